Source: an optimization exercise on an open RTL-to-GDS flow (aim: small area, a short achievable clock period and few clock cycles). Production flows keep margins and buffers that such runs may drop. At most, simulation tests tie the RTL to the original design; equivalence was not proved. Runs are listed by start time; runs that overlapped did not see each other's results, and the first one shown may already differ from the original design. The series may have gaps, and a smaller design here may also do less where the tests do not look. For runs 2 to 7, only the layout was checked, not whether the RTL still works. Power is estimated from default activity; no workload was simulated.

===== flow/config.mk =====
export PLATFORM = sky130hd
export DESIGN_NAME = booth_mul
export DESIGN_NICKNAME = booth_mul
export VERILOG_FILES = /design/flow/design.v
export SDC_FILE = /design/flow/constraint.sdc
export NUM_CORES = 4
export LEC_CHECK = 0
export CAP_MARGIN = 20
export CORE_MARGIN = 2
export CORE_UTILIZATION = 40
export PLACE_DENSITY = 0.6
export SLEW_MARGIN = 20

===== flow/constraint.sdc =====
create_clock -name core_clock -period 8.0 [get_ports {clk}]
set_input_delay 1.6000 -clock core_clock [delete_from_list [all_inputs] [get_ports {clk}]]
set_output_delay 1.6000 -clock core_clock [all_outputs]
set_load 0.01 [all_outputs]

===== flow/design.v =====
module booth (clk, rst, start, multiplicand, multiplier, product, total_add_ops, total_sub_ops, done);
    input clk;
    input rst;
    input start;
    input signed [31:0] multiplicand;
    input signed [31:0] multiplier;
    output reg signed [63:0] product;
    output reg [4:0] total_add_ops;
    output reg [4:0] total_sub_ops;
    output reg done;
    reg [4:0] i;
    reg prev_bit;
    reg busy;
    reg signed [31:0] mcand;
    reg signed [31:0] mplier;
    wire curr_bit = mplier[i];
    wire signed [31:0] early_checker = mplier >>> (i + 5'd1);
    always @(posedge clk) begin
        if (rst) begin
            product <= 0;
            done <= 0;
            busy <= 0;
            total_add_ops <= 0;
            total_sub_ops <= 0;
            prev_bit <= 0;
            i <= 0;
        end
        else if (start && !busy) begin
            mcand <= multiplicand;
            mplier <= multiplier;
            product <= 0;
            done <= 0;
            busy <= 1;
            total_add_ops <= 0;
            total_sub_ops <= 0;
            i <= 0;
            prev_bit <= 0;
        end
        else if (busy) begin
            if (curr_bit != prev_bit) begin
                if (curr_bit == 1) begin
                    product <= product - (mcand <<< i);
                    total_sub_ops <= total_sub_ops + 1;
                end
                else begin
                    product <= product + (mcand <<< i);
                    total_add_ops <= total_add_ops + 1;
                end
            end
            if ((curr_bit == 0 && early_checker == 0) ||
                (curr_bit == 1 && early_checker == -1) ||
                (i == 31)) begin
                done <= 1;
                busy <= 0;
            end
            prev_bit <= curr_bit;
            i <= i + 1;
        end
    end
endmodule
module booth_mul (clk, rst, start, multiplicand, multiplier, product, total_add_ops, total_sub_ops, done);
    input clk;
    input rst;
    input start;
    input [31:0] multiplicand;
    input [31:0] multiplier;
    output [63:0] product;
    output [4:0] total_add_ops;
    output [4:0] total_sub_ops;
    output done;
    booth B (clk, rst, start, multiplicand, multiplier, product, total_add_ops, total_sub_ops, done);
endmodule

===== flow/run.sh =====
#!/bin/bash
# synth_recipe.tcl (not shown) runs the flow's synth.tcl, then flattens the netlist and writes it again
# the make line also repeats each setting of config.mk as NAME=value (left out here)
make -C /OpenROAD-flow-scripts/flow DESIGN_CONFIG=/design/flow/config.mk WORK_HOME=/design/flow/orfs CLKGATE_MAP_FILE= SYNTH_SCRIPT=/design/flow/synth_recipe.tcl finish

==> notes.md, run 1 <==
status: complete, no violations
Syn Nets: 2,035
fmax: 139 MHz
combined area of the multi-input logic cells: 11,600 um^2
Tcrit/Tclk final: 0.901
dpl hpwl: 38.3 mm
filler instances: 3,840
Post-route DRC: 0
worst min-delay path category: reg2reg
Crit Path Class: reg2reg
Post-synth top cells: nand2_1, a21oi_1, nor2_1
crit start category: flip-flop
synthesized cell area: 15,900 um^2
Max Slew Vio Count: 0
ANT nets after route: 0
share of cells above drive strength 1: 0.109
Total GRT Usage: 0.243
first-pass GRT wire length: 80.0 mm
largest family of logic cells by synthesized area: compound AO/OA/AOI/OAI gates
clock latency (worst-skew pair): 0.49 ns
Finish-stage setup viols: 0
Core Region: 38,900 um^2
Die Ht: 203 um
crit path DAT: 7.61 ns
Distinct cells, synth: 95
Ports: 142
largest net degree at the start of global routing: 75
via density per instance: 6.06
GRT Residual Overflow: 0
Power Dens Cells: 141 nW/um^2
Post-CTS Setup Bufs: 0
Seq. cell area: 3570 um^2
DRT iter0 DRCs: 1,619
gpl congestion: 0.939
leakage: 6.80 nW
cts repair resizes: 0
Worst Setup End Kind: flip-flop
total power: 2.55 mW
maximum VDD drop: 0.172 mV
Min Hold Slack: 0.473 ns
Slew headroom: 0.285
Worst Skew: 0.0151 ns
mux cell area share after synthesis: 0.193
nets: 2,083
minimum clock period: 7.21 ns
post-synthesis adder-cell area fraction: 0.0564
drt pass-1 iters: 6
area leader, netlist: edfxtp_1
number of flops mapped to enable cells by yosys: 64
Cells after Synth: 1,897
post-synth top area share: 0.121
CTS tree: done
routed via count: 15,000
Max-Cap Viols: 0
Synth Area in XOR/XNOR: 0.0689
CP max FO: 74
Layout area overhead: 14.1%
RSZ-0062 raised after global routing: false
Post-Synth Simple-Gate Area: 0.191
Max Root-Sink Buffers: 2
PortBufs: 141
Hold-fix buffers, CTS: 0
Root Buffer: clkbuf_16
Synth Flop Type: dfxtp_1
number of synthesized register bits: 146
number of buffers created by CTS: 17
width of the die: 203 um
clock sinks: 146
post-synthesis sequential area ratio: 0.224
Synth Warn #: 1
final worst slack: 0.795 ns
Antenna diodes: 0
Syn Area/Cell: 8.37 um^2
cell row count: 72
synth top area cells: edfxtp_1, mux4_2, dfxtp_1
Avg WL per Cell: 20.3 um
starting density of the core: 0.408
clk slew on worst S/H paths: 0.07 ns
Synth Area in Compound Gates: 0.218
DP Cell Count: 2,444
Layout Cells excl Fill: 2,476
fin util: 0.466
H-tree depth: 4
setup tns final: 0 ns
Slew @ Worst Pin: 1.07 ns
initial antenna violation count: 1
Place WS: 0.945 ns
vias in the first global route: 14,200
area of the die: 41,300 um^2
Total Wirelength: 50.2 mm
Placed Area: 17,500 um^2
post-route cell area: 18,100 um^2
fraction of registers with async set/reset: 0
Crit path required time: 8.40 ns
count leader, synth: nand2_1
Fin. Hold Viols: 0
-- path summary, 6_finish.rpt --
kind | end | start | cells after the start | slack (ns)
worst max register to register | B.product[63]$_SDFFE_PP0P_ | B.i[1]$_SDFFE_PP0P_ | 25 | 0.79
worst max-delay path | B.product[63]$_SDFFE_PP0P_ | B.i[1]$_SDFFE_PP0P_ | 25 | 0.79
worst min register to register | B.done$_SDFFE_PP0P_ | B.done$_SDFFE_PP0P_ | 1 | 0.47
worst min-delay path | B.done$_SDFFE_PP0P_ | B.done$_SDFFE_PP0P_ | 1 | 0.47
-- cells in the final DEF, fill, tap and decap left out, types with 10 or more instances in the layout --
master	count
and3_1	30
o21a_1	15
nor2_1	147
a211oi_1	29
dfxtp_1	77
nand2b_1	20
a31oi_1	29
buf_4	21
and2_1	18
nor4_1	10
ha_1	69
mux2i_1	69
mux2_2	37
a21oi_1	182
nor3_1	22
o21ai_0	91
clkbuf_16	17
clkdlybuf4s50_1	141
xnor2_1	64
nor2b_1	22
xor2_1	58
o211ai_1	11
a311oi_1	11
inv_1	30
mux4_2	77
nand3_1	51
o21bai_1	16
nand4_1	22
nand2_1	276
a21o_1	51
edfxtp_1	64
-- final cells by class --
| class | instances | area share |
|---|---|---|
| clock inverters | 15 | 0.00981 |
| inverters | 31 | 0.00642 |
| repair buffers | 162 | 0.0866 |
| clock buffers | 17 | 0.0235 |
| flip-flops and latches | 146 | 0.197 |
| multi-input cells | 1587 | 0.641 |
| well taps | 518 | 0.0358 |
-- worst max-delay path, cell delays in order, from the launching register on --
cell       delay, ns
dfxtp_4         1.01
mux2i_1         0.50
o22ai_1         0.25
o311ai_0        0.57
o2111ai_1       0.29
nor3_1          0.42
and2_1          0.27
nand3_1         0.21
nor3_1          0.39
nand2b_1        0.20
nor2_1          0.17
a31oi_1         0.11
xor2_1          0.17
ha_1            0.39
a21o_1          0.21
a21o_1          0.18
a21o_1          0.18
a21oi_1         0.14
nor2_1          0.05
o211ai_1        0.25
nand4_1         0.15
a311oi_1        0.28
nor2b_1         0.10
xor2_1          0.17
or3_1           0.31
a21oi_1         0.13
-- flip-flops by register name (all words and copies together), names as in the netlist --
signal           count
B.busy               1
B.done               1
B.i                  5
B.mcand             32
B.mplier            32
B.prev_bit           1
B.product           64
B.total_add_ops      5
B.total_sub_ops      5
-- routing by layer --
layer	up-vias	share of wire	track usage
li1	7177	-	-
met1	7128	0.48	0.364
met2	634	0.43	0.352
met3	63	0.072	0.0479
met4	0	0.020	0.0701
met5	-	0	0
-- report_power, final --
| group | switching, mW | leakage [nW] | internal [mW] |
|---|---|---|---|
| logic | 0.490 | 5.24 | 0.358 |
| clock network | 0.390 | 0.300 | 0.449 |
| registers | 0.0548 | 1.26 | 0.811 |
-- cell families (layout without fill, tap and decap cells) --
group / after synthesis / after routing
mux: 196 / 196
compound gates: 538 / 538
simple gates: 657 / 657
flops: 146 / 146
buf+inv: 164 / 225
xor+xnor: 125 / 125
fa+ha+maj: 71 / 71
Testbench counts, summed over its fixed seeds: cycles 45,967.
==> run 2: too many edits to list; what changed since run 1 <==
flow/design.v: 72 -> 1594 lines; modules unchanged: 0
  booth_core: new, 1560 lines, shown in part
  booth_mul: edited, 12 -> 34 lines
  removed: booth
==> module booth_core as of run 2, first 34 of 1560 lines <==
module booth_core (a, b, p);
    input [31:0] a;
    input [31:0] b;
    output [63:0] p;
    wire one0 = b[0] ^ 1'b0;
    wire two0 = (b[1] & ~b[0] & ~1'b0) | (~b[1] & b[0] & 1'b0);
    wire neg0 = b[1];
    wire pp0_0 = ((one0 & a[0]) | (two0 & 1'b0)) ^ neg0;
    wire pp0_1 = ((one0 & a[1]) | (two0 & a[0])) ^ neg0;
    wire pp0_2 = ((one0 & a[2]) | (two0 & a[1])) ^ neg0;
    wire pp0_3 = ((one0 & a[3]) | (two0 & a[2])) ^ neg0;
    wire pp0_4 = ((one0 & a[4]) | (two0 & a[3])) ^ neg0;
    wire pp0_5 = ((one0 & a[5]) | (two0 & a[4])) ^ neg0;
    wire pp0_6 = ((one0 & a[6]) | (two0 & a[5])) ^ neg0;
    wire pp0_7 = ((one0 & a[7]) | (two0 & a[6])) ^ neg0;
    wire pp0_8 = ((one0 & a[8]) | (two0 & a[7])) ^ neg0;
    wire pp0_9 = ((one0 & a[9]) | (two0 & a[8])) ^ neg0;
    wire pp0_10 = ((one0 & a[10]) | (two0 & a[9])) ^ neg0;
    wire pp0_11 = ((one0 & a[11]) | (two0 & a[10])) ^ neg0;
    wire pp0_12 = ((one0 & a[12]) | (two0 & a[11])) ^ neg0;
    wire pp0_13 = ((one0 & a[13]) | (two0 & a[12])) ^ neg0;
    wire pp0_14 = ((one0 & a[14]) | (two0 & a[13])) ^ neg0;
    wire pp0_15 = ((one0 & a[15]) | (two0 & a[14])) ^ neg0;
    wire pp0_16 = ((one0 & a[16]) | (two0 & a[15])) ^ neg0;
    wire pp0_17 = ((one0 & a[17]) | (two0 & a[16])) ^ neg0;
    wire pp0_18 = ((one0 & a[18]) | (two0 & a[17])) ^ neg0;
    wire pp0_19 = ((one0 & a[19]) | (two0 & a[18])) ^ neg0;
    wire pp0_20 = ((one0 & a[20]) | (two0 & a[19])) ^ neg0;
    wire pp0_21 = ((one0 & a[21]) | (two0 & a[20])) ^ neg0;
    wire pp0_22 = ((one0 & a[22]) | (two0 & a[21])) ^ neg0;
    wire pp0_23 = ((one0 & a[23]) | (two0 & a[22])) ^ neg0;
    wire pp0_24 = ((one0 & a[24]) | (two0 & a[23])) ^ neg0;
    wire pp0_25 = ((one0 & a[25]) | (two0 & a[24])) ^ neg0;
    wire pp0_26 = ((one0 & a[26]) | (two0 & a[25])) ^ neg0;
==> module booth_mul as of run 2 <==
module booth_mul (clk, rst, start, multiplicand, multiplier, product, total_add_ops, total_sub_ops, done);
    input clk;
    input rst;
    input start;
    input [31:0] multiplicand;
    input [31:0] multiplier;
    output [63:0] product;
    output [4:0] total_add_ops;
    output [4:0] total_sub_ops;
    output reg done;
    reg [31:0] a_r;
    reg [31:0] b_r;
    always @(posedge clk) begin
        if (rst)
            done <= 1'b0;
        else if (start)
            done <= 1'b1;
        if (start && !rst) begin
            a_r <= multiplicand;
            b_r <= multiplier;
        end
    end
    booth_core M (.a(a_r), .b(b_r), .p(product));
    wire [31:0] tr = b_r ^ {b_r[30:0], 1'b0};
    reg [5:0] t;
    integer k;
    always @(*) begin
        t = 6'd0;
        for (k = 0; k < 32; k = k + 1)
            t = t + {5'd0, tr[k]};
    end
    assign total_add_ops = t[5:1];
    assign total_sub_ops = t[5:1] + {4'd0, t[0]};
endmodule
==> run 2 against run 1 <==
Against the previous run:
- now fails the layout checks on negative setup slack
- critical endpoint is now product[60]
- via count rose by 66%
- maximum frequency fell by 20%
- synthesized cell count rose by 59%
- core utilization grew 6.8 points
- largest cell class unchanged
- highest routed layer unchanged
- die area is 72% higher
- clock skew decreased by 0.015 ns
- hold slack better by 0.0036 ns
- sequential cell count fell by 81
- area after synthesis increased by 74%
==> notes.md, run 2 <==
status: failed layout checks
SO Viols: negative setup slack
number of synthesized register bits: 65
Antenna diodes: 0
initial antenna violation count: 0
routed via count: 25,000
Die Ht: 267 um
Reg2Reg Launch Point: done$_SDFFE_PP0P_
Core Region: 68,500 um^2
Finish-stage setup viols: 39
worst min-delay path category: reg2reg
drt pass-1 iters: 6
Syn Area/Cell: 9.13 um^2
width of the die: 267 um
GRT Residual Overflow: 0
fin util: 0.534
Min Hold Slack: 0.476 ns
post-synth top area share: 0.317
vias in the first global route: 26,600
Total Wirelength: 103 mm
clk slew on worst S/H paths: 0.06 ns
ANT nets after route: 0
Top Registers: a_r: 32 flops, b_r: 32 flops, done: 1 flops
RSZ-0062 raised after global routing: true
Synth Flop Type: edfxtp_1
starting density of the core: 0.403
Distinct cells, synth: 80
worst hold start: done$_SDFFE_PP0P_
cell count of the worst hold path: 2
area of the die: 71,100 um^2
met1 usage: 0.374
Slew headroom: 0.458
dpl hpwl: 81.4 mm
most common cell after layout, fill and taps aside: xnor2_1
Post-synth top cells: xnor2_1, inv_1, a22oi_1
Ports: 142
Fin. Hold Viols: 0
Worst R2R End: done$_SDFFE_PP0P_
Slew @ Worst Pin: 0.813 ns
Max Slew Vio Count: 0
nets: 4,151
filler instances: 6,167
largest net degree at the start of global routing: 65
Worst Setup End Kind: output pin
synth top area cells: fa_1, xnor2_1, a22oi_1
Worst path slowest cell: fa_2
H-tree depth: 3
Worst Hold Endpoint: done$_SDFFE_PP0P_
number of flops mapped to enable cells by yosys: 64
Avg WL per Cell: 23.6 um
synthesized cell area: 27,600 um^2
Max-Cap Viols: 0
first-pass GRT wire length: 158 mm
minimum clock period: 8.98 ns
fraction of registers with async set/reset: 0
number of buffers created by CTS: 9
Worst Skew: 0 ns
CTS tree: done
CP max FO: 6
final worst slack: -0.978 ns
Total GRT Usage: 0.289
most frequent cells in the layout: xnor2_1, buf_4, inv_1
cell row count: 96
clock sinks: 65
Synth Warn #: 1
crit path DAT: 7.38 ns
Cells after Synth: 3,019
Worst path max stage delay: 0.59 ns
post-synthesis sequential area ratio: 0.0704
post-route cell area: 36,500 um^2
busiest grt layer: met2
Layout area overhead: 32.5%
count leader, synth: xnor2_1
fmax: 111 MHz
reg2reg setup slack: 7.45 ns
PortBufs: 141
DRT iter0 DRCs: 2,245
Crit Path Class: reg2out
share of cells above drive strength 1: 0.315
Crit path required time: 6.40 ns
area leader, netlist: fa_1
gpl congestion: 0.965
R2R depth: 2
Placed Area: 33,600 um^2
Root Buffer: clkbuf_16
Tcrit/Tclk final: 1.12
crit start category: flip-flop
Max Root-Sink Buffers: 2
Syn Nets: 3,682
met2 Track Usage GR: 0.488
Post-route DRC: 0
clock latency (worst-skew pair): 0.34 ns
via density per instance: 5.70
routing usage on met3: 0.0384
==> run 2: changes by cell type after synthesis, moves of 90 or more <==
cell | before | now
a21oi_1 | 182 | 74
nor2_1 | 148 | 34
clkbuf_1 | 74 | 232
a22oi_1 | 5 | 497
inv_1 | 30 | 505
nand2_1 | 276 | 79
ha_1 | 70 | 160
xnor2_1 | 66 | 557
fa_1 | 1 | 436
==> run 2: timing repair <==
| action | 4_1_cts | 5_1_grt |
|---|---|---|
| resized for setup | 512 | 154 |
| buffers inserted | 52 | 43 |
| endpoints found under the setup margin | 47 | 49 |
| hold buffers | 0 | 0 |
| endpoints found under the hold margin | 0 | 0 |
| pin swaps | 166 | 113 |
| gates cloned | 4 | 0 |
==> run 2: through the flow <==
stage               std cells  setup TNS [ns]  setup WS [ns]
floorplan                3019          -0.404         -0.254
global placement         4269          -36.69          -1.29
global route             4375          -31.24          -1.15
finish                   4375          -22.15         -0.978
detailed placement       4269          -39.30          -1.32
CTS                      4338          -20.97         -0.984
==> run 2: cell type report <==
cell class              count  area, um^2  share of cell area
well taps                 882        1100              0.0302
multi-input cells        2167       24900               0.682
repair buffers            728        6280               0.172
flip-flops and latches     65        1940              0.0531
clock buffers               9         225             0.00616
inverters                 517        1980              0.0542
clock inverters             7        93.8             0.00257
==> run 2: worst max-delay path, delay by kind of cell, from the launching register on <==
kind | cells | cell delay [ns]
multiplexers | 1 | 0.34
XOR/XNOR | 2 | 0.26
AO/OA/AOI/OAI | 9 | 1.78
buffers and inverters | 8 | 0.92
adder cells (fa/ha/maj) | 8 | 3.29
flip-flops | 1 | 0.41
==> run 2: per-layer routing <==
layer / wire (um) / part of all wire / vias up
met1: 41400 / 0.40 / 12700
met3: 7540 / 0.073 / 234
met2: 49400 / 0.48 / 1152
met4: 4770 / 0.046 / 0
li1: - / - / 10900
met5: 0 / 0 / -
==> run 2: logic make-up (layout without fill, tap and decap cells) <==
kind of cell	count (synthesis)	count (layout)	synth area share
buffers and inverters	788	1261	0.109
adder cells (fa/ha/maj)	596	596	0.389
multiplexers	23	24	0.00917
XOR/XNOR	610	610	0.194
flip-flops	65	65	0.0704
AO/OA/AOI/OAI	746	746	0.196
AND/OR/NAND/NOR	191	191	0.0329
==> run 2: worst max-delay path by stage <==
stage | from | to | slack (ns) | cells after the start
after floorplan | b_r[5]$_DFFE_PP_ | product[62] | -0.25 | 26
after global placement | b_r[1]$_DFFE_PP_ | product[55] | -1.29 | 27
after detailed placement | b_r[9]$_DFFE_PP_ | product[60] | -1.32 | 27
after CTS | b_r[3]$_DFFE_PP_ | product[62] | -0.98 | 25
after global routing | b_r[3]$_DFFE_PP_ | product[62] | -1.15 | 25
final | b_r[9]$_DFFE_PP_ | product[60] | -0.98 | 28
Power of run 2 is left out: the tool's default activity adds up to more than one toggle a clock period on the data nets, which glitch-free logic cannot reach.
==> run 3, diff against run 2 <==
==> flow/design.v (replaced) <==
module booth (clk, rst, start, multiplicand, multiplier, product, total_add_ops, total_sub_ops, done);
    input clk;
    input rst;
    input start;
    input [31:0] multiplicand;
    input [31:0] multiplier;
    output [63:0] product;
    output [4:0] total_add_ops;
    output [4:0] total_sub_ops;
    output reg done;
    reg [31:0] a_r;
    reg [31:0] b_r;
    reg        swap;       
    reg [7:0]  sel;        
    reg        busy;
    reg [63:0] p;
    reg [5:0]  t;          
    function [7:0] groups_needed;
        input [31:0] v;
        reg [30:0] d;
        integer j;
        begin
            d = v[31:1] ^ v[30:0];    
            groups_needed[0] = 1'b1;
            for (j = 1; j < 8; j = j + 1)
                groups_needed[j] = |(d & ~((31'd1 << (4*j-1)) - 31'd1));
        end
    endfunction
    wire [7:0] need_a = groups_needed(multiplicand);
    wire [7:0] need_b = groups_needed(multiplier);
    wire [7:0] need   = need_a & need_b;
    wire       swap_in = |(need_b & ~need_a);
    wire [7:0] top    = need & ~{1'b0, need[7:1]};
    wire [31:0] x = swap ? b_r : a_r;
    wire [31:0] y = swap ? a_r : b_r;
    wire [32:0] yx = {y, 1'b0};
    reg  [4:0]  win;
    integer k;
    always @(*) begin
        win = 5'd0;
        for (k = 0; k < 8; k = k + 1)
            win = win | ({5{sel[k]}} & yx[4*k +: 5]);
    end
    wire one_l = win[1] ^ win[0];
    wire two_l = (win[2] & ~win[1] & ~win[0]) | (~win[2] & win[1] & win[0]);
    wire neg_l = win[2];
    wire one_h = win[3] ^ win[2];
    wire two_h = (win[4] & ~win[3] & ~win[2]) | (~win[4] & win[3] & win[2]);
    wire neg_h = win[4];
    wire [32:0] xs = {x[31], x};
    wire [32:0] xd = {x, 1'b0};
    wire [32:0] l = (({33{one_l}} & xs) | ({33{two_l}} & xd)) ^ {33{neg_l}};
    wire [32:0] h = (({33{one_h}} & xs) | ({33{two_h}} & xd)) ^ {33{neg_h}};
    wire [35:0] v1 = {p[31:0], 1'b0, neg_h, 1'b0, neg_l};
    wire [35:0] v2 = {1'b1, ~l[32], l[32], l[32], l[31:0]};
    wire [35:0] v3 = {1'b0, ~h[32], h[31:0], 2'b00};
    wire [37:0] lo = {2'b00, v1} + {2'b00, v2} + {2'b00, v3};
    wire        inc = lo[37];
    wire        dec = ~lo[37] & ~lo[36];
    wire [27:0] hp = p[59:32];
    reg  [27:0] hi;
    reg         ones, zeros;
    integer m;
    always @(*) begin
        ones = 1'b1;
        zeros = 1'b1;
        for (m = 0; m < 28; m = m + 1) begin
            hi[m] = hp[m] ^ ((inc & ones) | (dec & zeros));
            ones = ones & hp[m];
            zeros = zeros & ~hp[m];
        end
    end
    wire [31:0] tr = b_r ^ {b_r[30:0], 1'b0};
    reg  [5:0]  tcount;
    integer q;
    always @(*) begin
        tcount = 6'd0;
        for (q = 0; q < 32; q = q + 1)
            tcount = tcount + {5'd0, tr[q]};
    end
    always @(posedge clk) begin
        if (start) begin
            a_r <= multiplicand;
            b_r <= multiplier;
            swap <= swap_in;
            sel <= top;
        end else if (busy) begin
            sel <= {1'b0, sel[7:1]};
        end
        if (start)
            p <= 64'd0;
        else if (busy)
            p <= {hi, lo[35:0]};
        if (busy)
            t <= tcount;
        if (rst) begin
            busy <= 1'b0;
            done <= 1'b0;
        end else if (start) begin
            busy <= 1'b1;
            done <= 1'b0;
        end else if (busy && sel[0]) begin
            busy <= 1'b0;
            done <= 1'b1;
        end
    end
    assign product = p;
    assign total_add_ops = t[5:1];
    assign total_sub_ops = t[5:1] + {4'd0, t[0]};
endmodule
module booth_mul (clk, rst, start, multiplicand, multiplier, product, total_add_ops, total_sub_ops, done);
    input clk;
    input rst;
    input start;
    input [31:0] multiplicand;
    input [31:0] multiplier;
    output [63:0] product;
    output [4:0] total_add_ops;
    output [4:0] total_sub_ops;
    output done;
    booth B (clk, rst, start, multiplicand, multiplier, product, total_add_ops, total_sub_ops, done);
endmodule
==> run 3 against run 2 <==
Against the previous run:
- the run now finishes clean
- wire length decreased by 51%
- hold slack improved by 0.0077 ns
- cell count shrank 47%
- area after synthesis shrank 48%
- sequential share of layout area grew 16 points
- largest cell class unchanged
==> notes.md, run 3 <==
status: complete, no violations
Finish-stage setup viols: 0
Synth Area in XOR/XNOR: 0.0668
crit-path most repeated cell: buf_6
count leader, synth: nor2_1
Place WS: -0.109 ns
Synth Flop Type: edfxtp_1
final worst slack: 0.180 ns
worst hold start: B.p[62]$_SDFFE_PP0P_
fraction of registers with async set/reset: 0
Root Buffer: clkbuf_16
CP max FO: 8
worst min-delay path category: reg2reg
gpl congestion: 0.947
Syn Area/Cell: 8.52 um^2
share of cells above drive strength 1: 0.140
Crit path required time: 8.37 ns
drt pass-1 iters: 6
Synth Warn #: 1
post-synthesis sequential area ratio: 0.259
via density per instance: 6.20
Synth Area in Compound Gates: 0.269
width of the die: 193 um
largest family of logic cells by synthesized area: compound AO/OA/AOI/OAI gates
ANT nets after route: 0
Fin. Hold Viols: 0
Total GRT Usage: 0.272
Worst R2R End: B.p[50]$_SDFFE_PP0P_
Distinct cells, synth: 87
Largest Register: B.p
area of the die: 37,200 um^2
number of flops mapped to enable cells by yosys: 79
post-synth top area share: 0.166
Worst path max stage delay: 0.46 ns
Worst path slowest cell: or4_4
crit start category: flip-flop
Top Registers: B.p: 64 flops, B.a_r: 32 flops, B.b_r: 32 flops
Worst Setup End Kind: flip-flop
CTS tree: done
Avg WL per Cell: 21.9 um
largest net degree at the start of global routing: 71
clock sinks: 145
reg2reg setup slack: 0.18 ns
number of synthesized register bits: 145
Layout area overhead: 23.5%
clk slew on worst S/H paths: 0.08 ns
Max Root-Sink Buffers: 2
crit path DAT: 8.19 ns
most frequent cells in the layout: clkdlybuf4s50_1, nor2_1, nand2_1
filler instances: 3,380
post-synthesis adder-cell area fraction: 0.103
Crit Path Class: reg2reg
nets: 2,003
max FFs per register: 64
clock latency (worst-skew pair): 0.46 ns
fmax: 128 MHz
DRT iter0 DRCs: 1,382
synth top area cells: edfxtp_1, dfxtp_1, ha_1
cell count of the worst hold path: 2
Slew @ Worst Pin: 1.01 ns
area leader, netlist: edfxtp_1
PortBufs: 141
Reg2Reg Launch Point: B.swap$_DFFE_PP_
R2R depth: 38
Slew headroom: 0.329
dpl hpwl: 38.0 mm
Core Region: 35,300 um^2
Worst Skew: 0.0128 ns
vias in the first global route: 13,900
Ports: 142
Tcrit/Tclk final: 0.978
first-pass GRT wire length: 78.5 mm
Total Wirelength: 50.5 mm
Min Hold Slack: 0.484 ns
synthesized cell area: 14,300 um^2
Post-route DRC: 0
cell row count: 69
Post-Synth Simple-Gate Area: 0.164
number of buffers created by CTS: 17
Die Ht: 193 um
Syn Nets: 1,844
GRT Residual Overflow: 0
Cells after Synth: 1,674
routed via count: 14,300
RSZ-0062 raised after global routing: true
initial antenna violation count: 1
Max Slew Vio Count: 0
Post-synth top cells: nor2_1, nand2_1, a21oi_1
most common cell after layout, fill and taps aside: clkdlybuf4s50_1
starting density of the core: 0.404
H-tree depth: 4
minimum clock period: 7.82 ns
mux cell area share after synthesis: 0.0896
Max-Cap Viols: 0
Worst Hold Endpoint: B.p[62]$_SDFFE_PP0P_
## run 3: how the worst max path moves through the flow
stage | endpoint | cells after the start | slack [ns] | start
floorplan | B.p[45]$_SDFFE_PP0P_ | 34 | 0.005 | B.swap$_DFFE_PP_
global placement | B.p[54]$_SDFFE_PP0P_ | 32 | -0.03 | B.swap$_DFFE_PP_
detailed placement | B.p[54]$_SDFFE_PP0P_ | 34 | -0.11 | B.swap$_DFFE_PP_
CTS | B.p[54]$_SDFFE_PP0P_ | 33 | 0.03 | B.swap$_DFFE_PP_
global route | B.p[51]$_SDFFE_PP0P_ | 35 | -0.17 | B.swap$_DFFE_PP_
finish | B.p[50]$_SDFFE_PP0P_ | 38 | 0.18 | B.swap$_DFFE_PP_
## run 3: cell families (layout without fill, tap and decap cells)
kind of cell    count (synthesis)  after routing
flops                         145            145
xor+xnor                      108            108
other cells                     0              1
compound gates                549            549
fa+ha+maj                     103            103
buf+inv                       171            343
simple gates                  478            478
mux                           120            120
## run 3: cell type report
type                       count  area, um^2  area share
inverter                      64         240      0.0136
sequential                   145        3690       0.210
timing repair buffer         247        2380       0.135
clock buffer                  17         425      0.0241
antenna                        1        2.50    0.000142
multi-input combinational   1358       10100       0.575
clock inverter                15         171     0.00973
tap                          461         577      0.0327
## run 3: repair_timing
action | CTS | global route
cloned | 0 | 4
pin swaps | 0 | 39
hold buffers | 0 | 0
setup endpoints to repair | 20 | 28
hold endpoints to repair | 0 | 0
resized for setup | 6 | 79
setup buffers | 0 | 19
## run 3: critical path: cells and delay by family, from the launching register on
kind / cells / cell delay [ns]
AOI/OAI and AO/OA: 16 / 2.99
xor gates and xnor gates: 2 / 0.20
adders and majority gates: 2 / 0.67
buffers and inverters: 8 / 1.20
DFF: 1 / 0.43
muxes: 1 / 0.30
and+or+nand+nor: 9 / 1.95
## run 3: per-layer routing
metal  global-route usage  up-vias  part of all wire
met4               0.0837        0             0.027
li1                     -     6760                 -
met5                    0        -                 0
met3               0.0362       77             0.050
met2                0.476      484              0.49
met1                0.346     6982              0.43
## run 3: per-stage QoR
step | instances | utilization | cell area, um^2 | setup TNS [ns]
2_1_floorplan | 1674 | - | 14300 | 0
3_3_place_gp | 2252 | 0.466 | 16500 | -0.0268
3_5_place_dp | 2252 | 0.466 | 16500 | -0.608
4_1_cts | 2284 | 0.484 | 17100 | 0
5_1_grt | 2307 | 0.499 | 17600 | -2.49
6_report | 2308 | 0.499 | 17600 | 0
Power of run 3 is not shown: the default activity estimate is doubtful for this run.
==> run 4, diff against run 3 <==
--- a/flow/config.mk
+++ b/flow/config.mk
@@ -7,2 +7,3 @@
 export LEC_CHECK = 0
+export ABC_CLOCK_PERIOD_IN_PS = 3000
 export CAP_MARGIN = 20
@@ -11,2 +12,3 @@
 export PLACE_DENSITY = 0.6
+export SETUP_SLACK_MARGIN = 5
 export SLEW_MARGIN = 20
==> run 4 against run 3 <==
Against the previous run:
- clock skew up 0.0059 ns
- largest cell class unchanged
- worst setup slack better by 0.27 ns
- critical path depth down 7
==> notes.md, run 4 <==
number of synthesized register bits: 145
post-synth top area share: 0.166
Max Root-Sink Buffers: 2
R2R depth: 31
Total Wirelength: 54.2 mm
initial antenna violation count: 4
status: complete, no violations
Hold-fix buffers, CTS: 0
Layout area overhead: 38.1%
Min Hold Slack: 0.467 ns
Total GRT Usage: 0.283
Crit Path Class: reg2reg
area of the die: 37,200 um^2
Post-Synth Simple-Gate Area: 0.164
routed via count: 14,900
Synth Area in Compound Gates: 0.269
reg2reg setup slack: 0.45 ns
Synth Warn #: 1
Max-Cap Viols: 0
cell row count: 69
post-synthesis sequential area ratio: 0.259
nets: 2,097
fmax: 132 MHz
clock latency (worst-skew pair): 0.47 ns
Worst path slowest cell: or4_4
GRT Residual Overflow: 0
Worst Skew: 0.0187 ns
Finish-stage setup viols: 0
Avg WL per Cell: 22.6 um
Post-synth top cells: nor2_1, nand2_1, a21oi_1
count leader, synth: nor2_1
Slew headroom: 0.338
share of cells above drive strength 1: 0.287
Max Slew Vio Count: 0
cell count of the worst hold path: 2
crit-path most repeated cell: a21o_1
CTS tree: done
ANT nets after route: 0
Worst path max stage delay: 0.54 ns
first-pass GRT wire length: 81.1 mm
Core Region: 35,300 um^2
Distinct cells, synth: 87
crit path DAT: 7.91 ns
Reg2Reg Launch Point: B.swap$_DFFE_PP_
largest family of logic cells by synthesized area: compound AO/OA/AOI/OAI gates
Syn Area/Cell: 8.52 um^2
Synth Flop Type: edfxtp_1
Cells after Synth: 1,674
via density per instance: 6.20
vias in the first global route: 14,300
synthesized cell area: 14,300 um^2
clk slew on worst S/H paths: 0.08 ns
largest net degree at the start of global routing: 85
H-tree depth: 4
Seq. cell area: 3770 um^2
Synth Area in XOR/XNOR: 0.0668
Worst Hold Endpoint: B.p[62]$_SDFFE_PP0P_
worst min-delay path category: reg2reg
Slew @ Worst Pin: 0.992 ns
number of flops mapped to enable cells by yosys: 79
Ports: 142
setup tns final: 0 ns
synth top area cells: edfxtp_1, dfxtp_1, ha_1
dpl hpwl: 37.7 mm
Fin. Hold Viols: 0
most common cell after layout, fill and taps aside: buf_4
Tcrit/Tclk final: 0.944
filler instances: 3,188
number of buffers created by CTS: 17
post-synthesis adder-cell area fraction: 0.103
worst hold start: B.p[62]$_SDFFE_PP0P_
fraction of registers with async set/reset: 0
combined area of the multi-input logic cells: 11,100 um^2
drt pass-1 iters: 6
starting density of the core: 0.404
Top Registers: B.p: 64 flops, B.a_r: 32 flops, B.b_r: 32 flops
Syn Nets: 1,844
Root Buffer: clkbuf_16
clock sinks: 145
width of the die: 193 um
PortBufs: 141
DRT iter0 DRCs: 1,376
CP max FO: 10
Worst R2R End: B.p[51]$_SDFFE_PP0P_
most frequent cells in the layout: buf_4, nor2_1, nand2_1
max FFs per register: 64
RSZ-0062 raised after global routing: true
Largest Register: B.p
gpl congestion: 0.902
crit start category: flip-flop
Crit path required time: 8.36 ns
mux cell area share after synthesis: 0.0896
minimum clock period: 7.55 ns
Die Ht: 193 um
Post-route DRC: 0
Worst Setup End Kind: flip-flop
area leader, netlist: edfxtp_1
## run 4: cell families (layout without fill, tap and decap cells)
logic type | Yosys count | after routing
flops | 145 | 145
other cells | 0 | 2
xor+xnor | 108 | 108
buf+inv | 171 | 433
simple gates | 478 | 482
compound gates | 549 | 549
fa+ha+maj | 103 | 103
mux | 120 | 120
## run 4: per-layer routing
| metal | share of wire | routed length [um] | global-route usage |
|---|---|---|---|
| met2 | 0.49 | 26300 | 0.492 |
| met4 | 0.036 | 1950 | 0.104 |
| met1 | 0.42 | 22700 | 0.352 |
| met3 | 0.060 | 3260 | 0.0460 |
| met5 | 0.00024 | 13 | 0 |
## run 4: worst max path at each step
stage / endpoint / slack [ns] / from / cells after the start
6_report: B.p[51]$_SDFFE_PP0P_ / 0.45 / B.swap$_DFFE_PP_ / 31
3_5_place_dp: B.p[49]$_SDFFE_PP0P_ / 0.01 / B.swap$_DFFE_PP_ / 32
5_1_grt: B.p[59]$_SDFFE_PP0P_ / 0.17 / B.swap$_DFFE_PP_ / 33
4_1_cts: B.p[51]$_SDFFE_PP0P_ / 0.63 / B.swap$_DFFE_PP_ / 34
3_3_place_gp: B.p[55]$_SDFFE_PP0P_ / 0.13 / B.swap$_DFFE_PP_ / 31
2_1_floorplan: B.p[60]$_SDFFE_PP0P_ / 0.66 / B.swap$_DFFE_PP_ / 37
## run 4: metrics by stage
| stage | std cells | cell area, um^2 | setup WS, ns | utilization |
|---|---|---|---|---|
| 2_1_floorplan | 1674 | 14600 | 0.660 | - |
| 3_3_place_gp | 2220 | 16500 | 0.129 | 0.466 |
| 3_5_place_dp | 2220 | 16500 | 0.0116 | 0.466 |
| 4_1_cts | 2351 | 18500 | 0.627 | 0.525 |
| 5_1_grt | 2402 | 19700 | 0.172 | 0.558 |
| 6_report | 2403 | 19700 | 0.449 | 0.558 |
## run 4: repair_timing
action,in CTS,in global routing
pin swaps,92,80
gates resized for setup,152,305
setup endpoints to repair,154,205
buffers inserted,89,49
gates cloned,10,1
## run 4: layout make-up
type	instances	share of cell area
inverters	64	0.0124
diodes	2	0.000254
well taps	461	0.0293
repair buffers	337	0.171
flip-flops and latches	145	0.191
multi-input cells	1362	0.566
clock inverters	15	0.00838
clock buffers	17	0.0216
## run 4: critical path, delay by kind of cell, from the launching register on
kind	cells	cell delay, ns
adder cells (fa/ha/maj)	2	0.61
flip-flops	1	0.48
multiplexers	1	0.32
buffers and inverters	7	0.99
AO/OA/AOI/OAI	12	2.38
AND/OR/NAND/NOR	9	2.62
Power of run 4 is not shown: the default activity estimate is doubtful for this run.
==> run 5, diff against run 4 <==
--- a/flow/design.v
+++ b/flow/design.v
@@ -56,3 +56,5 @@
     wire [35:0] v3 = {1'b0, ~h[32], h[31:0], 2'b00};
-    wire [37:0] lo = {2'b00, v1} + {2'b00, v2} + {2'b00, v3};
+    wire [35:0] cs_s = v1 ^ v2 ^ v3;
+    wire [35:0] cs_c = (v1 & v2) | (v1 & v3) | (v2 & v3);
+    wire [37:0] lo = {2'b00, cs_s} + {1'b0, cs_c, 1'b0};
     wire        inc = lo[37];
==> run 5 against run 4 <==
Against the previous run:
- wire length is 0.85% higher
- clock skew fell by 0.0010 ns
- still clean on timing, DRC and antenna
- sequential cell count unchanged
- core utilization up 5.7 points
- die area down 4.3%
- synthesized cell count decreased by 2.7%
- via count is 0.50% lower
==> notes.md, run 5 <==
synth top area cells: edfxtp_1, dfxtp_1, fa_1
crit-path most repeated cell: buf_6
filler instances: 2,703
Layout Cells excl Fill: 2,372
first-pass GRT wire length: 79.8 mm
Reg2Reg Launch Point: B.swap$_DFFE_PP_
worst min-delay path category: reg2reg
number of synthesized register bits: 145
Largest Register: B.p
PortBufs: 141
Synth Flop Type: edfxtp_1
Fin. Hold Viols: 0
Worst Skew: 0.0176 ns
gpl congestion: 0.896
GRT Residual Overflow: 0
setup tns final: 0 ns
initial antenna violation count: 0
Slew @ Worst Pin: 0.913 ns
RSZ-0062 raised after global routing: true
Tcrit/Tclk final: 0.728
area leader, netlist: edfxtp_1
clock latency (worst-skew pair): 0.47 ns
CTS tree: done
synthesized cell area: 13,600 um^2
DP Cell Count: 2,128
Core Region: 33,500 um^2
minimum clock period: 5.82 ns
clock sinks: 145
H-tree depth: 4
Max Root-Sink Buffers: 2
Syn Nets: 1,799
dpl hpwl: 32.3 mm
R2R depth: 24
CP endpoint: B.p[53]$_SDFFE_PP0P_
max FFs per register: 64
Layout area overhead: 51.1%
fraction of registers with async set/reset: 0
crit start category: flip-flop
Post-synth top cells: nand2_1, inv_1, o21ai_0
Ports: 142
Crit. Startpoint: B.swap$_DFFE_PP_
routed via count: 14,800
status: complete, no violations
Worst path slowest cell: mux2i_1
Worst R2R End: B.p[53]$_SDFFE_PP0P_
Total Wirelength: 54.7 mm
Avg WL per Cell: 23.1 um
Antenna diodes: 0
CP max FO: 37
number of buffers created by CTS: 17
Hold-fix buffers, CTS: 0
width of the die: 189 um
DRT iter0 DRCs: 1,695
Die Ht: 189 um
post-synth top area share: 0.174
Seq. cell area: 3760 um^2
nets: 2,081
most common cell after layout, fill and taps aside: buf_4
Post-route DRC: 0
vias in the first global route: 14,200
starting density of the core: 0.407
Crit Path Class: reg2reg
Top Registers: B.p: 64 flops, B.a_r: 32 flops, B.b_r: 32 flops
largest net degree at the start of global routing: 63
reg2reg setup slack: 2.18 ns
Min Hold Slack: 0.490 ns
crit path cell chain: buf_6, buf_8, buf_4, bufbuf_16, mux2i_1, nand3_1, a31oi_1, nor2_2, fa_1, inv_2, ha_4, a21o_1, a21oi_4, o21ai_2, a311o_1, buf_6, nand4_1, buf_6, a21oi_4, buf_6, and3_1, a31oi_1, xor2_1, o21ai_1
Synth Warn #: 1
most frequent cells in the layout: buf_4, inv_1, nand2_1
Crit path required time: 8.33 ns
Syn Area/Cell: 8.38 um^2
Cells after Synth: 1,629
clk slew on worst S/H paths: 0.06 ns
Worst Setup End Kind: flip-flop
cell row count: 67
drt pass-1 iters: 6
Distinct cells, synth: 77
crit path DAT: 6.15 ns
Worst path max stage delay: 0.77 ns
combined area of the multi-input logic cells: 11,500 um^2
fmax: 172 MHz
ANT nets after route: 0
Root Buffer: clkbuf_16
post-synthesis sequential area ratio: 0.271
count leader, synth: nand2_1
Max Slew Vio Count: 0
area of the die: 35,600 um^2
share of cells above drive strength 1: 0.366
via density per instance: 6.25
Max-Cap Viols: 0
Total GRT Usage: 0.287
Finish-stage setup viols: 0
number of flops mapped to enable cells by yosys: 79
Slew headroom: 0.379
-- run 5: changes by cell type in the layout (fill, tap and decap cells not counted), sizes merged, moves of 22 or more --
cell	change
fa	+30
a222oi	-32
buf	+30
dlymetal6s2s	-61
ha	-30
nor2	-65
a221oi	-28
nand2	+35
inv	+66
a21o	-24
dlygate4sd2	+51
maj3	+22
a22oi	+29
mux2	-25
-- run 5: how the worst min path moves through the flow --
| stage | startpoint | to | slack [ns] | depth (start not counted) |
|---|---|---|---|---|
| 6_report | B.p[62]$_SDFFE_PP0P_ | B.p[62]$_SDFFE_PP0P_ | 0.49 | 2 |
| 2_1_floorplan | B.p[53]$_SDFFE_PP0P_ | B.p[53]$_SDFFE_PP0P_ | 0.51 | 2 |
| 3_5_place_dp | B.p[62]$_SDFFE_PP0P_ | B.p[62]$_SDFFE_PP0P_ | 0.48 | 2 |
| 5_1_grt | B.p[53]$_SDFFE_PP0P_ | B.p[53]$_SDFFE_PP0P_ | 0.51 | 2 |
| 4_1_cts | B.p[53]$_SDFFE_PP0P_ | B.p[53]$_SDFFE_PP0P_ | 0.49 | 2 |
| 3_3_place_gp | B.p[62]$_SDFFE_PP0P_ | B.p[62]$_SDFFE_PP0P_ | 0.47 | 2 |
-- run 5: final cells by class --
class	count	area share
multi-input cells	1248	0.558
well taps	448	0.0272
clock inverters	15	0.00449
flip-flops and latches	145	0.182
inverters	137	0.0254
clock buffers	17	0.0206
repair buffers	362	0.181
-- run 5: kinds of logic (layout without fill, tap and decap cells) --
logic type / after synthesis / count (layout) / synth area share
compound gates: 477 / 479 / 0.224
simple gates: 457 / 466 / 0.164
buf+inv: 247 / 531 / 0.0738
flops: 145 / 145 / 0.271
fa+ha+maj: 125 / 125 / 0.141
mux: 93 / 93 / 0.0716
xor+xnor: 85 / 85 / 0.0546
-- run 5: metal layers --
| metal | share of wire | track usage | vias up |
|---|---|---|---|
| li1 | - | - | 6599 |
| met1 | 0.40 | 0.370 | 7185 |
| met2 | 0.47 | 0.466 | 850 |
| met4 | 0.041 | 0.122 | 0 |
| met5 | 0 | 0 | - |
| met3 | 0.089 | 0.0602 | 195 |
-- run 5: through the flow --
| stage | util | setup WS [ns] | area (um^2) |
|---|---|---|---|
| floorplan | - | 2.64 | 14200 |
| global placement | 0.467 | 1.17 | 15700 |
| detailed placement | 0.467 | 0.955 | 15700 |
| CTS | 0.564 | 2.44 | 18900 |
| global route | 0.615 | 2.05 | 20600 |
| finish | 0.615 | 2.18 | 20600 |
-- run 5: what timing repair did --
item                                    4_1_cts  5_1_grt
resized for setup                           494      265
pin swaps                                   118      148
buffers inserted                            120       63
gates cloned                                 22        6
endpoints found under the setup margin      135      105
-- run 5: worst max-delay path: cells and delay by family, from the launching register on --
family                   cells  cell delay, ns
multiplexers                 1            0.77
buffers and inverters        8            1.31
XOR/XNOR                     1            0.19
adder cells (fa/ha/maj)      2            0.79
flip-flops                   1            0.38
AO/OA/AOI/OAI                8            1.57
AND/OR/NAND/NOR              4            0.65
Power of run 5 is not shown: the default activity estimate is doubtful for this run.
==> run 6, diff against run 5 <==
--- a/flow/design.v
+++ b/flow/design.v
@@ -10,4 +10,4 @@
     output reg done;
-    reg [31:0] a_r;
-    reg [31:0] b_r;
+    reg [31:0] x_r;        
+    reg [31:0] y_r;        
     reg        swap;       
@@ -17,2 +17,3 @@
     reg [5:0]  t;          
+    reg        one_l, two_l, neg_l, one_h, two_h, neg_h;
     function [7:0] groups_needed;
@@ -28,25 +29,24 @@
     endfunction
-    wire [7:0] need_a = groups_needed(multiplicand);
-    wire [7:0] need_b = groups_needed(multiplier);
-    wire [7:0] need   = need_a & need_b;
+    function [4:0] window;
+        input [31:0] v;
+        input [7:0] s;
+        reg [32:0] vx;
+        integer j;
+        begin
+            vx = {v, 1'b0};
+            window = 5'd0;
+            for (j = 0; j < 8; j = j + 1)
+                window = window | ({5{s[j]}} & vx[4*j +: 5]);
+        end
+    endfunction
+    wire [7:0] need_a  = groups_needed(multiplicand);
+    wire [7:0] need_b  = groups_needed(multiplier);
+    wire [7:0] need    = need_a & need_b;
     wire       swap_in = |(need_b & ~need_a);
-    wire [7:0] top    = need & ~{1'b0, need[7:1]};
-    wire [31:0] x = swap ? b_r : a_r;
-    wire [31:0] y = swap ? a_r : b_r;
-    wire [32:0] yx = {y, 1'b0};
-    reg  [4:0]  win;
-    integer k;
-    always @(*) begin
-        win = 5'd0;
-        for (k = 0; k < 8; k = k + 1)
-            win = win | ({5{sel[k]}} & yx[4*k +: 5]);
-    end
-    wire one_l = win[1] ^ win[0];
-    wire two_l = (win[2] & ~win[1] & ~win[0]) | (~win[2] & win[1] & win[0]);
-    wire neg_l = win[2];
-    wire one_h = win[3] ^ win[2];
-    wire two_h = (win[4] & ~win[3] & ~win[2]) | (~win[4] & win[3] & win[2]);
-    wire neg_h = win[4];
-    wire [32:0] xs = {x[31], x};
-    wire [32:0] xd = {x, 1'b0};
+    wire [7:0] top     = need & ~{1'b0, need[7:1]};
+    wire [31:0] y_in   = swap_in ? multiplicand : multiplier;
+    wire [7:0] sel_nx  = {1'b0, sel[7:1]};
+    wire [4:0] win     = start ? window(y_in, top) : window(y_r, sel_nx);
+    wire [32:0] xs = {x_r[31], x_r};
+    wire [32:0] xd = {x_r, 1'b0};
     wire [32:0] l = (({33{one_l}} & xs) | ({33{two_l}} & xd)) ^ {33{neg_l}};
@@ -74,3 +74,4 @@
     end
-    wire [31:0] tr = b_r ^ {b_r[30:0], 1'b0};
+    wire [31:0] b_v = swap ? x_r : y_r;
+    wire [31:0] tr = b_v ^ {b_v[30:0], 1'b0};
     reg  [5:0]  tcount;
@@ -84,4 +85,4 @@
         if (start) begin
-            a_r <= multiplicand;
-            b_r <= multiplier;
+            x_r <= swap_in ? multiplier : multiplicand;
+            y_r <= y_in;
             swap <= swap_in;
@@ -89,3 +90,11 @@
         end else if (busy) begin
-            sel <= {1'b0, sel[7:1]};
+            sel <= sel_nx;
+        end
+        if (start || busy) begin
+            one_l <= win[1] ^ win[0];
+            two_l <= (win[2] & ~win[1] & ~win[0]) | (~win[2] & win[1] & win[0]);
+            neg_l <= win[2];
+            one_h <= win[3] ^ win[2];
+            two_h <= (win[4] & ~win[3] & ~win[2]) | (~win[4] & win[3] & win[2]);
+            neg_h <= win[4];
         end
==> run 6 against run 5 <==
Against the previous run:
- clock skew is 0.0091 ns lower
- maximum frequency grew 6.5%
- count of clock-buffer cells in the layout rose by 1
- global-route usage shrank 3.4 points
- area after synthesis is 3.4% lower
- cell count is 12% lower
- synthesized cell count decreased by 15%
- sequential cell count up 6
- register-to-register slack improved by 0.35 ns
- worst setup slack gained 0.35 ns
- critical path type unchanged
==> notes.md, run 6 <==
status: complete, no violations
Highest Signal Layer: met4
drt pass-1 iters: 6
Avg WL per Cell: 21.1 um
post-route cell area: 19,200 um^2
initial antenna violation count: 0
vias in the first global route: 11,500
Layout area overhead: 46.0%
Slew @ Worst Pin: 0.979 ns
M1 WL: 19.7 mm
Finish-stage setup viols: 0
worst min-delay path category: reg2reg
Cells after Synth: 1,377
Top Registers: B.p: 64 flops, B.x_r: 32 flops, B.y_r: 32 flops
Total Wirelength: 44.0 mm
Antenna diodes: 0
CP max FO: 5
Max-Cap Viols: 0
clock latency (worst-skew pair): 0.44 ns
via density per instance: 5.71
Placed Area: 15,900 um^2
Place WS: 2.15 ns
ANT nets after route: 0
Core Region: 32,500 um^2
share of cells above drive strength 1: 0.400
area leader, netlist: edfxtp_1
post-synth top area share: 0.194
Slew headroom: 0.347
gpl congestion: 0.870
fraction of registers with async set/reset: 0
first-pass GRT wire length: 66.7 mm
met3 WL: 2.08 mm
DRT iter0 DRCs: 960
minimum clock period: 5.47 ns
GRT Residual Overflow: 0
Distinct cells, synth: 84
max FFs per register: 64
Die Ht: 185 um
starting density of the core: 0.406
Crit path required time: 8.19 ns
Tcrit/Tclk final: 0.683
Synth Warn #: 1
Syn Nets: 1,547
Syn Area/Cell: 9.57 um^2
width of the die: 185 um
fmax: 183 MHz
nets: 1,796
PortBufs: 141
DR WL met2: 20.7 mm
Max Slew Vio Count: 0
CTS tree: done
most common cell after layout, fill and taps aside: xnor2_1
Worst Setup End Kind: flip-flop
clk slew on worst S/H paths: 0.07 ns
Max Root-Sink Buffers: 2
clock sinks: 151
Synth Flop Type: edfxtp_1
synthesized cell area: 13,200 um^2
Crit Path Class: reg2reg
count leader, synth: xnor2_1
Ports: 142
cell row count: 66
area of the die: 34,400 um^2
Fin. Hold Viols: 0
RSZ-0062 raised after global routing: true
Largest Register: B.p
final worst slack: 2.53 ns
Total GRT Usage: 0.253
setup tns final: 0 ns
routed via count: 11,900
number of synthesized register bits: 151
post-synthesis sequential area ratio: 0.294
crit start category: flip-flop
Post-route DRC: 0
largest net degree at the start of global routing: 72
Post-synth top cells: xnor2_1, nand2_1, edfxtp_1
H-tree depth: 4
Min Hold Slack: 0.453 ns
Worst Skew: 0.00848 ns
crit path DAT: 5.65 ns
synth top area cells: edfxtp_1, dfxtp_1, fa_1
number of flops mapped to enable cells by yosys: 85
dpl hpwl: 29.5 mm
number of buffers created by CTS: 17
most frequent cells in the layout: xnor2_1, buf_4, edfxtp_1
Root Buffer: clkbuf_16
-- run 6: final cells by class --
type	instances	area [um^2]
Fill cell	2638	13200
Multi-Input combinational cell	1083	10600
Sequential cell	151	3960
Timing Repair Buffer	324	3350
Tap cell	442	553
Clock buffer	18	429
Inverter	49	184
Clock inverter	14	116
-- run 6: final timing paths --
| path | end | start | slack [ns] | cells after the start |
|---|---|---|---|---|
| worst max-delay path | B.t[4]$_DFFE_PP_ | B.swap$_DFFE_PP_ | 2.53 | 15 |
| worst max register to register | B.t[4]$_DFFE_PP_ | B.swap$_DFFE_PP_ | 2.53 | 15 |
| worst min register to register | B.p[60]$_SDFFE_PP0P_ | B.p[60]$_SDFFE_PP0P_ | 0.45 | 2 |
| worst min-delay path | B.p[60]$_SDFFE_PP0P_ | B.p[60]$_SDFFE_PP0P_ | 0.45 | 2 |
-- run 6: timing repair --
item | CTS | global route
hold buffers | 0 | 0
endpoints found under the hold margin | 0 | 0
setup buffers | 107 | 45
gates resized for setup | 472 | 156
pin swaps | 93 | 92
setup endpoints to repair | 213 | 163
cloned | 17 | 1
-- run 6: stage by stage --
stage | cells | utilization
after CTS | 2035 | 0.567
after detailed placement | 1879 | 0.490
after global routing | 2081 | 0.593
final | 2081 | 0.593
after floorplan | 1377 | -
after global placement | 1879 | 0.490
-- run 6: kinds of logic after synthesis --
kind of cell / synth area share
fa+ha+maj: 0.129
flops: 0.294
compound gates: 0.178
mux: 0.103
buf+inv: 0.0443
simple gates: 0.134
xor+xnor: 0.118
-- run 6: layer usage --
metal,track usage,vias up
met5,0,-
met2,0.417,414
met4,0.0911,0
met1,0.342,5838
met3,0.0295,96
li1,-,5536
-- run 6: worst max-delay path: stages (launching register included) --
cell,delay (ns)
edfxtp_1,0.53
buf_6,0.16
mux2i_4,0.27
ha_4,0.24
fa_1,0.47
fa_1,0.52
fa_1,0.43
fa_1,0.51
fa_1,0.43
fa_1,0.52
inv_2,0.04
fa_2,0.34
fa_2,0.35
a21o_1,0.19
a21oi_2,0.14
xnor2_1,0.07
Power of run 6 is not shown: the default activity estimate is doubtful for this run.
==> run 7, diff against run 6 <==
==> flow/design.v (replaced) <==
module booth_step (p, x, one, two, neg, s);
    input  [63:0] p;
    input  [31:0] x;
    input  [7:0] one;
    input  [7:0] two;
    input  [7:0] neg;
    output [63:0] s;
    wire pp0_0 = ((one[0] & x[0]) | (two[0] & 1'b0)) ^ neg[0];
    wire pp0_1 = ((one[0] & x[1]) | (two[0] & x[0])) ^ neg[0];
    wire pp0_2 = ((one[0] & x[2]) | (two[0] & x[1])) ^ neg[0];
    wire pp0_3 = ((one[0] & x[3]) | (two[0] & x[2])) ^ neg[0];
    wire pp0_4 = ((one[0] & x[4]) | (two[0] & x[3])) ^ neg[0];
    wire pp0_5 = ((one[0] & x[5]) | (two[0] & x[4])) ^ neg[0];
    wire pp0_6 = ((one[0] & x[6]) | (two[0] & x[5])) ^ neg[0];
    wire pp0_7 = ((one[0] & x[7]) | (two[0] & x[6])) ^ neg[0];
    wire pp0_8 = ((one[0] & x[8]) | (two[0] & x[7])) ^ neg[0];
    wire pp0_9 = ((one[0] & x[9]) | (two[0] & x[8])) ^ neg[0];
    wire pp0_10 = ((one[0] & x[10]) | (two[0] & x[9])) ^ neg[0];
    wire pp0_11 = ((one[0] & x[11]) | (two[0] & x[10])) ^ neg[0];
    wire pp0_12 = ((one[0] & x[12]) | (two[0] & x[11])) ^ neg[0];
    wire pp0_13 = ((one[0] & x[13]) | (two[0] & x[12])) ^ neg[0];
    wire pp0_14 = ((one[0] & x[14]) | (two[0] & x[13])) ^ neg[0];
    wire pp0_15 = ((one[0] & x[15]) | (two[0] & x[14])) ^ neg[0];
    wire pp0_16 = ((one[0] & x[16]) | (two[0] & x[15])) ^ neg[0];
    wire pp0_17 = ((one[0] & x[17]) | (two[0] & x[16])) ^ neg[0];
    wire pp0_18 = ((one[0] & x[18]) | (two[0] & x[17])) ^ neg[0];
    wire pp0_19 = ((one[0] & x[19]) | (two[0] & x[18])) ^ neg[0];
    wire pp0_20 = ((one[0] & x[20]) | (two[0] & x[19])) ^ neg[0];
    wire pp0_21 = ((one[0] & x[21]) | (two[0] & x[20])) ^ neg[0];
    wire pp0_22 = ((one[0] & x[22]) | (two[0] & x[21])) ^ neg[0];
    wire pp0_23 = ((one[0] & x[23]) | (two[0] & x[22])) ^ neg[0];
    wire pp0_24 = ((one[0] & x[24]) | (two[0] & x[23])) ^ neg[0];
    wire pp0_25 = ((one[0] & x[25]) | (two[0] & x[24])) ^ neg[0];
    wire pp0_26 = ((one[0] & x[26]) | (two[0] & x[25])) ^ neg[0];
    wire pp0_27 = ((one[0] & x[27]) | (two[0] & x[26])) ^ neg[0];
    wire pp0_28 = ((one[0] & x[28]) | (two[0] & x[27])) ^ neg[0];
    wire pp0_29 = ((one[0] & x[29]) | (two[0] & x[28])) ^ neg[0];
    wire pp0_30 = ((one[0] & x[30]) | (two[0] & x[29])) ^ neg[0];
    wire pp0_31 = ((one[0] & x[31]) | (two[0] & x[30])) ^ neg[0];
    wire pp0_32 = ((one[0] & x[31]) | (two[0] & x[31])) ^ neg[0];
    wire pp0_s = ~pp0_32;
    wire pp1_0 = ((one[1] & x[0]) | (two[1] & 1'b0)) ^ neg[1];
    wire pp1_1 = ((one[1] & x[1]) | (two[1] & x[0])) ^ neg[1];
    wire pp1_2 = ((one[1] & x[2]) | (two[1] & x[1])) ^ neg[1];
    wire pp1_3 = ((one[1] & x[3]) | (two[1] & x[2])) ^ neg[1];
    wire pp1_4 = ((one[1] & x[4]) | (two[1] & x[3])) ^ neg[1];
    wire pp1_5 = ((one[1] & x[5]) | (two[1] & x[4])) ^ neg[1];
    wire pp1_6 = ((one[1] & x[6]) | (two[1] & x[5])) ^ neg[1];
    wire pp1_7 = ((one[1] & x[7]) | (two[1] & x[6])) ^ neg[1];
    wire pp1_8 = ((one[1] & x[8]) | (two[1] & x[7])) ^ neg[1];
    wire pp1_9 = ((one[1] & x[9]) | (two[1] & x[8])) ^ neg[1];
    wire pp1_10 = ((one[1] & x[10]) | (two[1] & x[9])) ^ neg[1];
    wire pp1_11 = ((one[1] & x[11]) | (two[1] & x[10])) ^ neg[1];
    wire pp1_12 = ((one[1] & x[12]) | (two[1] & x[11])) ^ neg[1];
    wire pp1_13 = ((one[1] & x[13]) | (two[1] & x[12])) ^ neg[1];
    wire pp1_14 = ((one[1] & x[14]) | (two[1] & x[13])) ^ neg[1];
    wire pp1_15 = ((one[1] & x[15]) | (two[1] & x[14])) ^ neg[1];
    wire pp1_16 = ((one[1] & x[16]) | (two[1] & x[15])) ^ neg[1];
    wire pp1_17 = ((one[1] & x[17]) | (two[1] & x[16])) ^ neg[1];
    wire pp1_18 = ((one[1] & x[18]) | (two[1] & x[17])) ^ neg[1];
    wire pp1_19 = ((one[1] & x[19]) | (two[1] & x[18])) ^ neg[1];
    wire pp1_20 = ((one[1] & x[20]) | (two[1] & x[19])) ^ neg[1];
    wire pp1_21 = ((one[1] & x[21]) | (two[1] & x[20])) ^ neg[1];
    wire pp1_22 = ((one[1] & x[22]) | (two[1] & x[21])) ^ neg[1];
    wire pp1_23 = ((one[1] & x[23]) | (two[1] & x[22])) ^ neg[1];
    wire pp1_24 = ((one[1] & x[24]) | (two[1] & x[23])) ^ neg[1];
    wire pp1_25 = ((one[1] & x[25]) | (two[1] & x[24])) ^ neg[1];
    wire pp1_26 = ((one[1] & x[26]) | (two[1] & x[25])) ^ neg[1];
    wire pp1_27 = ((one[1] & x[27]) | (two[1] & x[26])) ^ neg[1];
    wire pp1_28 = ((one[1] & x[28]) | (two[1] & x[27])) ^ neg[1];
    wire pp1_29 = ((one[1] & x[29]) | (two[1] & x[28])) ^ neg[1];
    wire pp1_30 = ((one[1] & x[30]) | (two[1] & x[29])) ^ neg[1];
    wire pp1_31 = ((one[1] & x[31]) | (two[1] & x[30])) ^ neg[1];
    wire pp1_32 = ((one[1] & x[31]) | (two[1] & x[31])) ^ neg[1];
    wire pp1_s = ~pp1_32;
    wire pp2_0 = ((one[2] & x[0]) | (two[2] & 1'b0)) ^ neg[2];
    wire pp2_1 = ((one[2] & x[1]) | (two[2] & x[0])) ^ neg[2];
    wire pp2_2 = ((one[2] & x[2]) | (two[2] & x[1])) ^ neg[2];
    wire pp2_3 = ((one[2] & x[3]) | (two[2] & x[2])) ^ neg[2];
    wire pp2_4 = ((one[2] & x[4]) | (two[2] & x[3])) ^ neg[2];
    wire pp2_5 = ((one[2] & x[5]) | (two[2] & x[4])) ^ neg[2];
    wire pp2_6 = ((one[2] & x[6]) | (two[2] & x[5])) ^ neg[2];
    wire pp2_7 = ((one[2] & x[7]) | (two[2] & x[6])) ^ neg[2];
    wire pp2_8 = ((one[2] & x[8]) | (two[2] & x[7])) ^ neg[2];
    wire pp2_9 = ((one[2] & x[9]) | (two[2] & x[8])) ^ neg[2];
    wire pp2_10 = ((one[2] & x[10]) | (two[2] & x[9])) ^ neg[2];
    wire pp2_11 = ((one[2] & x[11]) | (two[2] & x[10])) ^ neg[2];
    wire pp2_12 = ((one[2] & x[12]) | (two[2] & x[11])) ^ neg[2];
    wire pp2_13 = ((one[2] & x[13]) | (two[2] & x[12])) ^ neg[2];
    wire pp2_14 = ((one[2] & x[14]) | (two[2] & x[13])) ^ neg[2];
    wire pp2_15 = ((one[2] & x[15]) | (two[2] & x[14])) ^ neg[2];
    wire pp2_16 = ((one[2] & x[16]) | (two[2] & x[15])) ^ neg[2];
    wire pp2_17 = ((one[2] & x[17]) | (two[2] & x[16])) ^ neg[2];
    wire pp2_18 = ((one[2] & x[18]) | (two[2] & x[17])) ^ neg[2];
    wire pp2_19 = ((one[2] & x[19]) | (two[2] & x[18])) ^ neg[2];
    wire pp2_20 = ((one[2] & x[20]) | (two[2] & x[19])) ^ neg[2];
    wire pp2_21 = ((one[2] & x[21]) | (two[2] & x[20])) ^ neg[2];
    wire pp2_22 = ((one[2] & x[22]) | (two[2] & x[21])) ^ neg[2];
    wire pp2_23 = ((one[2] & x[23]) | (two[2] & x[22])) ^ neg[2];
    wire pp2_24 = ((one[2] & x[24]) | (two[2] & x[23])) ^ neg[2];
    wire pp2_25 = ((one[2] & x[25]) | (two[2] & x[24])) ^ neg[2];
    wire pp2_26 = ((one[2] & x[26]) | (two[2] & x[25])) ^ neg[2];
    wire pp2_27 = ((one[2] & x[27]) | (two[2] & x[26])) ^ neg[2];
    wire pp2_28 = ((one[2] & x[28]) | (two[2] & x[27])) ^ neg[2];
    wire pp2_29 = ((one[2] & x[29]) | (two[2] & x[28])) ^ neg[2];
    wire pp2_30 = ((one[2] & x[30]) | (two[2] & x[29])) ^ neg[2];
    wire pp2_31 = ((one[2] & x[31]) | (two[2] & x[30])) ^ neg[2];
    wire pp2_32 = ((one[2] & x[31]) | (two[2] & x[31])) ^ neg[2];
    wire pp2_s = ~pp2_32;
    wire pp3_0 = ((one[3] & x[0]) | (two[3] & 1'b0)) ^ neg[3];
    wire pp3_1 = ((one[3] & x[1]) | (two[3] & x[0])) ^ neg[3];
    wire pp3_2 = ((one[3] & x[2]) | (two[3] & x[1])) ^ neg[3];
    wire pp3_3 = ((one[3] & x[3]) | (two[3] & x[2])) ^ neg[3];
    wire pp3_4 = ((one[3] & x[4]) | (two[3] & x[3])) ^ neg[3];
    wire pp3_5 = ((one[3] & x[5]) | (two[3] & x[4])) ^ neg[3];
    wire pp3_6 = ((one[3] & x[6]) | (two[3] & x[5])) ^ neg[3];
    wire pp3_7 = ((one[3] & x[7]) | (two[3] & x[6])) ^ neg[3];
    wire pp3_8 = ((one[3] & x[8]) | (two[3] & x[7])) ^ neg[3];
    wire pp3_9 = ((one[3] & x[9]) | (two[3] & x[8])) ^ neg[3];
    wire pp3_10 = ((one[3] & x[10]) | (two[3] & x[9])) ^ neg[3];
    wire pp3_11 = ((one[3] & x[11]) | (two[3] & x[10])) ^ neg[3];
    wire pp3_12 = ((one[3] & x[12]) | (two[3] & x[11])) ^ neg[3];
    wire pp3_13 = ((one[3] & x[13]) | (two[3] & x[12])) ^ neg[3];
    wire pp3_14 = ((one[3] & x[14]) | (two[3] & x[13])) ^ neg[3];
    wire pp3_15 = ((one[3] & x[15]) | (two[3] & x[14])) ^ neg[3];
    wire pp3_16 = ((one[3] & x[16]) | (two[3] & x[15])) ^ neg[3];
    wire pp3_17 = ((one[3] & x[17]) | (two[3] & x[16])) ^ neg[3];
    wire pp3_18 = ((one[3] & x[18]) | (two[3] & x[17])) ^ neg[3];
    wire pp3_19 = ((one[3] & x[19]) | (two[3] & x[18])) ^ neg[3];
    wire pp3_20 = ((one[3] & x[20]) | (two[3] & x[19])) ^ neg[3];
    wire pp3_21 = ((one[3] & x[21]) | (two[3] & x[20])) ^ neg[3];
    wire pp3_22 = ((one[3] & x[22]) | (two[3] & x[21])) ^ neg[3];
    wire pp3_23 = ((one[3] & x[23]) | (two[3] & x[22])) ^ neg[3];
    wire pp3_24 = ((one[3] & x[24]) | (two[3] & x[23])) ^ neg[3];
    wire pp3_25 = ((one[3] & x[25]) | (two[3] & x[24])) ^ neg[3];
    wire pp3_26 = ((one[3] & x[26]) | (two[3] & x[25])) ^ neg[3];
    wire pp3_27 = ((one[3] & x[27]) | (two[3] & x[26])) ^ neg[3];
    wire pp3_28 = ((one[3] & x[28]) | (two[3] & x[27])) ^ neg[3];
    wire pp3_29 = ((one[3] & x[29]) | (two[3] & x[28])) ^ neg[3];
    wire pp3_30 = ((one[3] & x[30]) | (two[3] & x[29])) ^ neg[3];
    wire pp3_31 = ((one[3] & x[31]) | (two[3] & x[30])) ^ neg[3];
    wire pp3_32 = ((one[3] & x[31]) | (two[3] & x[31])) ^ neg[3];
    wire pp3_s = ~pp3_32;
    wire pp4_0 = ((one[4] & x[0]) | (two[4] & 1'b0)) ^ neg[4];
    wire pp4_1 = ((one[4] & x[1]) | (two[4] & x[0])) ^ neg[4];
    wire pp4_2 = ((one[4] & x[2]) | (two[4] & x[1])) ^ neg[4];
    wire pp4_3 = ((one[4] & x[3]) | (two[4] & x[2])) ^ neg[4];
    wire pp4_4 = ((one[4] & x[4]) | (two[4] & x[3])) ^ neg[4];
    wire pp4_5 = ((one[4] & x[5]) | (two[4] & x[4])) ^ neg[4];
    wire pp4_6 = ((one[4] & x[6]) | (two[4] & x[5])) ^ neg[4];
    wire pp4_7 = ((one[4] & x[7]) | (two[4] & x[6])) ^ neg[4];
    wire pp4_8 = ((one[4] & x[8]) | (two[4] & x[7])) ^ neg[4];
    wire pp4_9 = ((one[4] & x[9]) | (two[4] & x[8])) ^ neg[4];
    wire pp4_10 = ((one[4] & x[10]) | (two[4] & x[9])) ^ neg[4];
    wire pp4_11 = ((one[4] & x[11]) | (two[4] & x[10])) ^ neg[4];
    wire pp4_12 = ((one[4] & x[12]) | (two[4] & x[11])) ^ neg[4];
    wire pp4_13 = ((one[4] & x[13]) | (two[4] & x[12])) ^ neg[4];
    wire pp4_14 = ((one[4] & x[14]) | (two[4] & x[13])) ^ neg[4];
    wire pp4_15 = ((one[4] & x[15]) | (two[4] & x[14])) ^ neg[4];
    wire pp4_16 = ((one[4] & x[16]) | (two[4] & x[15])) ^ neg[4];
    wire pp4_17 = ((one[4] & x[17]) | (two[4] & x[16])) ^ neg[4];
    wire pp4_18 = ((one[4] & x[18]) | (two[4] & x[17])) ^ neg[4];
    wire pp4_19 = ((one[4] & x[19]) | (two[4] & x[18])) ^ neg[4];
    wire pp4_20 = ((one[4] & x[20]) | (two[4] & x[19])) ^ neg[4];
    wire pp4_21 = ((one[4] & x[21]) | (two[4] & x[20])) ^ neg[4];
    wire pp4_22 = ((one[4] & x[22]) | (two[4] & x[21])) ^ neg[4];
    wire pp4_23 = ((one[4] & x[23]) | (two[4] & x[22])) ^ neg[4];
    wire pp4_24 = ((one[4] & x[24]) | (two[4] & x[23])) ^ neg[4];
    wire pp4_25 = ((one[4] & x[25]) | (two[4] & x[24])) ^ neg[4];
    wire pp4_26 = ((one[4] & x[26]) | (two[4] & x[25])) ^ neg[4];
    wire pp4_27 = ((one[4] & x[27]) | (two[4] & x[26])) ^ neg[4];
    wire pp4_28 = ((one[4] & x[28]) | (two[4] & x[27])) ^ neg[4];
    wire pp4_29 = ((one[4] & x[29]) | (two[4] & x[28])) ^ neg[4];
    wire pp4_30 = ((one[4] & x[30]) | (two[4] & x[29])) ^ neg[4];
    wire pp4_31 = ((one[4] & x[31]) | (two[4] & x[30])) ^ neg[4];
    wire pp4_32 = ((one[4] & x[31]) | (two[4] & x[31])) ^ neg[4];
    wire pp4_s = ~pp4_32;
    wire pp5_0 = ((one[5] & x[0]) | (two[5] & 1'b0)) ^ neg[5];
    wire pp5_1 = ((one[5] & x[1]) | (two[5] & x[0])) ^ neg[5];
    wire pp5_2 = ((one[5] & x[2]) | (two[5] & x[1])) ^ neg[5];
    wire pp5_3 = ((one[5] & x[3]) | (two[5] & x[2])) ^ neg[5];
    wire pp5_4 = ((one[5] & x[4]) | (two[5] & x[3])) ^ neg[5];
    wire pp5_5 = ((one[5] & x[5]) | (two[5] & x[4])) ^ neg[5];
    wire pp5_6 = ((one[5] & x[6]) | (two[5] & x[5])) ^ neg[5];
    wire pp5_7 = ((one[5] & x[7]) | (two[5] & x[6])) ^ neg[5];
    wire pp5_8 = ((one[5] & x[8]) | (two[5] & x[7])) ^ neg[5];
    wire pp5_9 = ((one[5] & x[9]) | (two[5] & x[8])) ^ neg[5];
    wire pp5_10 = ((one[5] & x[10]) | (two[5] & x[9])) ^ neg[5];
    wire pp5_11 = ((one[5] & x[11]) | (two[5] & x[10])) ^ neg[5];
    wire pp5_12 = ((one[5] & x[12]) | (two[5] & x[11])) ^ neg[5];
    wire pp5_13 = ((one[5] & x[13]) | (two[5] & x[12])) ^ neg[5];
    wire pp5_14 = ((one[5] & x[14]) | (two[5] & x[13])) ^ neg[5];
    wire pp5_15 = ((one[5] & x[15]) | (two[5] & x[14])) ^ neg[5];
    wire pp5_16 = ((one[5] & x[16]) | (two[5] & x[15])) ^ neg[5];
    wire pp5_17 = ((one[5] & x[17]) | (two[5] & x[16])) ^ neg[5];
    wire pp5_18 = ((one[5] & x[18]) | (two[5] & x[17])) ^ neg[5];
    wire pp5_19 = ((one[5] & x[19]) | (two[5] & x[18])) ^ neg[5];
    wire pp5_20 = ((one[5] & x[20]) | (two[5] & x[19])) ^ neg[5];
    wire pp5_21 = ((one[5] & x[21]) | (two[5] & x[20])) ^ neg[5];
    wire pp5_22 = ((one[5] & x[22]) | (two[5] & x[21])) ^ neg[5];
    wire pp5_23 = ((one[5] & x[23]) | (two[5] & x[22])) ^ neg[5];
    wire pp5_24 = ((one[5] & x[24]) | (two[5] & x[23])) ^ neg[5];
    wire pp5_25 = ((one[5] & x[25]) | (two[5] & x[24])) ^ neg[5];
    wire pp5_26 = ((one[5] & x[26]) | (two[5] & x[25])) ^ neg[5];
    wire pp5_27 = ((one[5] & x[27]) | (two[5] & x[26])) ^ neg[5];
    wire pp5_28 = ((one[5] & x[28]) | (two[5] & x[27])) ^ neg[5];
    wire pp5_29 = ((one[5] & x[29]) | (two[5] & x[28])) ^ neg[5];
    wire pp5_30 = ((one[5] & x[30]) | (two[5] & x[29])) ^ neg[5];
    wire pp5_31 = ((one[5] & x[31]) | (two[5] & x[30])) ^ neg[5];
    wire pp5_32 = ((one[5] & x[31]) | (two[5] & x[31])) ^ neg[5];
    wire pp5_s = ~pp5_32;
    wire pp6_0 = ((one[6] & x[0]) | (two[6] & 1'b0)) ^ neg[6];
    wire pp6_1 = ((one[6] & x[1]) | (two[6] & x[0])) ^ neg[6];
    wire pp6_2 = ((one[6] & x[2]) | (two[6] & x[1])) ^ neg[6];
    wire pp6_3 = ((one[6] & x[3]) | (two[6] & x[2])) ^ neg[6];
    wire pp6_4 = ((one[6] & x[4]) | (two[6] & x[3])) ^ neg[6];
    wire pp6_5 = ((one[6] & x[5]) | (two[6] & x[4])) ^ neg[6];
    wire pp6_6 = ((one[6] & x[6]) | (two[6] & x[5])) ^ neg[6];
    wire pp6_7 = ((one[6] & x[7]) | (two[6] & x[6])) ^ neg[6];
    wire pp6_8 = ((one[6] & x[8]) | (two[6] & x[7])) ^ neg[6];
    wire pp6_9 = ((one[6] & x[9]) | (two[6] & x[8])) ^ neg[6];
    wire pp6_10 = ((one[6] & x[10]) | (two[6] & x[9])) ^ neg[6];
    wire pp6_11 = ((one[6] & x[11]) | (two[6] & x[10])) ^ neg[6];
    wire pp6_12 = ((one[6] & x[12]) | (two[6] & x[11])) ^ neg[6];
    wire pp6_13 = ((one[6] & x[13]) | (two[6] & x[12])) ^ neg[6];
    wire pp6_14 = ((one[6] & x[14]) | (two[6] & x[13])) ^ neg[6];
    wire pp6_15 = ((one[6] & x[15]) | (two[6] & x[14])) ^ neg[6];
    wire pp6_16 = ((one[6] & x[16]) | (two[6] & x[15])) ^ neg[6];
    wire pp6_17 = ((one[6] & x[17]) | (two[6] & x[16])) ^ neg[6];
    wire pp6_18 = ((one[6] & x[18]) | (two[6] & x[17])) ^ neg[6];
    wire pp6_19 = ((one[6] & x[19]) | (two[6] & x[18])) ^ neg[6];
    wire pp6_20 = ((one[6] & x[20]) | (two[6] & x[19])) ^ neg[6];
    wire pp6_21 = ((one[6] & x[21]) | (two[6] & x[20])) ^ neg[6];
    wire pp6_22 = ((one[6] & x[22]) | (two[6] & x[21])) ^ neg[6];
    wire pp6_23 = ((one[6] & x[23]) | (two[6] & x[22])) ^ neg[6];
    wire pp6_24 = ((one[6] & x[24]) | (two[6] & x[23])) ^ neg[6];
    wire pp6_25 = ((one[6] & x[25]) | (two[6] & x[24])) ^ neg[6];
    wire pp6_26 = ((one[6] & x[26]) | (two[6] & x[25])) ^ neg[6];
    wire pp6_27 = ((one[6] & x[27]) | (two[6] & x[26])) ^ neg[6];
    wire pp6_28 = ((one[6] & x[28]) | (two[6] & x[27])) ^ neg[6];
    wire pp6_29 = ((one[6] & x[29]) | (two[6] & x[28])) ^ neg[6];
    wire pp6_30 = ((one[6] & x[30]) | (two[6] & x[29])) ^ neg[6];
    wire pp6_31 = ((one[6] & x[31]) | (two[6] & x[30])) ^ neg[6];
    wire pp6_32 = ((one[6] & x[31]) | (two[6] & x[31])) ^ neg[6];
    wire pp6_s = ~pp6_32;
    wire pp7_0 = ((one[7] & x[0]) | (two[7] & 1'b0)) ^ neg[7];
    wire pp7_1 = ((one[7] & x[1]) | (two[7] & x[0])) ^ neg[7];
    wire pp7_2 = ((one[7] & x[2]) | (two[7] & x[1])) ^ neg[7];
    wire pp7_3 = ((one[7] & x[3]) | (two[7] & x[2])) ^ neg[7];
    wire pp7_4 = ((one[7] & x[4]) | (two[7] & x[3])) ^ neg[7];
    wire pp7_5 = ((one[7] & x[5]) | (two[7] & x[4])) ^ neg[7];
    wire pp7_6 = ((one[7] & x[6]) | (two[7] & x[5])) ^ neg[7];
    wire pp7_7 = ((one[7] & x[7]) | (two[7] & x[6])) ^ neg[7];
    wire pp7_8 = ((one[7] & x[8]) | (two[7] & x[7])) ^ neg[7];
    wire pp7_9 = ((one[7] & x[9]) | (two[7] & x[8])) ^ neg[7];
    wire pp7_10 = ((one[7] & x[10]) | (two[7] & x[9])) ^ neg[7];
    wire pp7_11 = ((one[7] & x[11]) | (two[7] & x[10])) ^ neg[7];
    wire pp7_12 = ((one[7] & x[12]) | (two[7] & x[11])) ^ neg[7];
    wire pp7_13 = ((one[7] & x[13]) | (two[7] & x[12])) ^ neg[7];
    wire pp7_14 = ((one[7] & x[14]) | (two[7] & x[13])) ^ neg[7];
    wire pp7_15 = ((one[7] & x[15]) | (two[7] & x[14])) ^ neg[7];
    wire pp7_16 = ((one[7] & x[16]) | (two[7] & x[15])) ^ neg[7];
    wire pp7_17 = ((one[7] & x[17]) | (two[7] & x[16])) ^ neg[7];
    wire pp7_18 = ((one[7] & x[18]) | (two[7] & x[17])) ^ neg[7];
    wire pp7_19 = ((one[7] & x[19]) | (two[7] & x[18])) ^ neg[7];
    wire pp7_20 = ((one[7] & x[20]) | (two[7] & x[19])) ^ neg[7];
    wire pp7_21 = ((one[7] & x[21]) | (two[7] & x[20])) ^ neg[7];
    wire pp7_22 = ((one[7] & x[22]) | (two[7] & x[21])) ^ neg[7];
    wire pp7_23 = ((one[7] & x[23]) | (two[7] & x[22])) ^ neg[7];
    wire pp7_24 = ((one[7] & x[24]) | (two[7] & x[23])) ^ neg[7];
    wire pp7_25 = ((one[7] & x[25]) | (two[7] & x[24])) ^ neg[7];
    wire pp7_26 = ((one[7] & x[26]) | (two[7] & x[25])) ^ neg[7];
    wire pp7_27 = ((one[7] & x[27]) | (two[7] & x[26])) ^ neg[7];
    wire pp7_28 = ((one[7] & x[28]) | (two[7] & x[27])) ^ neg[7];
    wire pp7_29 = ((one[7] & x[29]) | (two[7] & x[28])) ^ neg[7];
    wire pp7_30 = ((one[7] & x[30]) | (two[7] & x[29])) ^ neg[7];
    wire pp7_31 = ((one[7] & x[31]) | (two[7] & x[30])) ^ neg[7];
    wire pp7_32 = ((one[7] & x[31]) | (two[7] & x[31])) ^ neg[7];
    wire pp7_s = ~pp7_32;
    wire s1 = pp0_s ^ pp1_30;
    wire c2 = pp0_s & pp1_30;
    wire s3 = pp1_31 ^ pp2_29;
    wire c4 = pp1_31 & pp2_29;
    wire s5 = pp0_10 ^ pp1_8;
    wire c6 = pp0_10 & pp1_8;
    wire s7 = pp0_11 ^ pp1_9;
    wire c8 = pp0_11 & pp1_9;
    wire s9 = pp0_12 ^ pp1_10 ^ pp2_8;
    wire c10 = (pp0_12 & pp1_10) | (pp0_12 & pp2_8) | (pp1_10 & pp2_8);
    wire s11 = pp3_6 ^ pp4_4;
    wire c12 = pp3_6 & pp4_4;
    wire s13 = pp0_13 ^ pp1_11 ^ pp2_9;
    wire c14 = (pp0_13 & pp1_11) | (pp0_13 & pp2_9) | (pp1_11 & pp2_9);
    wire s15 = pp3_7 ^ pp4_5;
    wire c16 = pp3_7 & pp4_5;
    wire s17 = pp0_14 ^ pp1_12 ^ pp2_10;
    wire c18 = (pp0_14 & pp1_12) | (pp0_14 & pp2_10) | (pp1_12 & pp2_10);
    wire s19 = pp3_8 ^ pp4_6 ^ pp5_4;
    wire c20 = (pp3_8 & pp4_6) | (pp3_8 & pp5_4) | (pp4_6 & pp5_4);
    wire s21 = pp6_2 ^ pp7_0;
    wire c22 = pp6_2 & pp7_0;
    wire s23 = pp0_15 ^ pp1_13 ^ pp2_11;
    wire c24 = (pp0_15 & pp1_13) | (pp0_15 & pp2_11) | (pp1_13 & pp2_11);
    wire s25 = pp3_9 ^ pp4_7 ^ pp5_5;
    wire c26 = (pp3_9 & pp4_7) | (pp3_9 & pp5_5) | (pp4_7 & pp5_5);
    wire s27 = pp6_3 ^ pp7_1;
    wire c28 = pp6_3 & pp7_1;
    wire s29 = pp0_16 ^ pp1_14 ^ pp2_12;
    wire c30 = (pp0_16 & pp1_14) | (pp0_16 & pp2_12) | (pp1_14 & pp2_12);
    wire s31 = pp3_10 ^ pp4_8 ^ pp5_6;
    wire c32 = (pp3_10 & pp4_8) | (pp3_10 & pp5_6) | (pp4_8 & pp5_6);
    wire s33 = pp6_4 ^ pp7_2 ^ p[0];
    wire c34 = (pp6_4 & pp7_2) | (pp6_4 & p[0]) | (pp7_2 & p[0]);
    wire s35 = pp0_17 ^ pp1_15 ^ pp2_13;
    wire c36 = (pp0_17 & pp1_15) | (pp0_17 & pp2_13) | (pp1_15 & pp2_13);
    wire s37 = pp3_11 ^ pp4_9 ^ pp5_7;
    wire c38 = (pp3_11 & pp4_9) | (pp3_11 & pp5_7) | (pp4_9 & pp5_7);
    wire s39 = pp6_5 ^ pp7_3 ^ p[1];
    wire c40 = (pp6_5 & pp7_3) | (pp6_5 & p[1]) | (pp7_3 & p[1]);
    wire s41 = pp0_18 ^ pp1_16 ^ pp2_14;
    wire c42 = (pp0_18 & pp1_16) | (pp0_18 & pp2_14) | (pp1_16 & pp2_14);
    wire s43 = pp3_12 ^ pp4_10 ^ pp5_8;
    wire c44 = (pp3_12 & pp4_10) | (pp3_12 & pp5_8) | (pp4_10 & pp5_8);
    wire s45 = pp6_6 ^ pp7_4 ^ p[2];
    wire c46 = (pp6_6 & pp7_4) | (pp6_6 & p[2]) | (pp7_4 & p[2]);
    wire s47 = pp0_19 ^ pp1_17 ^ pp2_15;
    wire c48 = (pp0_19 & pp1_17) | (pp0_19 & pp2_15) | (pp1_17 & pp2_15);
    wire s49 = pp3_13 ^ pp4_11 ^ pp5_9;
    wire c50 = (pp3_13 & pp4_11) | (pp3_13 & pp5_9) | (pp4_11 & pp5_9);
    wire s51 = pp6_7 ^ pp7_5 ^ p[3];
    wire c52 = (pp6_7 & pp7_5) | (pp6_7 & p[3]) | (pp7_5 & p[3]);
    wire s53 = pp0_20 ^ pp1_18 ^ pp2_16;
    wire c54 = (pp0_20 & pp1_18) | (pp0_20 & pp2_16) | (pp1_18 & pp2_16);
    wire s55 = pp3_14 ^ pp4_12 ^ pp5_10;
    wire c56 = (pp3_14 & pp4_12) | (pp3_14 & pp5_10) | (pp4_12 & pp5_10);
    wire s57 = pp6_8 ^ pp7_6 ^ p[4];
    wire c58 = (pp6_8 & pp7_6) | (pp6_8 & p[4]) | (pp7_6 & p[4]);
    wire s59 = pp0_21 ^ pp1_19 ^ pp2_17;
    wire c60 = (pp0_21 & pp1_19) | (pp0_21 & pp2_17) | (pp1_19 & pp2_17);
    wire s61 = pp3_15 ^ pp4_13 ^ pp5_11;
    wire c62 = (pp3_15 & pp4_13) | (pp3_15 & pp5_11) | (pp4_13 & pp5_11);
    wire s63 = pp6_9 ^ pp7_7 ^ p[5];
    wire c64 = (pp6_9 & pp7_7) | (pp6_9 & p[5]) | (pp7_7 & p[5]);
    wire s65 = pp0_22 ^ pp1_20 ^ pp2_18;
    wire c66 = (pp0_22 & pp1_20) | (pp0_22 & pp2_18) | (pp1_20 & pp2_18);
    wire s67 = pp3_16 ^ pp4_14 ^ pp5_12;
    wire c68 = (pp3_16 & pp4_14) | (pp3_16 & pp5_12) | (pp4_14 & pp5_12);
    wire s69 = pp6_10 ^ pp7_8 ^ p[6];
    wire c70 = (pp6_10 & pp7_8) | (pp6_10 & p[6]) | (pp7_8 & p[6]);
    wire s71 = pp0_23 ^ pp1_21 ^ pp2_19;
    wire c72 = (pp0_23 & pp1_21) | (pp0_23 & pp2_19) | (pp1_21 & pp2_19);
    wire s73 = pp3_17 ^ pp4_15 ^ pp5_13;
    wire c74 = (pp3_17 & pp4_15) | (pp3_17 & pp5_13) | (pp4_15 & pp5_13);
    wire s75 = pp6_11 ^ pp7_9 ^ p[7];
    wire c76 = (pp6_11 & pp7_9) | (pp6_11 & p[7]) | (pp7_9 & p[7]);
    wire s77 = pp0_24 ^ pp1_22 ^ pp2_20;
    wire c78 = (pp0_24 & pp1_22) | (pp0_24 & pp2_20) | (pp1_22 & pp2_20);
    wire s79 = pp3_18 ^ pp4_16 ^ pp5_14;
    wire c80 = (pp3_18 & pp4_16) | (pp3_18 & pp5_14) | (pp4_16 & pp5_14);
    wire s81 = pp6_12 ^ pp7_10 ^ p[8];
    wire c82 = (pp6_12 & pp7_10) | (pp6_12 & p[8]) | (pp7_10 & p[8]);
    wire s83 = pp0_25 ^ pp1_23 ^ pp2_21;
    wire c84 = (pp0_25 & pp1_23) | (pp0_25 & pp2_21) | (pp1_23 & pp2_21);
    wire s85 = pp3_19 ^ pp4_17 ^ pp5_15;
    wire c86 = (pp3_19 & pp4_17) | (pp3_19 & pp5_15) | (pp4_17 & pp5_15);
    wire s87 = pp6_13 ^ pp7_11 ^ p[9];
    wire c88 = (pp6_13 & pp7_11) | (pp6_13 & p[9]) | (pp7_11 & p[9]);
    wire s89 = pp0_26 ^ pp1_24 ^ pp2_22;
    wire c90 = (pp0_26 & pp1_24) | (pp0_26 & pp2_22) | (pp1_24 & pp2_22);
    wire s91 = pp3_20 ^ pp4_18 ^ pp5_16;
    wire c92 = (pp3_20 & pp4_18) | (pp3_20 & pp5_16) | (pp4_18 & pp5_16);
    wire s93 = pp6_14 ^ pp7_12 ^ p[10];
    wire c94 = (pp6_14 & pp7_12) | (pp6_14 & p[10]) | (pp7_12 & p[10]);
    wire s95 = pp0_27 ^ pp1_25 ^ pp2_23;
    wire c96 = (pp0_27 & pp1_25) | (pp0_27 & pp2_23) | (pp1_25 & pp2_23);
    wire s97 = pp3_21 ^ pp4_19 ^ pp5_17;
    wire c98 = (pp3_21 & pp4_19) | (pp3_21 & pp5_17) | (pp4_19 & pp5_17);
    wire s99 = pp6_15 ^ pp7_13 ^ p[11];
    wire c100 = (pp6_15 & pp7_13) | (pp6_15 & p[11]) | (pp7_13 & p[11]);
    wire s101 = pp0_28 ^ pp1_26 ^ pp2_24;
    wire c102 = (pp0_28 & pp1_26) | (pp0_28 & pp2_24) | (pp1_26 & pp2_24);
    wire s103 = pp3_22 ^ pp4_20 ^ pp5_18;
    wire c104 = (pp3_22 & pp4_20) | (pp3_22 & pp5_18) | (pp4_20 & pp5_18);
    wire s105 = pp6_16 ^ pp7_14 ^ p[12];
    wire c106 = (pp6_16 & pp7_14) | (pp6_16 & p[12]) | (pp7_14 & p[12]);
    wire s107 = pp0_29 ^ pp1_27 ^ pp2_25;
    wire c108 = (pp0_29 & pp1_27) | (pp0_29 & pp2_25) | (pp1_27 & pp2_25);
    wire s109 = pp3_23 ^ pp4_21 ^ pp5_19;
    wire c110 = (pp3_23 & pp4_21) | (pp3_23 & pp5_19) | (pp4_21 & pp5_19);
    wire s111 = pp6_17 ^ pp7_15 ^ p[13];
    wire c112 = (pp6_17 & pp7_15) | (pp6_17 & p[13]) | (pp7_15 & p[13]);
    wire s113 = pp0_30 ^ pp1_28 ^ pp2_26;
    wire c114 = (pp0_30 & pp1_28) | (pp0_30 & pp2_26) | (pp1_28 & pp2_26);
    wire s115 = pp3_24 ^ pp4_22 ^ pp5_20;
    wire c116 = (pp3_24 & pp4_22) | (pp3_24 & pp5_20) | (pp4_22 & pp5_20);
    wire s117 = pp6_18 ^ pp7_16 ^ p[14];
    wire c118 = (pp6_18 & pp7_16) | (pp6_18 & p[14]) | (pp7_16 & p[14]);
    wire s119 = pp0_31 ^ pp1_29 ^ pp2_27;
    wire c120 = (pp0_31 & pp1_29) | (pp0_31 & pp2_27) | (pp1_29 & pp2_27);
    wire s121 = pp3_25 ^ pp4_23 ^ pp5_21;
    wire c122 = (pp3_25 & pp4_23) | (pp3_25 & pp5_21) | (pp4_23 & pp5_21);
    wire s123 = pp6_19 ^ pp7_17 ^ p[15];
    wire c124 = (pp6_19 & pp7_17) | (pp6_19 & p[15]) | (pp7_17 & p[15]);
    wire s125 = s1 ^ pp2_28 ^ pp3_26;
    wire c126 = (s1 & pp2_28) | (s1 & pp3_26) | (pp2_28 & pp3_26);
    wire s127 = pp4_24 ^ pp5_22 ^ pp6_20;
    wire c128 = (pp4_24 & pp5_22) | (pp4_24 & pp6_20) | (pp5_22 & pp6_20);
    wire s129 = pp7_18 ^ p[16] ^ 1'b1;
    wire c130 = (pp7_18 & p[16]) | (pp7_18 & 1'b1) | (p[16] & 1'b1);
    wire s131 = c2 ^ s3 ^ pp3_27;
    wire c132 = (c2 & s3) | (c2 & pp3_27) | (s3 & pp3_27);
    wire s133 = pp4_25 ^ pp5_23 ^ pp6_21;
    wire c134 = (pp4_25 & pp5_23) | (pp4_25 & pp6_21) | (pp5_23 & pp6_21);
    wire s135 = pp7_19 ^ p[17] ^ 1'b1;
    wire c136 = (pp7_19 & p[17]) | (pp7_19 & 1'b1) | (p[17] & 1'b1);
    wire s137 = c4 ^ pp1_s ^ pp2_30;
    wire c138 = (c4 & pp1_s) | (c4 & pp2_30) | (pp1_s & pp2_30);
    wire s139 = pp3_28 ^ pp4_26 ^ pp5_24;
    wire c140 = (pp3_28 & pp4_26) | (pp3_28 & pp5_24) | (pp4_26 & pp5_24);
    wire s141 = pp6_22 ^ pp7_20 ^ p[18];
    wire c142 = (pp6_22 & pp7_20) | (pp6_22 & p[18]) | (pp7_20 & p[18]);
    wire s143 = pp2_31 ^ pp3_29 ^ pp4_27;
    wire c144 = (pp2_31 & pp3_29) | (pp2_31 & pp4_27) | (pp3_29 & pp4_27);
    wire s145 = pp5_25 ^ pp6_23 ^ pp7_21;
    wire c146 = (pp5_25 & pp6_23) | (pp5_25 & pp7_21) | (pp6_23 & pp7_21);
    wire s147 = p[19] ^ 1'b1;
    wire c148 = p[19] & 1'b1;
    wire s149 = pp2_s ^ pp3_30 ^ pp4_28;
    wire c150 = (pp2_s & pp3_30) | (pp2_s & pp4_28) | (pp3_30 & pp4_28);
    wire s151 = pp5_26 ^ pp6_24 ^ pp7_22;
    wire c152 = (pp5_26 & pp6_24) | (pp5_26 & pp7_22) | (pp6_24 & pp7_22);
    wire s153 = pp3_31 ^ pp4_29 ^ pp5_27;
    wire c154 = (pp3_31 & pp4_29) | (pp3_31 & pp5_27) | (pp4_29 & pp5_27);
    wire s155 = pp6_25 ^ pp7_23;
    wire c156 = pp6_25 & pp7_23;
    wire s157 = pp3_s ^ pp4_30 ^ pp5_28;
    wire c158 = (pp3_s & pp4_30) | (pp3_s & pp5_28) | (pp4_30 & pp5_28);
    wire s159 = pp4_31 ^ pp5_29;
    wire c160 = pp4_31 & pp5_29;
    wire s161 = pp0_6 ^ pp1_4;
    wire c162 = pp0_6 & pp1_4;
    wire s163 = pp0_7 ^ pp1_5;
    wire c164 = pp0_7 & pp1_5;
    wire s165 = pp0_8 ^ pp1_6 ^ pp2_4;
    wire c166 = (pp0_8 & pp1_6) | (pp0_8 & pp2_4) | (pp1_6 & pp2_4);
    wire s167 = pp3_2 ^ pp4_0;
    wire c168 = pp3_2 & pp4_0;
    wire s169 = pp0_9 ^ pp1_7 ^ pp2_5;
    wire c170 = (pp0_9 & pp1_7) | (pp0_9 & pp2_5) | (pp1_7 & pp2_5);
    wire s171 = pp3_3 ^ pp4_1;
    wire c172 = pp3_3 & pp4_1;
    wire s173 = s5 ^ pp2_6 ^ pp3_4;
    wire c174 = (s5 & pp2_6) | (s5 & pp3_4) | (pp2_6 & pp3_4);
    wire s175 = pp4_2 ^ pp5_0 ^ neg[5];
    wire c176 = (pp4_2 & pp5_0) | (pp4_2 & neg[5]) | (pp5_0 & neg[5]);
    wire s177 = c6 ^ s7 ^ pp2_7;
    wire c178 = (c6 & s7) | (c6 & pp2_7) | (s7 & pp2_7);
    wire s179 = pp3_5 ^ pp4_3 ^ pp5_1;
    wire c180 = (pp3_5 & pp4_3) | (pp3_5 & pp5_1) | (pp4_3 & pp5_1);
    wire s181 = c8 ^ s9 ^ s11;
    wire c182 = (c8 & s9) | (c8 & s11) | (s9 & s11);
    wire s183 = pp5_2 ^ pp6_0 ^ neg[6];
    wire c184 = (pp5_2 & pp6_0) | (pp5_2 & neg[6]) | (pp6_0 & neg[6]);
    wire s185 = c10 ^ c12 ^ s13;
    wire c186 = (c10 & c12) | (c10 & s13) | (c12 & s13);
    wire s187 = s15 ^ pp5_3 ^ pp6_1;
    wire c188 = (s15 & pp5_3) | (s15 & pp6_1) | (pp5_3 & pp6_1);
    wire s189 = c14 ^ c16 ^ s17;
    wire c190 = (c14 & c16) | (c14 & s17) | (c16 & s17);
    wire s191 = s19 ^ s21 ^ neg[7];
    wire c192 = (s19 & s21) | (s19 & neg[7]) | (s21 & neg[7]);
    wire s193 = c18 ^ c20 ^ c22;
    wire c194 = (c18 & c20) | (c18 & c22) | (c20 & c22);
    wire s195 = s23 ^ s25 ^ s27;
    wire c196 = (s23 & s25) | (s23 & s27) | (s25 & s27);
    wire s197 = c24 ^ c26 ^ c28;
    wire c198 = (c24 & c26) | (c24 & c28) | (c26 & c28);
    wire s199 = s29 ^ s31 ^ s33;
    wire c200 = (s29 & s31) | (s29 & s33) | (s31 & s33);
    wire s201 = c30 ^ c32 ^ c34;
    wire c202 = (c30 & c32) | (c30 & c34) | (c32 & c34);
    wire s203 = s35 ^ s37 ^ s39;
    wire c204 = (s35 & s37) | (s35 & s39) | (s37 & s39);
    wire s205 = c36 ^ c38 ^ c40;
    wire c206 = (c36 & c38) | (c36 & c40) | (c38 & c40);
    wire s207 = s41 ^ s43 ^ s45;
    wire c208 = (s41 & s43) | (s41 & s45) | (s43 & s45);
    wire s209 = c42 ^ c44 ^ c46;
    wire c210 = (c42 & c44) | (c42 & c46) | (c44 & c46);
    wire s211 = s47 ^ s49 ^ s51;
    wire c212 = (s47 & s49) | (s47 & s51) | (s49 & s51);
    wire s213 = c48 ^ c50 ^ c52;
    wire c214 = (c48 & c50) | (c48 & c52) | (c50 & c52);
    wire s215 = s53 ^ s55 ^ s57;
    wire c216 = (s53 & s55) | (s53 & s57) | (s55 & s57);
    wire s217 = c54 ^ c56 ^ c58;
    wire c218 = (c54 & c56) | (c54 & c58) | (c56 & c58);
    wire s219 = s59 ^ s61 ^ s63;
    wire c220 = (s59 & s61) | (s59 & s63) | (s61 & s63);
    wire s221 = c60 ^ c62 ^ c64;
    wire c222 = (c60 & c62) | (c60 & c64) | (c62 & c64);
    wire s223 = s65 ^ s67 ^ s69;
    wire c224 = (s65 & s67) | (s65 & s69) | (s67 & s69);
    wire s225 = c66 ^ c68 ^ c70;
    wire c226 = (c66 & c68) | (c66 & c70) | (c68 & c70);
    wire s227 = s71 ^ s73 ^ s75;
    wire c228 = (s71 & s73) | (s71 & s75) | (s73 & s75);
    wire s229 = c72 ^ c74 ^ c76;
    wire c230 = (c72 & c74) | (c72 & c76) | (c74 & c76);
    wire s231 = s77 ^ s79 ^ s81;
    wire c232 = (s77 & s79) | (s77 & s81) | (s79 & s81);
    wire s233 = c78 ^ c80 ^ c82;
    wire c234 = (c78 & c80) | (c78 & c82) | (c80 & c82);
    wire s235 = s83 ^ s85 ^ s87;
    wire c236 = (s83 & s85) | (s83 & s87) | (s85 & s87);
    wire s237 = c84 ^ c86 ^ c88;
    wire c238 = (c84 & c86) | (c84 & c88) | (c86 & c88);
    wire s239 = s89 ^ s91 ^ s93;
    wire c240 = (s89 & s91) | (s89 & s93) | (s91 & s93);
    wire s241 = c90 ^ c92 ^ c94;
    wire c242 = (c90 & c92) | (c90 & c94) | (c92 & c94);
    wire s243 = s95 ^ s97 ^ s99;
    wire c244 = (s95 & s97) | (s95 & s99) | (s97 & s99);
    wire s245 = c96 ^ c98 ^ c100;
    wire c246 = (c96 & c98) | (c96 & c100) | (c98 & c100);
    wire s247 = s101 ^ s103 ^ s105;
    wire c248 = (s101 & s103) | (s101 & s105) | (s103 & s105);
    wire s249 = c102 ^ c104 ^ c106;
    wire c250 = (c102 & c104) | (c102 & c106) | (c104 & c106);
    wire s251 = s107 ^ s109 ^ s111;
    wire c252 = (s107 & s109) | (s107 & s111) | (s109 & s111);
    wire s253 = c108 ^ c110 ^ c112;
    wire c254 = (c108 & c110) | (c108 & c112) | (c110 & c112);
    wire s255 = s113 ^ s115 ^ s117;
    wire c256 = (s113 & s115) | (s113 & s117) | (s115 & s117);
    wire s257 = c114 ^ c116 ^ c118;
    wire c258 = (c114 & c116) | (c114 & c118) | (c116 & c118);
    wire s259 = s119 ^ s121 ^ s123;
    wire c260 = (s119 & s121) | (s119 & s123) | (s121 & s123);
    wire s261 = c120 ^ c122 ^ c124;
    wire c262 = (c120 & c122) | (c120 & c124) | (c122 & c124);
    wire s263 = s125 ^ s127 ^ s129;
    wire c264 = (s125 & s127) | (s125 & s129) | (s127 & s129);
    wire s265 = c126 ^ c128 ^ c130;
    wire c266 = (c126 & c128) | (c126 & c130) | (c128 & c130);
    wire s267 = s131 ^ s133 ^ s135;
    wire c268 = (s131 & s133) | (s131 & s135) | (s133 & s135);
    wire s269 = c132 ^ c134 ^ c136;
    wire c270 = (c132 & c134) | (c132 & c136) | (c134 & c136);
    wire s271 = s137 ^ s139 ^ s141;
    wire c272 = (s137 & s139) | (s137 & s141) | (s139 & s141);
    wire s273 = c138 ^ c140 ^ c142;
    wire c274 = (c138 & c140) | (c138 & c142) | (c140 & c142);
    wire s275 = s143 ^ s145 ^ s147;
    wire c276 = (s143 & s145) | (s143 & s147) | (s145 & s147);
    wire s277 = c144 ^ c146 ^ c148;
    wire c278 = (c144 & c146) | (c144 & c148) | (c146 & c148);
    wire s279 = s149 ^ s151 ^ p[20];
    wire c280 = (s149 & s151) | (s149 & p[20]) | (s151 & p[20]);
    wire s281 = c150 ^ c152 ^ s153;
    wire c282 = (c150 & c152) | (c150 & s153) | (c152 & s153);
    wire s283 = s155 ^ p[21] ^ 1'b1;
    wire c284 = (s155 & p[21]) | (s155 & 1'b1) | (p[21] & 1'b1);
    wire s285 = c154 ^ c156 ^ s157;
    wire c286 = (c154 & c156) | (c154 & s157) | (c156 & s157);
    wire s287 = pp6_26 ^ pp7_24 ^ p[22];
    wire c288 = (pp6_26 & pp7_24) | (pp6_26 & p[22]) | (pp7_24 & p[22]);
    wire s289 = c158 ^ s159 ^ pp6_27;
    wire c290 = (c158 & s159) | (c158 & pp6_27) | (s159 & pp6_27);
    wire s291 = pp7_25 ^ p[23] ^ 1'b1;
    wire c292 = (pp7_25 & p[23]) | (pp7_25 & 1'b1) | (p[23] & 1'b1);
    wire s293 = c160 ^ pp4_s ^ pp5_30;
    wire c294 = (c160 & pp4_s) | (c160 & pp5_30) | (pp4_s & pp5_30);
    wire s295 = pp6_28 ^ pp7_26 ^ p[24];
    wire c296 = (pp6_28 & pp7_26) | (pp6_28 & p[24]) | (pp7_26 & p[24]);
    wire s297 = pp5_31 ^ pp6_29 ^ pp7_27;
    wire c298 = (pp5_31 & pp6_29) | (pp5_31 & pp7_27) | (pp6_29 & pp7_27);
    wire s299 = p[25] ^ 1'b1;
    wire c300 = p[25] & 1'b1;
    wire s301 = pp5_s ^ pp6_30 ^ pp7_28;
    wire c302 = (pp5_s & pp6_30) | (pp5_s & pp7_28) | (pp6_30 & pp7_28);
    wire s303 = pp6_31 ^ pp7_29;
    wire c304 = pp6_31 & pp7_29;
    wire s305 = pp0_4 ^ pp1_2;
    wire c306 = pp0_4 & pp1_2;
    wire s307 = pp0_5 ^ pp1_3;
    wire c308 = pp0_5 & pp1_3;
    wire s309 = s161 ^ pp2_2 ^ pp3_0;
    wire c310 = (s161 & pp2_2) | (s161 & pp3_0) | (pp2_2 & pp3_0);
    wire s311 = c162 ^ s163 ^ pp2_3;
    wire c312 = (c162 & s163) | (c162 & pp2_3) | (s163 & pp2_3);
    wire s313 = c164 ^ s165 ^ s167;
    wire c314 = (c164 & s165) | (c164 & s167) | (s165 & s167);
    wire s315 = c166 ^ c168 ^ s169;
    wire c316 = (c166 & c168) | (c166 & s169) | (c168 & s169);
    wire s317 = c170 ^ c172 ^ s173;
    wire c318 = (c170 & c172) | (c170 & s173) | (c172 & s173);
    wire s319 = c174 ^ c176 ^ s177;
    wire c320 = (c174 & c176) | (c174 & s177) | (c176 & s177);
    wire s321 = c178 ^ c180 ^ s181;
    wire c322 = (c178 & c180) | (c178 & s181) | (c180 & s181);
    wire s323 = c182 ^ c184 ^ s185;
    wire c324 = (c182 & c184) | (c182 & s185) | (c184 & s185);
    wire s325 = c186 ^ c188 ^ s189;
    wire c326 = (c186 & c188) | (c186 & s189) | (c188 & s189);
    wire s327 = c190 ^ c192 ^ s193;
    wire c328 = (c190 & c192) | (c190 & s193) | (c192 & s193);
    wire s329 = c194 ^ c196 ^ s197;
    wire c330 = (c194 & c196) | (c194 & s197) | (c196 & s197);
    wire s331 = c198 ^ c200 ^ s201;
    wire c332 = (c198 & c200) | (c198 & s201) | (c200 & s201);
    wire s333 = c202 ^ c204 ^ s205;
    wire c334 = (c202 & c204) | (c202 & s205) | (c204 & s205);
    wire s335 = c206 ^ c208 ^ s209;
    wire c336 = (c206 & c208) | (c206 & s209) | (c208 & s209);
    wire s337 = c210 ^ c212 ^ s213;
    wire c338 = (c210 & c212) | (c210 & s213) | (c212 & s213);
    wire s339 = c214 ^ c216 ^ s217;
    wire c340 = (c214 & c216) | (c214 & s217) | (c216 & s217);
    wire s341 = c218 ^ c220 ^ s221;
    wire c342 = (c218 & c220) | (c218 & s221) | (c220 & s221);
    wire s343 = c222 ^ c224 ^ s225;
    wire c344 = (c222 & c224) | (c222 & s225) | (c224 & s225);
    wire s345 = c226 ^ c228 ^ s229;
    wire c346 = (c226 & c228) | (c226 & s229) | (c228 & s229);
    wire s347 = c230 ^ c232 ^ s233;
    wire c348 = (c230 & c232) | (c230 & s233) | (c232 & s233);
    wire s349 = c234 ^ c236 ^ s237;
    wire c350 = (c234 & c236) | (c234 & s237) | (c236 & s237);
    wire s351 = c238 ^ c240 ^ s241;
    wire c352 = (c238 & c240) | (c238 & s241) | (c240 & s241);
    wire s353 = c242 ^ c244 ^ s245;
    wire c354 = (c242 & c244) | (c242 & s245) | (c244 & s245);
    wire s355 = c246 ^ c248 ^ s249;
    wire c356 = (c246 & c248) | (c246 & s249) | (c248 & s249);
    wire s357 = c250 ^ c252 ^ s253;
    wire c358 = (c250 & c252) | (c250 & s253) | (c252 & s253);
    wire s359 = c254 ^ c256 ^ s257;
    wire c360 = (c254 & c256) | (c254 & s257) | (c256 & s257);
    wire s361 = c258 ^ c260 ^ s261;
    wire c362 = (c258 & c260) | (c258 & s261) | (c260 & s261);
    wire s363 = c262 ^ c264 ^ s265;
    wire c364 = (c262 & c264) | (c262 & s265) | (c264 & s265);
    wire s365 = c266 ^ c268 ^ s269;
    wire c366 = (c266 & c268) | (c266 & s269) | (c268 & s269);
    wire s367 = c270 ^ c272 ^ s273;
    wire c368 = (c270 & c272) | (c270 & s273) | (c272 & s273);
    wire s369 = c274 ^ c276 ^ s277;
    wire c370 = (c274 & c276) | (c274 & s277) | (c276 & s277);
    wire s371 = c278 ^ c280 ^ s281;
    wire c372 = (c278 & c280) | (c278 & s281) | (c280 & s281);
    wire s373 = c282 ^ c284 ^ s285;
    wire c374 = (c282 & c284) | (c282 & s285) | (c284 & s285);
    wire s375 = c286 ^ c288 ^ s289;
    wire c376 = (c286 & c288) | (c286 & s289) | (c288 & s289);
    wire s377 = c290 ^ c292 ^ s293;
    wire c378 = (c290 & c292) | (c290 & s293) | (c292 & s293);
    wire s379 = c294 ^ c296 ^ s297;
    wire c380 = (c294 & c296) | (c294 & s297) | (c296 & s297);
    wire s381 = c298 ^ c300 ^ s301;
    wire c382 = (c298 & c300) | (c298 & s301) | (c300 & s301);
    wire s383 = c302 ^ s303 ^ p[27];
    wire c384 = (c302 & s303) | (c302 & p[27]) | (s303 & p[27]);
    wire s385 = c304 ^ pp6_s ^ pp7_30;
    wire c386 = (c304 & pp6_s) | (c304 & pp7_30) | (pp6_s & pp7_30);
    wire s387 = pp7_31 ^ p[29];
    wire c388 = pp7_31 & p[29];
    wire s389 = pp0_2 ^ pp1_0;
    wire c390 = pp0_2 & pp1_0;
    wire s391 = pp0_3 ^ pp1_1;
    wire c392 = pp0_3 & pp1_1;
    wire s393 = s305 ^ pp2_0 ^ neg[2];
    wire c394 = (s305 & pp2_0) | (s305 & neg[2]) | (pp2_0 & neg[2]);
    wire s395 = c306 ^ s307 ^ pp2_1;
    wire c396 = (c306 & s307) | (c306 & pp2_1) | (s307 & pp2_1);
    wire s397 = c308 ^ s309 ^ neg[3];
    wire c398 = (c308 & s309) | (c308 & neg[3]) | (s309 & neg[3]);
    wire s399 = c310 ^ s311 ^ pp3_1;
    wire c400 = (c310 & s311) | (c310 & pp3_1) | (s311 & pp3_1);
    wire s401 = c312 ^ s313 ^ neg[4];
    wire c402 = (c312 & s313) | (c312 & neg[4]) | (s313 & neg[4]);
    wire s403 = c314 ^ s315 ^ s171;
    wire c404 = (c314 & s315) | (c314 & s171) | (s315 & s171);
    wire s405 = c316 ^ s317 ^ s175;
    wire c406 = (c316 & s317) | (c316 & s175) | (s317 & s175);
    wire s407 = c318 ^ s319 ^ s179;
    wire c408 = (c318 & s319) | (c318 & s179) | (s319 & s179);
    wire s409 = c320 ^ s321 ^ s183;
    wire c410 = (c320 & s321) | (c320 & s183) | (s321 & s183);
    wire s411 = c322 ^ s323 ^ s187;
    wire c412 = (c322 & s323) | (c322 & s187) | (s323 & s187);
    wire s413 = c324 ^ s325 ^ s191;
    wire c414 = (c324 & s325) | (c324 & s191) | (s325 & s191);
    wire s415 = c326 ^ s327 ^ s195;
    wire c416 = (c326 & s327) | (c326 & s195) | (s327 & s195);
    wire s417 = c328 ^ s329 ^ s199;
    wire c418 = (c328 & s329) | (c328 & s199) | (s329 & s199);
    wire s419 = c330 ^ s331 ^ s203;
    wire c420 = (c330 & s331) | (c330 & s203) | (s331 & s203);
    wire s421 = c332 ^ s333 ^ s207;
    wire c422 = (c332 & s333) | (c332 & s207) | (s333 & s207);
    wire s423 = c334 ^ s335 ^ s211;
    wire c424 = (c334 & s335) | (c334 & s211) | (s335 & s211);
    wire s425 = c336 ^ s337 ^ s215;
    wire c426 = (c336 & s337) | (c336 & s215) | (s337 & s215);
    wire s427 = c338 ^ s339 ^ s219;
    wire c428 = (c338 & s339) | (c338 & s219) | (s339 & s219);
    wire s429 = c340 ^ s341 ^ s223;
    wire c430 = (c340 & s341) | (c340 & s223) | (s341 & s223);
    wire s431 = c342 ^ s343 ^ s227;
    wire c432 = (c342 & s343) | (c342 & s227) | (s343 & s227);
    wire s433 = c344 ^ s345 ^ s231;
    wire c434 = (c344 & s345) | (c344 & s231) | (s345 & s231);
    wire s435 = c346 ^ s347 ^ s235;
    wire c436 = (c346 & s347) | (c346 & s235) | (s347 & s235);
    wire s437 = c348 ^ s349 ^ s239;
    wire c438 = (c348 & s349) | (c348 & s239) | (s349 & s239);
    wire s439 = c350 ^ s351 ^ s243;
    wire c440 = (c350 & s351) | (c350 & s243) | (s351 & s243);
    wire s441 = c352 ^ s353 ^ s247;
    wire c442 = (c352 & s353) | (c352 & s247) | (s353 & s247);
    wire s443 = c354 ^ s355 ^ s251;
    wire c444 = (c354 & s355) | (c354 & s251) | (s355 & s251);
    wire s445 = c356 ^ s357 ^ s255;
    wire c446 = (c356 & s357) | (c356 & s255) | (s357 & s255);
    wire s447 = c358 ^ s359 ^ s259;
    wire c448 = (c358 & s359) | (c358 & s259) | (s359 & s259);
    wire s449 = c360 ^ s361 ^ s263;
    wire c450 = (c360 & s361) | (c360 & s263) | (s361 & s263);
    wire s451 = c362 ^ s363 ^ s267;
    wire c452 = (c362 & s363) | (c362 & s267) | (s363 & s267);
    wire s453 = c364 ^ s365 ^ s271;
    wire c454 = (c364 & s365) | (c364 & s271) | (s365 & s271);
    wire s455 = c366 ^ s367 ^ s275;
    wire c456 = (c366 & s367) | (c366 & s275) | (s367 & s275);
    wire s457 = c368 ^ s369 ^ s279;
    wire c458 = (c368 & s369) | (c368 & s279) | (s369 & s279);
    wire s459 = c370 ^ s371 ^ s283;
    wire c460 = (c370 & s371) | (c370 & s283) | (s371 & s283);
    wire s461 = c372 ^ s373 ^ s287;
    wire c462 = (c372 & s373) | (c372 & s287) | (s373 & s287);
    wire s463 = c374 ^ s375 ^ s291;
    wire c464 = (c374 & s375) | (c374 & s291) | (s375 & s291);
    wire s465 = c376 ^ s377 ^ s295;
    wire c466 = (c376 & s377) | (c376 & s295) | (s377 & s295);
    wire s467 = c378 ^ s379 ^ s299;
    wire c468 = (c378 & s379) | (c378 & s299) | (s379 & s299);
    wire s469 = c380 ^ s381 ^ p[26];
    wire c470 = (c380 & s381) | (c380 & p[26]) | (s381 & p[26]);
    wire s471 = c382 ^ s383 ^ 1'b1;
    wire c472 = (c382 & s383) | (c382 & 1'b1) | (s383 & 1'b1);
    wire s473 = c384 ^ s385 ^ p[28];
    wire c474 = (c384 & s385) | (c384 & p[28]) | (s385 & p[28]);
    wire s475 = c386 ^ s387 ^ 1'b1;
    wire c476 = (c386 & s387) | (c386 & 1'b1) | (s387 & 1'b1);
    wire s477 = c388 ^ pp7_s ^ p[30];
    wire c478 = (c388 & pp7_s) | (c388 & p[30]) | (pp7_s & p[30]);
    wire s479 = p[31] ^ 1'b1;
    wire c480 = p[31] & 1'b1;
    wire [49:0] r0 = {1'b0, c480, c478, c476, c474, c472, c470, c468, c466, c464, c462, c460, c458, c456, c454, c452, c450, c448, c446, c444, c442, c440, c438, c436, c434, c432, c430, c428, c426, c424, c422, c420, c418, c416, c414, c412, c410, c408, c406, c404, c402, c400, c398, c396, c394, c392, c390, s389, pp0_1, pp0_0};
    wire [49:0] r1 = {1'b0, 1'b0, s479, s477, s475, s473, s471, s469, s467, s465, s463, s461, s459, s457, s455, s453, s451, s449, s447, s445, s443, s441, s439, s437, s435, s433, s431, s429, s427, s425, s423, s421, s419, s417, s415, s413, s411, s409, s407, s405, s403, s401, s399, s397, s395, s393, s391, neg[1], 1'b0, neg[0]};
    wire [49:0] lo = r0 + r1;
    wire inc = lo[49];
    wire dec = ~lo[49] & ~lo[48];
    wire [15:0] hp = p[47:32];
    reg  [15:0] hi;
    reg ones, zeros;
    integer m;
    always @(*) begin
        ones = 1'b1;
        zeros = 1'b1;
        for (m = 0; m < 16; m = m + 1) begin
            hi[m] = hp[m] ^ ((inc & ones) | (dec & zeros));
            ones = ones & hp[m];
            zeros = zeros & ~hp[m];
        end
    end
    assign s = {hi, lo[47:0]};
endmodule
module booth_mul (clk, rst, start, multiplicand, multiplier, product, total_add_ops, total_sub_ops, done);
    input clk;
    input rst;
    input start;
    input [31:0] multiplicand;
    input [31:0] multiplier;
    output [63:0] product;
    output [4:0] total_add_ops;
    output [4:0] total_sub_ops;
    output reg done;
    localparam K = 16;               
    localparam R = K / 2;            
    localparam G = (32 + K - 1) / K;  
    reg [31:0]  x_r;        
    reg [31:0]  y_r;        
    reg [G-1:0] sel;        
    reg         busy;
    reg [63:0]  p;
    reg [5:0]   t;          
    reg [R-1:0] one, two, neg;
    function [G-1:0] groups_needed;
        input [31:0] v;
        reg [30:0] d;
        integer g;
        begin
            d = v[31:1] ^ v[30:0];    
            groups_needed[0] = 1'b1;
            for (g = 1; g < G; g = g + 1)
                groups_needed[g] = |(d & ~((31'd1 << (K*g-1)) - 31'd1));
        end
    endfunction
    function [K:0] window;
        input [31:0] v;
        input [G-1:0] s;
        reg [K*G:0] vx;
        integer g;
        begin
            vx = {{(K*G-32){v[31]}}, v, 1'b0};
            window = {(K+1){1'b0}};
            for (g = 0; g < G; g = g + 1)
                window = window | ({(K+1){s[g]}} & vx[K*g +: K+1]);
        end
    endfunction
    wire [G-1:0] need_a  = groups_needed(multiplicand);
    wire [G-1:0] need_b  = groups_needed(multiplier);
    wire [G-1:0] need    = need_a & need_b;
    wire         swap_in = |(need_b & ~need_a);
    wire [G-1:0] top     = need & ~{1'b0, need[G-1:1]};
    wire [31:0]  y_in    = swap_in ? multiplicand : multiplier;
    wire [G-1:0] sel_nx  = {1'b0, sel[G-1:1]};
    wire [K:0]   win     = start ? window(y_in, top) : window(y_r, sel_nx);
    wire [63:0] s;
    booth_step S (.p(p), .x(x_r), .one(one), .two(two), .neg(neg), .s(s));
    wire [31:0] tr = multiplier ^ {multiplier[30:0], 1'b0};
    reg  [1:0]  c1 [0:15];
    reg  [2:0]  c2 [0:7];
    reg  [3:0]  c3 [0:3];
    reg  [4:0]  c4 [0:1];
    reg  [5:0]  tcount;
    integer q;
    always @(*) begin
        for (q = 0; q < 16; q = q + 1) c1[q] = {1'b0, tr[2*q]} + {1'b0, tr[2*q+1]};
        for (q = 0; q < 8; q = q + 1)  c2[q] = {1'b0, c1[2*q]} + {1'b0, c1[2*q+1]};
        for (q = 0; q < 4; q = q + 1)  c3[q] = {1'b0, c2[2*q]} + {1'b0, c2[2*q+1]};
        for (q = 0; q < 2; q = q + 1)  c4[q] = {1'b0, c3[2*q]} + {1'b0, c3[2*q+1]};
        tcount = {1'b0, c4[0]} + {1'b0, c4[1]};
    end
    integer i;
    always @(posedge clk) begin
        if (start) begin
            x_r <= swap_in ? multiplier : multiplicand;
            y_r <= y_in;
            sel <= top;
            t <= tcount;
        end else if (busy) begin
            sel <= sel_nx;
        end
        if (start || busy) begin
            for (i = 0; i < R; i = i + 1) begin
                one[i] <= win[2*i+1] ^ win[2*i];
                two[i] <= (win[2*i+2] & ~win[2*i+1] & ~win[2*i]) | (~win[2*i+2] & win[2*i+1] & win[2*i]);
                neg[i] <= win[2*i+2];
            end
        end
        if (start)
            p <= 64'd0;
        else if (busy)
            p <= s;
        if (rst) begin
            busy <= 1'b0;
            done <= 1'b0;
        end else if (start) begin
            busy <= ~top[0];
            done <= top[0];
        end else if (busy && sel_nx[0]) begin
            busy <= 1'b0;
            done <= 1'b1;
        end
    end
    assign product = s;
    assign total_add_ops = t[5:1];
    assign total_sub_ops = t[5:1] + {4'd0, t[0]};
endmodule
--- a/flow/config.mk
+++ b/flow/config.mk
@@ -7,3 +7,2 @@
 export LEC_CHECK = 0
-export ABC_CLOCK_PERIOD_IN_PS = 3000
 export CAP_MARGIN = 20
@@ -12,3 +11,2 @@
 export PLACE_DENSITY = 0.6
-export SETUP_SLACK_MARGIN = 5
 export SLEW_MARGIN = 20
==> run 7 against run 6 <==
Against the previous run:
- now fails the layout checks on negative setup slack
- wire length grew 49%
- clock skew grew 0.019 ns
- core utilization shrank 9.2 points
- die area is 53% higher
- via count up 43%
- global-route usage is 0.53 points lower
- sequential cell count down 22
- critical path depth is 8 higher
- critical path type is now reg2out
- largest cell class unchanged
==> notes.md, run 7 <==
Worst path slowest cell: fa_2
largest net degree at the start of global routing: 64
Post-route DRC: 0
Largest Register: p
Worst Skew: 0.0278 ns
Fin. Hold Viols: 0
filler instances: 4,637
cell row count: 82
Crit Path Class: reg2out
Placed Area: 23,300 um^2
Finish-stage setup viols: 4
H-tree depth: 4
clk slew on worst S/H paths: 0.07 ns
fraction of registers with async set/reset: 0
minimum clock period: 8.05 ns
count leader, synth: inv_1
initial antenna violation count: 1
Total Wirelength: 65.8 mm
area leader, netlist: fa_1
post-route cell area: 25,200 um^2
dpl hpwl: 52.0 mm
most common cell after layout, fill and taps aside: inv_1
vias in the first global route: 16,900
Avg WL per Cell: 21.2 um
first-pass GRT wire length: 100 mm
area of the die: 52,700 um^2
gpl congestion: 0.946
Seq. cell area: 3380 um^2
Layout area overhead: 23.7%
Worst path max stage delay: 0.61 ns
Antenna diodes: 0
post-synth top area share: 0.227
nets: 2,795
max FFs per register: 48
number of synthesized register bits: 129
clock latency (worst-skew pair): 0.48 ns
share of cells above drive strength 1: 0.206
CTS tree: done
Slew headroom: 0.374
most frequent cells in the layout: inv_1, xnor2_1, a22oi_1
Crit path required time: 6.40 ns
Synth Warn #: 6
Max Root-Sink Buffers: 2
Worst Path Buf+Inv: 6
Tcrit/Tclk final: 1.01
synthesized cell area: 20,300 um^2
Synth Flop Type: edfxtp_1
Ports: 142
clock sinks: 129
CP max FO: 6
routed via count: 17,000
Total GRT Usage: 0.247
DRT iter0 DRCs: 1,394
Syn Nets: 2,615
fmax: 124 MHz
Worst Setup End Kind: output pin
post-synthesis sequential area ratio: 0.166
GRT Residual Overflow: 0
crit start category: flip-flop
starting density of the core: 0.405
synth top area cells: fa_1, edfxtp_1, xnor2_1
final worst slack: -0.0509 ns
cell count of the worst hold path: 2
combined area of the multi-input logic cells: 15,600 um^2
Max Slew Vio Count: 0
width of the die: 229 um
drt pass-1 iters: 8
Die Ht: 229 um
Layout Cells excl Fill: 3,098
Max-Cap Viols: 0
Root Buffer: clkbuf_16
CP top delay family: adder cells
Cells after Synth: 2,233
PortBufs: 141
Core Region: 50,200 um^2
DP Cell Count: 3,017
number of buffers created by CTS: 17
Slew @ Worst Pin: 0.939 ns
status: failed layout checks
CP Depth: 23
SO Viols: negative setup slack
crit-path most repeated cell: fa_1
via density per instance: 5.47
RSZ-0062 raised after global routing: true
ANT nets after route: 0
crit path DAT: 6.45 ns
crit path cell chain: buf_6, a22oi_2, xnor2_2, fa_1, fa_1, inv_2, fa_1, inv_2, fa_2, ha_4, and2_4, and3_4, a32oi_4, a2111oi_4, buf_4, o2111ai_4, o21ai_2, a41o_1, or2_4, buf_4, o31ai_4, xnor2_1, buf_2
Syn Area/Cell: 9.11 um^2
R2R depth: 22
Hold-fix buffers, CTS: 0
number of flops mapped to enable cells by yosys: 79
Top Registers: p: 48 flops, x_r: 32 flops, y_r: 16 flops
worst min-delay path category: reg2reg
Distinct cells, synth: 74
Post-synth top cells: inv_1, xnor2_1, a22oi_1
run 7: worst reg2reg max path: stages, from the launching register on:
cell	delay, ns
edfxtp_1	0.48
buf_6	0.17
a22oi_2	0.22
xnor2_2	0.15
fa_1	0.48
fa_1	0.57
inv_2	0.04
fa_1	0.55
inv_2	0.05
fa_2	0.61
ha_4	0.22
and2_4	0.14
and3_4	0.16
a32oi_4	0.31
buf_4	0.18
a21oi_2	0.07
o2111ai_2	0.33
a21oi_1	0.13
nor2b_2	0.21
o21ai_0	0.15
xor2_1	0.20
buf_4	0.14
a31o_2	0.23
run 7: worst paths after layout:
| kind | start | endpoint | slack, ns |
|---|---|---|---|
| setup reg to reg | one[1]$_DFFE_PP_ | p[35]$_SDFFE_PP0P_ | 2.14 |
| hold / removal | p[30]$_SDFFE_PP0P_ | p[30]$_SDFFE_PP0P_ | 0.50 |
| hold reg to reg | p[30]$_SDFFE_PP0P_ | p[30]$_SDFFE_PP0P_ | 0.50 |
| setup / recovery | one[1]$_DFFE_PP_ | product[59] | -0.05 |
run 7: layer usage:
metal  GRT usage  routed length (um)
met4      0.0751                1830
met5           0                   0
met1       0.345               29500
met3      0.0376                4290
met2       0.395               30200
run 7: layout make-up:
class	instances	area share
clock buffers	17	0.0169
clock inverters	15	0.00776
inverters	358	0.0534
multi-input cells	1548	0.620
flip-flops and latches	129	0.134
well taps	672	0.0334
repair buffers	359	0.134
run 7: kinds of logic after synthesis:
kind of cell    count (synthesis)  share of synthesized area
compound gates                469                      0.165
xor+xnor                      369                      0.159
fa+ha+maj                     315                      0.279
buf+inv                       556                      0.105
flops                         129                      0.166
mux                           116                     0.0612
simple gates                  279                     0.0655
run 7: timing repair:
action | CTS | global route
endpoints found under the hold margin | 0 | 0
cloned | 4 | 2
resized for setup | 137 | 141
pin swaps | 35 | 71
setup endpoints to repair | 29 | 37
setup buffers | 25 | 19
run 7: through the flow:
stage | setup slack (ns) | TNS, ns | util | hold slack [ns]
floorplan | 0.457 | 0 | - | 0.460
global placement | -0.0909 | -0.349 | 0.464 | 0.480
detailed placement | -0.128 | -0.834 | 0.464 | 0.491
CTS | -0.0373 | -0.0373 | 0.490 | 0.510
global route | -0.308 | -2.44 | 0.501 | 0.537
finish | -0.0509 | -0.147 | 0.501 | 0.499
Power of run 7 is left out: the tool's default activity adds up to more than one toggle a clock period on the data nets, which glitch-free logic cannot reach.
==> run 8, diff against run 7 <==
==> flow/design.v (replaced) <==
module booth_step (p, x, one, two, neg, s);
    input  [63:0] p;
    input  [31:0] x;
    input  [4:0] one;
    input  [4:0] two;
    input  [4:0] neg;
    output [63:0] s;
    wire pp0_0 = ((one[0] & x[0]) | (two[0] & 1'b0)) ^ neg[0];
    wire pp0_1 = ((one[0] & x[1]) | (two[0] & x[0])) ^ neg[0];
    wire pp0_2 = ((one[0] & x[2]) | (two[0] & x[1])) ^ neg[0];
    wire pp0_3 = ((one[0] & x[3]) | (two[0] & x[2])) ^ neg[0];
    wire pp0_4 = ((one[0] & x[4]) | (two[0] & x[3])) ^ neg[0];
    wire pp0_5 = ((one[0] & x[5]) | (two[0] & x[4])) ^ neg[0];
    wire pp0_6 = ((one[0] & x[6]) | (two[0] & x[5])) ^ neg[0];
    wire pp0_7 = ((one[0] & x[7]) | (two[0] & x[6])) ^ neg[0];
    wire pp0_8 = ((one[0] & x[8]) | (two[0] & x[7])) ^ neg[0];
    wire pp0_9 = ((one[0] & x[9]) | (two[0] & x[8])) ^ neg[0];
    wire pp0_10 = ((one[0] & x[10]) | (two[0] & x[9])) ^ neg[0];
    wire pp0_11 = ((one[0] & x[11]) | (two[0] & x[10])) ^ neg[0];
    wire pp0_12 = ((one[0] & x[12]) | (two[0] & x[11])) ^ neg[0];
    wire pp0_13 = ((one[0] & x[13]) | (two[0] & x[12])) ^ neg[0];
    wire pp0_14 = ((one[0] & x[14]) | (two[0] & x[13])) ^ neg[0];
    wire pp0_15 = ((one[0] & x[15]) | (two[0] & x[14])) ^ neg[0];
    wire pp0_16 = ((one[0] & x[16]) | (two[0] & x[15])) ^ neg[0];
    wire pp0_17 = ((one[0] & x[17]) | (two[0] & x[16])) ^ neg[0];
    wire pp0_18 = ((one[0] & x[18]) | (two[0] & x[17])) ^ neg[0];
    wire pp0_19 = ((one[0] & x[19]) | (two[0] & x[18])) ^ neg[0];
    wire pp0_20 = ((one[0] & x[20]) | (two[0] & x[19])) ^ neg[0];
    wire pp0_21 = ((one[0] & x[21]) | (two[0] & x[20])) ^ neg[0];
    wire pp0_22 = ((one[0] & x[22]) | (two[0] & x[21])) ^ neg[0];
    wire pp0_23 = ((one[0] & x[23]) | (two[0] & x[22])) ^ neg[0];
    wire pp0_24 = ((one[0] & x[24]) | (two[0] & x[23])) ^ neg[0];
    wire pp0_25 = ((one[0] & x[25]) | (two[0] & x[24])) ^ neg[0];
    wire pp0_26 = ((one[0] & x[26]) | (two[0] & x[25])) ^ neg[0];
    wire pp0_27 = ((one[0] & x[27]) | (two[0] & x[26])) ^ neg[0];
    wire pp0_28 = ((one[0] & x[28]) | (two[0] & x[27])) ^ neg[0];
    wire pp0_29 = ((one[0] & x[29]) | (two[0] & x[28])) ^ neg[0];
    wire pp0_30 = ((one[0] & x[30]) | (two[0] & x[29])) ^ neg[0];
    wire pp0_31 = ((one[0] & x[31]) | (two[0] & x[30])) ^ neg[0];
    wire pp0_32 = ((one[0] & x[31]) | (two[0] & x[31])) ^ neg[0];
    wire pp0_s = ~pp0_32;
    wire pp1_0 = ((one[1] & x[0]) | (two[1] & 1'b0)) ^ neg[1];
    wire pp1_1 = ((one[1] & x[1]) | (two[1] & x[0])) ^ neg[1];
    wire pp1_2 = ((one[1] & x[2]) | (two[1] & x[1])) ^ neg[1];
    wire pp1_3 = ((one[1] & x[3]) | (two[1] & x[2])) ^ neg[1];
    wire pp1_4 = ((one[1] & x[4]) | (two[1] & x[3])) ^ neg[1];
    wire pp1_5 = ((one[1] & x[5]) | (two[1] & x[4])) ^ neg[1];
    wire pp1_6 = ((one[1] & x[6]) | (two[1] & x[5])) ^ neg[1];
    wire pp1_7 = ((one[1] & x[7]) | (two[1] & x[6])) ^ neg[1];
    wire pp1_8 = ((one[1] & x[8]) | (two[1] & x[7])) ^ neg[1];
    wire pp1_9 = ((one[1] & x[9]) | (two[1] & x[8])) ^ neg[1];
    wire pp1_10 = ((one[1] & x[10]) | (two[1] & x[9])) ^ neg[1];
    wire pp1_11 = ((one[1] & x[11]) | (two[1] & x[10])) ^ neg[1];
    wire pp1_12 = ((one[1] & x[12]) | (two[1] & x[11])) ^ neg[1];
    wire pp1_13 = ((one[1] & x[13]) | (two[1] & x[12])) ^ neg[1];
    wire pp1_14 = ((one[1] & x[14]) | (two[1] & x[13])) ^ neg[1];
    wire pp1_15 = ((one[1] & x[15]) | (two[1] & x[14])) ^ neg[1];
    wire pp1_16 = ((one[1] & x[16]) | (two[1] & x[15])) ^ neg[1];
    wire pp1_17 = ((one[1] & x[17]) | (two[1] & x[16])) ^ neg[1];
    wire pp1_18 = ((one[1] & x[18]) | (two[1] & x[17])) ^ neg[1];
    wire pp1_19 = ((one[1] & x[19]) | (two[1] & x[18])) ^ neg[1];
    wire pp1_20 = ((one[1] & x[20]) | (two[1] & x[19])) ^ neg[1];
    wire pp1_21 = ((one[1] & x[21]) | (two[1] & x[20])) ^ neg[1];
    wire pp1_22 = ((one[1] & x[22]) | (two[1] & x[21])) ^ neg[1];
    wire pp1_23 = ((one[1] & x[23]) | (two[1] & x[22])) ^ neg[1];
    wire pp1_24 = ((one[1] & x[24]) | (two[1] & x[23])) ^ neg[1];
    wire pp1_25 = ((one[1] & x[25]) | (two[1] & x[24])) ^ neg[1];
    wire pp1_26 = ((one[1] & x[26]) | (two[1] & x[25])) ^ neg[1];
    wire pp1_27 = ((one[1] & x[27]) | (two[1] & x[26])) ^ neg[1];
    wire pp1_28 = ((one[1] & x[28]) | (two[1] & x[27])) ^ neg[1];
    wire pp1_29 = ((one[1] & x[29]) | (two[1] & x[28])) ^ neg[1];
    wire pp1_30 = ((one[1] & x[30]) | (two[1] & x[29])) ^ neg[1];
    wire pp1_31 = ((one[1] & x[31]) | (two[1] & x[30])) ^ neg[1];
    wire pp1_32 = ((one[1] & x[31]) | (two[1] & x[31])) ^ neg[1];
    wire pp1_s = ~pp1_32;
    wire pp2_0 = ((one[2] & x[0]) | (two[2] & 1'b0)) ^ neg[2];
    wire pp2_1 = ((one[2] & x[1]) | (two[2] & x[0])) ^ neg[2];
    wire pp2_2 = ((one[2] & x[2]) | (two[2] & x[1])) ^ neg[2];
    wire pp2_3 = ((one[2] & x[3]) | (two[2] & x[2])) ^ neg[2];
    wire pp2_4 = ((one[2] & x[4]) | (two[2] & x[3])) ^ neg[2];
    wire pp2_5 = ((one[2] & x[5]) | (two[2] & x[4])) ^ neg[2];
    wire pp2_6 = ((one[2] & x[6]) | (two[2] & x[5])) ^ neg[2];
    wire pp2_7 = ((one[2] & x[7]) | (two[2] & x[6])) ^ neg[2];
    wire pp2_8 = ((one[2] & x[8]) | (two[2] & x[7])) ^ neg[2];
    wire pp2_9 = ((one[2] & x[9]) | (two[2] & x[8])) ^ neg[2];
    wire pp2_10 = ((one[2] & x[10]) | (two[2] & x[9])) ^ neg[2];
    wire pp2_11 = ((one[2] & x[11]) | (two[2] & x[10])) ^ neg[2];
    wire pp2_12 = ((one[2] & x[12]) | (two[2] & x[11])) ^ neg[2];
    wire pp2_13 = ((one[2] & x[13]) | (two[2] & x[12])) ^ neg[2];
    wire pp2_14 = ((one[2] & x[14]) | (two[2] & x[13])) ^ neg[2];
    wire pp2_15 = ((one[2] & x[15]) | (two[2] & x[14])) ^ neg[2];
    wire pp2_16 = ((one[2] & x[16]) | (two[2] & x[15])) ^ neg[2];
    wire pp2_17 = ((one[2] & x[17]) | (two[2] & x[16])) ^ neg[2];
    wire pp2_18 = ((one[2] & x[18]) | (two[2] & x[17])) ^ neg[2];
    wire pp2_19 = ((one[2] & x[19]) | (two[2] & x[18])) ^ neg[2];
    wire pp2_20 = ((one[2] & x[20]) | (two[2] & x[19])) ^ neg[2];
    wire pp2_21 = ((one[2] & x[21]) | (two[2] & x[20])) ^ neg[2];
    wire pp2_22 = ((one[2] & x[22]) | (two[2] & x[21])) ^ neg[2];
    wire pp2_23 = ((one[2] & x[23]) | (two[2] & x[22])) ^ neg[2];
    wire pp2_24 = ((one[2] & x[24]) | (two[2] & x[23])) ^ neg[2];
    wire pp2_25 = ((one[2] & x[25]) | (two[2] & x[24])) ^ neg[2];
    wire pp2_26 = ((one[2] & x[26]) | (two[2] & x[25])) ^ neg[2];
    wire pp2_27 = ((one[2] & x[27]) | (two[2] & x[26])) ^ neg[2];
    wire pp2_28 = ((one[2] & x[28]) | (two[2] & x[27])) ^ neg[2];
    wire pp2_29 = ((one[2] & x[29]) | (two[2] & x[28])) ^ neg[2];
    wire pp2_30 = ((one[2] & x[30]) | (two[2] & x[29])) ^ neg[2];
    wire pp2_31 = ((one[2] & x[31]) | (two[2] & x[30])) ^ neg[2];
    wire pp2_32 = ((one[2] & x[31]) | (two[2] & x[31])) ^ neg[2];
    wire pp2_s = ~pp2_32;
    wire pp3_0 = ((one[3] & x[0]) | (two[3] & 1'b0)) ^ neg[3];
    wire pp3_1 = ((one[3] & x[1]) | (two[3] & x[0])) ^ neg[3];
    wire pp3_2 = ((one[3] & x[2]) | (two[3] & x[1])) ^ neg[3];
    wire pp3_3 = ((one[3] & x[3]) | (two[3] & x[2])) ^ neg[3];
    wire pp3_4 = ((one[3] & x[4]) | (two[3] & x[3])) ^ neg[3];
    wire pp3_5 = ((one[3] & x[5]) | (two[3] & x[4])) ^ neg[3];
    wire pp3_6 = ((one[3] & x[6]) | (two[3] & x[5])) ^ neg[3];
    wire pp3_7 = ((one[3] & x[7]) | (two[3] & x[6])) ^ neg[3];
    wire pp3_8 = ((one[3] & x[8]) | (two[3] & x[7])) ^ neg[3];
    wire pp3_9 = ((one[3] & x[9]) | (two[3] & x[8])) ^ neg[3];
    wire pp3_10 = ((one[3] & x[10]) | (two[3] & x[9])) ^ neg[3];
    wire pp3_11 = ((one[3] & x[11]) | (two[3] & x[10])) ^ neg[3];
    wire pp3_12 = ((one[3] & x[12]) | (two[3] & x[11])) ^ neg[3];
    wire pp3_13 = ((one[3] & x[13]) | (two[3] & x[12])) ^ neg[3];
    wire pp3_14 = ((one[3] & x[14]) | (two[3] & x[13])) ^ neg[3];
    wire pp3_15 = ((one[3] & x[15]) | (two[3] & x[14])) ^ neg[3];
    wire pp3_16 = ((one[3] & x[16]) | (two[3] & x[15])) ^ neg[3];
    wire pp3_17 = ((one[3] & x[17]) | (two[3] & x[16])) ^ neg[3];
    wire pp3_18 = ((one[3] & x[18]) | (two[3] & x[17])) ^ neg[3];
    wire pp3_19 = ((one[3] & x[19]) | (two[3] & x[18])) ^ neg[3];
    wire pp3_20 = ((one[3] & x[20]) | (two[3] & x[19])) ^ neg[3];
    wire pp3_21 = ((one[3] & x[21]) | (two[3] & x[20])) ^ neg[3];
    wire pp3_22 = ((one[3] & x[22]) | (two[3] & x[21])) ^ neg[3];
    wire pp3_23 = ((one[3] & x[23]) | (two[3] & x[22])) ^ neg[3];
    wire pp3_24 = ((one[3] & x[24]) | (two[3] & x[23])) ^ neg[3];
    wire pp3_25 = ((one[3] & x[25]) | (two[3] & x[24])) ^ neg[3];
    wire pp3_26 = ((one[3] & x[26]) | (two[3] & x[25])) ^ neg[3];
    wire pp3_27 = ((one[3] & x[27]) | (two[3] & x[26])) ^ neg[3];
    wire pp3_28 = ((one[3] & x[28]) | (two[3] & x[27])) ^ neg[3];
    wire pp3_29 = ((one[3] & x[29]) | (two[3] & x[28])) ^ neg[3];
    wire pp3_30 = ((one[3] & x[30]) | (two[3] & x[29])) ^ neg[3];
    wire pp3_31 = ((one[3] & x[31]) | (two[3] & x[30])) ^ neg[3];
    wire pp3_32 = ((one[3] & x[31]) | (two[3] & x[31])) ^ neg[3];
    wire pp3_s = ~pp3_32;
    wire pp4_0 = ((one[4] & x[0]) | (two[4] & 1'b0)) ^ neg[4];
    wire pp4_1 = ((one[4] & x[1]) | (two[4] & x[0])) ^ neg[4];
    wire pp4_2 = ((one[4] & x[2]) | (two[4] & x[1])) ^ neg[4];
    wire pp4_3 = ((one[4] & x[3]) | (two[4] & x[2])) ^ neg[4];
    wire pp4_4 = ((one[4] & x[4]) | (two[4] & x[3])) ^ neg[4];
    wire pp4_5 = ((one[4] & x[5]) | (two[4] & x[4])) ^ neg[4];
    wire pp4_6 = ((one[4] & x[6]) | (two[4] & x[5])) ^ neg[4];
    wire pp4_7 = ((one[4] & x[7]) | (two[4] & x[6])) ^ neg[4];
    wire pp4_8 = ((one[4] & x[8]) | (two[4] & x[7])) ^ neg[4];
    wire pp4_9 = ((one[4] & x[9]) | (two[4] & x[8])) ^ neg[4];
    wire pp4_10 = ((one[4] & x[10]) | (two[4] & x[9])) ^ neg[4];
    wire pp4_11 = ((one[4] & x[11]) | (two[4] & x[10])) ^ neg[4];
    wire pp4_12 = ((one[4] & x[12]) | (two[4] & x[11])) ^ neg[4];
    wire pp4_13 = ((one[4] & x[13]) | (two[4] & x[12])) ^ neg[4];
    wire pp4_14 = ((one[4] & x[14]) | (two[4] & x[13])) ^ neg[4];
    wire pp4_15 = ((one[4] & x[15]) | (two[4] & x[14])) ^ neg[4];
    wire pp4_16 = ((one[4] & x[16]) | (two[4] & x[15])) ^ neg[4];
    wire pp4_17 = ((one[4] & x[17]) | (two[4] & x[16])) ^ neg[4];
    wire pp4_18 = ((one[4] & x[18]) | (two[4] & x[17])) ^ neg[4];
    wire pp4_19 = ((one[4] & x[19]) | (two[4] & x[18])) ^ neg[4];
    wire pp4_20 = ((one[4] & x[20]) | (two[4] & x[19])) ^ neg[4];
    wire pp4_21 = ((one[4] & x[21]) | (two[4] & x[20])) ^ neg[4];
    wire pp4_22 = ((one[4] & x[22]) | (two[4] & x[21])) ^ neg[4];
    wire pp4_23 = ((one[4] & x[23]) | (two[4] & x[22])) ^ neg[4];
    wire pp4_24 = ((one[4] & x[24]) | (two[4] & x[23])) ^ neg[4];
    wire pp4_25 = ((one[4] & x[25]) | (two[4] & x[24])) ^ neg[4];
    wire pp4_26 = ((one[4] & x[26]) | (two[4] & x[25])) ^ neg[4];
    wire pp4_27 = ((one[4] & x[27]) | (two[4] & x[26])) ^ neg[4];
    wire pp4_28 = ((one[4] & x[28]) | (two[4] & x[27])) ^ neg[4];
    wire pp4_29 = ((one[4] & x[29]) | (two[4] & x[28])) ^ neg[4];
    wire pp4_30 = ((one[4] & x[30]) | (two[4] & x[29])) ^ neg[4];
    wire pp4_31 = ((one[4] & x[31]) | (two[4] & x[30])) ^ neg[4];
    wire pp4_32 = ((one[4] & x[31]) | (two[4] & x[31])) ^ neg[4];
    wire pp4_s = ~pp4_32;
    wire s1 = pp0_s ^ pp1_30;
    wire c2 = pp0_s & pp1_30;
    wire s3 = pp1_31 ^ pp2_29;
    wire c4 = pp1_31 & pp2_29;
    wire s5 = pp0_6 ^ pp1_4;
    wire c6 = pp0_6 & pp1_4;
    wire s7 = pp0_7 ^ pp1_5;
    wire c8 = pp0_7 & pp1_5;
    wire s9 = pp0_8 ^ pp1_6 ^ pp2_4;
    wire c10 = (pp0_8 & pp1_6) | (pp0_8 & pp2_4) | (pp1_6 & pp2_4);
    wire s11 = pp3_2 ^ pp4_0;
    wire c12 = pp3_2 & pp4_0;
    wire s13 = pp0_9 ^ pp1_7 ^ pp2_5;
    wire c14 = (pp0_9 & pp1_7) | (pp0_9 & pp2_5) | (pp1_7 & pp2_5);
    wire s15 = pp3_3 ^ pp4_1;
    wire c16 = pp3_3 & pp4_1;
    wire s17 = pp0_10 ^ pp1_8 ^ pp2_6;
    wire c18 = (pp0_10 & pp1_8) | (pp0_10 & pp2_6) | (pp1_8 & pp2_6);
    wire s19 = pp3_4 ^ pp4_2 ^ p[0];
    wire c20 = (pp3_4 & pp4_2) | (pp3_4 & p[0]) | (pp4_2 & p[0]);
    wire s21 = pp0_11 ^ pp1_9 ^ pp2_7;
    wire c22 = (pp0_11 & pp1_9) | (pp0_11 & pp2_7) | (pp1_9 & pp2_7);
    wire s23 = pp3_5 ^ pp4_3 ^ p[1];
    wire c24 = (pp3_5 & pp4_3) | (pp3_5 & p[1]) | (pp4_3 & p[1]);
    wire s25 = pp0_12 ^ pp1_10 ^ pp2_8;
    wire c26 = (pp0_12 & pp1_10) | (pp0_12 & pp2_8) | (pp1_10 & pp2_8);
    wire s27 = pp3_6 ^ pp4_4 ^ p[2];
    wire c28 = (pp3_6 & pp4_4) | (pp3_6 & p[2]) | (pp4_4 & p[2]);
    wire s29 = pp0_13 ^ pp1_11 ^ pp2_9;
    wire c30 = (pp0_13 & pp1_11) | (pp0_13 & pp2_9) | (pp1_11 & pp2_9);
    wire s31 = pp3_7 ^ pp4_5 ^ p[3];
    wire c32 = (pp3_7 & pp4_5) | (pp3_7 & p[3]) | (pp4_5 & p[3]);
    wire s33 = pp0_14 ^ pp1_12 ^ pp2_10;
    wire c34 = (pp0_14 & pp1_12) | (pp0_14 & pp2_10) | (pp1_12 & pp2_10);
    wire s35 = pp3_8 ^ pp4_6 ^ p[4];
    wire c36 = (pp3_8 & pp4_6) | (pp3_8 & p[4]) | (pp4_6 & p[4]);
    wire s37 = pp0_15 ^ pp1_13 ^ pp2_11;
    wire c38 = (pp0_15 & pp1_13) | (pp0_15 & pp2_11) | (pp1_13 & pp2_11);
    wire s39 = pp3_9 ^ pp4_7 ^ p[5];
    wire c40 = (pp3_9 & pp4_7) | (pp3_9 & p[5]) | (pp4_7 & p[5]);
    wire s41 = pp0_16 ^ pp1_14 ^ pp2_12;
    wire c42 = (pp0_16 & pp1_14) | (pp0_16 & pp2_12) | (pp1_14 & pp2_12);
    wire s43 = pp3_10 ^ pp4_8 ^ p[6];
    wire c44 = (pp3_10 & pp4_8) | (pp3_10 & p[6]) | (pp4_8 & p[6]);
    wire s45 = pp0_17 ^ pp1_15 ^ pp2_13;
    wire c46 = (pp0_17 & pp1_15) | (pp0_17 & pp2_13) | (pp1_15 & pp2_13);
    wire s47 = pp3_11 ^ pp4_9 ^ p[7];
    wire c48 = (pp3_11 & pp4_9) | (pp3_11 & p[7]) | (pp4_9 & p[7]);
    wire s49 = pp0_18 ^ pp1_16 ^ pp2_14;
    wire c50 = (pp0_18 & pp1_16) | (pp0_18 & pp2_14) | (pp1_16 & pp2_14);
    wire s51 = pp3_12 ^ pp4_10 ^ p[8];
    wire c52 = (pp3_12 & pp4_10) | (pp3_12 & p[8]) | (pp4_10 & p[8]);
    wire s53 = pp0_19 ^ pp1_17 ^ pp2_15;
    wire c54 = (pp0_19 & pp1_17) | (pp0_19 & pp2_15) | (pp1_17 & pp2_15);
    wire s55 = pp3_13 ^ pp4_11 ^ p[9];
    wire c56 = (pp3_13 & pp4_11) | (pp3_13 & p[9]) | (pp4_11 & p[9]);
    wire s57 = pp0_20 ^ pp1_18 ^ pp2_16;
    wire c58 = (pp0_20 & pp1_18) | (pp0_20 & pp2_16) | (pp1_18 & pp2_16);
    wire s59 = pp3_14 ^ pp4_12 ^ p[10];
    wire c60 = (pp3_14 & pp4_12) | (pp3_14 & p[10]) | (pp4_12 & p[10]);
    wire s61 = pp0_21 ^ pp1_19 ^ pp2_17;
    wire c62 = (pp0_21 & pp1_19) | (pp0_21 & pp2_17) | (pp1_19 & pp2_17);
    wire s63 = pp3_15 ^ pp4_13 ^ p[11];
    wire c64 = (pp3_15 & pp4_13) | (pp3_15 & p[11]) | (pp4_13 & p[11]);
    wire s65 = pp0_22 ^ pp1_20 ^ pp2_18;
    wire c66 = (pp0_22 & pp1_20) | (pp0_22 & pp2_18) | (pp1_20 & pp2_18);
    wire s67 = pp3_16 ^ pp4_14 ^ p[12];
    wire c68 = (pp3_16 & pp4_14) | (pp3_16 & p[12]) | (pp4_14 & p[12]);
    wire s69 = pp0_23 ^ pp1_21 ^ pp2_19;
    wire c70 = (pp0_23 & pp1_21) | (pp0_23 & pp2_19) | (pp1_21 & pp2_19);
    wire s71 = pp3_17 ^ pp4_15 ^ p[13];
    wire c72 = (pp3_17 & pp4_15) | (pp3_17 & p[13]) | (pp4_15 & p[13]);
    wire s73 = pp0_24 ^ pp1_22 ^ pp2_20;
    wire c74 = (pp0_24 & pp1_22) | (pp0_24 & pp2_20) | (pp1_22 & pp2_20);
    wire s75 = pp3_18 ^ pp4_16 ^ p[14];
    wire c76 = (pp3_18 & pp4_16) | (pp3_18 & p[14]) | (pp4_16 & p[14]);
    wire s77 = pp0_25 ^ pp1_23 ^ pp2_21;
    wire c78 = (pp0_25 & pp1_23) | (pp0_25 & pp2_21) | (pp1_23 & pp2_21);
    wire s79 = pp3_19 ^ pp4_17 ^ p[15];
    wire c80 = (pp3_19 & pp4_17) | (pp3_19 & p[15]) | (pp4_17 & p[15]);
    wire s81 = pp0_26 ^ pp1_24 ^ pp2_22;
    wire c82 = (pp0_26 & pp1_24) | (pp0_26 & pp2_22) | (pp1_24 & pp2_22);
    wire s83 = pp3_20 ^ pp4_18 ^ p[16];
    wire c84 = (pp3_20 & pp4_18) | (pp3_20 & p[16]) | (pp4_18 & p[16]);
    wire s85 = pp0_27 ^ pp1_25 ^ pp2_23;
    wire c86 = (pp0_27 & pp1_25) | (pp0_27 & pp2_23) | (pp1_25 & pp2_23);
    wire s87 = pp3_21 ^ pp4_19 ^ p[17];
    wire c88 = (pp3_21 & pp4_19) | (pp3_21 & p[17]) | (pp4_19 & p[17]);
    wire s89 = pp0_28 ^ pp1_26 ^ pp2_24;
    wire c90 = (pp0_28 & pp1_26) | (pp0_28 & pp2_24) | (pp1_26 & pp2_24);
    wire s91 = pp3_22 ^ pp4_20 ^ p[18];
    wire c92 = (pp3_22 & pp4_20) | (pp3_22 & p[18]) | (pp4_20 & p[18]);
    wire s93 = pp0_29 ^ pp1_27 ^ pp2_25;
    wire c94 = (pp0_29 & pp1_27) | (pp0_29 & pp2_25) | (pp1_27 & pp2_25);
    wire s95 = pp3_23 ^ pp4_21 ^ p[19];
    wire c96 = (pp3_23 & pp4_21) | (pp3_23 & p[19]) | (pp4_21 & p[19]);
    wire s97 = pp0_30 ^ pp1_28 ^ pp2_26;
    wire c98 = (pp0_30 & pp1_28) | (pp0_30 & pp2_26) | (pp1_28 & pp2_26);
    wire s99 = pp3_24 ^ pp4_22 ^ p[20];
    wire c100 = (pp3_24 & pp4_22) | (pp3_24 & p[20]) | (pp4_22 & p[20]);
    wire s101 = pp0_31 ^ pp1_29 ^ pp2_27;
    wire c102 = (pp0_31 & pp1_29) | (pp0_31 & pp2_27) | (pp1_29 & pp2_27);
    wire s103 = pp3_25 ^ pp4_23 ^ p[21];
    wire c104 = (pp3_25 & pp4_23) | (pp3_25 & p[21]) | (pp4_23 & p[21]);
    wire s105 = s1 ^ pp2_28 ^ pp3_26;
    wire c106 = (s1 & pp2_28) | (s1 & pp3_26) | (pp2_28 & pp3_26);
    wire s107 = pp4_24 ^ p[22] ^ 1'b1;
    wire c108 = (pp4_24 & p[22]) | (pp4_24 & 1'b1) | (p[22] & 1'b1);
    wire s109 = c2 ^ s3 ^ pp3_27;
    wire c110 = (c2 & s3) | (c2 & pp3_27) | (s3 & pp3_27);
    wire s111 = pp4_25 ^ p[23] ^ 1'b1;
    wire c112 = (pp4_25 & p[23]) | (pp4_25 & 1'b1) | (p[23] & 1'b1);
    wire s113 = c4 ^ pp1_s ^ pp2_30;
    wire c114 = (c4 & pp1_s) | (c4 & pp2_30) | (pp1_s & pp2_30);
    wire s115 = pp3_28 ^ pp4_26 ^ p[24];
    wire c116 = (pp3_28 & pp4_26) | (pp3_28 & p[24]) | (pp4_26 & p[24]);
    wire s117 = pp2_31 ^ pp3_29 ^ pp4_27;
    wire c118 = (pp2_31 & pp3_29) | (pp2_31 & pp4_27) | (pp3_29 & pp4_27);
    wire s119 = p[25] ^ 1'b1;
    wire c120 = p[25] & 1'b1;
    wire s121 = pp2_s ^ pp3_30 ^ pp4_28;
    wire c122 = (pp2_s & pp3_30) | (pp2_s & pp4_28) | (pp3_30 & pp4_28);
    wire s123 = pp3_31 ^ pp4_29;
    wire c124 = pp3_31 & pp4_29;
    wire s125 = pp0_4 ^ pp1_2;
    wire c126 = pp0_4 & pp1_2;
    wire s127 = pp0_5 ^ pp1_3;
    wire c128 = pp0_5 & pp1_3;
    wire s129 = s5 ^ pp2_2 ^ pp3_0;
    wire c130 = (s5 & pp2_2) | (s5 & pp3_0) | (pp2_2 & pp3_0);
    wire s131 = c6 ^ s7 ^ pp2_3;
    wire c132 = (c6 & s7) | (c6 & pp2_3) | (s7 & pp2_3);
    wire s133 = c8 ^ s9 ^ s11;
    wire c134 = (c8 & s9) | (c8 & s11) | (s9 & s11);
    wire s135 = c10 ^ c12 ^ s13;
    wire c136 = (c10 & c12) | (c10 & s13) | (c12 & s13);
    wire s137 = c14 ^ c16 ^ s17;
    wire c138 = (c14 & c16) | (c14 & s17) | (c16 & s17);
    wire s139 = c18 ^ c20 ^ s21;
    wire c140 = (c18 & c20) | (c18 & s21) | (c20 & s21);
    wire s141 = c22 ^ c24 ^ s25;
    wire c142 = (c22 & c24) | (c22 & s25) | (c24 & s25);
    wire s143 = c26 ^ c28 ^ s29;
    wire c144 = (c26 & c28) | (c26 & s29) | (c28 & s29);
    wire s145 = c30 ^ c32 ^ s33;
    wire c146 = (c30 & c32) | (c30 & s33) | (c32 & s33);
    wire s147 = c34 ^ c36 ^ s37;
    wire c148 = (c34 & c36) | (c34 & s37) | (c36 & s37);
    wire s149 = c38 ^ c40 ^ s41;
    wire c150 = (c38 & c40) | (c38 & s41) | (c40 & s41);
    wire s151 = c42 ^ c44 ^ s45;
    wire c152 = (c42 & c44) | (c42 & s45) | (c44 & s45);
    wire s153 = c46 ^ c48 ^ s49;
    wire c154 = (c46 & c48) | (c46 & s49) | (c48 & s49);
    wire s155 = c50 ^ c52 ^ s53;
    wire c156 = (c50 & c52) | (c50 & s53) | (c52 & s53);
    wire s157 = c54 ^ c56 ^ s57;
    wire c158 = (c54 & c56) | (c54 & s57) | (c56 & s57);
    wire s159 = c58 ^ c60 ^ s61;
    wire c160 = (c58 & c60) | (c58 & s61) | (c60 & s61);
    wire s161 = c62 ^ c64 ^ s65;
    wire c162 = (c62 & c64) | (c62 & s65) | (c64 & s65);
    wire s163 = c66 ^ c68 ^ s69;
    wire c164 = (c66 & c68) | (c66 & s69) | (c68 & s69);
    wire s165 = c70 ^ c72 ^ s73;
    wire c166 = (c70 & c72) | (c70 & s73) | (c72 & s73);
    wire s167 = c74 ^ c76 ^ s77;
    wire c168 = (c74 & c76) | (c74 & s77) | (c76 & s77);
    wire s169 = c78 ^ c80 ^ s81;
    wire c170 = (c78 & c80) | (c78 & s81) | (c80 & s81);
    wire s171 = c82 ^ c84 ^ s85;
    wire c172 = (c82 & c84) | (c82 & s85) | (c84 & s85);
    wire s173 = c86 ^ c88 ^ s89;
    wire c174 = (c86 & c88) | (c86 & s89) | (c88 & s89);
    wire s175 = c90 ^ c92 ^ s93;
    wire c176 = (c90 & c92) | (c90 & s93) | (c92 & s93);
    wire s177 = c94 ^ c96 ^ s97;
    wire c178 = (c94 & c96) | (c94 & s97) | (c96 & s97);
    wire s179 = c98 ^ c100 ^ s101;
    wire c180 = (c98 & c100) | (c98 & s101) | (c100 & s101);
    wire s181 = c102 ^ c104 ^ s105;
    wire c182 = (c102 & c104) | (c102 & s105) | (c104 & s105);
    wire s183 = c106 ^ c108 ^ s109;
    wire c184 = (c106 & c108) | (c106 & s109) | (c108 & s109);
    wire s185 = c110 ^ c112 ^ s113;
    wire c186 = (c110 & c112) | (c110 & s113) | (c112 & s113);
    wire s187 = c114 ^ c116 ^ s117;
    wire c188 = (c114 & c116) | (c114 & s117) | (c116 & s117);
    wire s189 = c118 ^ c120 ^ s121;
    wire c190 = (c118 & c120) | (c118 & s121) | (c120 & s121);
    wire s191 = c122 ^ s123 ^ p[27];
    wire c192 = (c122 & s123) | (c122 & p[27]) | (s123 & p[27]);
    wire s193 = c124 ^ pp3_s ^ pp4_30;
    wire c194 = (c124 & pp3_s) | (c124 & pp4_30) | (pp3_s & pp4_30);
    wire s195 = pp4_31 ^ p[29];
    wire c196 = pp4_31 & p[29];
    wire s197 = pp0_2 ^ pp1_0;
    wire c198 = pp0_2 & pp1_0;
    wire s199 = pp0_3 ^ pp1_1;
    wire c200 = pp0_3 & pp1_1;
    wire s201 = s125 ^ pp2_0 ^ neg[2];
    wire c202 = (s125 & pp2_0) | (s125 & neg[2]) | (pp2_0 & neg[2]);
    wire s203 = c126 ^ s127 ^ pp2_1;
    wire c204 = (c126 & s127) | (c126 & pp2_1) | (s127 & pp2_1);
    wire s205 = c128 ^ s129 ^ neg[3];
    wire c206 = (c128 & s129) | (c128 & neg[3]) | (s129 & neg[3]);
    wire s207 = c130 ^ s131 ^ pp3_1;
    wire c208 = (c130 & s131) | (c130 & pp3_1) | (s131 & pp3_1);
    wire s209 = c132 ^ s133 ^ neg[4];
    wire c210 = (c132 & s133) | (c132 & neg[4]) | (s133 & neg[4]);
    wire s211 = c134 ^ s135 ^ s15;
    wire c212 = (c134 & s135) | (c134 & s15) | (s135 & s15);
    wire s213 = c136 ^ s137 ^ s19;
    wire c214 = (c136 & s137) | (c136 & s19) | (s137 & s19);
    wire s215 = c138 ^ s139 ^ s23;
    wire c216 = (c138 & s139) | (c138 & s23) | (s139 & s23);
    wire s217 = c140 ^ s141 ^ s27;
    wire c218 = (c140 & s141) | (c140 & s27) | (s141 & s27);
    wire s219 = c142 ^ s143 ^ s31;
    wire c220 = (c142 & s143) | (c142 & s31) | (s143 & s31);
    wire s221 = c144 ^ s145 ^ s35;
    wire c222 = (c144 & s145) | (c144 & s35) | (s145 & s35);
    wire s223 = c146 ^ s147 ^ s39;
    wire c224 = (c146 & s147) | (c146 & s39) | (s147 & s39);
    wire s225 = c148 ^ s149 ^ s43;
    wire c226 = (c148 & s149) | (c148 & s43) | (s149 & s43);
    wire s227 = c150 ^ s151 ^ s47;
    wire c228 = (c150 & s151) | (c150 & s47) | (s151 & s47);
    wire s229 = c152 ^ s153 ^ s51;
    wire c230 = (c152 & s153) | (c152 & s51) | (s153 & s51);
    wire s231 = c154 ^ s155 ^ s55;
    wire c232 = (c154 & s155) | (c154 & s55) | (s155 & s55);
    wire s233 = c156 ^ s157 ^ s59;
    wire c234 = (c156 & s157) | (c156 & s59) | (s157 & s59);
    wire s235 = c158 ^ s159 ^ s63;
    wire c236 = (c158 & s159) | (c158 & s63) | (s159 & s63);
    wire s237 = c160 ^ s161 ^ s67;
    wire c238 = (c160 & s161) | (c160 & s67) | (s161 & s67);
    wire s239 = c162 ^ s163 ^ s71;
    wire c240 = (c162 & s163) | (c162 & s71) | (s163 & s71);
    wire s241 = c164 ^ s165 ^ s75;
    wire c242 = (c164 & s165) | (c164 & s75) | (s165 & s75);
    wire s243 = c166 ^ s167 ^ s79;
    wire c244 = (c166 & s167) | (c166 & s79) | (s167 & s79);
    wire s245 = c168 ^ s169 ^ s83;
    wire c246 = (c168 & s169) | (c168 & s83) | (s169 & s83);
    wire s247 = c170 ^ s171 ^ s87;
    wire c248 = (c170 & s171) | (c170 & s87) | (s171 & s87);
    wire s249 = c172 ^ s173 ^ s91;
    wire c250 = (c172 & s173) | (c172 & s91) | (s173 & s91);
    wire s251 = c174 ^ s175 ^ s95;
    wire c252 = (c174 & s175) | (c174 & s95) | (s175 & s95);
    wire s253 = c176 ^ s177 ^ s99;
    wire c254 = (c176 & s177) | (c176 & s99) | (s177 & s99);
    wire s255 = c178 ^ s179 ^ s103;
    wire c256 = (c178 & s179) | (c178 & s103) | (s179 & s103);
    wire s257 = c180 ^ s181 ^ s107;
    wire c258 = (c180 & s181) | (c180 & s107) | (s181 & s107);
    wire s259 = c182 ^ s183 ^ s111;
    wire c260 = (c182 & s183) | (c182 & s111) | (s183 & s111);
    wire s261 = c184 ^ s185 ^ s115;
    wire c262 = (c184 & s185) | (c184 & s115) | (s185 & s115);
    wire s263 = c186 ^ s187 ^ s119;
    wire c264 = (c186 & s187) | (c186 & s119) | (s187 & s119);
    wire s265 = c188 ^ s189 ^ p[26];
    wire c266 = (c188 & s189) | (c188 & p[26]) | (s189 & p[26]);
    wire s267 = c190 ^ s191 ^ 1'b1;
    wire c268 = (c190 & s191) | (c190 & 1'b1) | (s191 & 1'b1);
    wire s269 = c192 ^ s193 ^ p[28];
    wire c270 = (c192 & s193) | (c192 & p[28]) | (s193 & p[28]);
    wire s271 = c194 ^ s195 ^ 1'b1;
    wire c272 = (c194 & s195) | (c194 & 1'b1) | (s195 & 1'b1);
    wire s273 = c196 ^ pp4_s ^ p[30];
    wire c274 = (c196 & pp4_s) | (c196 & p[30]) | (pp4_s & p[30]);
    wire s275 = p[31] ^ 1'b1;
    wire c276 = p[31] & 1'b1;
    wire [43:0] r0 = {1'b0, c276, c274, c272, c270, c268, c266, c264, c262, c260, c258, c256, c254, c252, c250, c248, c246, c244, c242, c240, c238, c236, c234, c232, c230, c228, c226, c224, c222, c220, c218, c216, c214, c212, c210, c208, c206, c204, c202, c200, c198, s197, pp0_1, pp0_0};
    wire [43:0] r1 = {1'b0, 1'b0, s275, s273, s271, s269, s267, s265, s263, s261, s259, s257, s255, s253, s251, s249, s247, s245, s243, s241, s239, s237, s235, s233, s231, s229, s227, s225, s223, s221, s219, s217, s215, s213, s211, s209, s207, s205, s203, s201, s199, neg[1], 1'b0, neg[0]};
    wire [43:0] lo = r0 + r1;
    wire inc = lo[43];
    wire dec = ~lo[43] & ~lo[42];
    wire [21:0] hp = p[53:32];
    reg  [21:0] hi;
    reg ones, zeros;
    integer m;
    always @(*) begin
        ones = 1'b1;
        zeros = 1'b1;
        for (m = 0; m < 22; m = m + 1) begin
            hi[m] = hp[m] ^ ((inc & ones) | (dec & zeros));
            ones = ones & hp[m];
            zeros = zeros & ~hp[m];
        end
    end
    assign s = {hi, lo[41:0]};
endmodule
module booth_mul (clk, rst, start, multiplicand, multiplier, product, total_add_ops, total_sub_ops, done);
    input clk;
    input rst;
    input start;
    input [31:0] multiplicand;
    input [31:0] multiplier;
    output [63:0] product;
    output [4:0] total_add_ops;
    output [4:0] total_sub_ops;
    output reg done;
    localparam K = 10;               
    localparam R = K / 2;            
    localparam G = (32 + K - 1) / K;  
    reg [31:0]  x_r;        
    reg [31:0]  y_r;        
    reg [G-1:0] sel;        
    reg         busy;
    reg [63:0]  p;
    reg [5:0]   t;          
    reg [R-1:0] one, two, neg;
    function [G-1:0] groups_needed;
        input [31:0] v;
        reg [30:0] d;
        integer g;
        begin
            d = v[31:1] ^ v[30:0];    
            groups_needed[0] = 1'b1;
            for (g = 1; g < G; g = g + 1)
                groups_needed[g] = |(d & ~((31'd1 << (K*g-1)) - 31'd1));
        end
    endfunction
    function [K:0] window;
        input [31:0] v;
        input [G-1:0] s;
        reg [K*G:0] vx;
        integer g;
        begin
            vx = {{(K*G-32){v[31]}}, v, 1'b0};
            window = {(K+1){1'b0}};
            for (g = 0; g < G; g = g + 1)
                window = window | ({(K+1){s[g]}} & vx[K*g +: K+1]);
        end
    endfunction
    wire [G-1:0] need_a  = groups_needed(multiplicand);
    wire [G-1:0] need_b  = groups_needed(multiplier);
    wire [G-1:0] need    = need_a & need_b;
    wire         swap_in = |(need_b & ~need_a);
    wire [G-1:0] top     = need & ~{1'b0, need[G-1:1]};
    wire [31:0]  y_in    = swap_in ? multiplicand : multiplier;
    wire [G-1:0] sel_nx  = {1'b0, sel[G-1:1]};
    wire [K:0]   win     = start ? window(y_in, top) : window(y_r, sel_nx);
    wire [63:0] s;
    booth_step S (.p(p), .x(x_r), .one(one), .two(two), .neg(neg), .s(s));
    wire [31:0] tr = multiplier ^ {multiplier[30:0], 1'b0};
    reg  [1:0]  c1 [0:15];
    reg  [2:0]  c2 [0:7];
    reg  [3:0]  c3 [0:3];
    reg  [4:0]  c4 [0:1];
    reg  [5:0]  tcount;
    integer q;
    always @(*) begin
        for (q = 0; q < 16; q = q + 1) c1[q] = {1'b0, tr[2*q]} + {1'b0, tr[2*q+1]};
        for (q = 0; q < 8; q = q + 1)  c2[q] = {1'b0, c1[2*q]} + {1'b0, c1[2*q+1]};
        for (q = 0; q < 4; q = q + 1)  c3[q] = {1'b0, c2[2*q]} + {1'b0, c2[2*q+1]};
        for (q = 0; q < 2; q = q + 1)  c4[q] = {1'b0, c3[2*q]} + {1'b0, c3[2*q+1]};
        tcount = {1'b0, c4[0]} + {1'b0, c4[1]};
    end
    integer i;
    always @(posedge clk) begin
        if (start) begin
            x_r <= swap_in ? multiplier : multiplicand;
            y_r <= y_in;
            sel <= top;
            t <= tcount;
        end else if (busy) begin
            sel <= sel_nx;
        end
        if (start || busy) begin
            for (i = 0; i < R; i = i + 1) begin
                one[i] <= win[2*i+1] ^ win[2*i];
                two[i] <= (win[2*i+2] & ~win[2*i+1] & ~win[2*i]) | (~win[2*i+2] & win[2*i+1] & win[2*i]);
                neg[i] <= win[2*i+2];
            end
        end
        if (start)
            p <= 64'd0;
        else if (busy)
            p <= s;
        if (rst) begin
            busy <= 1'b0;
            done <= 1'b0;
        end else if (start) begin
            busy <= ~top[0];
            done <= top[0];
        end else if (busy && sel_nx[0]) begin
            busy <= 1'b0;
            done <= 1'b1;
        end
    end
    assign product = s;
    assign total_add_ops = t[5:1];
    assign total_sub_ops = t[5:1] + {4'd0, t[0]};
endmodule
==> run 8 against run 7 <==
Against the previous run:
- now clean on timing, DRC and antenna
- register-to-register slack got worse by 0.12 ns
- global-route usage shrank 2.9 points
- critical path depth shrank 3
- maximum frequency is 1.6% higher
- hold slack worse by 0.0026 ns
- highest routed layer unchanged
==> notes.md, run 8 <==
status: complete, no violations
crit start category: flip-flop
minimum clock period: 7.93 ns
number of buffers created by CTS: 17
Crit. Startpoint: one[0]$_DFFE_PP_
Top Registers: p: 54 flops, x_r: 32 flops, y_r: 30 flops
starting density of the core: 0.405
dpl hpwl: 36.7 mm
Die Ht: 207 um
Post-synth top cells: inv_1, a22oi_1, fa_1
number of synthesized register bits: 142
setup tns final: 0 ns
Layout area overhead: 19.2%
Max Slew Vio Count: 0
Worst Skew: 0.0192 ns
synth top area cells: fa_1, edfxtp_1, a22oi_1
area leader, netlist: fa_1
Finish-stage setup viols: 0
Synth Warn #: 6
share of cells above drive strength 1: 0.136
RSZ-0062 raised after global routing: true
Max-Cap Viols: 0
Ports: 142
max FFs per register: 54
worst min-delay path category: reg2reg
Reg2Reg Launch Point: one[0]$_DFFE_PP_
nets: 2,161
most common cell after layout, fill and taps aside: inv_1
clk slew on worst S/H paths: 0.07 ns
Syn Nets: 2,044
Total GRT Usage: 0.218
CTS tree: done
Fin. Hold Viols: 0
Post-route DRC: 0
Antenna diodes: 0
crit-path most repeated cell: fa_1
post-synthesis sequential area ratio: 0.224
post-synth top area share: 0.172
Avg WL per Cell: 19.7 um
crit path DAT: 6.33 ns
fin util: 0.483
Worst Setup End Kind: output pin
crit path cell chain: buf_4, clkbuf_16, a22oi_1, xnor2_1, fa_1, fa_1, fa_1, ha_2, a21o_1, a21o_1, a21oi_1, o21ai_0, a41oi_1, o41ai_2, buf_4, a211oi_1, o21bai_1, a41oi_1, xnor2_1, clkdlybuf4s50_1
DRT iter0 DRCs: 1,046
Syn Area/Cell: 9.34 um^2
number of flops mapped to enable cells by yosys: 86
first-pass GRT wire length: 74.5 mm
fmax: 126 MHz
clock latency (worst-skew pair): 0.46 ns
clock sinks: 142
Cells after Synth: 1,767
Core Region: 40,700 um^2
CP max FO: 7
synthesized cell area: 16,500 um^2
Crit Path Class: reg2out
Tcrit/Tclk final: 0.991
via density per instance: 5.44
vias in the first global route: 13,200
width of the die: 207 um
ANT nets after route: 0
Slew headroom: 0.361
Hold-fix buffers, CTS: 0
gpl congestion: 0.934
Worst path slowest cell: clkdlybuf4s50_1
final worst slack: 0.0749 ns
Crit path required time: 6.40 ns
Largest Register: p
most frequent cells in the layout: inv_1, a22oi_1, fa_1
Worst path max stage delay: 0.61 ns
initial antenna violation count: 0
cell row count: 74
Total Wirelength: 47.7 mm
count leader, synth: inv_1
GRT Residual Overflow: 0
Root Buffer: clkbuf_16
PortBufs: 141
Synth Flop Type: edfxtp_1
Place WS: 0.0763 ns
routed via count: 13,200
area of the die: 42,900 um^2
largest net degree at the start of global routing: 74
H-tree depth: 4
worst hold start: p[22]$_SDFFE_PP0P_
drt pass-1 iters: 5
fraction of registers with async set/reset: 0
Distinct cells, synth: 74
Slew @ Worst Pin: 0.958 ns
Max Root-Sink Buffers: 2
## run 8: cell count changes after synthesis, moves of 18 or more
cell / previous run / this run
a22o_1: 0 / 26
a22oi_1: 261 / 166
clkbuf_1: 154 / 99
fa_1: 231 / 142
inv_1: 357 / 240
nor2_1: 83 / 65
xnor2_1: 269 / 139
xor2_1: 100 / 128
## run 8: cells by family (layout without fill, tap and decap cells)
family / after synthesis / in the layout / share of synthesized area
compound gates: 387 / 387 / 0.168
buf+inv: 384 / 513 / 0.0906
simple gates: 271 / 271 / 0.0820
xor+xnor: 269 / 269 / 0.144
fa+ha+maj: 210 / 210 / 0.224
flops: 142 / 142 / 0.224
mux: 104 / 104 / 0.0672
## run 8: routing by layer
metal  part of all wire  global-route usage  vias to the layer above
met5                  0                   0                        -
met4              0.016              0.0527                        0
met3              0.043              0.0305                       45
met2               0.48               0.365                      386
met1               0.46               0.298                     6533
li1                   -                   -                     6251
## run 8: worst paths after layout
kind              slack (ns)  depth (start not counted)                 end
hold / removal          0.50                          2  p[22]$_SDFFE_PP0P_
hold reg to reg         0.50                          2  p[22]$_SDFFE_PP0P_
setup / recovery        0.07                         20         product[37]
setup reg to reg        2.02                         22  p[52]$_SDFFE_PP0P_
## run 8: through the flow
stage          hold WS [ns]  cell area [um^2]  instances
3_5_place_dp          0.485             18500       2350
3_3_place_gp          0.477             18500       2350
6_report              0.497             19700       2428
4_1_cts               0.502             19300       2407
5_1_grt               0.525             19700       2428
2_1_floorplan         0.460             16500       1767
## run 8: final cells by class
class                           instances  area [um^2]
Multi-Input combinational cell       1241        11500
Clock inverter                         14          133
Inverter                              241          905
Sequential cell                       142         3700
Clock buffer                           17          425
Tap cell                              532          666
Timing Repair Buffer                  241         2290
Fill cell                            3915        21100
## run 8: timing repair
action,CTS,global route
setup buffers,25,20
gates resized for setup,36,60
cloned,1,1
setup endpoints to repair,27,28
pin swaps,6,16
## run 8: critical path, delay by kind of cell (launching register included)
kind / cells / cell delay [ns]
compound gates: 10 / 2.04
xor+xnor: 2 / 0.33
flops: 1 / 0.49
fa+ha+maj: 4 / 1.84
buf+inv: 4 / 1.14
Testbench counts for the RTL of run 8, summed over its fixed seeds: cycles 4,130.
Power of run 8 is left out for the same reason.

## afterwards: timing with drivers on the ports
How much do the figures lean on ideal ports? The routed layouts below were timed once more, with nothing changed but the port constraints. Step 1 (the two cells are an assumption about what drives the block):
set clk [get_ports {clk}]
set_driving_cell -lib_cell sky130_fd_sc_hd__clkbuf_16 $clk
set_driving_cell -lib_cell sky130_fd_sc_hd__buf_2 [delete_from_list [all_inputs] $clk]
Step 2 moves the port delays by t, midway between the first and last clock arrival at a register: inputs arrive t later, outputs are due t later. That takes back most of the time a late clock gives input paths. a / b / c = no drivers / after step 1 / after step 2; a / b = the first two.
run | t, ns | slack for setup (ns) | hold WS [ns] | worst slew at a driven data input, ns | pins driven straight from the clock port
run 1 | 0.530 | 0.795 / 0.795 / 0.795 | 0.473 / 0.473 / 0.473 | 0.06 | 1
run 2 | 0.390 | -0.978 / -1.023 / -0.634 | 0.476 / 0.476 / 0.476 | 0.05 | 1
run 3 | 0.506 | 0.180 / 0.180 / 0.180 | 0.484 / 0.484 / 0.484 | 0.07 | 1
run 4 | 0.514 | 0.449 / 0.449 / 0.449 | 0.467 / 0.467 / 0.467 | 0.08 | 1
run 5 | 0.516 | 2.179 / 2.179 / 2.179 | 0.490 / 0.490 / 0.490 | 0.06 | 1
run 6 | 0.482 | 2.534 / 2.534 / 2.534 | 0.453 / 0.453 / 0.453 | 0.06 | 1
run 7 | 0.528 | -0.051 / -0.111 / 0.417 | 0.499 / 0.499 / 0.499 | 0.04 | 1
run 8 | 0.502 | 0.075 / 0.019 / 0.521 | 0.497 / 0.497 / 0.497 | 0.05 | 1
